Context: an optimization exercise on an open-source flow, tuned for small area. The choices shown serve that exercise and are no tape-out recipe.
RTL that was checked went through simulation tests only; none was proved equivalent to the original.
Runs are listed by start time; runs that overlapped did not see each other's results, and the first one shown may already differ from the original design.
The series may have gaps, and a smaller design here may also do less where the tests do not look.
Function not checked in runs 1, 3, 5 to 7, 14, 15, 17 and 20: the RTL went through the layout flow alone.
The flow treats the clock pin as an ideal source, which a real chip does not have.

==> flow/run.sh <==
#!/bin/bash
# synth_recipe.tcl (not shown) runs the flow's synth.tcl, then flattens the netlist and writes it again
# the make line also repeats each setting of config.mk as NAME=value (left out here)
make -C /OpenROAD-flow-scripts/flow DESIGN_CONFIG=/design/flow/config.mk WORK_HOME=/design/flow/orfs CLKGATE_MAP_FILE= SYNTH_SCRIPT=/design/flow/synth_recipe.tcl finish
==> flow/config.mk <==
export PLATFORM = sky130hd
export DESIGN_NAME = swerv_mul
export DESIGN_NICKNAME = swerv_mul
export VERILOG_FILES = /design/flow/design.v
export SDC_FILE = /design/flow/constraint.sdc
export NUM_CORES = 4
export LEC_CHECK = 0
export CAP_MARGIN = 20
export CORE_MARGIN = 2
export CORE_UTILIZATION = 40
export SLEW_MARGIN = 20
==> flow/constraint.sdc <==
create_clock -name core_clock -period 8.0 [get_ports {clk}]
set_input_delay 1.6000 -clock core_clock [delete_from_list [all_inputs] [get_ports {clk}]]
set_output_delay 1.6000 -clock core_clock [all_outputs]
set_load 0.01 [all_outputs]
==> flow/design.v <==
module rvdff #( parameter WIDTH=1 )
   ( 
     input logic [WIDTH-1:0] din,
     input logic    	   clk,
     input logic	           rst_l,
     output logic [WIDTH-1:0] dout
     );
   always_ff @(posedge clk or negedge rst_l) begin
      if (rst_l == 0)
	dout[WIDTH-1:0] <= 0;
      else
	dout[WIDTH-1:0] <= din[WIDTH-1:0];
   end
endmodule 
module rvdffs #( parameter WIDTH=1 )
   ( 
     input logic [WIDTH-1:0] din,
     input logic             en,
     input logic    	   clk,
     input logic	           rst_l,
     output logic [WIDTH-1:0] dout
     );
   rvdff #(WIDTH) dffs (.din((en) ? din[WIDTH-1:0] : dout[WIDTH-1:0]), .*);
endmodule 
module rvdffe #( parameter WIDTH=1 )
   ( 
     input  logic [WIDTH-1:0] din,
     input  logic 	    en,
     input  logic 	    clk, 
     input  logic 	    rst_l,
     input  logic             scan_mode,
     output logic [WIDTH-1:0] dout
     );
   rvdffs #(WIDTH) dff (.din(din), .en(en), .clk(clk), .rst_l(rst_l), .dout(dout));
endmodule  
module rvtwoscomp #( parameter WIDTH=32 )
   ( 
     input logic [WIDTH-1:0] din,
     output logic [WIDTH-1:0] dout
     );
   logic [WIDTH-1:1] 	      dout_temp;    
   genvar 		      i;
   for ( i = 1; i < WIDTH; i++ )  begin : flip_after_first_one
      assign dout_temp[i] = (|din[i-1:0]) ? ~din[i] : din[i];
   end : flip_after_first_one
   assign dout[WIDTH-1:0]  = { dout_temp[WIDTH-1:1], din[0] };
endmodule   
module exu_mul_ctl
  (
   input logic         clk,               
   input logic         active_clk,        
   input logic         clk_override,      
   input logic         rst_l,             
   input logic         scan_mode,         
   input logic [31:0]  a,                 
   input logic [31:0]  b,                 
   input logic [31:0]  lsu_result_dc3,    
   input logic         freeze,            
   input logic         mp_valid,                    
   input logic         mp_rs1_sign,                 
   input logic         mp_rs2_sign,                 
   input logic         mp_low,                      
   input logic         mp_load_mul_rs1_bypass_e1,   
   input logic         mp_load_mul_rs2_bypass_e1,   
   output logic [31:0] out                
   );
   logic                valid_e1, valid_e2;
   logic                mul_c1_e1_clken,   mul_c1_e2_clken,   mul_c1_e3_clken;
   logic                exu_mul_c1_e1_clk, exu_mul_c1_e2_clk, exu_mul_c1_e3_clk;
   logic        [31:0]  a_ff_e1, a_e1;
   logic        [31:0]  b_ff_e1, b_e1;
   logic                load_mul_rs1_bypass_e1, load_mul_rs2_bypass_e1;
   logic                rs1_sign_e1, rs1_neg_e1;
   logic                rs2_sign_e1, rs2_neg_e1;
   logic signed [32:0]  a_ff_e2, b_ff_e2;
   logic        [63:0]  prod_e3;
   logic                low_e1, low_e2, low_e3;
   assign mul_c1_e1_clken        = (mp_valid | clk_override) & ~freeze;
   assign mul_c1_e2_clken        = (valid_e1 | clk_override) & ~freeze;
   assign mul_c1_e3_clken        = (valid_e2 | clk_override) & ~freeze;
   rvdffs #(1)  valid_e1_ff      (.*, .din(mp_valid),                  .dout(valid_e1),               .clk(active_clk),        .en(~freeze));
   rvdffs #(1)  rs1_sign_e1_ff   (.*, .din(mp_rs1_sign),               .dout(rs1_sign_e1),            .clk(active_clk),        .en(mul_c1_e1_clken));
   rvdffs #(1)  rs2_sign_e1_ff   (.*, .din(mp_rs2_sign),               .dout(rs2_sign_e1),            .clk(active_clk),        .en(mul_c1_e1_clken));
   rvdffs #(1)  low_e1_ff        (.*, .din(mp_low),                    .dout(low_e1),                 .clk(active_clk),        .en(mul_c1_e1_clken));
   rvdffs #(1)  ld_rs1_byp_e1_ff (.*, .din(mp_load_mul_rs1_bypass_e1), .dout(load_mul_rs1_bypass_e1), .clk(active_clk),        .en(mul_c1_e1_clken));
   rvdffs #(1)  ld_rs2_byp_e1_ff (.*, .din(mp_load_mul_rs2_bypass_e1), .dout(load_mul_rs2_bypass_e1), .clk(active_clk),        .en(mul_c1_e1_clken));
   rvdffs #(32) a_e1_ff          (.*, .din(a[31:0]),                   .dout(a_ff_e1[31:0]),          .clk(active_clk),        .en(mul_c1_e1_clken));
   rvdffs #(32) b_e1_ff          (.*, .din(b[31:0]),                   .dout(b_ff_e1[31:0]),          .clk(active_clk),        .en(mul_c1_e1_clken));
   assign a_e1[31:0]             = (load_mul_rs1_bypass_e1)  ?  lsu_result_dc3[31:0]  :  a_ff_e1[31:0];
   assign b_e1[31:0]             = (load_mul_rs2_bypass_e1)  ?  lsu_result_dc3[31:0]  :  b_ff_e1[31:0];
   assign rs1_neg_e1             =  rs1_sign_e1 & a_e1[31];
   assign rs2_neg_e1             =  rs2_sign_e1 & b_e1[31];
   rvdffs #(1)  valid_e2_ff      (.*, .din(valid_e1),                  .dout(valid_e2),               .clk(active_clk),        .en(~freeze));
   rvdffs #(1)  low_e2_ff        (.*, .din(low_e1),                    .dout(low_e2),                 .clk(active_clk),        .en(mul_c1_e2_clken));
   rvdffs #(33) a_e2_ff          (.*, .din({rs1_neg_e1, a_e1[31:0]}),  .dout(a_ff_e2[32:0]),          .clk(active_clk),        .en(mul_c1_e2_clken));
   rvdffs #(33) b_e2_ff          (.*, .din({rs2_neg_e1, b_e1[31:0]}),  .dout(b_ff_e2[32:0]),          .clk(active_clk),        .en(mul_c1_e2_clken));
   logic signed [65:0]  prod_e2;
   assign prod_e2[65:0]          =  a_ff_e2  *  b_ff_e2;
   rvdffs #(1)  low_e3_ff        (.*, .din(low_e2),                    .dout(low_e3),                 .clk(active_clk),        .en(mul_c1_e3_clken));
   rvdffs #(64) prod_e3_ff       (.*, .din(prod_e2[63:0]),             .dout(prod_e3[63:0]),          .clk(active_clk),        .en(mul_c1_e3_clken));
   assign out[31:0]            = low_e3  ?  prod_e3[31:0]  :  prod_e3[63:32];
endmodule  
module swerv_mul
  (
   input  logic        clk,
   input  logic        rst_l,        
   input  logic        valid,        
   input  logic        rs1_sign,     
   input  logic        rs2_sign,     
   input  logic        low,          
   input  logic [31:0] a,
   input  logic [31:0] b,
   input  logic        freeze,       
   output logic [31:0] out
   );
   exu_mul_ctl mul_e1 (
      .clk                       (clk),
      .active_clk                (clk),
      .clk_override              (1'b0),
      .rst_l                     (rst_l),
      .scan_mode                 (1'b0),
      .a                         (a),
      .b                         (b),
      .lsu_result_dc3            (32'd0),
      .freeze                    (freeze),
      .mp_valid                  (valid),
      .mp_rs1_sign               (rs1_sign),
      .mp_rs2_sign               (rs2_sign),
      .mp_low                    (low),
      .mp_load_mul_rs1_bypass_e1 (1'b0),
      .mp_load_mul_rs2_bypass_e1 (1'b0),
      .out                       (out));
endmodule
==> results of run 1 <==
[sequential cells by signal, summed over array words and instances, names as in the netlist, 32 cells and up]
| signal | cells |
|---|---|
| mul_e1.b_e1_ff.dffs.dout | 32 |
| mul_e1.a_e1_ff.dffs.dout | 32 |
| mul_e1.a_e2_ff.dffs.dout | 33 |
| mul_e1.prod_e3_ff.dffs.dout | 64 |
| mul_e1.b_e2_ff.dffs.dout | 33 |
[cell usage in the layout (no fill, tap or decap), drive strengths merged, types with 3 or more instances in the layout]
cell type	netlist	routed
a211oi	10	10
a21o	26	26
a21oi	67	67
a221oi	3	3
a31oi	8	8
and2	555	555
and3	5	5
buf	10	205
clkbuf	234	31
clkdlybuf4s50	0	101
clkinv	0	6
dfrtp	201	201
fa	1125	1125
ha	212	212
inv	1079	1084
mux2	165	165
nand2	625	625
nand2b	10	10
nand3	14	14
nand4	7	7
nor2	48	48
nor2b	6	6
nor3	5	5
nor4	3	3
o211ai	3	3
o21a	6	6
o21ai	92	92
o21bai	14	14
o221ai	3	3
o31a	4	4
o31ai	3	3
or3	4	4
xnor2	56	56
xor2	21	21
[cells by family after synthesis]
family,count (synthesis)
adders and majority gates,1337
DFF,201
AOI/OAI and AO/OA,250
muxes,165
xor gates and xnor gates,77
buffers and inverters,1323
and+or+nand+nor,1288
[timing repair]
action / 4_1_cts / 5_1_grt
resized for setup: 2 / 59
endpoints found under the setup margin: 2 / 23
pin swaps: 0 / 13
buffers inserted: 0 / 12
[synth_stat cells, types with 3 or more instances]
| master | n | area, sq um |
|---|---|---|
| a211oi_1 | 9 | 67.56 |
| a21o_1 | 24 | 180.2 |
| a21oi_1 | 66 | 330.3 |
| a31oi_1 | 8 | 50.05 |
| and2_1 | 555 | 3472 |
| and3_1 | 4 | 25.02 |
| buf_1 | 9 | 33.78 |
| clkbuf_1 | 232 | 870.8 |
| dfrtp_1 | 201 | 5030 |
| fa_1 | 1125 | 22520 |
| ha_1 | 212 | 2653 |
| inv_1 | 1079 | 4050 |
| mux2_2 | 165 | 1858 |
| nand2_1 | 624 | 2342 |
| nand2b_1 | 10 | 62.56 |
| nand3_1 | 13 | 65.06 |
| nand4_1 | 7 | 43.79 |
| nor2_1 | 47 | 176.4 |
| nor2b_1 | 6 | 37.54 |
| nor3_1 | 5 | 25.02 |
| o21a_1 | 6 | 45.04 |
| o21ai_0 | 89 | 445.4 |
| o21bai_1 | 14 | 105.1 |
| o31ai_1 | 3 | 22.52 |
| or3_1 | 4 | 25.02 |
| xnor2_1 | 56 | 490.5 |
| xor2_1 | 21 | 183.9 |
[worst max-delay path by stage]
| stage | to | slack (ns) | cells past startpoint | from |
|---|---|---|---|---|
| 2_1_floorplan | mul_e1.prod_e3_ff.dffs.dout[60] | 0.52 | 28 | mul_e1.b_e2_ff.dffs.dout[3] |
| 3_5_place_dp | mul_e1.prod_e3_ff.dffs.dout[56] | 0.03 | 27 | mul_e1.b_e2_ff.dffs.dout[2] |
| 5_1_grt | mul_e1.prod_e3_ff.dffs.dout[53] | -0.03 | 29 | mul_e1.a_e2_ff.dffs.dout[23] |
| 4_1_cts | mul_e1.prod_e3_ff.dffs.dout[61] | 0.02 | 27 | mul_e1.a_e2_ff.dffs.dout[31] |
| 3_3_place_gp | mul_e1.prod_e3_ff.dffs.dout[52] | 0.11 | 27 | mul_e1.b_e2_ff.dffs.dout[2] |
| 6_report | mul_e1.prod_e3_ff.dffs.dout[60] | 0.26 | 29 | mul_e1.a_e2_ff.dffs.dout[20] |
[worst max-delay path, delay by kind of cell, from the launching register on]
family                     cells  cell delay [ns]
AOI/OAI and AO/OA              5             1.05
DFF                            1             0.42
adders and majority gates      9             4.28
and+or+nand+nor                7             1.15
buffers and inverters          8             0.70
[cell type report]
| cell class | count | area [sq um] | share of cell area |
|---|---|---|---|
| Clock buffer | 31 | 656.9 | 0.01294 |
| Clock inverter | 13 | 148.9 | 0.002933 |
| Inverter | 1079 | 4050 | 0.07979 |
| Multi-Input combinational cell | 3117 | 35840 | 0.7061 |
| Sequential cell | 201 | 5047 | 0.09944 |
| Tap cell | 1500 | 1877 | 0.03697 |
| Timing Repair Buffer | 306 | 3138 | 0.06182 |
[per-layer routing]
layer,up-vias,GRT usage,part of all wire
met2,771,0.3799,0.50
met1,16480,0.2872,0.40
met5,-,0,0
li1,13600,-,-
met4,0,0.08214,0.045
met3,204,0.02733,0.050
[stage by stage]
step	util	setup slack [ns]	area [sq um]	setup TNS, ns	std cells
after detailed placement	0.4399	0.03320	49620	0	6190
after global placement	0.4399	0.1100	49620	0	6190
final	0.4500	0.2638	50760	0	6247
after floorplan	-	0.5165	45640	0	4641
after CTS	0.4471	0.01809	50430	0	6234
after global routing	0.4500	-0.02797	50760	-0.07096	6247
==> flow_summary.toml, run 1 <==
[worst_setup_path]
worstPathRequired_ns = 8.52
timing.rr.end = "mul_e1.prod_e3_ff.dffs.dout[60]"
rrSetupSlack_ns = 0.26
start_kind = "flop"
critPathKind = "reg -> reg"
slowest_stage = "fa_1"
crit_path_frequent_cell = "fa_1"
endpoint_kind = "flop"
crit_fanout = 25
slowest_delay_ns = 0.53
cp.arrival_ns = 8.25
reg2regPathDepth = 29
r2r-start = "mul_e1.a_e2_ff.dffs.dout[20]"

[timing]
rsz0062_at_grt = "yes"
slew_viol_final = 0
clock_skew_ns = 0.03202
hold_viol = 0
whs_ns = 0.4744
relSlewSlack = 0.2784
fmax_mhz = 129.3
period_minus_slack_ns = 7.736
tightest_slew_ns = 1.080
finalSetupViolations = 0
fin_crit_sh = 0.9670

[global_route]
grt_pass1_vias = 34640
grt_max_degree = 152
track_usage = 0.2214
grt_overflow = 0
grt_pass1_wl_um = 198400
antenna_found_initial = 2

[yosys]
ys_seq_area_frac = 0.1102
synth-main-ff-cell = "dfrtp_1"
synth-xor-area-share = 0.01478
synth-edff-count = 0
yosysUniqueCellTypes = 60
synthMuxAreaShare = 0.04071
syn_area_sq_mm = 0.04564
synth_compound_area_frac = 0.03374
synthAdderAreaFrac = 0.5515
yosys_warnings = 4
synth_top_family_by_area = "adder cells"
netlist_instances = 4641
synth-seq-cells = 201
synth_area_per_cell_sq_um = 9.835
synthSimpleGateAreaFrac = 0.1398
synthArstFlopShare = 1.000

[cts]
worst_skew_pair.late_latency_ns = 0.59
clk_pin_slew_ns = 0.07
ctsHtreeMaxLevel = 1
cts_tree = "done"
clock_path_buffers = 3
cts.sinks = 201
cts_buffers = 24
postCtsHoldBufs = 0
root_buffer = "clkbuf_16"

[cells_and_area]
final_nets = 6137
drive_above_1_share = 0.1001
diodes = 0
area_growth_pct = 11.21
n_fill_cell = 10640

[floorplan]
ios = 103
dieArea_sq_mm = 0.1168
core_area_sq_mm = 0.1128
initial_core_util = 0.4046
num_rows = 123
chipHeight_um = 341.8
die_x_um = 341.8

[job]
max_cap_violations = 0

[drt]
dr.first_iter.drc_count = 1804
vias = 31060
viasPerCell = 4.972
detail_route.wl_per_cell_um = 19.69
drcViolationCount = 0
wl_um = 123000
first_pass_iters = 7
postRouteAntennaNets = 0

[placed_design]
place_congestion = 0.8953
place_hpwl_um = 101800
io_buffers = 102

[worst_hold_path]
holdPathStages = 2
min_from = "mul_e1.prod_e3_ff.dffs.dout[58]"
hold_class = "reg -> reg"
min_to = "mul_e1.prod_e3_ff.dffs.dout[58]"

[status]
status = "timing/DRC/antenna clean"
Power of run 1 is not shown: default switching activity piles up to over one toggle a cycle in this logic, so the estimate is an artifact.
## Run 2: large edit since run 1, in outline
flow/design.v: 133 -> 3491 lines; modules unchanged: 0
  rvdffe_nr: new, 12 lines
  rvdffs: edited, 10 -> 15 lines
  mul_fa: new, 4 lines
  mul_ha: new, 4 lines
  mul33: new, 3404 lines, shown in part
  exu_mul_ctl: edited, 55 -> 27 lines
  swerv_mul: edited, 31 -> 25 lines
  removed: rvdff, rvdffe, rvtwoscomp
==> module rvdffe_nr as of run 2 <==
module rvdffe_nr #( parameter WIDTH=1 )
   (
     input  logic [WIDTH-1:0] din,
     input  logic             en,
     input  logic             clk,
     output logic [WIDTH-1:0] dout
     );
   always_ff @(posedge clk) begin
      if (en)
        dout[WIDTH-1:0] <= din[WIDTH-1:0];
   end
endmodule
==> module rvdffs as of run 2 <==
module rvdffs #( parameter WIDTH=1 )
   (
     input  logic [WIDTH-1:0] din,
     input  logic             en,
     input  logic             clk,
     input  logic             rst_l,
     output logic [WIDTH-1:0] dout
     );
   always_ff @(posedge clk or negedge rst_l) begin
      if (rst_l == 0)
        dout[WIDTH-1:0] <= 0;
      else if (en)
        dout[WIDTH-1:0] <= din[WIDTH-1:0];
   end
endmodule
==> module mul_fa as of run 2 <==
module mul_fa (input logic x, input logic y, input logic z, output logic s, output logic c);
   assign s = x ^ y ^ z;
   assign c = (x & y) | (x & z) | (y & z);
endmodule
==> module mul_ha as of run 2 <==
module mul_ha (input logic x, input logic y, output logic s, output logic c);
   assign s = x ^ y;
   assign c = x & y;
endmodule
==> module mul33 as of run 2, first 115 of 3404 lines <==
module mul33
  (
   input  logic [32:0] A,
   input  logic [32:0] B,
   output logic [63:0] P
   );
   wire one0;
   wire two0;
   wire neg0;
   wire pp0_0;
   wire pp0_1;
   wire pp0_2;
   wire pp0_3;
   wire pp0_4;
   wire pp0_5;
   wire pp0_6;
   wire pp0_7;
   wire pp0_8;
   wire pp0_9;
   wire pp0_10;
   wire pp0_11;
   wire pp0_12;
   wire pp0_13;
   wire pp0_14;
   wire pp0_15;
   wire pp0_16;
   wire pp0_17;
   wire pp0_18;
   wire pp0_19;
   wire pp0_20;
   wire pp0_21;
   wire pp0_22;
   wire pp0_23;
   wire pp0_24;
   wire pp0_25;
   wire pp0_26;
   wire pp0_27;
   wire pp0_28;
   wire pp0_29;
   wire pp0_30;
   wire pp0_31;
   wire pp0_32;
   wire pp0_33;
   wire one1;
   wire two1;
   wire neg1;
   wire pp1_0;
   wire pp1_1;
   wire pp1_2;
   wire pp1_3;
   wire pp1_4;
   wire pp1_5;
   wire pp1_6;
   wire pp1_7;
   wire pp1_8;
   wire pp1_9;
   wire pp1_10;
   wire pp1_11;
   wire pp1_12;
   wire pp1_13;
   wire pp1_14;
   wire pp1_15;
   wire pp1_16;
   wire pp1_17;
   wire pp1_18;
   wire pp1_19;
   wire pp1_20;
   wire pp1_21;
   wire pp1_22;
   wire pp1_23;
   wire pp1_24;
   wire pp1_25;
   wire pp1_26;
   wire pp1_27;
   wire pp1_28;
   wire pp1_29;
   wire pp1_30;
   wire pp1_31;
   wire pp1_32;
   wire pp1_33;
   wire one2;
   wire two2;
   wire neg2;
   wire pp2_0;
   wire pp2_1;
   wire pp2_2;
   wire pp2_3;
   wire pp2_4;
   wire pp2_5;
   wire pp2_6;
   wire pp2_7;
   wire pp2_8;
   wire pp2_9;
   wire pp2_10;
   wire pp2_11;
   wire pp2_12;
   wire pp2_13;
   wire pp2_14;
   wire pp2_15;
   wire pp2_16;
   wire pp2_17;
   wire pp2_18;
   wire pp2_19;
   wire pp2_20;
   wire pp2_21;
   wire pp2_22;
   wire pp2_23;
   wire pp2_24;
   wire pp2_25;
   wire pp2_26;
   wire pp2_27;
   wire pp2_28;
   wire pp2_29;
   wire pp2_30;
   wire pp2_31;
==> module exu_mul_ctl as of run 2 <==
module exu_mul_ctl
  (
   input  logic        clk,
   input  logic        rst_l,
   input  logic [31:0] a,
   input  logic [31:0] b,
   input  logic        freeze,
   input  logic        mp_valid,
   input  logic        mp_rs1_sign,
   input  logic        mp_rs2_sign,
   input  logic        mp_low,
   output logic [31:0] out
   );
   logic               valid_e1, valid_e2;
   logic        [32:0] a_e1, b_e1;
   logic               low_e1;
   logic        [63:0] prod_e1;
   logic        [31:0] res_e2;
   rvdffs    #(1)  valid_e1_ff (.din(mp_valid), .en(~freeze), .clk(clk), .rst_l(rst_l), .dout(valid_e1));
   rvdffs    #(1)  valid_e2_ff (.din(valid_e1), .en(~freeze), .clk(clk), .rst_l(rst_l), .dout(valid_e2));
   rvdffe_nr #(67) op_e1_ff    (.din({mp_low, mp_rs1_sign & a[31], a[31:0], mp_rs2_sign & b[31], b[31:0]}),
                                .en(mp_valid & ~freeze), .clk(clk), .dout({low_e1, a_e1, b_e1}));
   mul33 mul (.A(a_e1), .B(b_e1), .P(prod_e1));
   rvdffe_nr #(32) res_e2_ff   (.din(low_e1 ? prod_e1[31:0] : prod_e1[63:32]),
                                .en(valid_e1 & ~freeze), .clk(clk), .dout(res_e2));
   rvdffe_nr #(32) res_e3_ff   (.din(res_e2), .en(valid_e2 & ~freeze), .clk(clk), .dout(out));
endmodule
==> module swerv_mul as of run 2 <==
module swerv_mul
  (
   input  logic        clk,
   input  logic        rst_l,        
   input  logic        valid,        
   input  logic        rs1_sign,     
   input  logic        rs2_sign,     
   input  logic        low,          
   input  logic [31:0] a,
   input  logic [31:0] b,
   input  logic        freeze,       
   output logic [31:0] out
   );
   exu_mul_ctl mul_e1 (
      .clk                       (clk),
      .rst_l                     (rst_l),
      .a                         (a),
      .b                         (b),
      .freeze                    (freeze),
      .mp_valid                  (valid),
      .mp_rs1_sign               (rs1_sign),
      .mp_rs2_sign               (rs2_sign),
      .mp_low                    (low),
      .out                       (out));
endmodule
--- a/flow/config.mk
+++ b/flow/config.mk
@@ -10,2 +10,4 @@
 export CORE_UTILIZATION = 40
 export SLEW_MARGIN = 20
+export SYNTH_HIERARCHICAL = 1
+export SYNTH_MINIMUM_KEEP_SIZE = 0
==> run 2 against run 1 <==
Net effect: sequential share of layout area increased by 2.5 points; routed wire length decreased by 11%; maximum frequency decreased by 1.1%; via count decreased by 28%; synthesized area decreased by 38%; die area decreased by 37%; design area decreased by 37%; worst setup slack got worse by 0.089 ns; critical path depth decreased by 8; final cell count decreased by 42%; critical endpoint is now mul_e1.res_e2_ff.dout[18].
==> flow_summary.toml, run 2 <==
[status]
status = "timing/DRC/antenna clean"

[cells_and_area]
final_nets = 3344
drive_above_1_share = 0.1187
multiInputGateArea_sq_mm = 0.02318
final_common_cell = "xnor2_1"
reg_top3 = "mul_e1.op_e1_ff.dout (67), mul_e1.res_e2_ff.dout (32), mul_e1.res_e3_ff.dout (32)"
n_fill_cell = 6525
largest_register_ffs = 67
max_flop_register = "mul_e1.op_e1_ff.dout"
layout.area.seq_sq_mm = 0.003984
area_growth_pct = 12.32
final_cell_mix = "592 x xnor2_1, 489 x fa_1, 480 x a22oi_1, 186 x buf_4, 131 x edfxtp_1"

[worst_hold_path]
hold_class = "reg -> reg"
holdPathStages = 0

[timing]
clock_skew_ns = 0.01377
period_minus_slack_ns = 7.825
tightest_slew_ns = 1.122
fin_crit_sh = 0.9782
finalSetupTns_ns = 0
relSlewSlack = 0.2468
slew_viol_final = 0
hold_viol = 0
fmax_mhz = 127.8
finalSetupViolations = 0
rsz0062_at_grt = "no"

[yosys]
synthArstFlopShare = 0.01504
synth_most_common_cell = "xnor2_1"
yosysTopAreaCellShare = 0.3442
synth-edff-count = 131
yosys_warnings = 9
synthTopCellsByArea = "fa_1 34%, xnor2_1 18%, edfxtp_1 14%"
netlist_instances = 2632
yosysUniqueCellTypes = 57
synth_area_per_cell_sq_um = 10.81
synth-seq-cells = 133
ys_seq_area_frac = 0.1401
yosys-top-cells-count = "593 x xnor2_1, 489 x fa_1, 480 x a22oi_1"
yosysTopAreaCell = "fa_1"
syn_area_sq_mm = 0.02844
synth-main-ff-cell = "edfxtp_1"

[cts]
ctsHtreeMaxLevel = 4
cts_buffers = 17
root_buffer = "clkbuf_16"
clock_path_buffers = 2
cts_tree = "done"
clk_pin_slew_ns = 0.07
worst_skew_pair.late_latency_ns = 0.48
cts.sinks = 133

[worst_setup_path]
path_cells = "o21ai_2 -> buf_4 -> a22oi_1 -> xnor2_1 -> fa_1 -> fa_1 -> fa_1 -> fa_1 -> fa_1 -> ha_1 -> nand4_1 -> nor4_1 -> a21o_1 -> o211ai_2 -> nand2_2 -> o211ai_1 -> nand2_1 -> a31oi_1 -> buf_4 -> xnor2_1 -> mux2_4"
crit_buf_inv = 2
endpoint_kind = "flop"
crit_fanout = 14
critPathKind = "reg -> reg"
cp.arrival_ns = 8.17
crit_family = "adder cells"
slowest_stage = "o21ai_2"
start_kind = "flop"
slowest_delay_ns = 0.69
worstPathRequired_ns = 8.35
crit_path_frequent_cell = "fa_1"
reg2regPathDepth = 21
cp.depth = 21

[drt]
dr.first_iter.drc_count = 2818
vias = 22400
detail_route.wl_per_cell_um = 30.09
viasPerCell = 6.187
wl_um = 108900
drcViolationCount = 0
postRouteAntennaNets = 0
first_pass_iters = 7

[floorplan]
initial_core_util = 0.4047
num_rows = 97
core_area_sq_mm = 0.07027
dieArea_sq_mm = 0.07325
chipHeight_um = 270.6
ios = 103
die_x_um = 270.6

[job]
max_cap_violations = 0

[global_route]
grt_pass1_vias = 23510
antenna_found_initial = 2
track_usage = 0.2995
grt_max_degree = 68
grt_overflow = 0
grt_pass1_wl_um = 160300

[placed_design]
io_buffers = 102
place_hpwl_um = 85370
place_congestion = 1.031
==> run 2: per-stage QoR <==
stage / hold slack (ns) / instances / cell area, sq um / setup WS (ns) / util
2_1_floorplan: 0.4003 / 2648 / 28500 / 1.105 / -
3_5_place_dp: 0.4056 / 3587 / 31300 / 0.2887 / 0.4454
6_report: 0.4133 / 3620 / 31940 / 0.1746 / 0.4546
5_1_grt: 0.4260 / 3619 / 31940 / 0.005102 / 0.4546
4_1_cts: 0.4143 / 3619 / 31930 / 0.2566 / 0.4544
3_3_place_gp: 0.4011 / 3587 / 31300 / 0.3964 / 0.4454
==> run 2: area by class of cell <==
| class | count | share of cell area |
|---|---|---|
| Antenna cell | 1 | 0.00007834 |
| Clock buffer | 17 | 0.01332 |
| Clock inverter | 15 | 0.006384 |
| Inverter | 57 | 0.006854 |
| Multi-Input combinational cell | 2152 | 0.7255 |
| Sequential cell | 133 | 0.1247 |
| Tap cell | 940 | 0.03682 |
| Timing Repair Buffer | 305 | 0.08633 |
==> run 2: cell families after synthesis <==
family          Yosys count  synth area share
compound gates          664            0.1656
xor+xnor                620            0.1909
fa+ha+maj               607            0.3961
buf+inv                 363           0.04989
simple gates            208           0.03911
flops                   133            0.1401
mux                      35           0.01804
other cells               2         0.0002641
==> run 2: path summary, 6_finish.rpt <==
check,from,end,slack [ns]
max in group asynchronous,rst_l,mul_e1.valid_e2_ff.dout,6.58
worst max-delay path,mul_e1.op_e1_ff.dout[5],mul_e1.res_e2_ff.dout[18],0.17
worst min register to register,mul_e1.res_e2_ff.dout[7],mul_e1.res_e3_ff.dout[7],0.41
worst max register to register,mul_e1.op_e1_ff.dout[5],mul_e1.res_e2_ff.dout[18],0.17
worst min-delay path,mul_e1.res_e2_ff.dout[7],mul_e1.res_e3_ff.dout[7],0.41
min in group asynchronous,rst_l,mul_e1.valid_e1_ff.dout,1.29
==> run 2: metal layers <==
layer / wire length [um] / vias to the layer above / GRT usage
met1: 40020 / 11440 / 0.3747
met4: 7528 / 0 / 0.1739
met2: 49340 / 1479 / 0.4655
li1: - / 9133 / -
met3: 12030 / 347 / 0.08157
met5: 0 / - / 0
==> run 2: timing repair <==
item / CTS / global route
setup endpoints to repair: 0 / 5
resized for setup: 0 / 5
hold buffers: 0 / 0
buffers inserted: 0 / 0
==> run 2: Yosys stat by module (local to each module, per instance), excerpt <==
module	copies in the design	flip-flops and latches	area, sq um	cells inside
exu_mul_ctl	1	0	579.3	42
mul_fa	488	0	20.02	1
mul_ha	45	0	12.51	1
mul33	1	0	13510	1922
Power of run 2 is left out for the same reason.
==> run 3: too many edits to list; what changed since run 2 <==
flow/design.v: 3491 -> 4086 lines; modules unchanged: 6
  mul33: edited, 3404 -> 3999 lines, shown in part
==> module mul33, changes in run 3, first 30 of 1804 lines <==
@@ -1906,630 +1906,1225 @@
    assign two0 = (B[1] & ~B[0] & ~1'b0) | (~B[1] & B[0] & 1'b0);
    assign neg0 = B[1] & ~(B[0] & 1'b0);
-   assign pp0_0 = ((one0 & A[0])) ^ neg0;
-   assign pp0_1 = ((one0 & A[1]) | (two0 & A[0])) ^ neg0;
-   assign pp0_2 = ((one0 & A[2]) | (two0 & A[1])) ^ neg0;
-   assign pp0_3 = ((one0 & A[3]) | (two0 & A[2])) ^ neg0;
-   assign pp0_4 = ((one0 & A[4]) | (two0 & A[3])) ^ neg0;
-   assign pp0_5 = ((one0 & A[5]) | (two0 & A[4])) ^ neg0;
-   assign pp0_6 = ((one0 & A[6]) | (two0 & A[5])) ^ neg0;
-   assign pp0_7 = ((one0 & A[7]) | (two0 & A[6])) ^ neg0;
-   assign pp0_8 = ((one0 & A[8]) | (two0 & A[7])) ^ neg0;
-   assign pp0_9 = ((one0 & A[9]) | (two0 & A[8])) ^ neg0;
-   assign pp0_10 = ((one0 & A[10]) | (two0 & A[9])) ^ neg0;
-   assign pp0_11 = ((one0 & A[11]) | (two0 & A[10])) ^ neg0;
-   assign pp0_12 = ((one0 & A[12]) | (two0 & A[11])) ^ neg0;
-   assign pp0_13 = ((one0 & A[13]) | (two0 & A[12])) ^ neg0;
-   assign pp0_14 = ((one0 & A[14]) | (two0 & A[13])) ^ neg0;
-   assign pp0_15 = ((one0 & A[15]) | (two0 & A[14])) ^ neg0;
-   assign pp0_16 = ((one0 & A[16]) | (two0 & A[15])) ^ neg0;
-   assign pp0_17 = ((one0 & A[17]) | (two0 & A[16])) ^ neg0;
-   assign pp0_18 = ((one0 & A[18]) | (two0 & A[17])) ^ neg0;
-   assign pp0_19 = ((one0 & A[19]) | (two0 & A[18])) ^ neg0;
-   assign pp0_20 = ((one0 & A[20]) | (two0 & A[19])) ^ neg0;
-   assign pp0_21 = ((one0 & A[21]) | (two0 & A[20])) ^ neg0;
-   assign pp0_22 = ((one0 & A[22]) | (two0 & A[21])) ^ neg0;
-   assign pp0_23 = ((one0 & A[23]) | (two0 & A[22])) ^ neg0;
-   assign pp0_24 = ((one0 & A[24]) | (two0 & A[23])) ^ neg0;
-   assign pp0_25 = ((one0 & A[25]) | (two0 & A[24])) ^ neg0;
-   assign pp0_26 = ((one0 & A[26]) | (two0 & A[25])) ^ neg0;
==> run 3 against run 2 <==
Net effect: maximum frequency up 0.14%; hold slack better by 0.0046 ns; worst setup slack gained 0.011 ns; non-clock buffer count is 63 lower; critical endpoint is now mul_e1.res_e2_ff.dout[24]; highest routed layer unchanged; clock-buffer cell count grew 1; still clean.
==> flow_summary.toml, run 3 <==
[cts]
cts_buffers = 17
worst_skew_pair.late_latency_ns = 0.49
root_buffer = "clkbuf_16"
postCtsHoldBufs = 0
cts_tree = "done"
clk_pin_slew_ns = 0.07
cts.sinks = 133
ctsHtreeMaxLevel = 4
clock_path_buffers = 2

[drt]
postRouteAntennaNets = 0
vias = 21450
detail_route.wl_per_cell_um = 29.33
wl_um = 100600
viasPerCell = 6.253
first_pass_iters = 6
dr.first_iter.drc_count = 2394
drcViolationCount = 0

[global_route]
grt_pass1_wl_um = 149600
grt_pass1_vias = 23070
grt_overflow = 0
grt_max_degree = 68
antenna_found_initial = 1
track_usage = 0.2905

[timing]
rsz0062_at_grt = "no"
slew_viol_final = 0
fmax_mhz = 128.0
finalSetupViolations = 0
fin_crit_sh = 0.9768
finalSetupTns_ns = 0
period_minus_slack_ns = 7.815
tightest_slew_ns = 1.099
hold_viol = 0
clock_skew_ns = 0.01944
relSlewSlack = 0.2673

[job]
max_cap_violations = 0

[status]
status = "timing/DRC/antenna clean"

[yosys]
yosysTopAreaCell = "fa_1"
synthMuxAreaShare = 0.03050
yosys-top-cells-count = "548 x xnor2_1, 489 x fa_1, 466 x o22ai_1"
synth_compound_area_frac = 0.1532
yosysUniqueCellTypes = 62
synth-main-ff-cell = "edfxtp_1"
yosys_warnings = 9
ys_seq_area_frac = 0.1456
netlist_instances = 2504
synthSimpleGateAreaFrac = 0.03402
synth_most_common_cell = "xnor2_1"
synthTopCellsByArea = "fa_1 36%, xnor2_1 18%, edfxtp_1 14%"
synth-seq-cells = 133
synth_area_per_cell_sq_um = 10.93
synth_top_family_by_area = "adder cells"
synthAdderAreaFrac = 0.4117
yosysTopAreaCellShare = 0.3578
synth-edff-count = 131
synth-xor-area-share = 0.1844
synthArstFlopShare = 0.01504
syn_area_sq_mm = 0.02736

[floorplan]
core_area_sq_mm = 0.06740
initial_core_util = 0.4060
dieArea_sq_mm = 0.07052
die_x_um = 265.6
ios = 103
chipHeight_um = 265.6
num_rows = 95

[worst_setup_path]
rrSetupSlack_ns = 0.19
cp.arrival_ns = 8.05
critPathKind = "reg -> reg"
r2r-start = "mul_e1.op_e1_ff.dout[1]"
crit_fanout = 16
start_kind = "flop"
endpoint_kind = "flop"
timing.rr.end = "mul_e1.res_e2_ff.dout[24]"
worstPathRequired_ns = 8.24
reg2regPathDepth = 22

[worst_hold_path]
min_from = "mul_e1.res_e2_ff.dout[17]"
hold_class = "reg -> reg"
min_to = "mul_e1.res_e3_ff.dout[17]"
holdPathStages = 0

[cells_and_area]
area_growth_pct = 12.20
final_area_sq_mm = 0.03070
drive_above_1_share = 0.1017
final_cells = 3431
final_nets = 3222
post-route-util = 0.4556
largest_register_ffs = 67
max_flop_register = "mul_e1.op_e1_ff.dout"
reg_top3 = "mul_e1.op_e1_ff.dout (67), mul_e1.res_e2_ff.dout (32), mul_e1.res_e3_ff.dout (32)"
final_common_cell = "xnor2_1"
final_cell_mix = "548 x xnor2_1, 489 x fa_1, 465 x o22ai_1, 131 x edfxtp_1, 118 x buf_4"

[placed_design]
dp_cells = 3398
place_congestion = 0.9742
place_hpwl_um = 80340
placed_area_sq_mm = 0.03009
io_buffers = 102
## run 3: changes by cell type after synthesis, sizes merged, moves of 14 or more
cell	previous run	this run
xnor2	593	548
a22oi	480	0
o22ai	0	466
nor2	41	69
nor2b	16	36
o2bb2ai	0	14
a22o	1	31
mux2i	1	32
a21oi	92	51
clkbuf	250	159
buf	56	78
nand2b	61	3
inv	57	42
## run 3: repair_timing
action,CTS,global route
endpoints found under the hold margin,0,0
setup buffers,0,0
resized for setup,0,6
setup endpoints to repair,0,11
## run 3: worst max path at each step
| stage | startpoint | endpoint | slack [ns] | cells after the start |
|---|---|---|---|---|
| floorplan | mul_e1.op_e1_ff.dout[21] | mul_e1.res_e2_ff.dout[30] | 0.84 | 24 |
| global placement | mul_e1.op_e1_ff.dout[23] | mul_e1.res_e2_ff.dout[24] | 0.18 | 24 |
| detailed placement | mul_e1.op_e1_ff.dout[23] | mul_e1.res_e2_ff.dout[24] | 0.06 | 24 |
| CTS | mul_e1.op_e1_ff.dout[23] | mul_e1.res_e2_ff.dout[24] | 0.05 | 24 |
| global route | mul_e1.op_e1_ff.dout[23] | mul_e1.res_e2_ff.dout[20] | 0.05 | 23 |
| finish | mul_e1.op_e1_ff.dout[1] | mul_e1.res_e2_ff.dout[24] | 0.19 | 22 |
## run 3: Yosys stat by module, one instance, submodules excluded, excerpt
module / cells inside / times used
mul33: 1794 / 1
exu_mul_ctl: 42 / 1
mul_fa: 1 / 488
mul_ha: 1 / 45
## run 3: logic make-up after synthesis
kind of cell / count (synthesis)
AOI/OAI and AO/OA: 653
adders and majority gates: 607
xor gates and xnor gates: 576
buffers and inverters: 279
and+or+nand+nor: 187
DFF: 133
muxes: 67
other: 2
## run 3: critical path, stage by stage, from the launching register on
cell and delay, ns:
edfxtp_1 0.41, ha_1 0.25, nor2b_4 0.12, buf_4 0.31, xnor2_1 0.13, o21ai_0 0.54, fa_1 0.58, fa_1 0.61
fa_1 0.48, fa_1 0.44, fa_1 0.47, fa_1 0.50, ha_1 0.37, nand4_1 0.18, or3_1 0.42, a2111o_1 0.43
a21boi_0 0.39, buf_4 0.20, o21ai_0 0.07, nand2b_1 0.11, a21oi_1 0.08, xnor2_1 0.17, mux2_4 0.28
## run 3: through the flow
stage          worst slack [ns]  hold slack [ns]
2_1_floorplan            0.8417           0.4003
3_3_place_gp             0.1812           0.4025
3_5_place_dp            0.05966           0.4045
4_1_cts                 0.04919           0.4198
5_1_grt                 0.04943           0.4271
6_report                 0.1855           0.4179
## run 3: per-layer routing
metal  vias to the layer above  track usage  share of wire
li1                       8982            -              -
met1                     10930       0.3727           0.39
met2                      1237       0.4624           0.45
met3                       303      0.07101           0.10
met4                         0       0.1367          0.052
met5                         -            0              0
## run 3: cell type report
type	instances	area [sq um]
diodes	1	2.502
clock buffers	18	429.2
clock inverters	14	150.1
fillers	6188	36690
inverters	42	157.7
multi-input cells	2108	22550
flip-flops and latches	133	3984
well taps	873	1092
repair buffers	242	2338
Power of run 3 is left out for the same reason.
==> inputs of run 4 (changes only) <==
==> flow/design.v: back to that of run 2 <==
==> flow/flow/run.sh (new file) <==
#!/bin/bash
# Standard ORFS layout, except that the port buffers are the smallest buffer
# cell instead of the default delay buffer.
set -euo pipefail
bash standard.sh "BUFFER_PORTS_ARGS=-buffer_cell sky130_fd_sc_hd__buf_1" finish > standard_flow.log 2>&1
==> flow/standard.sh (new file) <==
#!/bin/bash
# synth_recipe.tcl (not shown) runs the flow's synth.tcl, then flattens the netlist and writes it again
# the make line also repeats each setting of config.mk as NAME=value (left out here)
make -C /OpenROAD-flow-scripts/flow DESIGN_CONFIG=/design/flow/config.mk WORK_HOME=/design/flow/orfs CLKGATE_MAP_FILE= SYNTH_SCRIPT=/design/flow/synth_recipe.tcl "${@:-finish}"
removed: flow/run.sh
==> run 4 against run 3 <==
Net effect: die area increased by 3.9%; still clean; highest routed layer is now met5; worst setup slack got worse by 0.013 ns; clock skew increased by 0.012 ns; register-to-register slack about the same; sequential share of layout area decreased by 0.26 points; critical path depth decreased by 2; synthesized cell count increased by 5.1%; critical path type unchanged; synthesized area increased by 3.9%; maximum frequency decreased by 0.16%; non-clock buffer count increased by 58; final cell count increased by 5.5%; global-route usage increased by 1.1 points.
==> flow_summary.toml, run 4 <==
[status]
status = "timing/DRC/antenna clean"

[drt]
postRouteAntennaNets = 0
dr.first_iter.drc_count = 2837
viasPerCell = 6.282
vias = 22730
wl_um = 110400
detail_route.wl_per_cell_um = 30.51
first_pass_iters = 6
drcViolationCount = 0

[yosys]
synthTopCellsByArea = "fa_1 34%, xnor2_1 18%, edfxtp_1 14%"
yosysUniqueCellTypes = 57
netlist_instances = 2632
synth-seq-cells = 133
yosysTopAreaCell = "fa_1"
yosys-top-cells-count = "593 x xnor2_1, 489 x fa_1, 480 x a22oi_1"
syn_area_sq_mm = 0.02844
synth_area_per_cell_sq_um = 10.81
synthArstFlopShare = 0.01504
synth-edff-count = 131
yosysTopAreaCellShare = 0.3442
ys_seq_area_frac = 0.1401
synth-main-ff-cell = "edfxtp_1"
yosys_warnings = 9
synth_most_common_cell = "xnor2_1"

[placed_design]
place_congestion = 1.053
io_buffers = 102
place_hpwl_um = 82530

[floorplan]
num_rows = 97
chipHeight_um = 270.6
dieArea_sq_mm = 0.07325
core_area_sq_mm = 0.07027
initial_core_util = 0.4047
ios = 103
die_x_um = 270.6

[worst_setup_path]
cp.arrival_ns = 8.19
worstPathRequired_ns = 8.37
slowest_delay_ns = 0.88
crit_family = "adder cells"
path_cells = "o21ai_2 -> a22oi_1 -> xnor2_1 -> fa_1 -> fa_1 -> fa_1 -> fa_1 -> fa_1 -> fa_1 -> ha_1 -> a21o_1 -> a21o_1 -> a21oi_1 -> o21ai_1 -> o21ai_2 -> a21boi_2 -> o21a_1 -> or4b_1 -> nand3_1 -> mux2_4"
crit_buf_inv = 0
endpoint_kind = "flop"
start_kind = "flop"
slowest_stage = "o21ai_2"
crit_path_frequent_cell = "fa_1"
crit_fanout = 15
critPathKind = "reg -> reg"

[cts]
cts.sinks = 133
root_buffer = "clkbuf_16"
ctsResizeCount = 0
cts_tree = "done"
ctsHtreeMaxLevel = 4
clock_path_buffers = 2
postCtsSetupBuffers = 0
postCtsHoldBufs = 0
clk_pin_slew_ns = 0.07
worst_skew_pair.late_latency_ns = 0.51
cts_buffers = 17

[timing]
relSlewSlack = 0.2575
fin_crit_sh = 0.9784
hold_viol = 0
fmax_mhz = 127.8
period_minus_slack_ns = 7.827
slew_viol_final = 0
rsz0062_at_grt = "no"
tightest_slew_ns = 1.114
finalSetupTns_ns = 0
finalSetupViolations = 0
clock_skew_ns = 0.03143

[cells_and_area]
largest_register_ffs = 67
final_common_cell = "xnor2_1"
final_nets = 3339
reg_top3 = "mul_e1.op_e1_ff.dout (67), mul_e1.res_e2_ff.dout (32), mul_e1.res_e3_ff.dout (32)"
max_flop_register = "mul_e1.op_e1_ff.dout"
area_growth_pct = 10.20
drive_above_1_share = 0.1171
n_fill_cell = 6624
final_cell_mix = "593 x xnor2_1, 489 x fa_1, 480 x a22oi_1, 177 x buf_4, 131 x edfxtp_1"

[job]
max_cap_violations = 0

[global_route]
grt_pass1_vias = 23500
grt_pass1_wl_um = 160600
grt_max_degree = 68
track_usage = 0.3011
antenna_found_initial = 5
grt_overflow = 0

[worst_hold_path]
hold_class = "reg -> reg"
## run 4: metrics by stage
| stage | cell area [sq um] | hold slack [ns] | setup WS [ns] | util | cells |
|---|---|---|---|---|---|
| after floorplan | 28500 | 0.4003 | 1.105 | - | 2648 |
| after global placement | 30640 | 0.4016 | 0.4114 | 0.4361 | 3581 |
| after detailed placement | 30640 | 0.4054 | 0.2789 | 0.4361 | 3581 |
| after CTS | 31270 | 0.4084 | 0.2514 | 0.4450 | 3613 |
| after global routing | 31330 | 0.4201 | 0.02903 | 0.4458 | 3614 |
| final | 31340 | 0.4130 | 0.1726 | 0.4460 | 3618 |
## run 4: cell type report
cell class / instances / area (sq um) / share of cell area
antenna: 4 / 10.01 / 0.0003194
clock buffer: 17 / 425.4 / 0.01357
clock inverter: 15 / 206.4 / 0.006587
inverter: 57 / 214.0 / 0.006827
multi-input combinational: 2152 / 23190 / 0.7401
sequential: 133 / 3984 / 0.1271
tap: 940 / 1176 / 0.03753
timing repair buffer: 300 / 2131 / 0.06799
## run 4: Yosys stat by module (local to each module, per instance), excerpt
module | copies in the design | area (sq um) | cells
exu_mul_ctl | 1 | 579.3 | 42
mul33 | 1 | 13510 | 1922
mul_fa | 488 | 20.02 | 1
mul_ha | 45 | 12.51 | 1
## run 4: worst paths after layout
path	start	endpoint	slack [ns]	cells past startpoint
worst max-delay path	mul_e1.op_e1_ff.dout[5]	mul_e1.res_e2_ff.dout[13]	0.17	20
max in group asynchronous	rst_l	mul_e1.valid_e1_ff.dout	6.97	1
worst min-delay path	mul_e1.res_e2_ff.dout[23]	mul_e1.res_e3_ff.dout[23]	0.41	0
worst max register to register	mul_e1.op_e1_ff.dout[5]	mul_e1.res_e2_ff.dout[13]	0.17	20
min in group asynchronous	rst_l	mul_e1.valid_e2_ff.dout	0.88	1
worst min register to register	mul_e1.res_e2_ff.dout[23]	mul_e1.res_e3_ff.dout[23]	0.41	0
## run 4: routing by layer
layer,global-route usage,vias to the layer above,wire length [um]
met1,0.3816,11640,40710
met3,0.08645,375,12870
li1,-,9131,-
met2,0.4650,1576,49760
met4,0.1618,6,6813
met5,0,-,240
## run 4: kinds of logic after synthesis
kind of cell	share of synthesized area
AOI/OAI and AO/OA	0.1656
xor gates and xnor gates	0.1909
adders and majority gates	0.3961
buffers and inverters	0.04989
DFF	0.1401
muxes	0.01804
other	0.0002641
and+or+nand+nor	0.03911
Power of run 4 is left out for the same reason.
## Run 5: large edit since run 4, in outline
flow/design.v: 3491 -> 4772 lines; modules unchanged: 6
  mul_bx: new, 3 lines
  mul_bs: new, 3 lines
  mul33: edited, 3404 -> 4679 lines, shown in part
==> module mul_bx as of run 5 <==
module mul_bx (input logic a, input logic neg, output logic zn);
   assign zn = ~(a ^ neg);
endmodule
==> module mul_bs as of run 5 <==
module mul_bs (input logic onen, input logic z0n, input logic twon, input logic z1n, output logic pp);
   assign pp = ~((onen | z0n) & (twon | z1n));
endmodule
==> module mul33, changes in run 5, first 111 of 6823 lines <==
@@ -8,4 +8,6 @@
    wire two0;
    wire neg0;
+   wire onen0;
+   wire twon0;
    wire pp0_0;
    wire pp0_1;
@@ -42,7 +44,10 @@
    wire pp0_32;
    wire pp0_33;
+   wire ps1;
    wire one1;
    wire two1;
    wire neg1;
+   wire onen1;
+   wire twon1;
    wire pp1_0;
    wire pp1_1;
@@ -79,7 +84,10 @@
    wire pp1_32;
    wire pp1_33;
+   wire ps2;
    wire one2;
    wire two2;
    wire neg2;
+   wire onen2;
+   wire twon2;
    wire pp2_0;
    wire pp2_1;
@@ -116,7 +124,10 @@
    wire pp2_32;
    wire pp2_33;
+   wire ps3;
    wire one3;
    wire two3;
    wire neg3;
+   wire onen3;
+   wire twon3;
    wire pp3_0;
    wire pp3_1;
@@ -153,7 +164,10 @@
    wire pp3_32;
    wire pp3_33;
+   wire ps4;
    wire one4;
    wire two4;
    wire neg4;
+   wire onen4;
+   wire twon4;
    wire pp4_0;
    wire pp4_1;
@@ -190,7 +204,10 @@
    wire pp4_32;
    wire pp4_33;
+   wire ps5;
    wire one5;
    wire two5;
    wire neg5;
+   wire onen5;
+   wire twon5;
    wire pp5_0;
    wire pp5_1;
@@ -227,7 +244,10 @@
    wire pp5_32;
    wire pp5_33;
+   wire ps6;
    wire one6;
    wire two6;
    wire neg6;
+   wire onen6;
+   wire twon6;
    wire pp6_0;
    wire pp6_1;
@@ -264,7 +284,10 @@
    wire pp6_32;
    wire pp6_33;
+   wire ps7;
    wire one7;
    wire two7;
    wire neg7;
+   wire onen7;
+   wire twon7;
    wire pp7_0;
    wire pp7_1;
@@ -301,7 +324,10 @@
    wire pp7_32;
    wire pp7_33;
+   wire ps8;
    wire one8;
    wire two8;
    wire neg8;
+   wire onen8;
+   wire twon8;
    wire pp8_0;
    wire pp8_1;
@@ -338,7 +364,10 @@
    wire pp8_32;
    wire pp8_33;
+   wire ps9;
    wire one9;
    wire two9;
    wire neg9;
+   wire onen9;
+   wire twon9;
    wire pp9_0;
    wire pp9_1;
@@ -375,7 +404,10 @@
    wire pp9_32;
    wire pp9_33;
+   wire ps10;
    wire one10;
removed: flow/flow/run.sh
removed: flow/standard.sh
==> flow/run.sh (new file) <==
#!/bin/bash
# synth_recipe.tcl (not shown) runs the flow's synth.tcl, then flattens the netlist and writes it again
# the make line also repeats each setting of config.mk as NAME=value (left out here)
make -C /OpenROAD-flow-scripts/flow DESIGN_CONFIG=/design/flow/config.mk WORK_HOME=/design/flow/orfs CLKGATE_MAP_FILE= SYNTH_SCRIPT=/design/flow/synth_recipe.tcl finish
==> run 5 against run 4 <==
Net effect: hold slack gained 0.0056 ns; clock-buffer cell count unchanged; design area shrank 1.4%; die area down 5.1%; synthesized cell count down 11%; synthesized area fell by 5.2%; global-route usage fell by 1.7 points; critical path depth up 2; sequential share of layout area rose by 0.18 points; critical endpoint unchanged.
==> flow_summary.toml, run 5 <==
[drt]
dr.first_iter.drc_count = 2330
postRouteAntennaNets = 0
viasPerCell = 6.282
vias = 22130
drcViolationCount = 0
detail_route.wl_per_cell_um = 27.66
first_pass_iters = 5
wl_um = 97450

[cells_and_area]
largest_register_ffs = 67
reg_top3 = "mul_e1.op_e1_ff.dout (67), mul_e1.res_e2_ff.dout (32), mul_e1.res_e3_ff.dout (32)"
final_nets = 3315
drive_above_1_share = 0.08943
max_flop_register = "mul_e1.op_e1_ff.dout"
final_cells = 3523
multiInputGateArea_sq_mm = 0.02290
diodes = 0
post-route-util = 0.4616
final_cell_mix = "603 x xnor2_1, 576 x o22ai_1, 489 x fa_1, 131 x edfxtp_1, 120 x buf_4"
final_common_cell = "xnor2_1"
area_growth_pct = 14.60
layout.area.seq_sq_mm = 0.003984
n_fill_cell = 6164

[global_route]
track_usage = 0.2839
grt_pass1_wl_um = 147200
grt_pass1_vias = 22860
grt_max_degree = 67
antenna_found_initial = 2
grt_overflow = 0

[placed_design]
io_buffers = 102
place_ws_ns = 0.1161
place_hpwl_um = 79140
dp_cells = 3482
place_congestion = 0.9979

[yosys]
netlist_instances = 2344
yosysUniqueCellTypes = 66
synth_most_common_cell = "xnor2_1"
ys_seq_area_frac = 0.1478
yosys-top-cells-count = "603 x xnor2_1, 576 x o22ai_1, 489 x fa_1"
yosysTopAreaCell = "fa_1"
syn_area_sq_mm = 0.02696
synthArstFlopShare = 0.01504
yosys_warnings = 9
synth_area_per_cell_sq_um = 11.50
synthTopCellsByArea = "fa_1 36%, xnor2_1 20%, edfxtp_1 15%"
yosysTopAreaCellShare = 0.3631
synth-edff-count = 131
synth-main-ff-cell = "edfxtp_1"
synth-seq-cells = 133

[worst_setup_path]
crit_fanout = 30
cp.arrival_ns = 7.87
crit_path_frequent_cell = "fa_1"
slowest_stage = "fa_1"
timing.rr.end = "mul_e1.res_e2_ff.dout[13]"
r2r-start = "mul_e1.op_e1_ff.dout[17]"
cp-endpoint = "mul_e1.res_e2_ff.dout[13]"
endpoint_kind = "flop"
worstPathRequired_ns = 8.25
reg2regPathDepth = 22
slowest_delay_ns = 0.55
critPathKind = "reg -> reg"
start_kind = "flop"
path_cells = "ha_1 -> nand2b_1 -> clkinv_1 -> buf_4 -> xnor2_1 -> o22ai_1 -> fa_1 -> fa_1 -> fa_1 -> fa_1 -> fa_1 -> fa_1 -> ha_1 -> o21ai_0 -> o21bai_2 -> a211oi_2 -> o311ai_4 -> o21ai_1 -> a31oi_2 -> nor4_1 -> a311o_1 -> mux2_4"
rrSetupSlack_ns = 0.38
startpoint = "mul_e1.op_e1_ff.dout[17]"

[cts]
worst_skew_pair.late_latency_ns = 0.50
root_buffer = "clkbuf_16"
ctsHtreeMaxLevel = 4
cts_tree = "done"
cts_buffers = 17
clk_pin_slew_ns = 0.09
postCtsHoldBufs = 0
clock_path_buffers = 2
cts.sinks = 133

[timing]
tightest_slew_ns = 1.101
fin_crit_sh = 0.9520
rsz0062_at_grt = "no"
relSlewSlack = 0.2658
slew_viol_final = 0
hold_viol = 0
period_minus_slack_ns = 7.616
fin_ws_ns = 0.3843
finalSetupTns_ns = 0
fmax_mhz = 131.3
finalSetupViolations = 0
clock_skew_ns = 0.03054

[floorplan]
ios = 103
die_x_um = 263.6
dieArea_sq_mm = 0.06949
chipHeight_um = 263.6
initial_core_util = 0.4028
core_area_sq_mm = 0.06692
num_rows = 95

[job]
max_cap_violations = 0

[worst_hold_path]
hold_class = "reg -> reg"

[status]
status = "timing/DRC/antenna clean"
==> run 5: cell families (layout without fill, tap and decap cells) <==
group	Yosys count	after routing	synth area share
AOI/OAI and AO/OA	711	711	0.1687
xor gates and xnor gates	620	620	0.2014
adders and majority gates	607	607	0.4179
buffers and inverters	71	329	0.01197
DFF	133	133	0.1478
muxes	35	35	0.01903
other	2	50	0.0002786
and+or+nand+nor	165	165	0.03291
==> run 5: critical path: cells and delay by family, from the launching register on <==
family	cells	cell delay (ns)
XOR/XNOR	1	0.27
buffers and inverters	2	0.66
flip-flops	1	0.48
multiplexers	1	0.27
AO/OA/AOI/OAI	8	2.00
AND/OR/NAND/NOR	2	0.25
adder cells (fa/ha/maj)	8	3.44
==> run 5: worst min path at each step <==
stage | depth (start not counted) | startpoint | end | slack [ns]
after floorplan | 0 | mul_e1.res_e2_ff.dout[0] | mul_e1.res_e3_ff.dout[0] | 0.40
after global placement | 0 | mul_e1.res_e2_ff.dout[26] | mul_e1.res_e3_ff.dout[26] | 0.40
after detailed placement | 0 | mul_e1.res_e2_ff.dout[5] | mul_e1.res_e3_ff.dout[5] | 0.40
after CTS | 0 | mul_e1.res_e2_ff.dout[21] | mul_e1.res_e3_ff.dout[21] | 0.42
after global routing | 0 | mul_e1.res_e2_ff.dout[14] | mul_e1.res_e3_ff.dout[14] | 0.42
final | 0 | mul_e1.res_e2_ff.dout[21] | mul_e1.res_e3_ff.dout[21] | 0.42
==> run 5: stage by stage <==
stage | hold WS [ns] | area (sq um)
floorplan | 0.4003 | 27140
global placement | 0.4017 | 30240
detailed placement | 0.4045 | 30240
CTS | 0.4207 | 30800
global route | 0.4238 | 30890
finish | 0.4186 | 30890
==> run 5: Yosys stat by module, one instance, submodules excluded, excerpt <==
module       cell area (sq um)  cells inside  copies in the design
exu_mul_ctl              579.3            42                     1
mul33                     3383           482                     1
mul_bs                   6.256             1                   576
mul_bx                   8.758             1                   576
mul_fa                   20.02             1                   488
mul_ha                   12.51             1                    45
==> run 5: timing repair <==
| item | 4_1_cts | 5_1_grt |
|---|---|---|
| setup buffers | 0 | 9 |
| endpoints found under the setup margin | 0 | 16 |
| resized for setup | 0 | 7 |
==> run 5: cell type report <==
type	count	area share
Clock inverter	15	0.004577
Sequential cell	133	0.1290
Clock buffer	17	0.01377
Timing Repair Buffer	231	0.06748
Tap cell	873	0.03536
Multi-Input combinational cell	2188	0.7414
Inverter	66	0.008505
==> run 5: metal layers <==
layer  track usage  share of wire  vias to the layer above
li1              -              -                     9304
met1        0.3856           0.40                    11090
met2        0.4294           0.43                     1516
met3       0.08362           0.13                      224
met4        0.1050          0.039                        2
met5             0        0.00011                        -
Power of run 5 is left out for the same reason.
## Run 6: large edit since run 5, in outline
flow/design.v: 4772 -> 4710 lines; modules unchanged: 7
  mul33: edited, 4679 -> 4611 lines, shown in part
  mul_hsel: new, 3 lines
  exu_mul_ctl: edited, 27 -> 30 lines
==> module mul33 as of run 6, first 115 of 4611 lines <==
module mul33
  (
   input  logic [32:0] A,
   input  logic [32:0] B,
   output logic [63:0] P
   );
   wire one0;
   wire two0;
   wire neg0;
   wire onen0;
   wire twon0;
   wire pp0_0;
   wire pp0_1;
   wire pp0_2;
   wire pp0_3;
   wire pp0_4;
   wire pp0_5;
   wire pp0_6;
   wire pp0_7;
   wire pp0_8;
   wire pp0_9;
   wire pp0_10;
   wire pp0_11;
   wire pp0_12;
   wire pp0_13;
   wire pp0_14;
   wire pp0_15;
   wire pp0_16;
   wire pp0_17;
   wire pp0_18;
   wire pp0_19;
   wire pp0_20;
   wire pp0_21;
   wire pp0_22;
   wire pp0_23;
   wire pp0_24;
   wire pp0_25;
   wire pp0_26;
   wire pp0_27;
   wire pp0_28;
   wire pp0_29;
   wire pp0_30;
   wire pp0_31;
   wire pp0_32;
   wire pp0_33;
   wire one1;
   wire two1;
   wire neg1;
   wire onen1;
   wire twon1;
   wire pp1_0;
   wire pp1_1;
   wire pp1_2;
   wire pp1_3;
   wire pp1_4;
   wire pp1_5;
   wire pp1_6;
   wire pp1_7;
   wire pp1_8;
   wire pp1_9;
   wire pp1_10;
   wire pp1_11;
   wire pp1_12;
   wire pp1_13;
   wire pp1_14;
   wire pp1_15;
   wire pp1_16;
   wire pp1_17;
   wire pp1_18;
   wire pp1_19;
   wire pp1_20;
   wire pp1_21;
   wire pp1_22;
   wire pp1_23;
   wire pp1_24;
   wire pp1_25;
   wire pp1_26;
   wire pp1_27;
   wire pp1_28;
   wire pp1_29;
   wire pp1_30;
   wire pp1_31;
   wire pp1_32;
   wire pp1_33;
   wire one2;
   wire two2;
   wire neg2;
   wire onen2;
   wire twon2;
   wire pp2_0;
   wire pp2_1;
   wire pp2_2;
   wire pp2_3;
   wire pp2_4;
   wire pp2_5;
   wire pp2_6;
   wire pp2_7;
   wire pp2_8;
   wire pp2_9;
   wire pp2_10;
   wire pp2_11;
   wire pp2_12;
   wire pp2_13;
   wire pp2_14;
   wire pp2_15;
   wire pp2_16;
   wire pp2_17;
   wire pp2_18;
   wire pp2_19;
   wire pp2_20;
   wire pp2_21;
   wire pp2_22;
   wire pp2_23;
   wire pp2_24;
   wire pp2_25;
==> module mul_hsel as of run 6 <==
module mul_hsel (input logic low, input logic lo, input logic hi, output logic y);
   assign y = low ? lo : hi;
endmodule
==> module exu_mul_ctl, changes in run 6 <==
@@ -16,4 +16,5 @@
    logic               low_e1;
    logic        [63:0] prod_e1;
+   logic        [31:0] half_e1;
    logic        [31:0] res_e2;
    rvdffs    #(1)  valid_e1_ff (.din(mp_valid), .en(~freeze), .clk(clk), .rst_l(rst_l), .dout(valid_e1));
@@ -22,6 +23,8 @@
                                 .en(mp_valid & ~freeze), .clk(clk), .dout({low_e1, a_e1, b_e1}));
    mul33 mul (.A(a_e1), .B(b_e1), .P(prod_e1));
-   rvdffe_nr #(32) res_e2_ff   (.din(low_e1 ? prod_e1[31:0] : prod_e1[63:32]),
-                                .en(valid_e1 & ~freeze), .clk(clk), .dout(res_e2));
+   for (genvar i = 0; i < 32; i++) begin : hsel
+      mul_hsel sel (.low(low_e1), .lo(prod_e1[i]), .hi(prod_e1[i+32]), .y(half_e1[i]));
+   end
+   rvdffe_nr #(32) res_e2_ff   (.din(half_e1), .en(valid_e1 & ~freeze), .clk(clk), .dout(res_e2));
    rvdffe_nr #(32) res_e3_ff   (.din(res_e2), .en(valid_e2 & ~freeze), .clk(clk), .dout(out));
 endmodule
removed: flow/run.sh
==> flow/flow/run.sh (new file) <==
#!/bin/bash
# Standard ORFS layout, except that the port buffers are the smallest buffer
# cell instead of the default delay buffer.
set -euo pipefail
bash standard.sh "BUFFER_PORTS_ARGS=-buffer_cell sky130_fd_sc_hd__buf_1" finish > standard_flow.log 2>&1
==> flow/standard.sh (new file) <==
#!/bin/bash
# synth_recipe.tcl (not shown) runs the flow's synth.tcl, then flattens the netlist and writes it again
# the make line also repeats each setting of config.mk as NAME=value (left out here)
make -C /OpenROAD-flow-scripts/flow DESIGN_CONFIG=/design/flow/config.mk WORK_HOME=/design/flow/orfs CLKGATE_MAP_FILE= SYNTH_SCRIPT=/design/flow/synth_recipe.tcl "${@:-finish}"
==> run 6 against run 5 <==
Net effect: flip-flop and latch count did not move; synthesized cell count fell by 3.8%; clock-buffer cell count did not move; critical path depth rose by 2.
==> flow_summary.toml, run 6 <==
[timing]
slew_viol_final = 0
tightest_slew_ns = 1.005
finalSetupTns_ns = 0
fin_crit_sh = 0.9663
period_minus_slack_ns = 7.731
fmax_mhz = 129.4
clock_skew_ns = 0.02615
rsz0062_at_grt = "no"
hold_viol = 0
finalSetupViolations = 0
relSlewSlack = 0.3303

[yosys]
synthArstFlopShare = 0.01504
syn_area_sq_mm = 0.02630
yosys-top-cells-count = "597 x xnor2_1, 528 x o22ai_1, 489 x fa_1"
yosysTopAreaCellShare = 0.3722
ys_seq_area_frac = 0.1515
synth-main-ff-cell = "edfxtp_1"
netlist_instances = 2256
synthTopCellsByArea = "fa_1 37%, xnor2_1 20%, edfxtp_1 15%"
yosysTopAreaCell = "fa_1"
synth-xor-area-share = 0.2031
yosysUniqueCellTypes = 51
synthMuxAreaShare = 0.01941
yosys_warnings = 9
synth_area_per_cell_sq_um = 11.66
synthAdderAreaFrac = 0.4283
synth_top_family_by_area = "adder cells"
synth-seq-cells = 133
synth-edff-count = 131
synth_compound_area_frac = 0.1575
synthSimpleGateAreaFrac = 0.03316
synth_most_common_cell = "xnor2_1"

[drt]
vias = 21300
detail_route.wl_per_cell_um = 28.06
highest_layer = "met4"
first_pass_iters = 7
wl_um = 95930
dr.first_iter.drc_count = 2277
drcViolationCount = 0
postRouteAntennaNets = 0
wl_met2_um = 43550
m1WireLength_um = 37290
viasPerCell = 6.229
wl_met3_um = 9467

[worst_setup_path]
reg2regPathDepth = 24
slowest_stage = "edfxtp_1"
r2r-start = "mul_e1.op_e1_ff.dout[1]"
path_cells = "ha_1 -> nand2b_4 -> clkinvlp_4 -> xnor2_2 -> o22ai_1 -> fa_1 -> fa_1 -> fa_1 -> fa_1 -> fa_1 -> fa_1 -> ha_1 -> nand2_1 -> o21ai_0 -> buf_4 -> a21oi_1 -> o221ai_1 -> or2b_4 -> nand3b_4 -> a21oi_4 -> o21ai_0 -> o211ai_1 -> xnor2_1 -> mux2_4"
worstPathRequired_ns = 8.24
endpoint_kind = "flop"
slowest_delay_ns = 0.58
startpoint = "mul_e1.op_e1_ff.dout[1]"
timing.rr.end = "mul_e1.res_e2_ff.dout[20]"
start_kind = "flop"
critPathKind = "reg -> reg"
rrSetupSlack_ns = 0.27
cp.arrival_ns = 7.97
crit_path_frequent_cell = "fa_1"
crit_fanout = 8

[floorplan]
chipHeight_um = 260.4
ios = 103
initial_core_util = 0.4022
num_rows = 94
dieArea_sq_mm = 0.06782
core_area_sq_mm = 0.06539
die_x_um = 260.4

[cts]
ctsHtreeMaxLevel = 4
postCtsHoldBufs = 0
root_buffer = "clkbuf_16"
cts_buffers = 17
cts.sinks = 133
worst_skew_pair.late_latency_ns = 0.50
postCtsSetupBuffers = 0
cts_tree = "done"
clk_pin_slew_ns = 0.08
clock_path_buffers = 2

[global_route]
grt_max_degree = 68
track_usage = 0.2887
grt_pass1_wl_um = 143200
grt_overflow = 0
antenna_found_initial = 0
grt_pass1_vias = 22830

[placed_design]
place_hpwl_um = 78280
place_congestion = 1.012
io_buffers = 102

[cells_and_area]
max_flop_register = "mul_e1.op_e1_ff.dout"
final_common_cell = "xnor2_1"
final_cell_mix = "586 x xnor2_1, 525 x o22ai_1, 467 x fa_1, 146 x buf_4, 131 x edfxtp_1"
final_nets = 3220
diodes = 0
largest_register_ffs = 67
area_growth_pct = 14.35
drive_above_1_share = 0.1190
n_fill_cell = 6110
reg_top3 = "mul_e1.op_e1_ff.dout (67), mul_e1.res_e2_ff.dout (32), mul_e1.res_e3_ff.dout (32)"

[worst_hold_path]
hold_class = "reg -> reg"
min_to = "mul_e1.res_e3_ff.dout[2]"
holdPathStages = 0
min_from = "mul_e1.res_e2_ff.dout[2]"

[job]
max_cap_violations = 0

[status]
status = "timing/DRC/antenna clean"
==> run 6: metrics by stage <==
stage	hold WS [ns]	instance area, sq um	setup slack, ns	instances	util
detailed placement	0.4057	29410	0.1629	3387	0.4498
global placement	0.4058	29410	0.2668	3387	0.4498
floorplan	0.4003	26680	-0.1111	2272	-
global route	0.4224	30080	0.008518	3419	0.4599
finish	0.4087	30080	0.2692	3419	0.4599
CTS	0.4005	30050	0.1289	3419	0.4596
==> run 6: how the worst max path moves through the flow <==
stage,to,slack (ns)
2_1_floorplan,mul_e1.res_e2_ff.dout[16],-0.11
3_3_place_gp,mul_e1.res_e2_ff.dout[24],0.27
3_5_place_dp,mul_e1.res_e2_ff.dout[20],0.16
4_1_cts,mul_e1.res_e2_ff.dout[20],0.13
5_1_grt,mul_e1.res_e2_ff.dout[30],0.009
6_report,mul_e1.res_e2_ff.dout[20],0.27
==> run 6: kinds of logic after synthesis <==
family,count (synthesis)
compound gates,655
buf+inv,47
xor+xnor,610
flops,133
mux,34
other cells,2
simple gates,168
fa+ha+maj,607
==> run 6: final cells by class <==
cell class              count  area (sq um)  area share
repair buffers            254          1599     0.05317
inverters                  44         183.9    0.006115
well taps                 864          1081     0.03594
clock buffers              17         425.4     0.01414
clock inverters            15         215.2    0.007155
multi-input cells        2092         22590      0.7510
flip-flops and latches    133          3984      0.1325
==> run 6: modules after synthesis, one instance, submodules excluded, a selection <==
module       flops+latches  cells
mul33                    0    462
mul_fa                   0      1
mul_bs                   0      1
exu_mul_ctl              0      6
mul_ha                   0      1
mul_hsel                 0      1
==> run 6: repair_timing <==
action                     4_1_cts  5_1_grt
hold endpoints to repair         0        0
setup endpoints to repair        0       20
gates resized for setup          0        4
==> run 6: metal layers <==
layer  GRT usage  vias to the layer above
met5           0                        -
met4      0.1529                        0
met3     0.06964                      288
met2      0.4565                     1198
met1      0.3670                    10880
li1            -                     8936
==> run 6: worst max-delay path, delay by kind of cell (launching register included) <==
family                   cells  cell delay, ns
adder cells (fa/ha/maj)      8            3.56
XOR/XNOR                     2            0.67
flip-flops                   1            0.58
AND/OR/NAND/NOR              4            0.70
multiplexers                 1            0.27
AO/OA/AOI/OAI                7            1.17
buffers and inverters        2            0.53
Power of run 6 is left out for the same reason.
==> inputs of run 7 (changes only) <==
--- a/flow/config.mk
+++ b/flow/config.mk
@@ -8,5 +8,5 @@
 export CAP_MARGIN = 20
 export CORE_MARGIN = 2
-export CORE_UTILIZATION = 40
+export CORE_UTILIZATION = 60
 export SLEW_MARGIN = 20
 export SYNTH_HIERARCHICAL = 1
==> run 7 against run 6 <==
Net effect: critical path depth did not move; design area fell by 1.3%; global-route usage rose by 13 points; register-to-register slack improved by 0.05 ns; critical path type unchanged; still clean on timing, DRC and antenna; synthesized cell count did not move; hold slack improved by 0.012 ns; clock-buffer cell count did not move; final cell count fell by 8.3%; first-iteration DRC count rose by 13%; worst setup slack improved by 0.054 ns; flip-flop and latch count did not move; sequential share of layout area rose by 0.18 points.
==> flow_summary.toml, run 7 <==
[status]
status = "timing/DRC/antenna clean"

[cells_and_area]
n_fill_cell = 3303
final_common_cell = "xnor2_1"
final_cells = 3134
drive_above_1_share = 0.1181
diodes = 0
largest_register_ffs = 67
final_cell_mix = "586 x xnor2_1, 525 x o22ai_1, 467 x fa_1, 138 x buf_4, 131 x edfxtp_1"
reg_top3 = "mul_e1.op_e1_ff.dout (67), mul_e1.res_e2_ff.dout (32), mul_e1.res_e3_ff.dout (32)"
max_flop_register = "mul_e1.op_e1_ff.dout"
area_growth_pct = 12.82
final_nets = 3214
post-route-util = 0.6873

[floorplan]
num_rows = 76
chipHeight_um = 213.4
ios = 103
die_x_um = 213.4
dieArea_sq_mm = 0.04553
initial_core_util = 0.6092
core_area_sq_mm = 0.04317

[timing]
fmax_mhz = 130.3
slew_viol_final = 0
finalSetupTns_ns = 0
fin_crit_sh = 0.9596
period_minus_slack_ns = 7.677
hold_viol = 0
tightest_slew_ns = 1.116
finalSetupViolations = 0
clock_skew_ns = 0.03132
relSlewSlack = 0.2560
rsz0062_at_grt = "no"

[worst_setup_path]
cp-endpoint = "mul_e1.res_e2_ff.dout[16]"
reg2regPathDepth = 24
startpoint = "mul_e1.op_e1_ff.dout[5]"
cp.arrival_ns = 7.90
r2r-start = "mul_e1.op_e1_ff.dout[5]"
crit_fanout = 34
timing.rr.end = "mul_e1.res_e2_ff.dout[16]"
endpoint_kind = "flop"
start_kind = "flop"
worstPathRequired_ns = 8.23
rrSetupSlack_ns = 0.32
critPathKind = "reg -> reg"

[placed_design]
io_buffers = 102
place_congestion = 1.059
dp_cells = 3097
place_hpwl_um = 76360

[yosys]
synth_area_per_cell_sq_um = 11.66
synth-edff-count = 131
yosys_warnings = 9
ys_seq_area_frac = 0.1515
synth-seq-cells = 133
synthTopCellsByArea = "fa_1 37%, xnor2_1 20%, edfxtp_1 15%"
yosysTopAreaCellShare = 0.3722
yosys-top-cells-count = "597 x xnor2_1, 528 x o22ai_1, 489 x fa_1"
synth_most_common_cell = "xnor2_1"
yosysUniqueCellTypes = 51
syn_area_sq_mm = 0.02630
synthArstFlopShare = 0.01504
netlist_instances = 2256
synth-main-ff-cell = "edfxtp_1"
yosysTopAreaCell = "fa_1"

[drt]
first_pass_iters = 6
wl_um = 92930
viasPerCell = 6.819
drcViolationCount = 0
detail_route.wl_per_cell_um = 29.65
vias = 21370
postRouteAntennaNets = 0
dr.first_iter.drc_count = 2577

[cts]
cts.sinks = 133
cts_buffers = 17
clk_pin_slew_ns = 0.07
cts_tree = "done"
worst_skew_pair.late_latency_ns = 0.50
root_buffer = "clkbuf_16"
ctsHtreeMaxLevel = 4
postCtsHoldBufs = 0
clock_path_buffers = 2

[global_route]
grt_pass1_vias = 21950
grt_overflow = 0
grt_max_degree = 59
track_usage = 0.4221
antenna_found_initial = 0
grt_pass1_wl_um = 137600

[job]
max_cap_violations = 0

[worst_hold_path]
hold_class = "reg -> reg"
==> run 7: cell counts after synthesis <==
Identical to the previous run, type by type.
==> run 7: cell type report <==
type	count	area, sq um	share of cell area
clock buffers	17	425.4	0.01434
repair buffers	248	1570	0.05292
clock inverters	15	181.4	0.006114
multi-input cells	2092	22590	0.7612
flip-flops and latches	133	3984	0.1343
well taps	585	732.0	0.02467
inverters	44	191.4	0.006452
==> run 7: worst min path at each step <==
stage / startpoint / to / slack [ns] / cells past startpoint
floorplan: mul_e1.res_e2_ff.dout[0] / mul_e1.res_e3_ff.dout[0] / 0.40 / 0
global placement: mul_e1.res_e2_ff.dout[3] / mul_e1.res_e3_ff.dout[3] / 0.40 / 0
detailed placement: mul_e1.res_e2_ff.dout[10] / mul_e1.res_e3_ff.dout[10] / 0.41 / 0
CTS: mul_e1.res_e2_ff.dout[10] / mul_e1.res_e3_ff.dout[10] / 0.42 / 0
global route: mul_e1.res_e2_ff.dout[9] / mul_e1.res_e3_ff.dout[9] / 0.43 / 0
finish: mul_e1.res_e2_ff.dout[15] / mul_e1.res_e3_ff.dout[15] / 0.42 / 0
==> run 7: timing repair <==
action	4_1_cts	5_1_grt
resized for setup	0	7
buffers inserted	0	5
setup endpoints to repair	0	21
==> run 7: critical path, stage by stage (launching register included) <==
cell,delay (ns)
edfxtp_1,0.51
ha_1,0.25
nand2b_1,0.29
clkinv_1,0.11
buf_6,0.38
xnor2_1,0.19
o22ai_1,0.41
fa_1,0.52
fa_2,0.39
fa_1,0.52
fa_2,0.39
fa_1,0.59
fa_1,0.48
ha_4,0.31
nand2_1,0.08
nor2_1,0.15
a21oi_1,0.09
o221ai_1,0.34
or2b_4,0.36
nand3b_4,0.11
a21oi_4,0.09
o21bai_1,0.25
a21oi_1,0.13
xnor2_1,0.16
mux2_4,0.28
==> run 7: stage by stage <==
| stage | hold slack [ns] | setup WS, ns | instance area, sq um |
|---|---|---|---|
| 6_report | 0.4203 | 0.3234 | 29670 |
| 5_1_grt | 0.4308 | 0.01914 | 29670 |
| 4_1_cts | 0.4224 | 0.01962 | 29600 |
| 3_5_place_dp | 0.4066 | 0.1277 | 28990 |
| 3_3_place_gp | 0.4024 | 0.2427 | 28990 |
| 2_1_floorplan | 0.4003 | -0.1111 | 26680 |
==> run 7: per-layer routing <==
| layer | track usage | part of all wire |
|---|---|---|
| met1 | 0.5721 | 0.39 |
| met2 | 0.6046 | 0.42 |
| met3 | 0.1577 | 0.14 |
| met4 | 0.1952 | 0.049 |
| met5 | 0 | 0 |
==> run 7: per-module statistics from Yosys (local to each module, per instance), excerpt <==
module | cells inside | area, sq um | times used | flip-flops and latches
exu_mul_ctl | 6 | 35.03 | 1 | 0
mul_bx | 1 | 8.758 | 560 | 0
mul_fa | 1 | 20.02 | 488 | 0
mul_ha | 1 | 12.51 | 45 | 0
mul33 | 462 | 3232 | 1 | 0
mul_hsel | 1 | 15.01 | 32 | 0
mul_bs | 1 | 6.256 | 528 | 0
==> run 7: kinds of logic after synthesis <==
kind of cell / share of synthesized area
xor+xnor: 0.2031
buf+inv: 0.006708
flops: 0.1515
simple gates: 0.03316
compound gates: 0.1575
other cells: 0.0002855
mux: 0.01941
fa+ha+maj: 0.4283
Power of run 7 is left out for the same reason.
==> inputs of run 8 (changes only) <==
--- a/flow/design.v
+++ b/flow/design.v
@@ -4315,7 +4315,7 @@
    assign rc[0] = 1'b0;
    mul_fa rfa0 (.x(fx[0]), .y(fy[0]), .z(rc[0]), .s(P[0]), .c(rc[1]));
-   mul_fa rfa1 (.x(fx[1]), .y(fy[1]), .z(rc[1]), .s(P[1]), .c(rc[2]));
-   mul_fa rfa2 (.x(fx[2]), .y(fy[2]), .z(rc[2]), .s(P[2]), .c(rc[3]));
-   mul_fa rfa3 (.x(fx[3]), .y(fy[3]), .z(rc[3]), .s(P[3]), .c(rc[4]));
+   mul_ha rha1 (.x(fx[1]), .y(rc[1]), .s(P[1]), .c(rc[2]));
+   mul_ha rha2 (.x(fx[2]), .y(rc[2]), .s(P[2]), .c(rc[3]));
+   mul_ha rha3 (.x(fx[3]), .y(rc[3]), .s(P[3]), .c(rc[4]));
    mul_fa rfa4 (.x(fx[4]), .y(fy[4]), .z(rc[4]), .s(P[4]), .c(rc[5]));
    mul_fa rfa5 (.x(fx[5]), .y(fy[5]), .z(rc[5]), .s(P[5]), .c(rc[6]));
==> run 8 against run 7 <==
Net effect: worst setup slack worse by 0.071 ns; non-clock buffer count increased by 12; synthesized cell count is the same; hold slack got worse by 0.0084 ns; flip-flop and latch count unchanged.
==> flow_summary.toml, run 8 <==
[cells_and_area]
final_common_cell = "xnor2_1"
n_fill_cell = 3335
area_growth_pct = 13.01
final_nets = 3224
max_flop_register = "mul_e1.op_e1_ff.dout"
final_area_sq_mm = 0.02970
final_cell_mix = "586 x xnor2_1, 525 x o22ai_1, 464 x fa_1, 154 x buf_4, 131 x edfxtp_1"
drive_above_1_share = 0.1227
reg_top3 = "mul_e1.op_e1_ff.dout (67), mul_e1.res_e2_ff.dout (32), mul_e1.res_e3_ff.dout (32)"
largest_register_ffs = 67

[timing]
whs_ns = 0.4119
fmax_mhz = 129.1
fin_crit_sh = 0.9684
finalSetupViolations = 0
tightest_slew_ns = 1.066
period_minus_slack_ns = 7.747
hold_viol = 0
relSlewSlack = 0.2893
clock_skew_ns = 0.02343
slew_viol_final = 0

[cts]
root_buffer = "clkbuf_16"
clk_pin_slew_ns = 0.07
worst_skew_pair.late_latency_ns = 0.48
clock_path_buffers = 2
cts_tree = "done"
postCtsHoldBufs = 0
cts.sinks = 133
cts_buffers = 17
ctsHtreeMaxLevel = 4

[floorplan]
core_area_sq_mm = 0.04317
num_rows = 76
dieArea_sq_mm = 0.04549
initial_core_util = 0.6087
ios = 103
die_x_um = 213.3
chipHeight_um = 213.3

[worst_hold_path]
holdPathStages = 0
min_from = "mul_e1.res_e2_ff.dout[6]"
min_to = "mul_e1.res_e3_ff.dout[6]"
hold_class = "reg -> reg"

[drt]
dr.first_iter.drc_count = 2838
drcViolationCount = 0
wl_um = 93840
first_pass_iters = 6
postRouteAntennaNets = 0
vias = 21680
detail_route.wl_per_cell_um = 29.84
viasPerCell = 6.892

[worst_setup_path]
r2r-start = "mul_e1.op_e1_ff.dout[21]"
reg2regPathDepth = 23
endpoint_kind = "flop"
worstPathRequired_ns = 8.22
path_cells = "ha_1 -> nand2b_1 -> clkinvlp_4 -> xnor2_1 -> o22ai_1 -> fa_1 -> fa_1 -> fa_1 -> fa_1 -> fa_1 -> fa_1 -> ha_4 -> a21oi_1 -> o21ai_1 -> a21oi_1 -> o221ai_1 -> or2b_4 -> nand3b_4 -> a21oi_4 -> nor2_1 -> a211oi_1 -> xnor2_1 -> mux2_4"
start_kind = "flop"
crit_fanout = 10
timing.rr.end = "mul_e1.res_e2_ff.dout[17]"
critPathKind = "reg -> reg"
slowest_stage = "fa_1"
slowest_delay_ns = 0.64
rrSetupSlack_ns = 0.25
cp.arrival_ns = 7.96
crit_path_frequent_cell = "fa_1"

[yosys]
syn_area_sq_mm = 0.02628
ys_seq_area_frac = 0.1516
yosys_warnings = 9
synthArstFlopShare = 0.01504
synth_most_common_cell = "xnor2_1"
yosysUniqueCellTypes = 51
synthTopCellsByArea = "fa_1 37%, xnor2_1 20%, edfxtp_1 15%"
netlist_instances = 2256
synth_area_per_cell_sq_um = 11.65
yosys-top-cells-count = "597 x xnor2_1, 528 x o22ai_1, 486 x fa_1"
synth-seq-cells = 133
synth-edff-count = 131
synth-main-ff-cell = "edfxtp_1"
yosysTopAreaCell = "fa_1"
yosysTopAreaCellShare = 0.3702

[global_route]
antenna_found_initial = 2
grt_overflow = 0
grt_pass1_wl_um = 138700
track_usage = 0.4266
grt_max_degree = 56
grt_pass1_vias = 22140

[job]
max_cap_violations = 0

[placed_design]
place_congestion = 1.059
place_hpwl_um = 77140
placed_area_sq_mm = 0.02901
io_buffers = 102

[status]
status = "timing/DRC/antenna clean"
-- run 8: changes by cell type in the layout (fill, tap and decap cells not counted), sizes merged, moves of 2 or more --
cell | previous run | this run
inv | 40 | 42
clkinv | 10 | 7
ha | 118 | 121
buf | 248 | 260
fa | 489 | 486
conb | 18 | 15
-- run 8: cell type report --
cell class | instances | area, sq um | share of cell area
Timing Repair inverter | 1 | 7.507 | 0.0002528
Inverter | 44 | 191.4 | 0.006446
Antenna cell | 1 | 2.502 | 0.00008426
Clock inverter | 15 | 200.2 | 0.006741
Sequential cell | 133 | 3984 | 0.1341
Clock buffer | 17 | 425.4 | 0.01432
Timing Repair Buffer | 260 | 1602 | 0.05393
Tap cell | 585 | 732.0 | 0.02465
Multi-Input combinational cell | 2089 | 22550 | 0.7594
-- run 8: metal layers --
metal | up-vias | part of all wire | track usage
met5 | - | 0.00012 | 0
met4 | 2 | 0.043 | 0.1662
met3 | 269 | 0.15 | 0.1603
met2 | 1654 | 0.42 | 0.6172
met1 | 10790 | 0.39 | 0.5836
li1 | 8959 | - | -
-- run 8: kinds of logic after synthesis --
family / count (synthesis) / synth area share
simple gates: 168 / 0.03319
fa+ha+maj: 607 / 0.4278
xor+xnor: 610 / 0.2033
other cells: 2 / 0.0002858
flops: 133 / 0.1516
buf+inv: 47 / 0.006713
mux: 34 / 0.01943
compound gates: 655 / 0.1576
-- run 8: per-module statistics from Yosys (local to each module, per instance), a selection --
| module | flip-flops and latches | copies in the design | cell area [sq um] | cells |
|---|---|---|---|---|
| mul_fa | 0 | 485 | 20.02 | 1 |
| mul_hsel | 0 | 32 | 15.01 | 1 |
| mul_bs | 0 | 528 | 6.256 | 1 |
| exu_mul_ctl | 0 | 1 | 35.03 | 6 |
| mul_bx | 0 | 560 | 8.758 | 1 |
| mul_ha | 0 | 48 | 12.51 | 1 |
| mul33 | 0 | 1 | 3232 | 462 |
-- run 8: timing repair --
| action | 4_1_cts | 5_1_grt |
|---|---|---|
| buffers inserted | 0 | 3 |
| gates resized for setup | 0 | 10 |
| setup endpoints to repair | 0 | 25 |
| endpoints found under the hold margin | 0 | 0 |
-- run 8: how the worst max path moves through the flow --
| stage | startpoint | end | cells past startpoint |
|---|---|---|---|
| 2_1_floorplan | mul_e1.op_e1_ff.dout[1] | mul_e1.res_e2_ff.dout[16] | 21 |
| 6_report | mul_e1.op_e1_ff.dout[21] | mul_e1.res_e2_ff.dout[17] | 23 |
| 3_5_place_dp | mul_e1.op_e1_ff.dout[21] | mul_e1.res_e2_ff.dout[20] | 23 |
| 3_3_place_gp | mul_e1.op_e1_ff.dout[3] | mul_e1.res_e2_ff.dout[31] | 24 |
| 5_1_grt | mul_e1.op_e1_ff.dout[11] | mul_e1.res_e2_ff.dout[17] | 24 |
| 4_1_cts | mul_e1.op_e1_ff.dout[21] | mul_e1.res_e2_ff.dout[20] | 23 |
-- run 8: critical path: cells and delay by family (launching register included) --
family / cells / cell delay (ns)
xor+xnor: 2 / 0.54
compound gates: 7 / 1.38
fa+ha+maj: 8 / 3.57
mux: 1 / 0.28
simple gates: 4 / 0.83
buf+inv: 1 / 0.45
flops: 1 / 0.46
-- run 8: metrics by stage --
step / TNS, ns / setup WS, ns / util / cells
final: 0 / 0.2527 / 0.6879 / 3145
after global routing: -0.008171 / -0.008171 / 0.6879 / 3144
after CTS: 0 / 0.01308 / 0.6865 / 3140
after detailed placement: 0 / 0.07257 / 0.6720 / 3108
after global placement: 0 / 0.1508 / 0.6720 / 3108
after floorplan: -0.8116 / -0.1111 / - / 2269
Power of run 8 is left out for the same reason.
==> inputs of run 9 (changes only) <==
--- a/flow/config.mk
+++ b/flow/config.mk
@@ -6,8 +6,9 @@
 export NUM_CORES = 4
 export LEC_CHECK = 0
-export CAP_MARGIN = 20
+export CAP_MARGIN = 0
 export CORE_MARGIN = 2
 export CORE_UTILIZATION = 60
-export SLEW_MARGIN = 20
+export CTS_BUF_LIST = sky130_fd_sc_hd__clkbuf_8
+export SLEW_MARGIN = 0
 export SYNTH_HIERARCHICAL = 1
 export SYNTH_MINIMUM_KEEP_SIZE = 0
==> run 9 against run 8 <==
Net effect: synthesized cell count did not move; final cell count hardly changed; still clean; die area did not move; non-clock buffer count grew 3; global-route usage fell by 0.14 points; design area decreased by 0.58%; critical path type unchanged; highest routed layer is now met4.
==> flow_summary.toml, run 9 <==
[status]
status = "timing/DRC/antenna clean"

[cells_and_area]
reg_top3 = "mul_e1.op_e1_ff.dout (67), mul_e1.res_e2_ff.dout (32), mul_e1.res_e3_ff.dout (32)"
diodes = 0
final_common_cell = "xnor2_1"
drive_above_1_share = 0.1237
final_cells = 3147
largest_register_ffs = 67
post-route-util = 0.6840
area_growth_pct = 12.36
final_cell_mix = "586 x xnor2_1, 525 x o22ai_1, 464 x fa_1, 157 x buf_4, 131 x edfxtp_1"
max_flop_register = "mul_e1.op_e1_ff.dout"
final_nets = 3227

[yosys]
ys_seq_area_frac = 0.1516
yosys-top-cells-count = "597 x xnor2_1, 528 x o22ai_1, 486 x fa_1"
yosys_warnings = 9
synthArstFlopShare = 0.01504
synth_area_per_cell_sq_um = 11.65
yosysUniqueCellTypes = 51
synth_most_common_cell = "xnor2_1"
yosysTopAreaCellShare = 0.3702
netlist_instances = 2256
yosysTopAreaCell = "fa_1"
synth-edff-count = 131
synthTopCellsByArea = "fa_1 37%, xnor2_1 20%, edfxtp_1 15%"
syn_area_sq_mm = 0.02628
synth-main-ff-cell = "edfxtp_1"
synth-seq-cells = 133

[cts]
clock_path_buffers = 2
clk_pin_slew_ns = 0.11
cts_buffers = 17
cts_tree = "done"
cts.sinks = 133
worst_skew_pair.late_latency_ns = 0.55
root_buffer = "clkbuf_8"
ctsHtreeMaxLevel = 4

[drt]
drcViolationCount = 0
m1WireLength_um = 36500
postRouteAntennaNets = 0
vias = 21580
wl_met2_um = 38990
first_pass_iters = 6
dr.first_iter.drc_count = 2886
detail_route.wl_per_cell_um = 29.61
wl_um = 93180
wl_met3_um = 13680
viasPerCell = 6.858
highest_layer = "met4"

[global_route]
grt_overflow = 0
grt_pass1_wl_um = 138100
antenna_found_initial = 0
grt_max_degree = 56
track_usage = 0.4253
grt_pass1_vias = 22040

[placed_design]
io_buffers = 102
dp_cells = 3108
place_congestion = 1.059
place_hpwl_um = 77140

[worst_setup_path]
reg2regPathDepth = 24
cp-endpoint = "mul_e1.res_e2_ff.dout[17]"
cp.arrival_ns = 8.08
critPathKind = "reg -> reg"
startpoint = "mul_e1.op_e1_ff.dout[5]"
rrSetupSlack_ns = 0.21
endpoint_kind = "flop"
crit_fanout = 6
timing.rr.end = "mul_e1.res_e2_ff.dout[17]"
start_kind = "flop"
worstPathRequired_ns = 8.29
r2r-start = "mul_e1.op_e1_ff.dout[5]"

[timing]
tightest_slew_ns = 1.068
rsz0062_at_grt = "no"
fin_crit_sh = 0.9736
relSlewSlack = 0.2881
hold_viol = 0
period_minus_slack_ns = 7.789
finalSetupViolations = 0
fmax_mhz = 128.4
slew_viol_final = 0
clock_skew_ns = 0.03635

[floorplan]
initial_core_util = 0.6087
num_rows = 76
ios = 103
core_area_sq_mm = 0.04317
die_x_um = 213.3
chipHeight_um = 213.3
dieArea_sq_mm = 0.04549

[job]
max_cap_violations = 0

[worst_hold_path]
hold_class = "reg -> reg"
[run 9: cell types whose count changed in the layout (fill, tap and decap cells not counted), sizes merged]
cell / previous run / this run
buf: 260 / 263
diode: 1 / 0
[run 9: cell families (layout without fill, tap and decap cells)]
family                     count (synthesis)  after routing  synth area share
xor gates and xnor gates                 610            610            0.2033
other                                      2             15         0.0002858
buffers and inverters                     47            340          0.006713
DFF                                      133            133            0.1516
adders and majority gates                607            607            0.4278
and+or+nand+nor                          168            168           0.03319
muxes                                     34             34           0.01943
AOI/OAI and AO/OA                        655            655            0.1576
[run 9: worst min-delay path by stage]
stage	startpoint	cells after the start	end	slack, ns
5_1_grt	mul_e1.res_e2_ff.dout[9]	0	mul_e1.res_e3_ff.dout[9]	0.43
6_report	mul_e1.res_e2_ff.dout[9]	0	mul_e1.res_e3_ff.dout[9]	0.42
2_1_floorplan	mul_e1.res_e2_ff.dout[0]	0	mul_e1.res_e3_ff.dout[0]	0.40
3_5_place_dp	mul_e1.res_e2_ff.dout[22]	0	mul_e1.res_e3_ff.dout[22]	0.41
4_1_cts	mul_e1.res_e2_ff.dout[9]	0	mul_e1.res_e3_ff.dout[9]	0.42
3_3_place_gp	mul_e1.res_e2_ff.dout[23]	0	mul_e1.res_e3_ff.dout[23]	0.40
[run 9: per-layer routing]
layer,track usage,vias to the layer above
met5,0,-
met4,0.1710,0
met3,0.1588,256
met2,0.6098,1579
met1,0.5850,10790
li1,-,8959
[run 9: through the flow]
stage          hold slack, ns  worst slack [ns]  area (sq um)  setup TNS, ns
6_report               0.4180            0.2111         29530              0
5_1_grt                0.4323          0.001413         29530              0
4_1_cts                0.4184           0.03448         29440              0
3_5_place_dp           0.4052           0.07257         29010              0
3_3_place_gp           0.4048            0.1508         29010              0
2_1_floorplan          0.4003           -0.1111         26640        -0.8116
[run 9: what timing repair did]
| action | in CTS | in global routing |
|---|---|---|
| buffers inserted | 0 | 6 |
| gates resized for setup | 0 | 10 |
| hold buffers | 0 | 0 |
| endpoints found under the setup margin | 0 | 25 |
[run 9: per-module statistics from Yosys (local to each module, per instance), a selection]
| module | cell area, sq um | cells inside | flops+latches |
|---|---|---|---|
| mul33 | 3232 | 462 | 0 |
| mul_bx | 8.758 | 1 | 0 |
| mul_bs | 6.256 | 1 | 0 |
| mul_fa | 20.02 | 1 | 0 |
| mul_ha | 12.51 | 1 | 0 |
| mul_hsel | 15.01 | 1 | 0 |
| exu_mul_ctl | 35.03 | 6 | 0 |
[run 9: worst max-delay path, stage by stage, from the launching register on]
cell and delay [ns]:
edfxtp_1 0.52, ha_1 0.19, nand2b_1 0.29, clkinvlp_4 0.28, buf_4 0.23, xnor2_1 0.25, o22ai_1 0.20, fa_1 0.51
fa_1 0.47, fa_1 0.44, fa_1 0.47, fa_1 0.56, fa_1 0.43, ha_1 0.39, a21oi_1 0.19, o21ai_1 0.18
a21oi_1 0.29, o221ai_1 0.21, or2b_4 0.29, nand3b_4 0.11, a21oi_4 0.25, nor2_1 0.08, a211oi_1 0.26, xnor2_1 0.16
mux2_4 0.28
[run 9: layout make-up]
| class | instances | area, sq um |
|---|---|---|
| multi-input combinational | 2089 | 22550 |
| fill | 3369 | 13640 |
| sequential | 133 | 3984 |
| timing repair buffer | 263 | 1624 |
| tap | 585 | 732.0 |
| clock buffer | 17 | 234.0 |
| clock inverter | 15 | 200.2 |
| inverter | 44 | 191.4 |
| timing repair inverter | 1 | 7.507 |
Power of run 9 is left out for the same reason.
==> inputs of run 10 (changes only) <==
--- a/flow/config.mk
+++ b/flow/config.mk
@@ -6,9 +6,9 @@
 export NUM_CORES = 4
 export LEC_CHECK = 0
-export CAP_MARGIN = 0
+export CAP_MARGIN = 20
 export CORE_MARGIN = 2
 export CORE_UTILIZATION = 60
 export CTS_BUF_LIST = sky130_fd_sc_hd__clkbuf_8
-export SLEW_MARGIN = 0
+export SLEW_MARGIN = 20
 export SYNTH_HIERARCHICAL = 1
 export SYNTH_MINIMUM_KEEP_SIZE = 0
==> run 10 against run 9 <==
Net effect: non-clock buffer count unchanged; routed wire length unchanged; critical path type unchanged; global-route usage is the same.
==> flow_summary.toml, run 10 <==
[yosys]
synth-main-ff-cell = "edfxtp_1"
synthArstFlopShare = 0.01504
yosys-top-cells-count = "597 x xnor2_1, 528 x o22ai_1, 486 x fa_1"
netlist_instances = 2256
synthTopCellsByArea = "fa_1 37%, xnor2_1 20%, edfxtp_1 15%"
yosys_warnings = 9
yosysUniqueCellTypes = 51
yosysTopAreaCellShare = 0.3702
yosysTopAreaCell = "fa_1"
synth_most_common_cell = "xnor2_1"
synth-edff-count = 131
synth-seq-cells = 133
syn_area_sq_mm = 0.02628
synth_area_per_cell_sq_um = 11.65
ys_seq_area_frac = 0.1516

[cts]
worst_skew_pair.late_latency_ns = 0.55
root_buffer = "clkbuf_8"
postCtsHoldBufs = 0
cts.sinks = 133
cts_tree = "done"
ctsHtreeMaxLevel = 4
clk_pin_slew_ns = 0.11
cts_buffers = 17
clock_path_buffers = 2

[status]
status = "timing/DRC/antenna clean"

[timing]
fin_crit_sh = 0.9736
fmax_mhz = 128.4
clock_skew_ns = 0.03635
finalSetupViolations = 0
period_minus_slack_ns = 7.789
fin_ws_ns = 0.2111
finalSetupTns_ns = 0
rsz0062_at_grt = "no"
tightest_slew_ns = 1.068
slew_viol_final = 0
hold_viol = 0
relSlewSlack = 0.2881

[cells_and_area]
drive_above_1_share = 0.1237
final_cells = 3147
final_common_cell = "xnor2_1"
area_growth_pct = 12.36
final_nets = 3227
post-route-util = 0.6840
max_flop_register = "mul_e1.op_e1_ff.dout"
diodes = 0
reg_top3 = "mul_e1.op_e1_ff.dout (67), mul_e1.res_e2_ff.dout (32), mul_e1.res_e3_ff.dout (32)"
largest_register_ffs = 67
final_cell_mix = "586 x xnor2_1, 525 x o22ai_1, 464 x fa_1, 157 x buf_4, 131 x edfxtp_1"

[global_route]
track_usage = 0.4253
grt_overflow = 0
grt_pass1_vias = 22040
grt_max_degree = 56
antenna_found_initial = 0
grt_pass1_wl_um = 138100

[drt]
postRouteAntennaNets = 0
drcViolationCount = 0
wl_um = 93180
dr.first_iter.drc_count = 2886
viasPerCell = 6.858
vias = 21580
detail_route.wl_per_cell_um = 29.61
first_pass_iters = 6

[job]
max_cap_violations = 0

[worst_setup_path]
critPathKind = "reg -> reg"
crit_fanout = 6
cp.arrival_ns = 8.08
reg2regPathDepth = 24
endpoint_kind = "flop"
timing.rr.end = "mul_e1.res_e2_ff.dout[17]"
worstPathRequired_ns = 8.29
rrSetupSlack_ns = 0.21
r2r-start = "mul_e1.op_e1_ff.dout[5]"
start_kind = "flop"

[worst_hold_path]
min_from = "mul_e1.res_e2_ff.dout[9]"
min_to = "mul_e1.res_e3_ff.dout[9]"
holdPathStages = 0
hold_class = "reg -> reg"

[placed_design]
place_ws_ns = 0.07257
place_congestion = 1.059
dp_cells = 3108
place_hpwl_um = 77140
io_buffers = 102

[floorplan]
num_rows = 76
chipHeight_um = 213.3
dieArea_sq_mm = 0.04549
core_area_sq_mm = 0.04317
ios = 103
initial_core_util = 0.6087
die_x_um = 213.3
-- run 10: cell counts in the layout (fill, tap and decap cells not counted) --
Identical to the previous run, type by type.
-- run 10: routing by layer --
| layer | vias to the layer above | global-route usage | share of wire | wire length, um |
|---|---|---|---|---|
| met5 | - | 0 | 0 | 0 |
| met4 | 0 | 0.1710 | 0.043 | 4014 |
| met3 | 256 | 0.1588 | 0.15 | 13680 |
| met2 | 1579 | 0.6098 | 0.42 | 38990 |
| met1 | 10790 | 0.5850 | 0.39 | 36500 |
| li1 | 8959 | - | - | - |
-- run 10: final cells by class --
type	instances	area (sq um)
Clock buffer	17	234.0
Clock inverter	15	200.2
Fill cell	3369	13640
Inverter	44	191.4
Multi-Input combinational cell	2089	22550
Sequential cell	133	3984
Tap cell	585	732.0
Timing Repair Buffer	263	1624
Timing Repair inverter	1	7.507
-- run 10: critical path: stages, from the launching register on --
cell and delay (ns):
edfxtp_1 0.52, ha_1 0.19, nand2b_1 0.29, clkinvlp_4 0.28
buf_4 0.23, xnor2_1 0.25, o22ai_1 0.20, fa_1 0.51
fa_1 0.47, fa_1 0.44, fa_1 0.47, fa_1 0.56
fa_1 0.43, ha_1 0.39, a21oi_1 0.19, o21ai_1 0.18
a21oi_1 0.29, o221ai_1 0.21, or2b_4 0.29, nand3b_4 0.11
a21oi_4 0.25, nor2_1 0.08, a211oi_1 0.26, xnor2_1 0.16
mux2_4 0.28
-- run 10: per-module statistics from Yosys, one instance, submodules excluded, excerpt --
module	times used	cell area (sq um)
exu_mul_ctl	1	35.03
mul33	1	3232
mul_bs	528	6.256
mul_bx	560	8.758
mul_fa	485	20.02
mul_ha	48	12.51
mul_hsel	32	15.01
-- run 10: worst max path at each step --
stage,from,endpoint
5_1_grt,mul_e1.op_e1_ff.dout[21],mul_e1.res_e2_ff.dout[30]
3_3_place_gp,mul_e1.op_e1_ff.dout[3],mul_e1.res_e2_ff.dout[31]
4_1_cts,mul_e1.op_e1_ff.dout[21],mul_e1.res_e2_ff.dout[20]
3_5_place_dp,mul_e1.op_e1_ff.dout[21],mul_e1.res_e2_ff.dout[20]
2_1_floorplan,mul_e1.op_e1_ff.dout[1],mul_e1.res_e2_ff.dout[16]
6_report,mul_e1.op_e1_ff.dout[5],mul_e1.res_e2_ff.dout[17]
-- run 10: kinds of logic (layout without fill, tap and decap cells) --
logic type,count (synthesis),after routing,share of synthesized area
other,2,15,0.0002858
and+or+nand+nor,168,168,0.03319
xor gates and xnor gates,610,610,0.2033
AOI/OAI and AO/OA,655,655,0.1576
muxes,34,34,0.01943
DFF,133,133,0.1516
buffers and inverters,47,340,0.006713
adders and majority gates,607,607,0.4278
-- run 10: repair_timing --
action                     4_1_cts  5_1_grt
resized for setup                0       10
buffers inserted                 0        6
setup endpoints to repair        0       25
-- run 10: per-stage QoR --
stage | hold slack (ns) | instance area, sq um
2_1_floorplan | 0.4003 | 26640
3_3_place_gp | 0.4048 | 29010
3_5_place_dp | 0.4052 | 29010
4_1_cts | 0.4184 | 29440
5_1_grt | 0.4323 | 29530
6_report | 0.4180 | 29530
Power of run 10 is left out for the same reason.
==> inputs of run 11 (changes only) <==
--- a/flow/config.mk
+++ b/flow/config.mk
@@ -8,6 +8,8 @@
 export CAP_MARGIN = 20
 export CORE_MARGIN = 2
-export CORE_UTILIZATION = 60
+export CORE_UTILIZATION = 70
 export CTS_BUF_LIST = sky130_fd_sc_hd__clkbuf_8
+export CTS_CLUSTER_DIAMETER = 100
+export CTS_CLUSTER_SIZE = 30
 export SLEW_MARGIN = 20
 export SYNTH_HIERARCHICAL = 1
==> run 11 against run 10 <==
Net effect: via count rose by 4.5%; flip-flop and latch count did not move; global-route usage rose by 7.4 points; hold slack improved by 0.0057 ns; die area down 14%; final cell count down 4.6%; worst setup slack got worse by 0.046 ns; utilization increased by 11 points; register-to-register slack got worse by 0.05 ns; clock-buffer cell count rose by 1; design area down 1.2%; critical path type unchanged; critical endpoint is now mul_e1.res_e2_ff.dout[30]; largest cell class unchanged.
==> flow_summary.toml, run 11 <==
[status]
status = "timing/DRC/antenna clean"

[cts]
root_buffer = "clkbuf_8"
clk_pin_slew_ns = 0.10
postCtsHoldBufs = 0
cts_tree = "done"
ctsResizeCount = 1
cts.sinks = 133
ctsHtreeMaxLevel = 4
worst_skew_pair.late_latency_ns = 0.52
postCtsSetupBuffers = 0
cts_buffers = 17
clock_path_buffers = 2

[yosys]
yosysTopAreaCell = "fa_1"
synthSimpleGateAreaFrac = 0.03319
synth-seq-cells = 133
netlist_instances = 2256
synthTopCellsByArea = "fa_1 37%, xnor2_1 20%, edfxtp_1 15%"
yosys_warnings = 9
syn_area_sq_mm = 0.02628
synth_top_family_by_area = "adder cells"
synth-edff-count = 131
synth-main-ff-cell = "edfxtp_1"
yosys-top-cells-count = "597 x xnor2_1, 528 x o22ai_1, 486 x fa_1"
synthAdderAreaFrac = 0.4278
synth_area_per_cell_sq_um = 11.65
synthArstFlopShare = 0.01504
synthMuxAreaShare = 0.01943
ys_seq_area_frac = 0.1516
synth_most_common_cell = "xnor2_1"
yosysTopAreaCellShare = 0.3702
synth_compound_area_frac = 0.1576
yosysUniqueCellTypes = 51
synth-xor-area-share = 0.2033

[worst_hold_path]
hold_class = "reg -> reg"

[global_route]
grt_overflow = 0
track_usage = 0.4991
antenna_found_initial = 0
grt_use_met3 = 0.2332
grt_pass1_wl_um = 140800
busiest_layer = "met2"
use_met1 = 0.6317
met2_usage = 0.7102
grt_pass1_vias = 23190
grt_max_degree = 61

[timing]
fin_crit_sh = 0.9794
clock_skew_ns = 0.03400
rsz0062_at_grt = "no"
period_minus_slack_ns = 7.835
slew_viol_final = 0
finalSetupTns_ns = 0
fmax_mhz = 127.6
finalSetupViolations = 0
relSlewSlack = 0.1549
tightest_slew_ns = 1.268
whs_ns = 0.4237
hold_viol = 0

[drt]
postRouteAntennaNets = 0
first_pass_iters = 9
detail_route.wl_per_cell_um = 31.61
vias = 22560
viasPerCell = 7.516
dr.first_iter.drc_count = 3459
drcViolationCount = 0
wl_um = 94890

[cells_and_area]
final_nets = 3199
post-route-util = 0.7927
area_growth_pct = 10.97
drive_above_1_share = 0.1125
diodes = 0
max_flop_register = "mul_e1.op_e1_ff.dout"
final_cells = 3002
reg_top3 = "mul_e1.op_e1_ff.dout (67), mul_e1.res_e2_ff.dout (32), mul_e1.res_e3_ff.dout (32)"
final_common_cell = "xnor2_1"
final_cell_mix = "585 x xnor2_1, 525 x o22ai_1, 464 x fa_1, 131 x edfxtp_1, 127 x buf_4"
largest_register_ffs = 67

[worst_setup_path]
endpoint_kind = "flop"
critPathKind = "reg -> reg"
crit_fanout = 19
start_kind = "flop"
cp.arrival_ns = 8.10
worstPathRequired_ns = 8.26

[placed_design]
place_congestion = 1.094
io_buffers = 102
dp_cells = 2970
place_hpwl_um = 75050

[floorplan]
die_x_um = 197.8
dieArea_sq_mm = 0.03911
num_rows = 70
chipHeight_um = 197.8
core_area_sq_mm = 0.03679
initial_core_util = 0.7144
ios = 103

[job]
max_cap_violations = 0
[run 11: cell counts after synthesis]
No cell type changed its count.
[run 11: path summary, 6_finish.rpt]
check | from | endpoint | slack (ns) | cells past startpoint
setup / recovery | mul_e1.op_e1_ff.dout[7] | mul_e1.res_e2_ff.dout[30] | 0.16 | 24
hold / removal | mul_e1.res_e2_ff.dout[9] | mul_e1.res_e3_ff.dout[9] | 0.42 | 0
setup reg to reg | mul_e1.op_e1_ff.dout[7] | mul_e1.res_e2_ff.dout[30] | 0.16 | 24
hold reg to reg | mul_e1.res_e2_ff.dout[9] | mul_e1.res_e3_ff.dout[9] | 0.42 | 0
max in group asynchronous | rst_l | mul_e1.valid_e2_ff.dout | 7.00 | 1
min in group asynchronous | rst_l | mul_e1.valid_e1_ff.dout | 0.87 | 1
[run 11: kinds of logic after synthesis]
logic type	after synthesis
other	2
multiplexers	34
buffers and inverters	47
adder cells (fa/ha/maj)	607
AND/OR/NAND/NOR	168
XOR/XNOR	610
flip-flops	133
AO/OA/AOI/OAI	655
[run 11: area by class of cell]
type | instances | area (sq um)
well taps | 468 | 585.6
clock buffers | 18 | 247.7
fillers | 2317 | 7625
repair buffers | 236 | 1476
flip-flops and latches | 133 | 3984
multi-input cells | 2089 | 22550
inverters | 44 | 173.9
clock inverters | 14 | 138.9
[run 11: worst max-delay path: stages (launching register included)]
cell and delay (ns):
edfxtp_1 0.50, ha_1 0.24, nand2b_1 0.30, inv_1 0.14, buf_4 0.35, xnor2_1 0.18, o22ai_1 0.40, fa_1 0.53
fa_1 0.52, fa_1 0.44, fa_1 0.45, fa_1 0.54, fa_1 0.42, ha_1 0.34, nand4_1 0.17, nor3_1 0.11
a221oi_2 0.29, o21ai_2 0.11, a221o_1 0.36, a21o_1 0.23, o2111ai_2 0.25, nand3b_2 0.14, a21oi_2 0.17, xnor2_1 0.09
mux2_4 0.27
[run 11: stage by stage]
step / instance area [sq um] / setup WS (ns)
floorplan: 26640 / -0.1111
global placement: 28760 / 0.1704
detailed placement: 28760 / -0.1815
CTS: 29150 / 0.1570
global route: 29160 / 0.005422
finish: 29160 / 0.1650
[run 11: per-layer routing]
metal / wire length [um] / up-vias
li1: - / 8881
met1: 32880 / 10910
met2: 38890 / 2208
met3: 16460 / 562
met4: 6636 / 2
met5: 20 / -
[run 11: per-module statistics from Yosys, one instance, submodules excluded, a selection]
module / times used / cell area [sq um]
exu_mul_ctl: 1 / 35.03
mul33: 1 / 3232
mul_bs: 528 / 6.256
mul_bx: 560 / 8.758
mul_fa: 485 / 20.02
mul_ha: 48 / 12.51
mul_hsel: 32 / 15.01
Power of run 11 is left out for the same reason.
==> inputs of run 12 (changes only) <==
==> flow/flow/run.sh (replaced) <==
#!/bin/bash
# Standard ORFS layout with three changes: the port buffers are the smallest
# buffer cell, CTS uses clkbuf_8 and no dummy loads, and after CTS the
# resizer's power recovery downsizes cells that have setup slack to spare.
set -euo pipefail
here=$(pwd)
bash standard.sh \
  "BUFFER_PORTS_ARGS=-buffer_cell sky130_fd_sc_hd__buf_1" \
  "CTS_ARGS=-sink_clustering_enable -repair_clock_nets -buf_list sky130_fd_sc_hd__clkbuf_8 -dont_use_dummy_load" \
  "POST_CTS_TCL=$here/flow/post_cts.tcl" \
  finish > standard_flow.log 2>&1
==> flow/flow/post_cts.tcl (new file) <==
# Downsize cells on paths with setup slack to spare, then re-legalize.
estimate_parasitics -placement
repair_timing -recover_power 100 -setup_margin 0.1 -verbose
detailed_placement
check_placement -verbose
--- a/flow/config.mk
+++ b/flow/config.mk
@@ -8,8 +8,5 @@
 export CAP_MARGIN = 20
 export CORE_MARGIN = 2
-export CORE_UTILIZATION = 70
-export CTS_BUF_LIST = sky130_fd_sc_hd__clkbuf_8
-export CTS_CLUSTER_DIAMETER = 100
-export CTS_CLUSTER_SIZE = 30
+export CORE_UTILIZATION = 60
 export SLEW_MARGIN = 20
 export SYNTH_HIERARCHICAL = 1
==> run 12 against run 11 <==
Net effect: hold slack got worse by 0.011 ns; sequential share of layout area decreased by 0.073 points; first-iteration DRC count decreased by 15%; register-to-register slack improved by 0.04 ns; critical endpoint is now mul_e1.res_e2_ff.dout[17]; highest routed layer unchanged.
==> flow_summary.toml, run 12 <==
[yosys]
synth-edff-count = 131
synthAdderAreaFrac = 0.4278
synth_top_family_by_area = "adder cells"
synthSimpleGateAreaFrac = 0.03319
yosysTopAreaCellShare = 0.3702
synthTopCellsByArea = "fa_1 37%, xnor2_1 20%, edfxtp_1 15%"
synth_most_common_cell = "xnor2_1"
synth_compound_area_frac = 0.1576
yosysUniqueCellTypes = 51
yosysTopAreaCell = "fa_1"
synth-main-ff-cell = "edfxtp_1"
synth-seq-cells = 133
ys_seq_area_frac = 0.1516
synth_area_per_cell_sq_um = 11.65
yosys-top-cells-count = "597 x xnor2_1, 528 x o22ai_1, 486 x fa_1"
synthArstFlopShare = 0.01504
syn_area_sq_mm = 0.02628
netlist_instances = 2256
synthMuxAreaShare = 0.01943
yosys_warnings = 9
synth-xor-area-share = 0.2033

[worst_setup_path]
slowest_delay_ns = 0.56
crit_path_frequent_cell = "fa_1"
slowest_stage = "edfxtp_1"
startpoint = "mul_e1.op_e1_ff.dout[3]"
cp.arrival_ns = 8.06
start_kind = "flop"
worstPathRequired_ns = 8.26
r2r-start = "mul_e1.op_e1_ff.dout[3]"
crit_fanout = 34
critPathKind = "reg -> reg"
endpoint_kind = "flop"
path_cells = "ha_1 -> nand2b_1 -> clkinv_1 -> buf_6 -> xnor2_1 -> o22ai_1 -> fa_1 -> fa_1 -> fa_1 -> fa_1 -> fa_1 -> fa_1 -> ha_1 -> a21oi_1 -> o21ai_1 -> a21oi_1 -> o221ai_1 -> or2b_4 -> nand3b_4 -> a21oi_4 -> nor2_1 -> a211oi_1 -> xnor2_1 -> mux2_1"

[cells_and_area]
largest_register_ffs = 67
drive_above_1_share = 0.1116
final_area_sq_mm = 0.02932
final_cells = 3140
final_nets = 3233
reg_top3 = "mul_e1.op_e1_ff.dout (67), mul_e1.res_e2_ff.dout (32), mul_e1.res_e3_ff.dout (32)"
area_growth_pct = 11.56
max_flop_register = "mul_e1.op_e1_ff.dout"
final_common_cell = "xnor2_1"
final_cell_mix = "586 x xnor2_1, 525 x o22ai_1, 464 x fa_1, 156 x buf_4, 131 x edfxtp_1"

[job]
max_cap_violations = 0

[cts]
worst_skew_pair.late_latency_ns = 0.53
cts_tree = "done"
clk_pin_slew_ns = 0.10
cts.sinks = 133

[timing]
finalSetupViolations = 0
fmax_mhz = 128.2
clock_skew_ns = 0.05364
whs_ns = 0.4123
relSlewSlack = 0.2867
fin_crit_sh = 0.9749
tightest_slew_ns = 1.070
hold_viol = 0
period_minus_slack_ns = 7.799
slew_viol_final = 0

[floorplan]
die_x_um = 213.3
ios = 103
core_area_sq_mm = 0.04317
dieArea_sq_mm = 0.04549
initial_core_util = 0.6087
num_rows = 76
chipHeight_um = 213.3

[placed_design]
io_buffers = 102
place_congestion = 1.059
dp_cells = 3108
place_hpwl_um = 77140
placed_area_sq_mm = 0.02901

[drt]
first_pass_iters = 6
viasPerCell = 6.897
drcViolationCount = 0
dr.first_iter.drc_count = 2940
postRouteAntennaNets = 0
vias = 21660
detail_route.wl_per_cell_um = 29.72
wl_um = 93330

[global_route]
grt_pass1_vias = 21960
grt_pass1_wl_um = 137800
grt_max_degree = 56
track_usage = 0.4243
grt_overflow = 0
antenna_found_initial = 2

[worst_hold_path]
hold_class = "reg -> reg"
min_from = "mul_e1.res_e2_ff.dout[23]"

[status]
status = "timing/DRC/antenna clean"
-- run 12: cell counts after synthesis --
Identical to the previous run, type by type.
-- run 12: path summary, 6_finish.rpt --
kind                            cells after the start                         to  slack, ns
min in group asynchronous                           1    mul_e1.valid_e2_ff.dout       0.83
worst max-delay path                               24  mul_e1.res_e2_ff.dout[17]       0.20
worst max register to register                     24  mul_e1.res_e2_ff.dout[17]       0.20
worst min register to register                      0  mul_e1.res_e3_ff.dout[23]       0.41
max in group asynchronous                           1    mul_e1.valid_e1_ff.dout       7.05
worst min-delay path                                0  mul_e1.res_e3_ff.dout[23]       0.41
-- run 12: cells by family (layout without fill, tap and decap cells) --
kind of cell / Yosys count / in the layout
AO/OA/AOI/OAI: 655 / 655
XOR/XNOR: 610 / 610
adder cells (fa/ha/maj): 607 / 607
buffers and inverters: 47 / 331
flip-flops: 133 / 133
multiplexers: 34 / 34
other: 2 / 17
AND/OR/NAND/NOR: 168 / 168
-- run 12: through the flow --
step | setup TNS (ns) | setup slack, ns | utilization
6_report | 0 | 0.2012 | 0.6791
5_1_grt | -0.02420 | -0.01436 | 0.6790
3_5_place_dp | 0 | 0.07257 | 0.6720
3_3_place_gp | 0 | 0.1508 | 0.6720
2_1_floorplan | -0.8116 | -0.1111 | -
-- run 12: routing by layer --
metal | vias to the layer above | track usage | wire (um)
li1 | 8967 | - | -
met1 | 10870 | 0.5879 | 36590
met2 | 1566 | 0.6144 | 39440
met3 | 254 | 0.1515 | 13670
met5 | - | 0 | 12
met4 | 2 | 0.1592 | 3621
-- run 12: Yosys stat by module (local to each module, per instance), a selection --
| module | cell area, sq um | cells | copies in the design | flip-flops and latches |
|---|---|---|---|---|
| exu_mul_ctl | 35.03 | 6 | 1 | 0 |
| mul33 | 3232 | 462 | 1 | 0 |
| mul_bs | 6.256 | 1 | 528 | 0 |
| mul_bx | 8.758 | 1 | 560 | 0 |
| mul_fa | 20.02 | 1 | 485 | 0 |
| mul_ha | 12.51 | 1 | 48 | 0 |
| mul_hsel | 15.01 | 1 | 32 | 0 |
-- run 12: critical path, delay by kind of cell, from the launching register on --
kind                     cells  cell delay [ns]
flip-flops                   1             0.56
buffers and inverters        2             0.49
AO/OA/AOI/OAI                7             1.54
adder cells (fa/ha/maj)      8             3.51
AND/OR/NAND/NOR              4             0.72
XOR/XNOR                     2             0.38
multiplexers                 1             0.30
-- run 12: layout make-up --
type,count,area [sq um]
diodes,2,5.005
fillers,3444,13850
repair buffers,269,1704
repair inverters,1,7.507
flip-flops and latches,133,3984
inverters,44,195.2
well taps,585,732.0
clock buffers,17,234.0
multi-input cells,2089,22460
Power of run 12 is left out for the same reason.
==> inputs of run 13 (changes only) <==
--- a/flow/config.mk
+++ b/flow/config.mk
@@ -8,5 +8,6 @@
 export CAP_MARGIN = 20
 export CORE_MARGIN = 2
-export CORE_UTILIZATION = 60
+export CORE_UTILIZATION = 70
+export PLACE_DENSITY = 0.85
 export SLEW_MARGIN = 20
 export SYNTH_HIERARCHICAL = 1
==> run 13 against run 12 <==
Net effect: clock-buffer cell count unchanged; hold slack got worse by 0.022 ns; maximum frequency is 0.31% higher; final cell count decreased by 4.6%; worst setup slack improved by 0.024 ns; synthesized area stayed put; via count rose by 4.0%; routed wire length hardly changed; critical endpoint is now mul_e1.res_e2_ff.dout[31]; synthesized cell count stayed put; global-route usage is 7.0 points higher; design area is 1.1% lower.
==> flow_summary.toml, run 13 <==
[cts]
cts_tree = "done"
cts.sinks = 133
clk_pin_slew_ns = 0.09
worst_skew_pair.late_latency_ns = 0.52

[drt]
wl_um = 93320
dr.first_iter.drc_count = 3463
first_pass_iters = 14
viasPerCell = 7.523
postRouteAntennaNets = 0
detail_route.wl_per_cell_um = 31.17
vias = 22530
drcViolationCount = 0

[yosys]
synth_area_per_cell_sq_um = 11.65
synth-seq-cells = 133
yosysTopAreaCell = "fa_1"
synthArstFlopShare = 0.01504
synth-main-ff-cell = "edfxtp_1"
yosysUniqueCellTypes = 51
ys_seq_area_frac = 0.1516
yosys_warnings = 9
yosys-top-cells-count = "597 x xnor2_1, 528 x o22ai_1, 486 x fa_1"
synth-edff-count = 131
synth_most_common_cell = "xnor2_1"
netlist_instances = 2256
yosysTopAreaCellShare = 0.3702
syn_area_sq_mm = 0.02628
synthTopCellsByArea = "fa_1 37%, xnor2_1 20%, edfxtp_1 15%"

[cells_and_area]
final_nets = 3206
area_growth_pct = 10.28
final_cells = 2994
drive_above_1_share = 0.09897
multiInputGateArea_sq_mm = 0.02243
max_flop_register = "mul_e1.op_e1_ff.dout"
final_common_cell = "xnor2_1"
final_cell_mix = "586 x xnor2_1, 525 x o22ai_1, 464 x fa_1, 131 x edfxtp_1, 127 x buf_4"
layout.area.seq_sq_mm = 0.003984
n_fill_cell = 2408
reg_top3 = "mul_e1.op_e1_ff.dout (67), mul_e1.res_e2_ff.dout (32), mul_e1.res_e3_ff.dout (32)"
diodes = 0
largest_register_ffs = 67

[global_route]
use_met1 = 0.6163
grt_max_degree = 64
grt_pass1_wl_um = 140200
track_usage = 0.4942
busiest_layer = "met2"
grt_use_met3 = 0.2155
grt_pass1_vias = 23390
antenna_found_initial = 1
grt_overflow = 0
met2_usage = 0.7174

[job]
max_cap_violations = 0

[timing]
clock_skew_ns = 0.04607
slew_viol_final = 0
hold_viol = 0
fmax_mhz = 128.6
rsz0062_at_grt = "no"
whs_ns = 0.3906
finalSetupViolations = 0
period_minus_slack_ns = 7.775
tightest_slew_ns = 1.187
relSlewSlack = 0.2071
fin_crit_sh = 0.9718

[status]
status = "timing/DRC/antenna clean"

[worst_setup_path]
slowest_delay_ns = 0.66
critPathKind = "reg -> reg"
cp.arrival_ns = 8.05
cp.depth = 23
crit_family = "adder cells"
crit_fanout = 39
crit_path_frequent_cell = "fa_1"
start_kind = "flop"
reg2regPathDepth = 23
rrSetupSlack_ns = 0.23
slowest_stage = "buf_4"
path_cells = "buf_4 -> nor2_1 -> a21oi_2 -> buf_4 -> o22ai_1 -> fa_1 -> fa_1 -> fa_1 -> fa_1 -> fa_1 -> fa_1 -> ha_1 -> nand2_1 -> o21ai_0 -> a21oi_1 -> o221ai_1 -> or2b_1 -> a21oi_4 -> o2111ai_2 -> nand3_1 -> o211ai_1 -> xnor2_1 -> mux2_1"
endpoint_kind = "flop"
crit_buf_inv = 2
worstPathRequired_ns = 8.28

[worst_hold_path]
holdPathStages = 0
hold_class = "reg -> reg"

[floorplan]
num_rows = 70
initial_core_util = 0.7144
core_area_sq_mm = 0.03679
chipHeight_um = 197.8
die_x_um = 197.8
dieArea_sq_mm = 0.03911
ios = 103

[placed_design]
dp_cells = 2969
place_congestion = 1.074
io_buffers = 102
place_hpwl_um = 73570
run 13: cell counts after synthesis:
No cell type changed its count.
run 13: through the flow:
step / util / cell area (sq um) / setup TNS, ns / setup WS (ns)
2_1_floorplan: - / 26640 / -0.8116 / -0.1111
3_3_place_gp: 0.7813 / 28740 / 0 / 0.3862
3_5_place_dp: 0.7813 / 28740 / 0 / 0.1828
5_1_grt: 0.7879 / 28980 / 0 / 0.009813
6_report: 0.7879 / 28980 / 0 / 0.2253
run 13: cells by family after synthesis:
group                      after synthesis  synth area share
DFF                                    133            0.1516
muxes                                   34           0.01943
other                                    2         0.0002858
adders and majority gates              607            0.4278
buffers and inverters                   47          0.006713
xor gates and xnor gates               610            0.2033
and+or+nand+nor                        168           0.03319
AOI/OAI and AO/OA                      655            0.1576
run 13: final timing paths:
path | startpoint | to
max | mul_e1.op_e1_ff.dout[1] | mul_e1.res_e2_ff.dout[31]
min | mul_e1.res_e2_ff.dout[23] | mul_e1.res_e3_ff.dout[23]
max reg2reg | mul_e1.op_e1_ff.dout[1] | mul_e1.res_e2_ff.dout[31]
min reg2reg | mul_e1.res_e2_ff.dout[23] | mul_e1.res_e3_ff.dout[23]
max in group asynchronous | rst_l | mul_e1.valid_e1_ff.dout
min in group asynchronous | rst_l | mul_e1.valid_e2_ff.dout
run 13: per-module statistics from Yosys (local to each module, per instance), excerpt:
module / times used / cells
exu_mul_ctl: 1 / 6
mul_bs: 528 / 1
mul_hsel: 32 / 1
mul_ha: 48 / 1
mul33: 1 / 462
mul_bx: 560 / 1
mul_fa: 485 / 1
run 13: layout make-up:
type	count	area share
inverter	44	0.006087
sequential	133	0.1375
clock buffer	17	0.008073
multi-input combinational	2089	0.7739
tap	468	0.02020
timing repair buffer	243	0.05427
run 13: routing by layer:
| layer | wire (um) | vias to the layer above |
|---|---|---|
| li1 | - | 8870 |
| met1 | 31210 | 10900 |
| met2 | 39010 | 2192 |
| met3 | 16010 | 560 |
| met4 | 6939 | 2 |
| met5 | 149 | - |
Power of run 13 is left out for the same reason.
==> run 14: too many edits to list; what changed since run 13 <==
flow/design.v: 4710 -> 4674 lines; modules unchanged: 9
  mul33: edited, 4611 -> 4575 lines, shown in part
==> module mul33, changes in run 14, first 55 of 2394 lines <==
@@ -1921,20 +1921,4 @@
    wire G1252;
    wire Pp1253;
-   wire G1254;
-   wire Pp1255;
-   wire G1256;
-   wire Pp1257;
-   wire G1258;
-   wire Pp1259;
-   wire G1260;
-   wire Pp1261;
-   wire G1262;
-   wire Pp1263;
-   wire G1264;
-   wire Pp1265;
-   wire G1266;
-   wire Pp1267;
-   wire G1268;
-   wire Pp1269;
    assign one0 = B[0] ^ 1'b0;
    assign two0 = (B[1] & ~B[0] & ~1'b0) | (~B[1] & B[0] & 1'b0);
@@ -1943,70 +1927,70 @@
    assign twon0 = ~two0;
    wire zn0_1;
-   mul_bx bx0_1 (.a(A[0]), .neg(neg0), .zn(zn0_1));
+   mul_bx bx0_1 (.a(A[0]), .neg(B[1]), .zn(zn0_1));
    wire zn0_2;
-   mul_bx bx0_2 (.a(A[1]), .neg(neg0), .zn(zn0_2));
+   mul_bx bx0_2 (.a(A[1]), .neg(B[1]), .zn(zn0_2));
    wire zn0_3;
-   mul_bx bx0_3 (.a(A[2]), .neg(neg0), .zn(zn0_3));
+   mul_bx bx0_3 (.a(A[2]), .neg(B[1]), .zn(zn0_3));
    wire zn0_4;
-   mul_bx bx0_4 (.a(A[3]), .neg(neg0), .zn(zn0_4));
+   mul_bx bx0_4 (.a(A[3]), .neg(B[1]), .zn(zn0_4));
    wire zn0_5;
-   mul_bx bx0_5 (.a(A[4]), .neg(neg0), .zn(zn0_5));
+   mul_bx bx0_5 (.a(A[4]), .neg(B[1]), .zn(zn0_5));
    wire zn0_6;
-   mul_bx bx0_6 (.a(A[5]), .neg(neg0), .zn(zn0_6));
+   mul_bx bx0_6 (.a(A[5]), .neg(B[1]), .zn(zn0_6));
    wire zn0_7;
-   mul_bx bx0_7 (.a(A[6]), .neg(neg0), .zn(zn0_7));
+   mul_bx bx0_7 (.a(A[6]), .neg(B[1]), .zn(zn0_7));
    wire zn0_8;
-   mul_bx bx0_8 (.a(A[7]), .neg(neg0), .zn(zn0_8));
+   mul_bx bx0_8 (.a(A[7]), .neg(B[1]), .zn(zn0_8));
    wire zn0_9;
-   mul_bx bx0_9 (.a(A[8]), .neg(neg0), .zn(zn0_9));
+   mul_bx bx0_9 (.a(A[8]), .neg(B[1]), .zn(zn0_9));
    wire zn0_10;
-   mul_bx bx0_10 (.a(A[9]), .neg(neg0), .zn(zn0_10));
+   mul_bx bx0_10 (.a(A[9]), .neg(B[1]), .zn(zn0_10));
    wire zn0_11;
-   mul_bx bx0_11 (.a(A[10]), .neg(neg0), .zn(zn0_11));
==> run 14 against run 13 <==
Net effect: critical endpoint is now mul_e1.res_e2_ff.dout[19]; synthesized cell count rose by 0.40%; via count increased by 6.0%; die area barely moved.
==> flow_summary.toml, run 14 <==
[status]
status = "timing/DRC/antenna clean"

[yosys]
synthTopCellsByArea = "fa_1 37%, xnor2_1 20%, edfxtp_1 15%"
yosysTopAreaCell = "fa_1"
synth_compound_area_frac = 0.1605
synth_most_common_cell = "xnor2_1"
syn_area_sq_mm = 0.02630
synthAdderAreaFrac = 0.4287
netlist_instances = 2265
yosysUniqueCellTypes = 49
synthSimpleGateAreaFrac = 0.03083
synthMuxAreaShare = 0.01941
ys_seq_area_frac = 0.1515
synth-seq-cells = 133
synth-edff-count = 131
synth_top_family_by_area = "adder cells"
yosysTopAreaCellShare = 0.3730
synth-xor-area-share = 0.2022
synth-main-ff-cell = "edfxtp_1"
yosys_warnings = 9
synthArstFlopShare = 0.01504
yosys-top-cells-count = "588 x xnor2_1, 528 x o22ai_1, 490 x fa_1"
synth_area_per_cell_sq_um = 11.61

[placed_design]
place_hpwl_um = 80910
io_buffers = 102
place_congestion = 1.148
dp_cells = 2989

[timing]
clock_skew_ns = 0.04897
period_minus_slack_ns = 7.700
tightest_slew_ns = 1.075
hold_viol = 0
finalSetupViolations = 0
fin_crit_sh = 0.9625
relSlewSlack = 0.2823
rsz0062_at_grt = "no"
fmax_mhz = 129.9
slew_viol_final = 0

[global_route]
grt_pass1_wl_um = 161000
grt_max_degree = 67
antenna_found_initial = 5
grt_overflow = 0
grt_pass1_vias = 25280
grt_use_met3 = 0.3308
track_usage = 0.5810
busiest_layer = "met2"
use_met1 = 0.6611
met2_usage = 0.7873

[worst_hold_path]
hold_class = "reg -> reg"

[cts]
clk_pin_slew_ns = 0.12
cts.sinks = 133
cts_tree = "done"
worst_skew_pair.late_latency_ns = 0.56

[worst_setup_path]
crit_path_frequent_cell = "fa_1"
critPathKind = "reg -> reg"
slowest_delay_ns = 0.58
cp.arrival_ns = 7.94
start_kind = "flop"
worstPathRequired_ns = 8.24
crit_fanout = 15
path_cells = "buf_4 -> nor2b_1 -> a21oi_2 -> buf_4 -> o22ai_1 -> fa_1 -> fa_1 -> fa_1 -> fa_1 -> fa_1 -> fa_1 -> ha_1 -> nand2_1 -> o21ai_1 -> o21ai_1 -> o21bai_1 -> nor2_1 -> a21oi_1 -> o21a_1 -> nor2_1 -> mux2_1"
endpoint_kind = "flop"
slowest_stage = "a21oi_2"

[drt]
dr.first_iter.drc_count = 4119
detail_route.wl_per_cell_um = 35.87
first_pass_iters = 14
vias = 23880
postRouteAntennaNets = 0
wl_um = 108000
viasPerCell = 7.932
drcViolationCount = 0

[cells_and_area]
largest_register_ffs = 67
final_common_cell = "xnor2_1"
max_flop_register = "mul_e1.op_e1_ff.dout"
final_cell_mix = "587 x xnor2_1, 528 x o22ai_1, 481 x fa_1, 136 x buf_4, 131 x edfxtp_1"
final_cells = 3011
n_fill_cell = 2332
reg_top3 = "mul_e1.op_e1_ff.dout (67), mul_e1.res_e2_ff.dout (32), mul_e1.res_e3_ff.dout (32)"
area_growth_pct = 9.698
final_nets = 3221
drive_above_1_share = 0.09327

[floorplan]
chipHeight_um = 197.8
initial_core_util = 0.7148
num_rows = 70
die_x_um = 197.8
core_area_sq_mm = 0.03679
ios = 103
dieArea_sq_mm = 0.03913

[job]
max_cap_violations = 0
==> run 14: cell types whose count changed in the layout (fill, tap and decap cells not counted), moves of 5 or more <==
cell	delta
nand2_1	+11
xor2_1	+6
nor3_1	+11
nor3b_1	-12
buf_4	+9
nand2b_1	-15
xnor2_2	-10
fa_2	-13
nor2_1	+16
nand4_1	-5
fa_1	+17
==> run 14: kinds of logic after synthesis <==
| group | Yosys count |
|---|---|
| xor gates and xnor gates | 607 |
| buffers and inverters | 46 |
| adders and majority gates | 607 |
| muxes | 34 |
| other | 2 |
| DFF | 133 |
| and+or+nand+nor | 174 |
| AOI/OAI and AO/OA | 662 |
==> run 14: stage by stage <==
stage	setup WS [ns]	hold slack, ns	TNS, ns	utilization	cell area [sq um]
6_report	0.3001	0.3887	0	0.7842	28850
5_1_grt	0.06828	0.4161	0	0.7840	28840
3_5_place_dp	0.6894	0.4045	0	0.7784	28640
3_3_place_gp	0.7687	0.4010	0	0.7784	28640
2_1_floorplan	-0.1510	0.4003	-0.6151	-	26520
==> run 14: path summary, 6_finish.rpt <==
path                                            from                   endpoint  slack [ns]  depth (start not counted)
max                         mul_e1.op_e1_ff.dout[15]  mul_e1.res_e2_ff.dout[19]        0.30                         21
min                        mul_e1.res_e2_ff.dout[17]  mul_e1.res_e3_ff.dout[17]        0.39                          0
max reg2reg                 mul_e1.op_e1_ff.dout[15]  mul_e1.res_e2_ff.dout[19]        0.30                         21
min reg2reg                mul_e1.res_e2_ff.dout[17]  mul_e1.res_e3_ff.dout[17]        0.39                          0
max in group asynchronous                      rst_l    mul_e1.valid_e1_ff.dout        7.05                          1
min in group asynchronous                      rst_l    mul_e1.valid_e2_ff.dout        0.81                          1
==> run 14: metal layers <==
metal  share of wire  wire length [um]
met2            0.40             42970
met5          0.0019               209
met1            0.31             33320
met4            0.11             12240
met3            0.18             19280
==> run 14: final cells by class <==
class / instances / area, sq um / area share
diodes: 2 / 5.005 / 0.0001735
clock buffers: 17 / 234.0 / 0.008111
repair buffers: 249 / 1589 / 0.05509
well taps: 468 / 585.6 / 0.02030
flip-flops and latches: 133 / 3984 / 0.1381
multi-input cells: 2099 / 22290 / 0.7726
inverters: 43 / 161.4 / 0.005596
==> run 14: worst max-delay path, delay by kind of cell, from the launching register on <==
family / cells / cell delay [ns]
adders and majority gates: 7 / 3.46
and+or+nand+nor: 4 / 0.34
AOI/OAI and AO/OA: 7 / 1.96
DFF: 1 / 0.48
muxes: 1 / 0.39
buffers and inverters: 2 / 0.75
==> run 14: per-module statistics from Yosys, one instance, submodules excluded, a selection <==
module / cells inside / flip-flops and latches
exu_mul_ctl: 6 / 0
mul33: 467 / 0
mul_bs: 1 / 0
mul_bx: 1 / 0
mul_fa: 1 / 0
mul_ha: 1 / 0
mul_hsel: 1 / 0
Power of run 14 is left out for the same reason.
==> run 15: too many edits to list; what changed since run 14 <==
flow/design.v: 4674 -> 4678 lines; modules unchanged: 9
  mul_fa1: new, 4 lines
  mul33: edited, 4575 -> 4575 lines, shown in part
==> module mul_fa1 as of run 15 <==
module mul_fa1 (input logic x, input logic y, output logic s, output logic c);
   assign s = ~(x ^ y);
   assign c = x | y;
endmodule
==> module mul33, changes in run 15, first 44 of 1785 lines <==
@@ -1927,70 +1927,70 @@
    assign twon0 = ~two0;
    wire zn0_1;
-   mul_bx bx0_1 (.a(A[0]), .neg(B[1]), .zn(zn0_1));
+   mul_bx bx0_1 (.a(A[0]), .neg(neg0), .zn(zn0_1));
    wire zn0_2;
-   mul_bx bx0_2 (.a(A[1]), .neg(B[1]), .zn(zn0_2));
+   mul_bx bx0_2 (.a(A[1]), .neg(neg0), .zn(zn0_2));
    wire zn0_3;
-   mul_bx bx0_3 (.a(A[2]), .neg(B[1]), .zn(zn0_3));
+   mul_bx bx0_3 (.a(A[2]), .neg(neg0), .zn(zn0_3));
    wire zn0_4;
-   mul_bx bx0_4 (.a(A[3]), .neg(B[1]), .zn(zn0_4));
+   mul_bx bx0_4 (.a(A[3]), .neg(neg0), .zn(zn0_4));
    wire zn0_5;
-   mul_bx bx0_5 (.a(A[4]), .neg(B[1]), .zn(zn0_5));
+   mul_bx bx0_5 (.a(A[4]), .neg(neg0), .zn(zn0_5));
    wire zn0_6;
-   mul_bx bx0_6 (.a(A[5]), .neg(B[1]), .zn(zn0_6));
+   mul_bx bx0_6 (.a(A[5]), .neg(neg0), .zn(zn0_6));
    wire zn0_7;
-   mul_bx bx0_7 (.a(A[6]), .neg(B[1]), .zn(zn0_7));
+   mul_bx bx0_7 (.a(A[6]), .neg(neg0), .zn(zn0_7));
    wire zn0_8;
-   mul_bx bx0_8 (.a(A[7]), .neg(B[1]), .zn(zn0_8));
+   mul_bx bx0_8 (.a(A[7]), .neg(neg0), .zn(zn0_8));
    wire zn0_9;
-   mul_bx bx0_9 (.a(A[8]), .neg(B[1]), .zn(zn0_9));
+   mul_bx bx0_9 (.a(A[8]), .neg(neg0), .zn(zn0_9));
    wire zn0_10;
-   mul_bx bx0_10 (.a(A[9]), .neg(B[1]), .zn(zn0_10));
+   mul_bx bx0_10 (.a(A[9]), .neg(neg0), .zn(zn0_10));
    wire zn0_11;
-   mul_bx bx0_11 (.a(A[10]), .neg(B[1]), .zn(zn0_11));
+   mul_bx bx0_11 (.a(A[10]), .neg(neg0), .zn(zn0_11));
    wire zn0_12;
-   mul_bx bx0_12 (.a(A[11]), .neg(B[1]), .zn(zn0_12));
+   mul_bx bx0_12 (.a(A[11]), .neg(neg0), .zn(zn0_12));
    wire zn0_13;
-   mul_bx bx0_13 (.a(A[12]), .neg(B[1]), .zn(zn0_13));
+   mul_bx bx0_13 (.a(A[12]), .neg(neg0), .zn(zn0_13));
    wire zn0_14;
-   mul_bx bx0_14 (.a(A[13]), .neg(B[1]), .zn(zn0_14));
+   mul_bx bx0_14 (.a(A[13]), .neg(neg0), .zn(zn0_14));
--- a/flow/config.mk
+++ b/flow/config.mk
@@ -10,4 +10,5 @@
 export CORE_UTILIZATION = 70
 export PLACE_DENSITY = 0.85
+export SETUP_SLACK_MARGIN = 0.05
 export SLEW_MARGIN = 20
 export SYNTH_HIERARCHICAL = 1
==> run 15 against run 14 <==
Net effect: still clean; utilization is 1.3 points lower; global-route usage is 6.6 points lower; routed wire length is 8.9% lower; synthesized area hardly changed; critical path type unchanged; critical endpoint is now mul_e1.res_e2_ff.dout[12]; largest cell class unchanged.
==> flow_summary.toml, run 15 <==
[cells_and_area]
final_nets = 3204
area_growth_pct = 9.404
reg_top3 = "mul_e1.op_e1_ff.dout (67), mul_e1.res_e2_ff.dout (32), mul_e1.res_e3_ff.dout (32)"
final_common_cell = "xnor2_1"
max_flop_register = "mul_e1.op_e1_ff.dout"
drive_above_1_share = 0.09231
layout.area.seq_sq_mm = 0.003984
multiInputGateArea_sq_mm = 0.02230
final_cells = 3000
largest_register_ffs = 67
final_cell_mix = "584 x xnor2_1, 527 x o22ai_1, 483 x fa_1, 131 x edfxtp_1, 121 x buf_4"
n_fill_cell = 2363

[drt]
postRouteAntennaNets = 0
first_pass_iters = 6
vias = 22650
wl_um = 98390
viasPerCell = 7.551
drcViolationCount = 0
dr.first_iter.drc_count = 3188
detail_route.wl_per_cell_um = 32.80

[yosys]
yosys_warnings = 9
synth-edff-count = 131
synth_area_per_cell_sq_um = 11.63
ys_seq_area_frac = 0.1515
yosysTopAreaCellShare = 0.3729
synth_most_common_cell = "xnor2_1"
yosysUniqueCellTypes = 47
synthArstFlopShare = 0.01504
syn_area_sq_mm = 0.02630
yosysTopAreaCell = "fa_1"
yosys-top-cells-count = "590 x xnor2_1, 529 x o22ai_1, 490 x fa_1"
synthTopCellsByArea = "fa_1 37%, xnor2_1 20%, edfxtp_1 15%"
synth-main-ff-cell = "edfxtp_1"
netlist_instances = 2261
synth-seq-cells = 133

[worst_setup_path]
cp.arrival_ns = 8.07
endpoint_kind = "flop"
critPathKind = "reg -> reg"
crit_path_frequent_cell = "fa_1"
start_kind = "flop"
slowest_delay_ns = 0.56
path_cells = "ha_1 -> nand2b_1 -> inv_1 -> buf_12 -> xnor2_1 -> o22ai_1 -> fa_1 -> fa_1 -> fa_1 -> fa_1 -> fa_1 -> fa_1 -> ha_1 -> nand2_1 -> nor2_1 -> nand2_1 -> nor2_1 -> o211ai_2 -> nand2b_1 -> a31oi_1 -> xnor2_1 -> mux2_1"
crit_family = "adder cells"
worstPathRequired_ns = 8.30
slowest_stage = "fa_1"
crit_buf_inv = 2
crit_fanout = 34

[timing]
period_minus_slack_ns = 7.762
fin_ws_ns = 0.2376
finalSetupViolations = 0
clock_skew_ns = 0.04478
rsz0062_at_grt = "no"
tightest_slew_ns = 1.212
relSlewSlack = 0.1911
hold_viol = 0
fmax_mhz = 128.8
fin_crit_sh = 0.9703
finalSetupTns_ns = 0
slew_viol_final = 0

[cts]
worst_skew_pair.late_latency_ns = 0.56
cts.sinks = 133
cts_tree = "done"
clk_pin_slew_ns = 0.11

[global_route]
track_usage = 0.5153
antenna_found_initial = 6
grt_overflow = 0
grt_pass1_wl_um = 144300
grt_max_degree = 68
grt_pass1_vias = 23230

[floorplan]
num_rows = 71
core_area_sq_mm = 0.03731
ios = 103
die_x_um = 197.9
dieArea_sq_mm = 0.03914
chipHeight_um = 197.9
initial_core_util = 0.7050

[placed_design]
place_congestion = 1.131
place_hpwl_um = 77270
io_buffers = 102
dp_cells = 2973
place_ws_ns = 0.3168

[job]
max_cap_violations = 0

[worst_hold_path]
hold_class = "reg -> reg"

[status]
status = "timing/DRC/antenna clean"
-- run 15: metrics by stage --
step | hold slack (ns) | util | area (sq um)
after floorplan | 0.4003 | - | 26440
after global placement | 0.4013 | 0.7627 | 28460
after detailed placement | 0.4045 | 0.7627 | 28460
after global routing | 0.4153 | 0.7712 | 28770
final | 0.4185 | 0.7713 | 28780
-- run 15: worst paths after layout --
kind / end / startpoint / depth (start not counted) / slack [ns]
max in group asynchronous: mul_e1.valid_e2_ff.dout / rst_l / 1 / 7.02
worst min-delay path: mul_e1.res_e3_ff.dout[22] / mul_e1.res_e2_ff.dout[22] / 0 / 0.42
min in group asynchronous: mul_e1.valid_e1_ff.dout / rst_l / 1 / 0.82
worst max register to register: mul_e1.res_e2_ff.dout[12] / mul_e1.op_e1_ff.dout[16] / 22 / 0.24
worst min register to register: mul_e1.res_e3_ff.dout[22] / mul_e1.res_e2_ff.dout[22] / 0 / 0.42
worst max-delay path: mul_e1.res_e2_ff.dout[12] / mul_e1.op_e1_ff.dout[16] / 22 / 0.24
-- run 15: layout make-up --
class / count / share of cell area
Multi-Input combinational cell: 2093 / 0.7750
Antenna cell: 2 / 0.0001739
Inverter: 45 / 0.006261
Clock buffer: 17 / 0.008130
Sequential cell: 133 / 0.1384
Tap cell: 474 / 0.02061
Timing Repair Buffer: 236 / 0.05135
-- run 15: per-module statistics from Yosys, one instance, submodules excluded, a selection --
module	times used	cells	flops+latches
exu_mul_ctl	1	6	0
mul33	1	463	0
mul_bs	528	1	0
mul_bx	560	1	0
mul_fa	489	1	0
mul_ha	48	1	0
mul_hsel	32	1	0
-- run 15: cells by family after synthesis --
group / synth area share
compound gates: 0.1593
fa+ha+maj: 0.4286
xor+xnor: 0.2014
simple gates: 0.03268
flops: 0.1515
buf+inv: 0.006850
mux: 0.01941
other cells: 0.0002855
-- run 15: per-layer routing --
metal	GRT usage	share of wire	routed length, um	vias to the layer above
met4	0.2949	0.071	6972	8
li1	-	-	-	8889
met1	0.6375	0.34	33470	11060
met5	0	0.00050	49	-
met2	0.7504	0.42	41510	2161
met3	0.2337	0.17	16390	537
Power of run 15 is left out for the same reason.
==> inputs of run 16 (changes only) <==
--- a/flow/design.v
+++ b/flow/design.v
@@ -36,8 +36,4 @@
    assign pp = ~((onen | z0n) & (twon | z1n));
 endmodule
-module mul_fa1 (input logic x, input logic y, output logic s, output logic c);
-   assign s = ~(x ^ y);
-   assign c = x | y;
-endmodule
 module mul_ha (input logic x, input logic y, output logic s, output logic c);
    assign s = x ^ y;
==> run 16 against run 15 <==
Net effect: final cell count unchanged; die area unchanged; hold slack is the same; synthesized cell count is the same; via count unchanged; highest routed layer unchanged; register-to-register slack barely moved; flip-flop and latch count is the same; still clean; first-iteration DRC count stayed put; global-route usage unchanged; worst setup slack stayed put; clock-buffer cell count is the same.
==> flow_summary.toml, run 16 <==
[status]
status = "timing/DRC/antenna clean"

[placed_design]
io_buffers = 102
place_hpwl_um = 77270
place_congestion = 1.131

[worst_hold_path]
holdPathStages = 0
min_from = "mul_e1.res_e2_ff.dout[22]"
hold_class = "reg -> reg"
min_to = "mul_e1.res_e3_ff.dout[22]"

[yosys]
ys_seq_area_frac = 0.1515
synth_most_common_cell = "xnor2_1"
synth-edff-count = 131
synthArstFlopShare = 0.01504
yosysTopAreaCellShare = 0.3729
synthTopCellsByArea = "fa_1 37%, xnor2_1 20%, edfxtp_1 15%"
yosysTopAreaCell = "fa_1"
yosys_warnings = 9
yosys-top-cells-count = "590 x xnor2_1, 529 x o22ai_1, 490 x fa_1"
synth-seq-cells = 133
synth_area_per_cell_sq_um = 11.63
syn_area_sq_mm = 0.02630
netlist_instances = 2261
yosysUniqueCellTypes = 47
synth-main-ff-cell = "edfxtp_1"

[worst_setup_path]
timing.rr.end = "mul_e1.res_e2_ff.dout[12]"
reg2regPathDepth = 22
cp.arrival_ns = 8.07
worstPathRequired_ns = 8.30
slowest_delay_ns = 0.56
critPathKind = "reg -> reg"
crit_path_frequent_cell = "fa_1"
endpoint_kind = "flop"
slowest_stage = "fa_1"
start_kind = "flop"
r2r-start = "mul_e1.op_e1_ff.dout[16]"
path_cells = "ha_1 -> nand2b_1 -> inv_1 -> buf_12 -> xnor2_1 -> o22ai_1 -> fa_1 -> fa_1 -> fa_1 -> fa_1 -> fa_1 -> fa_1 -> ha_1 -> nand2_1 -> nor2_1 -> nand2_1 -> nor2_1 -> o211ai_2 -> nand2b_1 -> a31oi_1 -> xnor2_1 -> mux2_1"
rrSetupSlack_ns = 0.24
crit_family = "adder cells"
crit_fanout = 34
crit_buf_inv = 2

[global_route]
grt_pass1_wl_um = 144300
grt_pass1_vias = 23230
track_usage = 0.5153
grt_max_degree = 68
grt_overflow = 0
antenna_found_initial = 6

[cells_and_area]
layout.area.seq_sq_mm = 0.003984
area_growth_pct = 9.404
multiInputGateArea_sq_mm = 0.02230
largest_register_ffs = 67
max_flop_register = "mul_e1.op_e1_ff.dout"
reg_top3 = "mul_e1.op_e1_ff.dout (67), mul_e1.res_e2_ff.dout (32), mul_e1.res_e3_ff.dout (32)"
final_common_cell = "xnor2_1"
drive_above_1_share = 0.09231
final_nets = 3204
final_cell_mix = "584 x xnor2_1, 527 x o22ai_1, 483 x fa_1, 131 x edfxtp_1, 121 x buf_4"
n_fill_cell = 2363
post-route-util = 0.7713

[drt]
postRouteAntennaNets = 0
dr.first_iter.drc_count = 3188
first_pass_iters = 6
drcViolationCount = 0
viasPerCell = 7.551
detail_route.wl_per_cell_um = 32.80
wl_um = 98390
vias = 22650

[timing]
fmax_mhz = 128.8
rsz0062_at_grt = "no"
tightest_slew_ns = 1.212
finalSetupViolations = 0
whs_ns = 0.4185
clock_skew_ns = 0.04478
slew_viol_final = 0
hold_viol = 0
period_minus_slack_ns = 7.762
fin_crit_sh = 0.9703
relSlewSlack = 0.1911

[floorplan]
ios = 103
core_area_sq_mm = 0.03731
chipHeight_um = 197.9
num_rows = 71
initial_core_util = 0.7050
die_x_um = 197.9
dieArea_sq_mm = 0.03914

[job]
max_cap_violations = 0

[cts]
clk_pin_slew_ns = 0.11
worst_skew_pair.late_latency_ns = 0.56
cts_tree = "done"
cts.sinks = 133
run 16: worst max path at each step:
stage	from	end	cells after the start
5_1_grt	mul_e1.op_e1_ff.dout[21]	mul_e1.res_e2_ff.dout[31]	23
2_1_floorplan	mul_e1.op_e1_ff.dout[1]	mul_e1.res_e2_ff.dout[1]	24
3_5_place_dp	mul_e1.op_e1_ff.dout[21]	mul_e1.res_e2_ff.dout[13]	22
6_report	mul_e1.op_e1_ff.dout[16]	mul_e1.res_e2_ff.dout[12]	22
3_3_place_gp	mul_e1.op_e1_ff.dout[21]	mul_e1.res_e2_ff.dout[13]	22
run 16: worst register-to-register path: cells and delay by family, from the launching register on:
kind	cells	cell delay, ns
compound gates	3	0.50
mux	1	0.45
simple gates	6	1.30
buf+inv	2	0.46
fa+ha+maj	8	3.64
xor+xnor	2	0.62
flops	1	0.53
run 16: through the flow:
step                      worst slack, ns  setup TNS, ns  cell area [sq um]  instances
after floorplan                   -0.1015        -0.4306              26440       2274
after global placement             0.5802              0              28460       2973
after detailed placement           0.3168              0              28460       2973
final                              0.2376              0              28780       3000
after global routing              0.05110              0              28770       2998
run 16: cell families (layout without fill, tap and decap cells):
| kind of cell | after synthesis | after routing | synth area share |
|---|---|---|---|
| adders and majority gates | 607 | 607 | 0.4286 |
| AOI/OAI and AO/OA | 662 | 662 | 0.1593 |
| xor gates and xnor gates | 605 | 605 | 0.2014 |
| buffers and inverters | 48 | 298 | 0.006850 |
| DFF | 133 | 133 | 0.1515 |
| and+or+nand+nor | 170 | 170 | 0.03268 |
| muxes | 34 | 34 | 0.01941 |
| other | 2 | 17 | 0.0002855 |
run 16: cell type report:
type                       instances  share of cell area
antenna                            2           0.0001739
clock buffer                      17            0.008130
inverter                          45            0.006261
multi-input combinational       2093              0.7750
sequential                       133              0.1384
tap                              474             0.02061
timing repair buffer             236             0.05135
run 16: layer usage:
metal  track usage  share of wire  vias up
li1              -              -     8889
met1        0.6375           0.34    11060
met2        0.7504           0.42     2161
met3        0.2337           0.17      537
met4        0.2949          0.071        8
met5             0        0.00050        -
run 16: per-module statistics from Yosys (local to each module, per instance), a selection:
module	area [sq um]	copies in the design	cells
exu_mul_ctl	35.03	1	6
mul_hsel	15.01	32	1
mul_bx	8.758	560	1
mul33	3177	1	463
mul_bs	6.256	528	1
mul_fa	20.02	489	1
mul_ha	12.51	48	1
Power of run 16 is left out for the same reason.
==> run 17: too many edits to list; what changed since run 16 <==
flow/design.v: 4674 -> 4673 lines; modules unchanged: 9
  mul_cn2: new, 4 lines
  mul_cp2: new, 4 lines
  mul_cn1: new, 3 lines
  mul_cp1: new, 3 lines
  mul33: edited, 4575 -> 4560 lines, shown in part
==> module mul_cn2 as of run 17 <==
module mul_cn2 (input logic g1, input logic p1, input logic g0, input logic p0, output logic g, output logic p);
   assign g = ~(g1 | (p1 & g0));
   assign p = ~(p1 & p0);
endmodule
==> module mul_cp2 as of run 17 <==
module mul_cp2 (input logic g1, input logic p1, input logic g0, input logic p0, output logic g, output logic p);
   assign g = ~(g1 & (p1 | g0));
   assign p = ~(p1 | p0);
endmodule
==> module mul_cn1 as of run 17 <==
module mul_cn1 (input logic g1, input logic p1, input logic g0, output logic g);
   assign g = ~(g1 | (p1 & g0));
endmodule
==> module mul_cp1 as of run 17 <==
module mul_cp1 (input logic g1, input logic p1, input logic g0, output logic g);
   assign g = ~(g1 & (p1 | g0));
endmodule
==> module mul33, changes in run 17, first 108 of 2670 lines <==
@@ -1725,114 +1725,114 @@
    wire c1056;
    wire s1057;
-   wire G1058;
-   wire Pp1059;
-   wire G1060;
-   wire Pp1061;
-   wire G1062;
-   wire Pp1063;
-   wire G1064;
-   wire Pp1065;
-   wire G1066;
-   wire Pp1067;
-   wire G1068;
-   wire Pp1069;
-   wire G1070;
-   wire Pp1071;
-   wire G1072;
-   wire Pp1073;
-   wire G1074;
-   wire Pp1075;
-   wire G1076;
-   wire Pp1077;
-   wire G1078;
-   wire Pp1079;
-   wire G1080;
-   wire Pp1081;
-   wire G1082;
-   wire Pp1083;
-   wire G1084;
-   wire Pp1085;
-   wire G1086;
-   wire Pp1087;
-   wire G1088;
-   wire Pp1089;
-   wire G1090;
-   wire Pp1091;
-   wire G1092;
-   wire Pp1093;
-   wire G1094;
-   wire Pp1095;
-   wire G1096;
-   wire Pp1097;
-   wire G1098;
-   wire Pp1099;
-   wire G1100;
-   wire Pp1101;
-   wire G1102;
-   wire Pp1103;
-   wire G1104;
-   wire Pp1105;
-   wire G1106;
-   wire Pp1107;
-   wire G1108;
-   wire Pp1109;
-   wire G1110;
-   wire Pp1111;
-   wire G1112;
-   wire Pp1113;
-   wire G1114;
-   wire Pp1115;
-   wire G1116;
-   wire Pp1117;
-   wire G1118;
-   wire Pp1119;
-   wire G1120;
-   wire Pp1121;
-   wire G1122;
-   wire Pp1123;
-   wire G1124;
-   wire Pp1125;
-   wire G1126;
-   wire Pp1127;
-   wire G1128;
-   wire Pp1129;
-   wire G1130;
-   wire Pp1131;
-   wire G1132;
-   wire Pp1133;
-   wire G1134;
-   wire Pp1135;
-   wire G1136;
-   wire Pp1137;
-   wire G1138;
-   wire Pp1139;
-   wire G1140;
-   wire Pp1141;
-   wire G1142;
-   wire Pp1143;
-   wire G1144;
-   wire Pp1145;
-   wire G1146;
-   wire Pp1147;
-   wire G1148;
-   wire Pp1149;
-   wire G1150;
-   wire Pp1151;
-   wire G1152;
-   wire Pp1153;
-   wire G1154;
-   wire Pp1155;
-   wire G1156;
-   wire Pp1157;
-   wire G1158;
-   wire Pp1159;
-   wire G1160;
-   wire Pp1161;
-   wire G1162;
==> run 17 against run 16 <==
Net effect: still clean; largest cell class unchanged; critical endpoint is now mul_e1.res_e2_ff.dout[9]; flip-flop and latch count is the same; die area shrank 0.24%; maximum frequency shrank 2.1%; clock-buffer cell count is the same; utilization grew 1.3 points.
==> flow_summary.toml, run 17 <==
[status]
status = "timing/DRC/antenna clean"

[yosys]
yosys-top-cells-count = "598 x xnor2_1, 528 x o22ai_1, 489 x fa_1"
synth-main-ff-cell = "edfxtp_1"
yosysTopAreaCell = "fa_1"
synth-seq-cells = 133
netlist_instances = 2228
synthSimpleGateAreaFrac = 0.02284
synthAdderAreaFrac = 0.4298
synth_area_per_cell_sq_um = 11.78
synth-xor-area-share = 0.2053
synthArstFlopShare = 0.01504
synth_compound_area_frac = 0.1629
synthMuxAreaShare = 0.01946
synth-edff-count = 131
yosysUniqueCellTypes = 29
synthTopCellsByArea = "fa_1 37%, xnor2_1 20%, edfxtp_1 15%"
ys_seq_area_frac = 0.1518
synth_top_family_by_area = "adder cells"
yosys_warnings = 9
yosysTopAreaCellShare = 0.3731
syn_area_sq_mm = 0.02624
synth_most_common_cell = "xnor2_1"

[global_route]
use_met1 = 0.6220
grt_pass1_vias = 23420
grt_overflow = 0
grt_pass1_wl_um = 142200
antenna_found_initial = 4
busiest_layer = "met2"
grt_max_degree = 50
grt_use_met3 = 0.1892
track_usage = 0.5083
met2_usage = 0.7646

[floorplan]
initial_core_util = 0.7133
num_rows = 70
dieArea_sq_mm = 0.03905
ios = 103
core_area_sq_mm = 0.03679
chipHeight_um = 197.6
die_x_um = 197.6

[placed_design]
place_ws_ns = 0.2556
place_hpwl_um = 75080
placed_area_sq_mm = 0.02848
place_congestion = 1.070
io_buffers = 102

[cells_and_area]
drive_above_1_share = 0.1220
post-route-util = 0.7845
final_cell_mix = "597 x xnor2_1, 527 x o22ai_1, 483 x fa_1, 131 x edfxtp_1, 130 x buf_4"
layout.area.seq_sq_mm = 0.003984
final_nets = 3181
multiInputGateArea_sq_mm = 0.02225
max_flop_register = "mul_e1.op_e1_ff.dout"
final_common_cell = "xnor2_1"
largest_register_ffs = 67
final_area_sq_mm = 0.02886
area_growth_pct = 9.985
reg_top3 = "mul_e1.op_e1_ff.dout (67), mul_e1.res_e2_ff.dout (32), mul_e1.res_e3_ff.dout (32)"
n_fill_cell = 2375

[timing]
fin_crit_sh = 0.9913
finalSetupViolations = 0
rsz0062_at_grt = "no"
relSlewSlack = 0.2996
hold_viol = 0
fin_ws_ns = 0.06937
period_minus_slack_ns = 7.931
fmax_mhz = 126.1
tightest_slew_ns = 1.051
slew_viol_final = 0
finalSetupTns_ns = 0
clock_skew_ns = 0.05426

[drt]
dr.first_iter.drc_count = 3019
vias = 22300
detail_route.wl_per_cell_um = 32.49
first_pass_iters = 9
viasPerCell = 7.509
wl_um = 96460
postRouteAntennaNets = 0
drcViolationCount = 0

[worst_setup_path]
worstPathRequired_ns = 8.41
rrSetupSlack_ns = 0.07
endpoint_kind = "flop"
cp.arrival_ns = 8.34
crit_fanout = 12
critPathKind = "reg -> reg"
start_kind = "flop"

[job]
max_cap_violations = 0

[cts]
worst_skew_pair.late_latency_ns = 0.56
cts_tree = "done"
cts.sinks = 133
clk_pin_slew_ns = 0.10

[worst_hold_path]
hold_class = "reg -> reg"
run 17: cell types whose count changed after synthesis, sizes merged, moves of 10 or more:
cell	previous run	this run
a21oi	50	79
nand2b	17	0
a21o	26	13
nor3	12	1
o21a	11	0
o21ai	20	30
run 17: area by class of cell:
cell class              count  share of cell area
clock buffers              17            0.008108
multi-input cells        2055              0.7710
well taps                 468             0.02029
inverters                  50            0.007024
diodes                      1          0.00008671
repair buffers            245             0.05541
flip-flops and latches    133              0.1380
run 17: per-stage QoR:
stage	hold slack (ns)	instances
after floorplan	0.4003	2241
after detailed placement	0.4045	2942
after global routing	0.4133	2968
final	0.3940	2969
after global placement	0.4013	2942
run 17: path summary, 6_finish.rpt:
path	start	endpoint	cells past startpoint
max	mul_e1.op_e1_ff.dout[11]	mul_e1.res_e2_ff.dout[9]	21
min	mul_e1.res_e2_ff.dout[24]	mul_e1.res_e3_ff.dout[24]	0
max in group asynchronous	rst_l	mul_e1.valid_e1_ff.dout	1
min reg2reg	mul_e1.res_e2_ff.dout[24]	mul_e1.res_e3_ff.dout[24]	0
min in group asynchronous	rst_l	mul_e1.valid_e2_ff.dout	1
max reg2reg	mul_e1.op_e1_ff.dout[11]	mul_e1.res_e2_ff.dout[9]	21
run 17: logic make-up after synthesis:
logic type | count (synthesis)
fa+ha+maj | 608
mux | 34
flops | 133
simple gates | 130
compound gates | 653
other cells | 2
buf+inv | 53
xor+xnor | 615
run 17: modules after synthesis (local to each module, per instance), excerpt:
module	cells	area, sq um	flops+latches
mul_bx	1	8.758	0
exu_mul_ctl	6	35.03	0
mul33	236	1490	0
mul_fa	1	20.02	0
mul_ha	1	12.51	0
mul_bs	1	6.256	0
mul_hsel	1	15.01	0
run 17: critical path, cell delays in order (launching register included):
cell and delay [ns]:
edfxtp_1 0.61, ha_1 0.38, inv_1 0.42, buf_4 0.27, o22ai_1 0.11, fa_1 0.47
fa_1 0.48, fa_1 0.44, fa_1 0.55, fa_1 0.58, fa_1 0.42, ha_1 0.37
nand2_1 0.10, nor2_1 0.44, nand2_1 0.17, o21ai_2 0.41, buf_4 0.23, a21oi_2 0.11
o21ai_1 0.36, a21oi_2 0.12, xnor2_2 0.49, mux2_4 0.26
run 17: per-layer routing:
metal / vias to the layer above / part of all wire
li1: 8743 / -
met1: 10910 / 0.33
met2: 2035 / 0.43
met3: 603 / 0.15
met4: 6 / 0.084
met5: - / 0.00048
Power of run 17 is left out for the same reason.
==> inputs of run 18 (changes only) <==
--- a/flow/design.v
+++ b/flow/design.v
@@ -1888,18 +1888,18 @@
    wire pp1164;
    wire gg1165;
-   wire G1166;
-   wire G1167;
-   wire G1168;
-   wire Pp1169;
-   wire G1170;
-   wire Pp1171;
-   wire G1172;
-   wire Pp1173;
-   wire G1174;
-   wire Pp1175;
-   wire G1176;
-   wire Pp1177;
+   wire pp1166;
+   wire gg1167;
+   wire pp1168;
+   wire gg1169;
+   wire pp1170;
+   wire gg1171;
+   wire pp1172;
+   wire gg1173;
+   wire pp1174;
+   wire gg1175;
+   wire pp1176;
+   wire gg1177;
    wire G1178;
-   wire Pp1179;
+   wire G1179;
    wire G1180;
    wire Pp1181;
@@ -1943,22 +1943,22 @@
    wire Pp1219;
    wire G1220;
-   wire G1221;
-   wire Pp1222;
-   wire G1223;
-   wire Pp1224;
-   wire G1225;
-   wire Pp1226;
-   wire G1227;
-   wire Pp1228;
-   wire G1229;
-   wire Pp1230;
-   wire G1231;
-   wire Pp1232;
-   wire G1233;
-   wire Pp1234;
-   wire G1235;
-   wire Pp1236;
-   wire G1237;
-   wire Pp1238;
+   wire Pp1221;
+   wire G1222;
+   wire Pp1223;
+   wire G1224;
+   wire Pp1225;
+   wire G1226;
+   wire Pp1227;
+   wire G1228;
+   wire Pp1229;
+   wire G1230;
+   wire Pp1231;
+   wire G1232;
+   wire Pp1233;
+   wire G1234;
+   wire Pp1235;
+   wire G1236;
+   wire Pp1237;
+   wire G1238;
    wire G1239;
    wire Pp1240;
@@ -1968,15 +1968,15 @@
    wire Pp1244;
    wire G1245;
-   wire G1246;
-   wire Pp1247;
-   wire G1248;
-   wire Pp1249;
-   wire G1250;
-   wire Pp1251;
-   wire G1252;
-   wire Pp1253;
-   wire G1254;
-   wire Pp1255;
-   wire G1256;
+   wire Pp1246;
+   wire G1247;
+   wire Pp1248;
+   wire G1249;
+   wire Pp1250;
+   wire G1251;
+   wire Pp1252;
+   wire G1253;
+   wire Pp1254;
+   wire G1255;
+   wire Pp1256;
    wire G1257;
    wire Pp1258;
@@ -1984,45 +1984,45 @@
    wire Pp1260;
    wire G1261;
-   wire iv1262;
+   wire Pp1262;
    wire G1263;
-   wire iv1264;
+   wire Pp1264;
    wire G1265;
-   wire G1266;
-   wire iv1267;
+   wire Pp1266;
+   wire G1267;
    wire G1268;
-   wire G1269;
+   wire Pp1269;
    wire G1270;
-   wire G1271;
+   wire Pp1271;
    wire G1272;
-   wire iv1273;
+   wire Pp1273;
    wire G1274;
-   wire iv1275;
+   wire Pp1275;
    wire G1276;
-   wire G1277;
+   wire Pp1277;
    wire G1278;
-   wire G1279;
+   wire Pp1279;
    wire G1280;
-   wire iv1281;
-   wire G1282;
+   wire G1281;
+   wire Pp1282;
    wire G1283;
-   wire G1284;
+   wire Pp1284;
    wire G1285;
    wire iv1286;
    wire G1287;
-   wire G1288;
+   wire iv1288;
    wire G1289;
    wire G1290;
-   wire iv1291;
-   wire G1292;
+   wire G1291;
+   wire iv1292;
    wire G1293;
    wire G1294;
    wire G1295;
    wire G1296;
-   wire iv1297;
-   wire G1298;
+   wire G1297;
+   wire iv1298;
    wire G1299;
    wire G1300;
-   wire G1301;
-   wire iv1302;
+   wire iv1301;
+   wire G1302;
    wire G1303;
    wire G1304;
@@ -2041,9 +2041,40 @@
    wire iv1317;
    wire G1318;
-   wire G1319;
+   wire iv1319;
    wire G1320;
    wire G1321;
-   wire iv1322;
+   wire G1322;
    wire G1323;
+   wire G1324;
+   wire iv1325;
+   wire G1326;
+   wire G1327;
+   wire G1328;
+   wire G1329;
+   wire iv1330;
+   wire G1331;
+   wire G1332;
+   wire G1333;
+   wire G1334;
+   wire iv1335;
+   wire G1336;
+   wire G1337;
+   wire G1338;
+   wire G1339;
+   wire iv1340;
+   wire G1341;
+   wire G1342;
+   wire G1343;
+   wire G1344;
+   wire iv1345;
+   wire G1346;
+   wire G1347;
+   wire G1348;
+   wire G1349;
+   wire iv1350;
+   wire G1351;
+   wire G1352;
+   wire G1353;
+   wire G1354;
    assign one0 = B[0] ^ 1'b0;
    assign two0 = (B[1] & ~B[0] & ~1'b0) | (~B[1] & B[0] & 1'b0);
@@ -4386,231 +4417,250 @@
    mul_ha rha2 (.x(fx[2]), .y(rc[2]), .s(P[2]), .c(rc[3]));
    mul_ha rha3 (.x(fx[3]), .y(rc[3]), .s(P[3]), .c(rc[4]));
-   mul_fa rfa4 (.x(fx[4]), .y(fy[4]), .z(rc[4]), .s(P[4]), .c(rc[5]));
-   mul_fa rfa5 (.x(fx[5]), .y(fy[5]), .z(rc[5]), .s(P[5]), .c(rc[6]));
-   mul_fa rfa6 (.x(fx[6]), .y(fy[6]), .z(rc[6]), .s(P[6]), .c(rc[7]));
-   mul_fa rfa7 (.x(fx[7]), .y(fy[7]), .z(rc[7]), .s(P[7]), .c(rc[8]));
-   mul_fa rfa8 (.x(fx[8]), .y(fy[8]), .z(rc[8]), .s(P[8]), .c(rc[9]));
-   mul_fa rfa9 (.x(fx[9]), .y(fy[9]), .z(rc[9]), .s(P[9]), .c(rc[10]));
-   mul_ha pgha10 (.x(fx[10]), .y(fy[10]), .s(pp1058), .c(gg1059));
-   mul_ha pgha11 (.x(fx[11]), .y(fy[11]), .s(pp1060), .c(gg1061));
-   mul_ha pgha12 (.x(fx[12]), .y(fy[12]), .s(pp1062), .c(gg1063));
-   mul_ha pgha13 (.x(fx[13]), .y(fy[13]), .s(pp1064), .c(gg1065));
-   mul_ha pgha14 (.x(fx[14]), .y(fy[14]), .s(pp1066), .c(gg1067));
-   mul_ha pgha15 (.x(fx[15]), .y(fy[15]), .s(pp1068), .c(gg1069));
-   mul_ha pgha16 (.x(fx[16]), .y(fy[16]), .s(pp1070), .c(gg1071));
-   mul_ha pgha17 (.x(fx[17]), .y(fy[17]), .s(pp1072), .c(gg1073));
-   mul_ha pgha18 (.x(fx[18]), .y(fy[18]), .s(pp1074), .c(gg1075));
-   mul_ha pgha19 (.x(fx[19]), .y(fy[19]), .s(pp1076), .c(gg1077));
-   mul_ha pgha20 (.x(fx[20]), .y(fy[20]), .s(pp1078), .c(gg1079));
-   mul_ha pgha21 (.x(fx[21]), .y(fy[21]), .s(pp1080), .c(gg1081));
-   mul_ha pgha22 (.x(fx[22]), .y(fy[22]), .s(pp1082), .c(gg1083));
-   mul_ha pgha23 (.x(fx[23]), .y(fy[23]), .s(pp1084), .c(gg1085));
-   mul_ha pgha24 (.x(fx[24]), .y(fy[24]), .s(pp1086), .c(gg1087));
-   mul_ha pgha25 (.x(fx[25]), .y(fy[25]), .s(pp1088), .c(gg1089));
-   mul_ha pgha26 (.x(fx[26]), .y(fy[26]), .s(pp1090), .c(gg1091));
-   mul_ha pgha27 (.x(fx[27]), .y(fy[27]), .s(pp1092), .c(gg1093));
-   mul_ha pgha28 (.x(fx[28]), .y(fy[28]), .s(pp1094), .c(gg1095));
-   mul_ha pgha29 (.x(fx[29]), .y(fy[29]), .s(pp1096), .c(gg1097));
-   mul_ha pgha30 (.x(fx[30]), .y(fy[30]), .s(pp1098), .c(gg1099));
-   mul_ha pgha31 (.x(fx[31]), .y(fy[31]), .s(pp1100), .c(gg1101));
-   mul_ha pgha32 (.x(fx[32]), .y(fy[32]), .s(pp1102), .c(gg1103));
-   mul_ha pgha33 (.x(fx[33]), .y(fy[33]), .s(pp1104), .c(gg1105));
-   mul_ha pgha34 (.x(fx[34]), .y(fy[34]), .s(pp1106), .c(gg1107));
-   mul_ha pgha35 (.x(fx[35]), .y(fy[35]), .s(pp1108), .c(gg1109));
-   mul_ha pgha36 (.x(fx[36]), .y(fy[36]), .s(pp1110), .c(gg1111));
-   mul_ha pgha37 (.x(fx[37]), .y(fy[37]), .s(pp1112), .c(gg1113));
-   mul_ha pgha38 (.x(fx[38]), .y(fy[38]), .s(pp1114), .c(gg1115));
-   mul_ha pgha39 (.x(fx[39]), .y(fy[39]), .s(pp1116), .c(gg1117));
-   mul_ha pgha40 (.x(fx[40]), .y(fy[40]), .s(pp1118), .c(gg1119));
-   mul_ha pgha41 (.x(fx[41]), .y(fy[41]), .s(pp1120), .c(gg1121));
-   mul_ha pgha42 (.x(fx[42]), .y(fy[42]), .s(pp1122), .c(gg1123));
-   mul_ha pgha43 (.x(fx[43]), .y(fy[43]), .s(pp1124), .c(gg1125));
-   mul_ha pgha44 (.x(fx[44]), .y(fy[44]), .s(pp1126), .c(gg1127));
-   mul_ha pgha45 (.x(fx[45]), .y(fy[45]), .s(pp1128), .c(gg1129));
-   mul_ha pgha46 (.x(fx[46]), .y(fy[46]), .s(pp1130), .c(gg1131));
-   mul_ha pgha47 (.x(fx[47]), .y(fy[47]), .s(pp1132), .c(gg1133));
-   mul_ha pgha48 (.x(fx[48]), .y(fy[48]), .s(pp1134), .c(gg1135));
-   mul_ha pgha49 (.x(fx[49]), .y(fy[49]), .s(pp1136), .c(gg1137));
-   mul_ha pgha50 (.x(fx[50]), .y(fy[50]), .s(pp1138), .c(gg1139));
-   mul_ha pgha51 (.x(fx[51]), .y(fy[51]), .s(pp1140), .c(gg1141));
-   mul_ha pgha52 (.x(fx[52]), .y(fy[52]), .s(pp1142), .c(gg1143));
-   mul_ha pgha53 (.x(fx[53]), .y(fy[53]), .s(pp1144), .c(gg1145));
-   mul_ha pgha54 (.x(fx[54]), .y(fy[54]), .s(pp1146), .c(gg1147));
-   mul_ha pgha55 (.x(fx[55]), .y(fy[55]), .s(pp1148), .c(gg1149));
-   mul_ha pgha56 (.x(fx[56]), .y(fy[56]), .s(pp1150), .c(gg1151));
-   mul_ha pgha57 (.x(fx[57]), .y(fy[57]), .s(pp1152), .c(gg1153));
-   mul_ha pgha58 (.x(fx[58]), .y(fy[58]), .s(pp1154), .c(gg1155));
-   mul_ha pgha59 (.x(fx[59]), .y(fy[59]), .s(pp1156), .c(gg1157));
-   mul_ha pgha60 (.x(fx[60]), .y(fy[60]), .s(pp1158), .c(gg1159));
-   mul_ha pgha61 (.x(fx[61]), .y(fy[61]), .s(pp1160), .c(gg1161));
-   mul_ha pgha62 (.x(fx[62]), .y(fy[62]), .s(pp1162), .c(gg1163));
-   mul_ha pgha63 (.x(fx[63]), .y(fy[63]), .s(pp1164), .c(gg1165));
-   assign G1166 = gg1059 | (pp1058 & rc[10]);
-   mul_cn1 pc1 (.g1(gg1061), .p1(pp1060), .g0(G1166), .g(G1167));
-   mul_cn2 pc2 (.g1(gg1065), .p1(pp1064), .g0(gg1063), .p0(pp1062), .g(G1168), .p(Pp1169));
-   mul_cn2 pc3 (.g1(gg1069), .p1(pp1068), .g0(gg1067), .p0(pp1066), .g(G1170), .p(Pp1171));
-   mul_cn2 pc4 (.g1(gg1073), .p1(pp1072), .g0(gg1071), .p0(pp1070), .g(G1172), .p(Pp1173));
-   mul_cn2 pc5 (.g1(gg1077), .p1(pp1076), .g0(gg1075), .p0(pp1074), .g(G1174), .p(Pp1175));
-   mul_cn2 pc6 (.g1(gg1081), .p1(pp1080), .g0(gg1079), .p0(pp1078), .g(G1176), .p(Pp1177));
-   mul_cn2 pc7 (.g1(gg1085), .p1(pp1084), .g0(gg1083), .p0(pp1082), .g(G1178), .p(Pp1179));
-   mul_cn2 pc8 (.g1(gg1089), .p1(pp1088), .g0(gg1087), .p0(pp1086), .g(G1180), .p(Pp1181));
-   mul_cn2 pc9 (.g1(gg1093), .p1(pp1092), .g0(gg1091), .p0(pp1090), .g(G1182), .p(Pp1183));
-   mul_cn2 pc10 (.g1(gg1097), .p1(pp1096), .g0(gg1095), .p0(pp1094), .g(G1184), .p(Pp1185));
-   mul_cn2 pc11 (.g1(gg1101), .p1(pp1100), .g0(gg1099), .p0(pp1098), .g(G1186), .p(Pp1187));
-   mul_cn2 pc12 (.g1(gg1105), .p1(pp1104), .g0(gg1103), .p0(pp1102), .g(G1188), .p(Pp1189));
-   mul_cn2 pc13 (.g1(gg1109), .p1(pp1108), .g0(gg1107), .p0(pp1106), .g(G1190), .p(Pp1191));
-   mul_cn2 pc14 (.g1(gg1113), .p1(pp1112), .g0(gg1111), .p0(pp1110), .g(G1192), .p(Pp1193));
-   mul_cn2 pc15 (.g1(gg1117), .p1(pp1116), .g0(gg1115), .p0(pp1114), .g(G1194), .p(Pp1195));
-   mul_cn2 pc16 (.g1(gg1121), .p1(pp1120), .g0(gg1119), .p0(pp1118), .g(G1196), .p(Pp1197));
-   mul_cn2 pc17 (.g1(gg1125), .p1(pp1124), .g0(gg1123), .p0(pp1122), .g(G1198), .p(Pp1199));
-   mul_cn2 pc18 (.g1(gg1129), .p1(pp1128), .g0(gg1127), .p0(pp1126), .g(G1200), .p(Pp1201));
-   mul_cn2 pc19 (.g1(gg1133), .p1(pp1132), .g0(gg1131), .p0(pp1130), .g(G1202), .p(Pp1203));
-   mul_cn2 pc20 (.g1(gg1137), .p1(pp1136), .g0(gg1135), .p0(pp1134), .g(G1204), .p(Pp1205));
-   mul_cn2 pc21 (.g1(gg1141), .p1(pp1140), .g0(gg1139), .p0(pp1138), .g(G1206), .p(Pp1207));
-   mul_cn2 pc22 (.g1(gg1145), .p1(pp1144), .g0(gg1143), .p0(pp1142), .g(G1208), .p(Pp1209));
-   mul_cn2 pc23 (.g1(gg1149), .p1(pp1148), .g0(gg1147), .p0(pp1146), .g(G1210), .p(Pp1211));
-   mul_cn2 pc24 (.g1(gg1153), .p1(pp1152), .g0(gg1151), .p0(pp1150), .g(G1212), .p(Pp1213));
-   mul_cn2 pc25 (.g1(gg1157), .p1(pp1156), .g0(gg1155), .p0(pp1154), .g(G1214), .p(Pp1215));
-   mul_cn2 pc26 (.g1(gg1161), .p1(pp1160), .g0(gg1159), .p0(pp1158), .g(G1216), .p(Pp1217));
-   mul_cn2 pc27 (.g1(gg1165), .p1(pp1164), .g0(gg1163), .p0(pp1162), .g(G1218), .p(Pp1219));
-   mul_cp1 pc28 (.g1(G1168), .p1(Pp1169), .g0(G1167), .g(G1220));
-   mul_cp2 pc29 (.g1(G1172), .p1(Pp1173), .g0(G1170), .p0(Pp1171), .g(G1221), .p(Pp1222));
-   mul_cp2 pc30 (.g1(G1176), .p1(Pp1177), .g0(G1174), .p0(Pp1175), .g(G1223), .p(Pp1224));
-   mul_cp2 pc31 (.g1(G1180), .p1(Pp1181), .g0(G1178), .p0(Pp1179), .g(G1225), .p(Pp1226));
-   mul_cp2 pc32 (.g1(G1184), .p1(Pp1185), .g0(G1182), .p0(Pp1183), .g(G1227), .p(Pp1228));
-   mul_cp2 pc33 (.g1(G1188), .p1(Pp1189), .g0(G1186), .p0(Pp1187), .g(G1229), .p(Pp1230));
-   mul_cp2 pc34 (.g1(G1192), .p1(Pp1193), .g0(G1190), .p0(Pp1191), .g(G1231), .p(Pp1232));
-   mul_cp2 pc35 (.g1(G1196), .p1(Pp1197), .g0(G1194), .p0(Pp1195), .g(G1233), .p(Pp1234));
-   mul_cp2 pc36 (.g1(G1200), .p1(Pp1201), .g0(G1198), .p0(Pp1199), .g(G1235), .p(Pp1236));
-   mul_cp2 pc37 (.g1(G1204), .p1(Pp1205), .g0(G1202), .p0(Pp1203), .g(G1237), .p(Pp1238));
-   mul_cp2 pc38 (.g1(G1208), .p1(Pp1209), .g0(G1206), .p0(Pp1207), .g(G1239), .p(Pp1240));
-   mul_cp2 pc39 (.g1(G1212), .p1(Pp1213), .g0(G1210), .p0(Pp1211), .g(G1241), .p(Pp1242));
-   mul_cp2 pc40 (.g1(G1216), .p1(Pp1217), .g0(G1214), .p0(Pp1215), .g(G1243), .p(Pp1244));
-   mul_cn1 pc41 (.g1(G1221), .p1(Pp1222), .g0(G1220), .g(G1245));
-   mul_cn2 pc42 (.g1(G1225), .p1(Pp1226), .g0(G1223), .p0(Pp1224), .g(G1246), .p(Pp1247));
-   mul_cn2 pc43 (.g1(G1229), .p1(Pp1230), .g0(G1227), .p0(Pp1228), .g(G1248), .p(Pp1249));
-   mul_cn2 pc44 (.g1(G1233), .p1(Pp1234), .g0(G1231), .p0(Pp1232), .g(G1250), .p(Pp1251));
-   mul_cn2 pc45 (.g1(G1237), .p1(Pp1238), .g0(G1235), .p0(Pp1236), .g(G1252), .p(Pp1253));
-   mul_cn2 pc46 (.g1(G1241), .p1(Pp1242), .g0(G1239), .p0(Pp1240), .g(G1254), .p(Pp1255));
-   mul_cp1 pc47 (.g1(G1246), .p1(Pp1247), .g0(G1245), .g(G1256));
-   mul_cp2 pc48 (.g1(G1250), .p1(Pp1251), .g0(G1248), .p0(Pp1249), .g(G1257), .p(Pp1258));
-   mul_cp2 pc49 (.g1(G1254), .p1(Pp1255), .g0(G1252), .p0(Pp1253), .g(G1259), .p(Pp1260));
-   mul_cn1 pc50 (.g1(G1257), .p1(Pp1258), .g0(G1256), .g(G1261));
-   assign iv1262 = ~G1261;
-   mul_cn1 pc51 (.g1(G1259), .p1(Pp1260), .g0(iv1262), .g(G1263));
-   assign iv1264 = ~G1256;
-   mul_cp1 pc52 (.g1(G1248), .p1(Pp1249), .g0(iv1264), .g(G1265));
-   mul_cp1 pc53 (.g1(G1252), .p1(Pp1253), .g0(G1261), .g(G1266));
-   assign iv1267 = ~G1245;
-   mul_cn1 pc54 (.g1(G1223), .p1(Pp1224), .g0(iv1267), .g(G1268));
-   mul_cn1 pc55 (.g1(G1227), .p1(Pp1228), .g0(G1256), .g(G1269));
-   mul_cn1 pc56 (.g1(G1231), .p1(Pp1232), .g0(G1265), .g(G1270));
-   mul_cn1 pc57 (.g1(G1235), .p1(Pp1236), .g0(iv1262), .g(G1271));
-   mul_cn1 pc58 (.g1(G1239), .p1(Pp1240), .g0(G1266), .g(G1272));
-   assign iv1273 = ~G1263;
-   mul_cn1 pc59 (.g1(G1243), .p1(Pp1244), .g0(iv1273), .g(G1274));
-   assign iv1275 = ~G1220;
-   mul_cp1 pc60 (.g1(G1170), .p1(Pp1171), .g0(iv1275), .g(G1276));
-   mul_cp1 pc61 (.g1(G1174), .p1(Pp1175), .g0(G1245), .g(G1277));
-   mul_cp1 pc62 (.g1(G1178), .p1(Pp1179), .g0(G1268), .g(G1278));
-   mul_cp1 pc63 (.g1(G1182), .p1(Pp1183), .g0(iv1264), .g(G1279));
-   mul_cp1 pc64 (.g1(G1186), .p1(Pp1187), .g0(G1269), .g(G1280));
-   assign iv1281 = ~G1265;
-   mul_cp1 pc65 (.g1(G1190), .p1(Pp1191), .g0(iv1281), .g(G1282));
-   mul_cp1 pc66 (.g1(G1194), .p1(Pp1195), .g0(G1270), .g(G1283));
-   mul_cp1 pc67 (.g1(G1198), .p1(Pp1199), .g0(G1261), .g(G1284));
-   mul_cp1 pc68 (.g1(G1202), .p1(Pp1203), .g0(G1271), .g(G1285));
-   assign iv1286 = ~G1266;
-   mul_cp1 pc69 (.g1(G1206), .p1(Pp1207), .g0(iv1286), .g(G1287));
-   mul_cp1 pc70 (.g1(G1210), .p1(Pp1211), .g0(G1272), .g(G1288));
-   mul_cp1 pc71 (.g1(G1214), .p1(Pp1215), .g0(G1263), .g(G1289));
-   mul_cp1 pc72 (.g1(G1218), .p1(Pp1219), .g0(G1274), .g(G1290));
-   assign iv1291 = ~G1167;
-   mul_cn1 pc73 (.g1(gg1063), .p1(pp1062), .g0(iv1291), .g(G1292));
-   mul_cn1 pc74 (.g1(gg1067), .p1(pp1066), .g0(G1220), .g(G1293));
-   mul_cn1 pc75 (.g1(gg1071), .p1(pp1070), .g0(G1276), .g(G1294));
-   mul_cn1 pc76 (.g1(gg1075), .p1(pp1074), .g0(iv1267), .g(G1295));
-   mul_cn1 pc77 (.g1(gg1079), .p1(pp1078), .g0(G1277), .g(G1296));
-   assign iv1297 = ~G1268;
-   mul_cn1 pc78 (.g1(gg1083), .p1(pp1082), .g0(iv1297), .g(G1298));
-   mul_cn1 pc79 (.g1(gg1087), .p1(pp1086), .g0(G1278), .g(G1299));
-   mul_cn1 pc80 (.g1(gg1091), .p1(pp1090), .g0(G1256), .g(G1300));
-   mul_cn1 pc81 (.g1(gg1095), .p1(pp1094), .g0(G1279), .g(G1301));
-   assign iv1302 = ~G1269;
-   mul_cn1 pc82 (.g1(gg1099), .p1(pp1098), .g0(iv1302), .g(G1303));
-   mul_cn1 pc83 (.g1(gg1103), .p1(pp1102), .g0(G1280), .g(G1304));
-   mul_cn1 pc84 (.g1(gg1107), .p1(pp1106), .g0(G1265), .g(G1305));
-   mul_cn1 pc85 (.g1(gg1111), .p1(pp1110), .g0(G1282), .g(G1306));
-   assign iv1307 = ~G1270;
-   mul_cn1 pc86 (.g1(gg1115), .p1(pp1114), .g0(iv1307), .g(G1308));
-   mul_cn1 pc87 (.g1(gg1119), .p1(pp1118), .g0(G1283), .g(G1309));
-   mul_cn1 pc88 (.g1(gg1123), .p1(pp1122), .g0(iv1262), .g(G1310));
-   mul_cn1 pc89 (.g1(gg1127), .p1(pp1126), .g0(G1284), .g(G1311));
-   assign iv1312 = ~G1271;
-   mul_cn1 pc90 (.g1(gg1131), .p1(pp1130), .g0(iv1312), .g(G1313));
-   mul_cn1 pc91 (.g1(gg1135), .p1(pp1134), .g0(G1285), .g(G1314));
-   mul_cn1 pc92 (.g1(gg1139), .p1(pp1138), .g0(G1266), .g(G1315));
-   mul_cn1 pc93 (.g1(gg1143), .p1(pp1142), .g0(G1287), .g(G1316));
-   assign iv1317 = ~G1272;
-   mul_cn1 pc94 (.g1(gg1147), .p1(pp1146), .g0(iv1317), .g(G1318));
-   mul_cn1 pc95 (.g1(gg1151), .p1(pp1150), .g0(G1288), .g(G1319));
-   mul_cn1 pc96 (.g1(gg1155), .p1(pp1154), .g0(iv1273), .g(G1320));
-   mul_cn1 pc97 (.g1(gg1159), .p1(pp1158), .g0(G1289), .g(G1321));
-   assign iv1322 = ~G1274;
-   mul_cn1 pc98 (.g1(gg1163), .p1(pp1162), .g0(iv1322), .g(G1323));
-   assign P[10] = pp1058 ^ rc[10];
-   assign P[11] = pp1060 ^ G1166;
-   assign P[12] = ~(pp1062 ^ G1167);
-   assign P[13] = ~(pp1064 ^ G1292);
-   assign P[14] = pp1066 ^ G1220;
-   assign P[15] = ~(pp1068 ^ G1293);
-   assign P[16] = pp1070 ^ G1276;
-   assign P[17] = ~(pp1072 ^ G1294);
-   assign P[18] = ~(pp1074 ^ G1245);
-   assign P[19] = ~(pp1076 ^ G1295);
-   assign P[20] = pp1078 ^ G1277;
-   assign P[21] = ~(pp1080 ^ G1296);
-   assign P[22] = ~(pp1082 ^ G1268);
-   assign P[23] = ~(pp1084 ^ G1298);
-   assign P[24] = pp1086 ^ G1278;
-   assign P[25] = ~(pp1088 ^ G1299);
-   assign P[26] = pp1090 ^ G1256;
-   assign P[27] = ~(pp1092 ^ G1300);
-   assign P[28] = pp1094 ^ G1279;
-   assign P[29] = ~(pp1096 ^ G1301);
-   assign P[30] = ~(pp1098 ^ G1269);
-   assign P[31] = ~(pp1100 ^ G1303);
-   assign P[32] = pp1102 ^ G1280;
-   assign P[33] = ~(pp1104 ^ G1304);
-   assign P[34] = pp1106 ^ G1265;
-   assign P[35] = ~(pp1108 ^ G1305);
-   assign P[36] = pp1110 ^ G1282;
-   assign P[37] = ~(pp1112 ^ G1306);
-   assign P[38] = ~(pp1114 ^ G1270);
-   assign P[39] = ~(pp1116 ^ G1308);
-   assign P[40] = pp1118 ^ G1283;
-   assign P[41] = ~(pp1120 ^ G1309);
-   assign P[42] = ~(pp1122 ^ G1261);
-   assign P[43] = ~(pp1124 ^ G1310);
-   assign P[44] = pp1126 ^ G1284;
-   assign P[45] = ~(pp1128 ^ G1311);
-   assign P[46] = ~(pp1130 ^ G1271);
-   assign P[47] = ~(pp1132 ^ G1313);
-   assign P[48] = pp1134 ^ G1285;
-   assign P[49] = ~(pp1136 ^ G1314);
-   assign P[50] = pp1138 ^ G1266;
-   assign P[51] = ~(pp1140 ^ G1315);
-   assign P[52] = pp1142 ^ G1287;
-   assign P[53] = ~(pp1144 ^ G1316);
-   assign P[54] = ~(pp1146 ^ G1272);
-   assign P[55] = ~(pp1148 ^ G1318);
-   assign P[56] = pp1150 ^ G1288;
-   assign P[57] = ~(pp1152 ^ G1319);
-   assign P[58] = ~(pp1154 ^ G1263);
-   assign P[59] = ~(pp1156 ^ G1320);
-   assign P[60] = pp1158 ^ G1289;
-   assign P[61] = ~(pp1160 ^ G1321);
-   assign P[62] = ~(pp1162 ^ G1274);
-   assign P[63] = ~(pp1164 ^ G1323);
+   mul_ha pgha4 (.x(fx[4]), .y(fy[4]), .s(pp1058), .c(gg1059));
+   mul_ha pgha5 (.x(fx[5]), .y(fy[5]), .s(pp1060), .c(gg1061));
+   mul_ha pgha6 (.x(fx[6]), .y(fy[6]), .s(pp1062), .c(gg1063));
+   mul_ha pgha7 (.x(fx[7]), .y(fy[7]), .s(pp1064), .c(gg1065));
+   mul_ha pgha8 (.x(fx[8]), .y(fy[8]), .s(pp1066), .c(gg1067));
+   mul_ha pgha9 (.x(fx[9]), .y(fy[9]), .s(pp1068), .c(gg1069));
+   mul_ha pgha10 (.x(fx[10]), .y(fy[10]), .s(pp1070), .c(gg1071));
+   mul_ha pgha11 (.x(fx[11]), .y(fy[11]), .s(pp1072), .c(gg1073));
+   mul_ha pgha12 (.x(fx[12]), .y(fy[12]), .s(pp1074), .c(gg1075));
+   mul_ha pgha13 (.x(fx[13]), .y(fy[13]), .s(pp1076), .c(gg1077));
+   mul_ha pgha14 (.x(fx[14]), .y(fy[14]), .s(pp1078), .c(gg1079));
+   mul_ha pgha15 (.x(fx[15]), .y(fy[15]), .s(pp1080), .c(gg1081));
+   mul_ha pgha16 (.x(fx[16]), .y(fy[16]), .s(pp1082), .c(gg1083));
+   mul_ha pgha17 (.x(fx[17]), .y(fy[17]), .s(pp1084), .c(gg1085));
+   mul_ha pgha18 (.x(fx[18]), .y(fy[18]), .s(pp1086), .c(gg1087));
+   mul_ha pgha19 (.x(fx[19]), .y(fy[19]), .s(pp1088), .c(gg1089));
+   mul_ha pgha20 (.x(fx[20]), .y(fy[20]), .s(pp1090), .c(gg1091));
+   mul_ha pgha21 (.x(fx[21]), .y(fy[21]), .s(pp1092), .c(gg1093));
+   mul_ha pgha22 (.x(fx[22]), .y(fy[22]), .s(pp1094), .c(gg1095));
+   mul_ha pgha23 (.x(fx[23]), .y(fy[23]), .s(pp1096), .c(gg1097));
+   mul_ha pgha24 (.x(fx[24]), .y(fy[24]), .s(pp1098), .c(gg1099));
+   mul_ha pgha25 (.x(fx[25]), .y(fy[25]), .s(pp1100), .c(gg1101));
+   mul_ha pgha26 (.x(fx[26]), .y(fy[26]), .s(pp1102), .c(gg1103));
+   mul_ha pgha27 (.x(fx[27]), .y(fy[27]), .s(pp1104), .c(gg1105));
+   mul_ha pgha28 (.x(fx[28]), .y(fy[28]), .s(pp1106), .c(gg1107));
+   mul_ha pgha29 (.x(fx[29]), .y(fy[29]), .s(pp1108), .c(gg1109));
+   mul_ha pgha30 (.x(fx[30]), .y(fy[30]), .s(pp1110), .c(gg1111));
+   mul_ha pgha31 (.x(fx[31]), .y(fy[31]), .s(pp1112), .c(gg1113));
+   mul_ha pgha32 (.x(fx[32]), .y(fy[32]), .s(pp1114), .c(gg1115));
+   mul_ha pgha33 (.x(fx[33]), .y(fy[33]), .s(pp1116), .c(gg1117));
+   mul_ha pgha34 (.x(fx[34]), .y(fy[34]), .s(pp1118), .c(gg1119));
+   mul_ha pgha35 (.x(fx[35]), .y(fy[35]), .s(pp1120), .c(gg1121));
+   mul_ha pgha36 (.x(fx[36]), .y(fy[36]), .s(pp1122), .c(gg1123));
+   mul_ha pgha37 (.x(fx[37]), .y(fy[37]), .s(pp1124), .c(gg1125));
+   mul_ha pgha38 (.x(fx[38]), .y(fy[38]), .s(pp1126), .c(gg1127));
+   mul_ha pgha39 (.x(fx[39]), .y(fy[39]), .s(pp1128), .c(gg1129));
+   mul_ha pgha40 (.x(fx[40]), .y(fy[40]), .s(pp1130), .c(gg1131));
+   mul_ha pgha41 (.x(fx[41]), .y(fy[41]), .s(pp1132), .c(gg1133));
+   mul_ha pgha42 (.x(fx[42]), .y(fy[42]), .s(pp1134), .c(gg1135));
+   mul_ha pgha43 (.x(fx[43]), .y(fy[43]), .s(pp1136), .c(gg1137));
+   mul_ha pgha44 (.x(fx[44]), .y(fy[44]), .s(pp1138), .c(gg1139));
+   mul_ha pgha45 (.x(fx[45]), .y(fy[45]), .s(pp1140), .c(gg1141));
+   mul_ha pgha46 (.x(fx[46]), .y(fy[46]), .s(pp1142), .c(gg1143));
+   mul_ha pgha47 (.x(fx[47]), .y(fy[47]), .s(pp1144), .c(gg1145));
+   mul_ha pgha48 (.x(fx[48]), .y(fy[48]), .s(pp1146), .c(gg1147));
+   mul_ha pgha49 (.x(fx[49]), .y(fy[49]), .s(pp1148), .c(gg1149));
+   mul_ha pgha50 (.x(fx[50]), .y(fy[50]), .s(pp1150), .c(gg1151));
+   mul_ha pgha51 (.x(fx[51]), .y(fy[51]), .s(pp1152), .c(gg1153));
+   mul_ha pgha52 (.x(fx[52]), .y(fy[52]), .s(pp1154), .c(gg1155));
+   mul_ha pgha53 (.x(fx[53]), .y(fy[53]), .s(pp1156), .c(gg1157));
+   mul_ha pgha54 (.x(fx[54]), .y(fy[54]), .s(pp1158), .c(gg1159));
+   mul_ha pgha55 (.x(fx[55]), .y(fy[55]), .s(pp1160), .c(gg1161));
+   mul_ha pgha56 (.x(fx[56]), .y(fy[56]), .s(pp1162), .c(gg1163));
+   mul_ha pgha57 (.x(fx[57]), .y(fy[57]), .s(pp1164), .c(gg1165));
+   mul_ha pgha58 (.x(fx[58]), .y(fy[58]), .s(pp1166), .c(gg1167));
+   mul_ha pgha59 (.x(fx[59]), .y(fy[59]), .s(pp1168), .c(gg1169));
+   mul_ha pgha60 (.x(fx[60]), .y(fy[60]), .s(pp1170), .c(gg1171));
+   mul_ha pgha61 (.x(fx[61]), .y(fy[61]), .s(pp1172), .c(gg1173));
+   mul_ha pgha62 (.x(fx[62]), .y(fy[62]), .s(pp1174), .c(gg1175));
+   mul_ha pgha63 (.x(fx[63]), .y(fy[63]), .s(pp1176), .c(gg1177));
+   assign G1178 = gg1059 | (pp1058 & rc[4]);
+   mul_cn1 pc1 (.g1(gg1061), .p1(pp1060), .g0(G1178), .g(G1179));
+   mul_cn2 pc2 (.g1(gg1065), .p1(pp1064), .g0(gg1063), .p0(pp1062), .g(G1180), .p(Pp1181));
+   mul_cn2 pc3 (.g1(gg1069), .p1(pp1068), .g0(gg1067), .p0(pp1066), .g(G1182), .p(Pp1183));
+   mul_cn2 pc4 (.g1(gg1073), .p1(pp1072), .g0(gg1071), .p0(pp1070), .g(G1184), .p(Pp1185));
+   mul_cn2 pc5 (.g1(gg1077), .p1(pp1076), .g0(gg1075), .p0(pp1074), .g(G1186), .p(Pp1187));
+   mul_cn2 pc6 (.g1(gg1081), .p1(pp1080), .g0(gg1079), .p0(pp1078), .g(G1188), .p(Pp1189));
+   mul_cn2 pc7 (.g1(gg1085), .p1(pp1084), .g0(gg1083), .p0(pp1082), .g(G1190), .p(Pp1191));
+   mul_cn2 pc8 (.g1(gg1089), .p1(pp1088), .g0(gg1087), .p0(pp1086), .g(G1192), .p(Pp1193));
+   mul_cn2 pc9 (.g1(gg1093), .p1(pp1092), .g0(gg1091), .p0(pp1090), .g(G1194), .p(Pp1195));
+   mul_cn2 pc10 (.g1(gg1097), .p1(pp1096), .g0(gg1095), .p0(pp1094), .g(G1196), .p(Pp1197));
+   mul_cn2 pc11 (.g1(gg1101), .p1(pp1100), .g0(gg1099), .p0(pp1098), .g(G1198), .p(Pp1199));
+   mul_cn2 pc12 (.g1(gg1105), .p1(pp1104), .g0(gg1103), .p0(pp1102), .g(G1200), .p(Pp1201));
+   mul_cn2 pc13 (.g1(gg1109), .p1(pp1108), .g0(gg1107), .p0(pp1106), .g(G1202), .p(Pp1203));
+   mul_cn2 pc14 (.g1(gg1113), .p1(pp1112), .g0(gg1111), .p0(pp1110), .g(G1204), .p(Pp1205));
+   mul_cn2 pc15 (.g1(gg1117), .p1(pp1116), .g0(gg1115), .p0(pp1114), .g(G1206), .p(Pp1207));
+   mul_cn2 pc16 (.g1(gg1121), .p1(pp1120), .g0(gg1119), .p0(pp1118), .g(G1208), .p(Pp1209));
+   mul_cn2 pc17 (.g1(gg1125), .p1(pp1124), .g0(gg1123), .p0(pp1122), .g(G1210), .p(Pp1211));
+   mul_cn2 pc18 (.g1(gg1129), .p1(pp1128), .g0(gg1127), .p0(pp1126), .g(G1212), .p(Pp1213));
+   mul_cn2 pc19 (.g1(gg1133), .p1(pp1132), .g0(gg1131), .p0(pp1130), .g(G1214), .p(Pp1215));
+   mul_cn2 pc20 (.g1(gg1137), .p1(pp1136), .g0(gg1135), .p0(pp1134), .g(G1216), .p(Pp1217));
+   mul_cn2 pc21 (.g1(gg1141), .p1(pp1140), .g0(gg1139), .p0(pp1138), .g(G1218), .p(Pp1219));
+   mul_cn2 pc22 (.g1(gg1145), .p1(pp1144), .g0(gg1143), .p0(pp1142), .g(G1220), .p(Pp1221));
+   mul_cn2 pc23 (.g1(gg1149), .p1(pp1148), .g0(gg1147), .p0(pp1146), .g(G1222), .p(Pp1223));
+   mul_cn2 pc24 (.g1(gg1153), .p1(pp1152), .g0(gg1151), .p0(pp1150), .g(G1224), .p(Pp1225));
+   mul_cn2 pc25 (.g1(gg1157), .p1(pp1156), .g0(gg1155), .p0(pp1154), .g(G1226), .p(Pp1227));
+   mul_cn2 pc26 (.g1(gg1161), .p1(pp1160), .g0(gg1159), .p0(pp1158), .g(G1228), .p(Pp1229));
+   mul_cn2 pc27 (.g1(gg1165), .p1(pp1164), .g0(gg1163), .p0(pp1162), .g(G1230), .p(Pp1231));
+   mul_cn2 pc28 (.g1(gg1169), .p1(pp1168), .g0(gg1167), .p0(pp1166), .g(G1232), .p(Pp1233));
+   mul_cn2 pc29 (.g1(gg1173), .p1(pp1172), .g0(gg1171), .p0(pp1170), .g(G1234), .p(Pp1235));
+   mul_cn2 pc30 (.g1(gg1177), .p1(pp1176), .g0(gg1175), .p0(pp1174), .g(G1236), .p(Pp1237));
+   mul_cp1 pc31 (.g1(G1180), .p1(Pp1181), .g0(G1179), .g(G1238));
+   mul_cp2 pc32 (.g1(G1184), .p1(Pp1185), .g0(G1182), .p0(Pp1183), .g(G1239), .p(Pp1240));
+   mul_cp2 pc33 (.g1(G1188), .p1(Pp1189), .g0(G1186), .p0(Pp1187), .g(G1241), .p(Pp1242));
+   mul_cp2 pc34 (.g1(G1192), .p1(Pp1193), .g0(G1190), .p0(Pp1191), .g(G1243), .p(Pp1244));
+   mul_cp2 pc35 (.g1(G1196), .p1(Pp1197), .g0(G1194), .p0(Pp1195), .g(G1245), .p(Pp1246));
+   mul_cp2 pc36 (.g1(G1200), .p1(Pp1201), .g0(G1198), .p0(Pp1199), .g(G1247), .p(Pp1248));
+   mul_cp2 pc37 (.g1(G1204), .p1(Pp1205), .g0(G1202), .p0(Pp1203), .g(G1249), .p(Pp1250));
+   mul_cp2 pc38 (.g1(G1208), .p1(Pp1209), .g0(G1206), .p0(Pp1207), .g(G1251), .p(Pp1252));
+   mul_cp2 pc39 (.g1(G1212), .p1(Pp1213), .g0(G1210), .p0(Pp1211), .g(G1253), .p(Pp1254));
+   mul_cp2 pc40 (.g1(G1216), .p1(Pp1217), .g0(G1214), .p0(Pp1215), .g(G1255), .p(Pp1256));
+   mul_cp2 pc41 (.g1(G1220), .p1(Pp1221), .g0(G1218), .p0(Pp1219), .g(G1257), .p(Pp1258));
+   mul_cp2 pc42 (.g1(G1224), .p1(Pp1225), .g0(G1222), .p0(Pp1223), .g(G1259), .p(Pp1260));
+   mul_cp2 pc43 (.g1(G1228), .p1(Pp1229), .g0(G1226), .p0(Pp1227), .g(G1261), .p(Pp1262));
+   mul_cp2 pc44 (.g1(G1232), .p1(Pp1233), .g0(G1230), .p0(Pp1231), .g(G1263), .p(Pp1264));
+   mul_cp2 pc45 (.g1(G1236), .p1(Pp1237), .g0(G1234), .p0(Pp1235), .g(G1265), .p(Pp1266));
+   mul_cn1 pc46 (.g1(G1239), .p1(Pp1240), .g0(G1238), .g(G1267));
+   mul_cn2 pc47 (.g1(G1243), .p1(Pp1244), .g0(G1241), .p0(Pp1242), .g(G1268), .p(Pp1269));
+   mul_cn2 pc48 (.g1(G1247), .p1(Pp1248), .g0(G1245), .p0(Pp1246), .g(G1270), .p(Pp1271));
+   mul_cn2 pc49 (.g1(G1251), .p1(Pp1252), .g0(G1249), .p0(Pp1250), .g(G1272), .p(Pp1273));
+   mul_cn2 pc50 (.g1(G1255), .p1(Pp1256), .g0(G1253), .p0(Pp1254), .g(G1274), .p(Pp1275));
+   mul_cn2 pc51 (.g1(G1259), .p1(Pp1260), .g0(G1257), .p0(Pp1258), .g(G1276), .p(Pp1277));
+   mul_cn2 pc52 (.g1(G1263), .p1(Pp1264), .g0(G1261), .p0(Pp1262), .g(G1278), .p(Pp1279));
+   mul_cp1 pc53 (.g1(G1268), .p1(Pp1269), .g0(G1267), .g(G1280));
+   mul_cp2 pc54 (.g1(G1272), .p1(Pp1273), .g0(G1270), .p0(Pp1271), .g(G1281), .p(Pp1282));
+   mul_cp2 pc55 (.g1(G1276), .p1(Pp1277), .g0(G1274), .p0(Pp1275), .g(G1283), .p(Pp1284));
+   mul_cn1 pc56 (.g1(G1281), .p1(Pp1282), .g0(G1280), .g(G1285));
+   assign iv1286 = ~G1285;
+   mul_cn1 pc57 (.g1(G1283), .p1(Pp1284), .g0(iv1286), .g(G1287));
+   assign iv1288 = ~G1280;
+   mul_cp1 pc58 (.g1(G1270), .p1(Pp1271), .g0(iv1288), .g(G1289));
+   mul_cp1 pc59 (.g1(G1274), .p1(Pp1275), .g0(G1285), .g(G1290));
+   mul_cp1 pc60 (.g1(G1278), .p1(Pp1279), .g0(G1287), .g(G1291));
+   assign iv1292 = ~G1267;
+   mul_cn1 pc61 (.g1(G1241), .p1(Pp1242), .g0(iv1292), .g(G1293));
+   mul_cn1 pc62 (.g1(G1245), .p1(Pp1246), .g0(G1280), .g(G1294));
+   mul_cn1 pc63 (.g1(G1249), .p1(Pp1250), .g0(G1289), .g(G1295));
+   mul_cn1 pc64 (.g1(G1253), .p1(Pp1254), .g0(iv1286), .g(G1296));
+   mul_cn1 pc65 (.g1(G1257), .p1(Pp1258), .g0(G1290), .g(G1297));
+   assign iv1298 = ~G1287;
+   mul_cn1 pc66 (.g1(G1261), .p1(Pp1262), .g0(iv1298), .g(G1299));
+   mul_cn1 pc67 (.g1(G1265), .p1(Pp1266), .g0(G1291), .g(G1300));
+   assign iv1301 = ~G1238;
+   mul_cp1 pc68 (.g1(G1182), .p1(Pp1183), .g0(iv1301), .g(G1302));
+   mul_cp1 pc69 (.g1(G1186), .p1(Pp1187), .g0(G1267), .g(G1303));
+   mul_cp1 pc70 (.g1(G1190), .p1(Pp1191), .g0(G1293), .g(G1304));
+   mul_cp1 pc71 (.g1(G1194), .p1(Pp1195), .g0(iv1288), .g(G1305));
+   mul_cp1 pc72 (.g1(G1198), .p1(Pp1199), .g0(G1294), .g(G1306));
+   assign iv1307 = ~G1289;
+   mul_cp1 pc73 (.g1(G1202), .p1(Pp1203), .g0(iv1307), .g(G1308));
+   mul_cp1 pc74 (.g1(G1206), .p1(Pp1207), .g0(G1295), .g(G1309));
+   mul_cp1 pc75 (.g1(G1210), .p1(Pp1211), .g0(G1285), .g(G1310));
+   mul_cp1 pc76 (.g1(G1214), .p1(Pp1215), .g0(G1296), .g(G1311));
+   assign iv1312 = ~G1290;
+   mul_cp1 pc77 (.g1(G1218), .p1(Pp1219), .g0(iv1312), .g(G1313));
+   mul_cp1 pc78 (.g1(G1222), .p1(Pp1223), .g0(G1297), .g(G1314));
+   mul_cp1 pc79 (.g1(G1226), .p1(Pp1227), .g0(G1287), .g(G1315));
+   mul_cp1 pc80 (.g1(G1230), .p1(Pp1231), .g0(G1299), .g(G1316));
+   assign iv1317 = ~G1291;
+   mul_cp1 pc81 (.g1(G1234), .p1(Pp1235), .g0(iv1317), .g(G1318));
+   assign iv1319 = ~G1179;
+   mul_cn1 pc82 (.g1(gg1063), .p1(pp1062), .g0(iv1319), .g(G1320));
+   mul_cn1 pc83 (.g1(gg1067), .p1(pp1066), .g0(G1238), .g(G1321));
+   mul_cn1 pc84 (.g1(gg1071), .p1(pp1070), .g0(G1302), .g(G1322));
+   mul_cn1 pc85 (.g1(gg1075), .p1(pp1074), .g0(iv1292), .g(G1323));
+   mul_cn1 pc86 (.g1(gg1079), .p1(pp1078), .g0(G1303), .g(G1324));
+   assign iv1325 = ~G1293;
+   mul_cn1 pc87 (.g1(gg1083), .p1(pp1082), .g0(iv1325), .g(G1326));
+   mul_cn1 pc88 (.g1(gg1087), .p1(pp1086), .g0(G1304), .g(G1327));
+   mul_cn1 pc89 (.g1(gg1091), .p1(pp1090), .g0(G1280), .g(G1328));
+   mul_cn1 pc90 (.g1(gg1095), .p1(pp1094), .g0(G1305), .g(G1329));
+   assign iv1330 = ~G1294;
+   mul_cn1 pc91 (.g1(gg1099), .p1(pp1098), .g0(iv1330), .g(G1331));
+   mul_cn1 pc92 (.g1(gg1103), .p1(pp1102), .g0(G1306), .g(G1332));
+   mul_cn1 pc93 (.g1(gg1107), .p1(pp1106), .g0(G1289), .g(G1333));
+   mul_cn1 pc94 (.g1(gg1111), .p1(pp1110), .g0(G1308), .g(G1334));
+   assign iv1335 = ~G1295;
+   mul_cn1 pc95 (.g1(gg1115), .p1(pp1114), .g0(iv1335), .g(G1336));
+   mul_cn1 pc96 (.g1(gg1119), .p1(pp1118), .g0(G1309), .g(G1337));
+   mul_cn1 pc97 (.g1(gg1123), .p1(pp1122), .g0(iv1286), .g(G1338));
+   mul_cn1 pc98 (.g1(gg1127), .p1(pp1126), .g0(G1310), .g(G1339));
+   assign iv1340 = ~G1296;
+   mul_cn1 pc99 (.g1(gg1131), .p1(pp1130), .g0(iv1340), .g(G1341));
+   mul_cn1 pc100 (.g1(gg1135), .p1(pp1134), .g0(G1311), .g(G1342));
+   mul_cn1 pc101 (.g1(gg1139), .p1(pp1138), .g0(G1290), .g(G1343));
+   mul_cn1 pc102 (.g1(gg1143), .p1(pp1142), .g0(G1313), .g(G1344));
+   assign iv1345 = ~G1297;
+   mul_cn1 pc103 (.g1(gg1147), .p1(pp1146), .g0(iv1345), .g(G1346));
+   mul_cn1 pc104 (.g1(gg1151), .p1(pp1150), .g0(G1314), .g(G1347));
+   mul_cn1 pc105 (.g1(gg1155), .p1(pp1154), .g0(iv1298), .g(G1348));
+   mul_cn1 pc106 (.g1(gg1159), .p1(pp1158), .g0(G1315), .g(G1349));
+   assign iv1350 = ~G1299;
+   mul_cn1 pc107 (.g1(gg1163), .p1(pp1162), .g0(iv1350), .g(G1351));
+   mul_cn1 pc108 (.g1(gg1167), .p1(pp1166), .g0(G1316), .g(G1352));
+   mul_cn1 pc109 (.g1(gg1171), .p1(pp1170), .g0(G1291), .g(G1353));
+   mul_cn1 pc110 (.g1(gg1175), .p1(pp1174), .g0(G1318), .g(G1354));
+   assign P[4] = pp1058 ^ rc[4];
+   assign P[5] = pp1060 ^ G1178;
+   assign P[6] = ~(pp1062 ^ G1179);
+   assign P[7] = ~(pp1064 ^ G1320);
+   assign P[8] = pp1066 ^ G1238;
+   assign P[9] = ~(pp1068 ^ G1321);
+   assign P[10] = pp1070 ^ G1302;
+   assign P[11] = ~(pp1072 ^ G1322);
+   assign P[12] = ~(pp1074 ^ G1267);
+   assign P[13] = ~(pp1076 ^ G1323);
+   assign P[14] = pp1078 ^ G1303;
+   assign P[15] = ~(pp1080 ^ G1324);
+   assign P[16] = ~(pp1082 ^ G1293);
+   assign P[17] = ~(pp1084 ^ G1326);
+   assign P[18] = pp1086 ^ G1304;
+   assign P[19] = ~(pp1088 ^ G1327);
+   assign P[20] = pp1090 ^ G1280;
+   assign P[21] = ~(pp1092 ^ G1328);
+   assign P[22] = pp1094 ^ G1305;
+   assign P[23] = ~(pp1096 ^ G1329);
+   assign P[24] = ~(pp1098 ^ G1294);
+   assign P[25] = ~(pp1100 ^ G1331);
+   assign P[26] = pp1102 ^ G1306;
+   assign P[27] = ~(pp1104 ^ G1332);
+   assign P[28] = pp1106 ^ G1289;
+   assign P[29] = ~(pp1108 ^ G1333);
+   assign P[30] = pp1110 ^ G1308;
+   assign P[31] = ~(pp1112 ^ G1334);
+   assign P[32] = ~(pp1114 ^ G1295);
+   assign P[33] = ~(pp1116 ^ G1336);
+   assign P[34] = pp1118 ^ G1309;
+   assign P[35] = ~(pp1120 ^ G1337);
+   assign P[36] = ~(pp1122 ^ G1285);
+   assign P[37] = ~(pp1124 ^ G1338);
+   assign P[38] = pp1126 ^ G1310;
+   assign P[39] = ~(pp1128 ^ G1339);
+   assign P[40] = ~(pp1130 ^ G1296);
+   assign P[41] = ~(pp1132 ^ G1341);
+   assign P[42] = pp1134 ^ G1311;
+   assign P[43] = ~(pp1136 ^ G1342);
+   assign P[44] = pp1138 ^ G1290;
+   assign P[45] = ~(pp1140 ^ G1343);
+   assign P[46] = pp1142 ^ G1313;
+   assign P[47] = ~(pp1144 ^ G1344);
+   assign P[48] = ~(pp1146 ^ G1297);
+   assign P[49] = ~(pp1148 ^ G1346);
+   assign P[50] = pp1150 ^ G1314;
+   assign P[51] = ~(pp1152 ^ G1347);
+   assign P[52] = ~(pp1154 ^ G1287);
+   assign P[53] = ~(pp1156 ^ G1348);
+   assign P[54] = pp1158 ^ G1315;
+   assign P[55] = ~(pp1160 ^ G1349);
+   assign P[56] = ~(pp1162 ^ G1299);
+   assign P[57] = ~(pp1164 ^ G1351);
+   assign P[58] = pp1166 ^ G1316;
+   assign P[59] = ~(pp1168 ^ G1352);
+   assign P[60] = pp1170 ^ G1291;
+   assign P[61] = ~(pp1172 ^ G1353);
+   assign P[62] = pp1174 ^ G1318;
+   assign P[63] = ~(pp1176 ^ G1354);
 endmodule
 module mul_hsel (input logic low, input logic lo, input logic hi, output logic y);
==> run 18 against run 17 <==
Net effect: still clean on timing, DRC and antenna; sequential share of layout area grew 0.069 points; synthesized area grew 0.44%; die area grew 0.43%; worst setup slack gained 0.22 ns; register-to-register slack gained 0.22 ns; non-clock buffer count shrank 15; routed wire length grew 2.1%; final cell count grew 1.8%; global-route usage grew 0.92 points; maximum frequency grew 2.9%.
==> flow_summary.toml, run 18 <==
[cells_and_area]
drive_above_1_share = 0.1108
area_growth_pct = 8.964
reg_top3 = "mul_e1.op_e1_ff.dout (67), mul_e1.res_e2_ff.dout (32), mul_e1.res_e3_ff.dout (32)"
max_flop_register = "mul_e1.op_e1_ff.dout"
final_cell_mix = "601 x xnor2_1, 527 x o22ai_1, 482 x fa_1, 131 x edfxtp_1, 125 x ha_1"
final_nets = 3189
largest_register_ffs = 67
final_common_cell = "xnor2_1"

[worst_setup_path]
crit_path_frequent_cell = "fa_1"
crit_family = "adder cells"
start_kind = "flop"
slowest_delay_ns = 0.54
cp.arrival_ns = 7.99
crit_fanout = 16
crit_buf_inv = 4
path_cells = "buf_4 -> ha_1 -> inv_1 -> buf_4 -> buf_4 -> o22ai_1 -> fa_1 -> fa_1 -> fa_1 -> fa_1 -> fa_1 -> fa_1 -> ha_1 -> nand2_1 -> nor2_1 -> nand2_1 -> o21ai_1 -> a21oi_2 -> o21ai_1 -> a21oi_2 -> xnor2_1 -> mux2_4"
critPathKind = "reg -> reg"
worstPathRequired_ns = 8.29
endpoint_kind = "flop"
slowest_stage = "fa_1"

[yosys]
yosysUniqueCellTypes = 29
synthTopCellsByArea = "fa_1 37%, xnor2_1 20%, edfxtp_1 15%"
yosysTopAreaCellShare = 0.3669
ys_seq_area_frac = 0.1512
synth-seq-cells = 133
synth_most_common_cell = "xnor2_1"
syn_area_sq_mm = 0.02635
synth-edff-count = 131
netlist_instances = 2251
synth_area_per_cell_sq_um = 11.71
synth-main-ff-cell = "edfxtp_1"
yosys_warnings = 9
yosysTopAreaCell = "fa_1"
yosys-top-cells-count = "601 x xnor2_1, 528 x o22ai_1, 483 x fa_1"
synthArstFlopShare = 0.01504

[timing]
fin_crit_sh = 0.9635
tightest_slew_ns = 1.130
finalSetupTns_ns = 0
fmax_mhz = 129.7
clock_skew_ns = 0.03094
rsz0062_at_grt = "no"
hold_viol = 0
relSlewSlack = 0.2464
slew_viol_final = 0
period_minus_slack_ns = 7.708
finalSetupViolations = 0

[drt]
viasPerCell = 7.438
wl_um = 98460
drcViolationCount = 0
dr.first_iter.drc_count = 3462
postRouteAntennaNets = 0
detail_route.wl_per_cell_um = 32.58
vias = 22480
first_pass_iters = 7

[global_route]
grt_pass1_vias = 22970
grt_max_degree = 63
grt_overflow = 0
grt_pass1_wl_um = 143800
antenna_found_initial = 4
track_usage = 0.5175

[cts]
cts.sinks = 133
cts_tree = "done"
clk_pin_slew_ns = 0.09
worst_skew_pair.late_latency_ns = 0.54

[worst_hold_path]
hold_class = "reg -> reg"

[job]
max_cap_violations = 0

[status]
status = "timing/DRC/antenna clean"

[placed_design]
place_congestion = 1.046
place_hpwl_um = 75920
io_buffers = 102

[floorplan]
core_area_sq_mm = 0.03740
dieArea_sq_mm = 0.03922
chipHeight_um = 198.0
die_x_um = 198.0
ios = 103
num_rows = 71
initial_core_util = 0.7047
run 18: changes by cell type in the layout (fill, tap and decap cells not counted), sizes merged, moves of 3 or more:
cell      change
nand2         +4
o21ai         +4
clkinvlp      -3
xnor2         +3
inv           +4
clkbuf        +3
a21oi         +7
fa            -6
buf          -18
ha            +6
xor2          +3
run 18: through the flow:
| stage | instance area [sq um] | std cells | hold WS, ns | util | worst slack (ns) |
|---|---|---|---|---|---|
| 5_1_grt | 28710 | 3020 | 0.4117 | 0.7677 | 0.1507 |
| 3_3_place_gp | 28450 | 2997 | 0.4031 | 0.7608 | 0.6002 |
| 2_1_floorplan | 26460 | 2264 | 0.4003 | - | 0.09814 |
| 6_report | 28720 | 3022 | 0.4123 | 0.7678 | 0.2919 |
| 3_5_place_dp | 28450 | 2997 | 0.4071 | 0.7608 | 0.4880 |
run 18: area by class of cell:
type / count / area (sq um)
multi-input combinational: 2077 / 22240
fill: 2418 / 8683
timing repair buffer: 230 / 1416
clock buffer: 17 / 234.0
inverter: 51 / 195.2
sequential: 133 / 3984
tap: 511 / 639.4
antenna: 3 / 7.507
run 18: cells by family (layout without fill, tap and decap cells):
family | count (synthesis) | after routing | share of synthesized area
multiplexers | 34 | 34 | 0.01937
other | 2 | 18 | 0.0002850
buffers and inverters | 54 | 298 | 0.007691
XOR/XNOR | 621 | 621 | 0.2064
adder cells (fa/ha/maj) | 608 | 608 | 0.4262
AND/OR/NAND/NOR | 135 | 135 | 0.02345
flip-flops | 133 | 133 | 0.1512
AO/OA/AOI/OAI | 664 | 664 | 0.1654
run 18: modules after synthesis (local to each module, per instance), a selection:
module | flops+latches | cells | area, sq um
mul_bs | 0 | 1 | 6.256
mul_ha | 0 | 1 | 12.51
mul_cp1 | 0 | 1 | 5.005
mul_bx | 0 | 1 | 8.758
mul_cn1 | 0 | 1 | 8.758
mul_hsel | 0 | 1 | 15.01
run 18: final timing paths:
| kind | startpoint | to | slack, ns | cells after the start |
|---|---|---|---|---|
| worst max-delay path | mul_e1.op_e1_ff.dout[17] | mul_e1.res_e2_ff.dout[19] | 0.29 | 22 |
| worst min-delay path | mul_e1.res_e2_ff.dout[19] | mul_e1.res_e3_ff.dout[19] | 0.41 | 0 |
| worst max register to register | mul_e1.op_e1_ff.dout[17] | mul_e1.res_e2_ff.dout[19] | 0.29 | 22 |
| worst min register to register | mul_e1.res_e2_ff.dout[19] | mul_e1.res_e3_ff.dout[19] | 0.41 | 0 |
| max in group asynchronous | rst_l | mul_e1.valid_e2_ff.dout | 7.04 | 1 |
| min in group asynchronous | rst_l | mul_e1.valid_e1_ff.dout | 0.83 | 1 |
run 18: layer usage:
metal / up-vias / track usage / share of wire
li1: 8809 / - / -
met1: 10960 / 0.6394 / 0.34
met2: 2144 / 0.7164 / 0.41
met3: 560 / 0.2844 / 0.18
met4: 2 / 0.2888 / 0.070
met5: - / 0.02937 / 0.00066
Power of run 18 is left out for the same reason.
==> inputs of run 19 (changes only) <==
--- a/flow/config.mk
+++ b/flow/config.mk
@@ -10,5 +10,4 @@
 export CORE_UTILIZATION = 70
 export PLACE_DENSITY = 0.85
-export SETUP_SLACK_MARGIN = 0.05
 export SLEW_MARGIN = 20
 export SYNTH_HIERARCHICAL = 1
==> run 19 against run 18 <==
Net effect: routed wire length about the same; die area unchanged; register-to-register slack worse by 0.06 ns; utilization down 0.077 points; hold slack about the same; critical path depth unchanged; via count down 0.17%; maximum frequency down 0.76%; global-route usage unchanged.
==> flow_summary.toml, run 19 <==
[worst_setup_path]
slowest_stage = "edfxtp_1"
path_cells = "xnor2_1 -> o22ai_1 -> fa_1 -> fa_1 -> fa_1 -> fa_1 -> fa_1 -> fa_1 -> ha_1 -> a21oi_2 -> o21ai_0 -> a21oi_2 -> o21ai_2 -> a21oi_2 -> inv_1 -> a21oi_1 -> inv_1 -> a21oi_1 -> o21ai_1 -> a21oi_2 -> xnor2_1 -> mux2_1"
cp.arrival_ns = 8.05
crit_path_frequent_cell = "fa_1"
timing.rr.end = "mul_e1.res_e2_ff.dout[27]"
rrSetupSlack_ns = 0.23
reg2regPathDepth = 22
worstPathRequired_ns = 8.29
r2r-start = "mul_e1.op_e1_ff.dout[39]"
start_kind = "flop"
critPathKind = "reg -> reg"
slowest_delay_ns = 0.72
crit_fanout = 5
endpoint_kind = "flop"

[placed_design]
place_hpwl_um = 75920
place_congestion = 1.046
io_buffers = 102

[drt]
first_pass_iters = 10
postRouteAntennaNets = 0
dr.first_iter.drc_count = 3575
vias = 22440
drcViolationCount = 0
viasPerCell = 7.430
wl_um = 98400
detail_route.wl_per_cell_um = 32.58

[timing]
finalSetupViolations = 0
fin_crit_sh = 0.9709
slew_viol_final = 0
tightest_slew_ns = 1.121
relSlewSlack = 0.2524
fmax_mhz = 128.7
clock_skew_ns = 0.03142
finalSetupTns_ns = 0
hold_viol = 0
period_minus_slack_ns = 7.767
rsz0062_at_grt = "no"

[yosys]
synth-main-ff-cell = "edfxtp_1"
yosysTopAreaCell = "fa_1"
syn_area_sq_mm = 0.02635
synth_area_per_cell_sq_um = 11.71
yosysTopAreaCellShare = 0.3669
synth-seq-cells = 133
ys_seq_area_frac = 0.1512
synthArstFlopShare = 0.01504
netlist_instances = 2251
yosys_warnings = 9
synthTopCellsByArea = "fa_1 37%, xnor2_1 20%, edfxtp_1 15%"
synth-edff-count = 131
synth_most_common_cell = "xnor2_1"
yosys-top-cells-count = "601 x xnor2_1, 528 x o22ai_1, 483 x fa_1"
yosysUniqueCellTypes = 29

[floorplan]
chipHeight_um = 198.0
dieArea_sq_mm = 0.03922
initial_core_util = 0.7047
ios = 103
num_rows = 71
die_x_um = 198.0
core_area_sq_mm = 0.03740

[cts]
clk_pin_slew_ns = 0.09
worst_skew_pair.late_latency_ns = 0.55
cts_tree = "done"
cts.sinks = 133

[global_route]
grt_pass1_wl_um = 143800
grt_overflow = 0
grt_pass1_vias = 22970
track_usage = 0.5175
grt_max_degree = 63
antenna_found_initial = 4

[cells_and_area]
largest_register_ffs = 67
final_common_cell = "xnor2_1"
reg_top3 = "mul_e1.op_e1_ff.dout (67), mul_e1.res_e2_ff.dout (32), mul_e1.res_e3_ff.dout (32)"
drive_above_1_share = 0.1090
area_growth_pct = 8.854
final_cell_mix = "601 x xnor2_1, 527 x o22ai_1, 482 x fa_1, 131 x edfxtp_1, 125 x ha_1"
max_flop_register = "mul_e1.op_e1_ff.dout"
final_nets = 3185
n_fill_cell = 2421

[worst_hold_path]
holdPathStages = 0
min_from = "mul_e1.res_e2_ff.dout[19]"
min_to = "mul_e1.res_e3_ff.dout[19]"
hold_class = "reg -> reg"

[job]
max_cap_violations = 0

[status]
status = "timing/DRC/antenna clean"
==> run 19: critical path: cells and delay by family (launching register included) <==
kind                       cells  cell delay, ns
adders and majority gates      7            3.44
AOI/OAI and AO/OA             10            2.06
xor gates and xnor gates       2            0.76
DFF                            1            0.72
muxes                          1            0.28
buffers and inverters          2            0.27
==> run 19: metrics by stage <==
stage	instance area, sq um	setup slack [ns]	hold WS (ns)	utilization	cells
after floorplan	26460	0.09814	0.4003	-	2264
after global placement	28450	0.6002	0.4031	0.7608	2997
after detailed placement	28450	0.4880	0.4071	0.7608	2997
after global routing	28680	0.01946	0.4117	0.7668	3016
final	28690	0.2326	0.4126	0.7671	3020
==> run 19: per-module statistics from Yosys, one instance, submodules excluded, excerpt <==
module	flip-flops and latches	area (sq um)
exu_mul_ctl	0	35.03
mul33	0	1546
mul_bs	0	6.256
mul_bx	0	8.758
mul_cn2	0	12.51
mul_cp1	0	5.005
mul_cp2	0	12.51
mul_fa	0	20.02
mul_ha	0	12.51
mul_hsel	0	15.01
==> run 19: cells by family after synthesis <==
group | share of synthesized area
and+or+nand+nor | 0.02345
muxes | 0.01937
other | 0.0002850
buffers and inverters | 0.007691
adders and majority gates | 0.4262
AOI/OAI and AO/OA | 0.1654
DFF | 0.1512
xor gates and xnor gates | 0.2064
==> run 19: area by class of cell <==
cell class,instances,area [sq um],area share
Tap cell,511,639.4,0.02229
Multi-Input combinational cell,2077,22240,0.7751
Inverter,51,195.2,0.006804
Sequential cell,133,3984,0.1389
Timing Repair Buffer,226,1386,0.04833
Clock buffer,17,234.0,0.008156
Antenna cell,5,12.51,0.0004361
==> run 19: layer usage <==
metal,part of all wire,vias up,global-route usage
met4,0.070,6,0.2888
met2,0.40,2175,0.7164
met5,0.0016,-,0.02937
met3,0.18,568,0.2844
met1,0.34,10900,0.6394
li1,-,8792,-
==> run 19: how the worst max path moves through the flow <==
stage / startpoint / end / cells after the start
5_1_grt: mul_e1.op_e1_ff.dout[33] / mul_e1.res_e2_ff.dout[27] / 23
6_report: mul_e1.op_e1_ff.dout[39] / mul_e1.res_e2_ff.dout[27] / 22
2_1_floorplan: mul_e1.op_e1_ff.dout[3] / mul_e1.res_e2_ff.dout[31] / 24
3_5_place_dp: mul_e1.op_e1_ff.dout[3] / mul_e1.res_e2_ff.dout[27] / 23
3_3_place_gp: mul_e1.op_e1_ff.dout[3] / mul_e1.res_e2_ff.dout[27] / 23
Power of run 19 is left out for the same reason.
==> inputs of run 20 (changes only) <==
--- a/flow/design.v
+++ b/flow/design.v
@@ -1961,64 +1961,64 @@
    wire Pp1237;
    wire G1238;
-   wire G1239;
-   wire Pp1240;
+   wire Pp1239;
+   wire iv1240;
    wire G1241;
-   wire Pp1242;
-   wire G1243;
-   wire Pp1244;
-   wire G1245;
-   wire Pp1246;
-   wire G1247;
-   wire Pp1248;
-   wire G1249;
-   wire Pp1250;
-   wire G1251;
-   wire Pp1252;
-   wire G1253;
-   wire Pp1254;
-   wire G1255;
-   wire Pp1256;
-   wire G1257;
-   wire Pp1258;
-   wire G1259;
-   wire Pp1260;
-   wire G1261;
-   wire Pp1262;
-   wire G1263;
-   wire Pp1264;
-   wire G1265;
-   wire Pp1266;
-   wire G1267;
+   wire G1242;
+   wire Pp1243;
+   wire G1244;
+   wire Pp1245;
+   wire G1246;
+   wire Pp1247;
+   wire G1248;
+   wire Pp1249;
+   wire G1250;
+   wire Pp1251;
+   wire G1252;
+   wire Pp1253;
+   wire G1254;
+   wire Pp1255;
+   wire G1256;
+   wire Pp1257;
+   wire G1258;
+   wire Pp1259;
+   wire G1260;
+   wire Pp1261;
+   wire G1262;
+   wire Pp1263;
+   wire G1264;
+   wire Pp1265;
+   wire G1266;
+   wire Pp1267;
    wire G1268;
    wire Pp1269;
    wire G1270;
-   wire Pp1271;
-   wire G1272;
-   wire Pp1273;
-   wire G1274;
-   wire Pp1275;
-   wire G1276;
-   wire Pp1277;
-   wire G1278;
-   wire Pp1279;
-   wire G1280;
+   wire G1271;
+   wire Pp1272;
+   wire G1273;
+   wire Pp1274;
+   wire G1275;
+   wire Pp1276;
+   wire G1277;
+   wire Pp1278;
+   wire G1279;
+   wire Pp1280;
    wire G1281;
    wire Pp1282;
    wire G1283;
-   wire Pp1284;
-   wire G1285;
-   wire iv1286;
-   wire G1287;
-   wire iv1288;
-   wire G1289;
+   wire G1284;
+   wire Pp1285;
+   wire G1286;
+   wire Pp1287;
+   wire G1288;
+   wire iv1289;
    wire G1290;
-   wire G1291;
-   wire iv1292;
+   wire iv1291;
+   wire G1292;
    wire G1293;
    wire G1294;
-   wire G1295;
+   wire iv1295;
    wire G1296;
    wire G1297;
-   wire iv1298;
+   wire G1298;
    wire G1299;
    wire G1300;
@@ -2026,55 +2026,60 @@
    wire G1302;
    wire G1303;
-   wire G1304;
+   wire iv1304;
    wire G1305;
    wire G1306;
-   wire iv1307;
+   wire G1307;
    wire G1308;
    wire G1309;
-   wire G1310;
+   wire iv1310;
    wire G1311;
-   wire iv1312;
+   wire G1312;
    wire G1313;
    wire G1314;
-   wire G1315;
+   wire iv1315;
    wire G1316;
-   wire iv1317;
+   wire G1317;
    wire G1318;
-   wire iv1319;
-   wire G1320;
+   wire G1319;
+   wire iv1320;
    wire G1321;
    wire G1322;
    wire G1323;
    wire G1324;
-   wire iv1325;
+   wire G1325;
    wire G1326;
    wire G1327;
-   wire G1328;
+   wire iv1328;
    wire G1329;
-   wire iv1330;
+   wire G1330;
    wire G1331;
    wire G1332;
-   wire G1333;
+   wire iv1333;
    wire G1334;
-   wire iv1335;
+   wire G1335;
    wire G1336;
    wire G1337;
-   wire G1338;
+   wire iv1338;
    wire G1339;
-   wire iv1340;
+   wire G1340;
    wire G1341;
    wire G1342;
-   wire G1343;
+   wire iv1343;
    wire G1344;
-   wire iv1345;
+   wire G1345;
    wire G1346;
    wire G1347;
-   wire G1348;
+   wire iv1348;
    wire G1349;
-   wire iv1350;
+   wire G1350;
    wire G1351;
    wire G1352;
-   wire G1353;
+   wire iv1353;
    wire G1354;
+   wire G1355;
+   wire G1356;
+   wire G1357;
+   wire iv1358;
+   wire G1359;
    assign one0 = B[0] ^ 1'b0;
    assign two0 = (B[1] & ~B[0] & ~1'b0) | (~B[1] & B[0] & 1'b0);
@@ -4415,6 +4420,4 @@
    mul_fa rfa0 (.x(fx[0]), .y(fy[0]), .z(rc[0]), .s(P[0]), .c(rc[1]));
    mul_ha rha1 (.x(fx[1]), .y(rc[1]), .s(P[1]), .c(rc[2]));
-   mul_ha rha2 (.x(fx[2]), .y(rc[2]), .s(P[2]), .c(rc[3]));
-   mul_ha rha3 (.x(fx[3]), .y(rc[3]), .s(P[3]), .c(rc[4]));
    mul_ha pgha4 (.x(fx[4]), .y(fy[4]), .s(pp1058), .c(gg1059));
    mul_ha pgha5 (.x(fx[5]), .y(fy[5]), .s(pp1060), .c(gg1061));
@@ -4477,190 +4480,196 @@
    mul_ha pgha62 (.x(fx[62]), .y(fy[62]), .s(pp1174), .c(gg1175));
    mul_ha pgha63 (.x(fx[63]), .y(fy[63]), .s(pp1176), .c(gg1177));
-   assign G1178 = gg1059 | (pp1058 & rc[4]);
-   mul_cn1 pc1 (.g1(gg1061), .p1(pp1060), .g0(G1178), .g(G1179));
-   mul_cn2 pc2 (.g1(gg1065), .p1(pp1064), .g0(gg1063), .p0(pp1062), .g(G1180), .p(Pp1181));
-   mul_cn2 pc3 (.g1(gg1069), .p1(pp1068), .g0(gg1067), .p0(pp1066), .g(G1182), .p(Pp1183));
-   mul_cn2 pc4 (.g1(gg1073), .p1(pp1072), .g0(gg1071), .p0(pp1070), .g(G1184), .p(Pp1185));
-   mul_cn2 pc5 (.g1(gg1077), .p1(pp1076), .g0(gg1075), .p0(pp1074), .g(G1186), .p(Pp1187));
-   mul_cn2 pc6 (.g1(gg1081), .p1(pp1080), .g0(gg1079), .p0(pp1078), .g(G1188), .p(Pp1189));
-   mul_cn2 pc7 (.g1(gg1085), .p1(pp1084), .g0(gg1083), .p0(pp1082), .g(G1190), .p(Pp1191));
-   mul_cn2 pc8 (.g1(gg1089), .p1(pp1088), .g0(gg1087), .p0(pp1086), .g(G1192), .p(Pp1193));
-   mul_cn2 pc9 (.g1(gg1093), .p1(pp1092), .g0(gg1091), .p0(pp1090), .g(G1194), .p(Pp1195));
-   mul_cn2 pc10 (.g1(gg1097), .p1(pp1096), .g0(gg1095), .p0(pp1094), .g(G1196), .p(Pp1197));
-   mul_cn2 pc11 (.g1(gg1101), .p1(pp1100), .g0(gg1099), .p0(pp1098), .g(G1198), .p(Pp1199));
-   mul_cn2 pc12 (.g1(gg1105), .p1(pp1104), .g0(gg1103), .p0(pp1102), .g(G1200), .p(Pp1201));
-   mul_cn2 pc13 (.g1(gg1109), .p1(pp1108), .g0(gg1107), .p0(pp1106), .g(G1202), .p(Pp1203));
-   mul_cn2 pc14 (.g1(gg1113), .p1(pp1112), .g0(gg1111), .p0(pp1110), .g(G1204), .p(Pp1205));
-   mul_cn2 pc15 (.g1(gg1117), .p1(pp1116), .g0(gg1115), .p0(pp1114), .g(G1206), .p(Pp1207));
-   mul_cn2 pc16 (.g1(gg1121), .p1(pp1120), .g0(gg1119), .p0(pp1118), .g(G1208), .p(Pp1209));
-   mul_cn2 pc17 (.g1(gg1125), .p1(pp1124), .g0(gg1123), .p0(pp1122), .g(G1210), .p(Pp1211));
-   mul_cn2 pc18 (.g1(gg1129), .p1(pp1128), .g0(gg1127), .p0(pp1126), .g(G1212), .p(Pp1213));
-   mul_cn2 pc19 (.g1(gg1133), .p1(pp1132), .g0(gg1131), .p0(pp1130), .g(G1214), .p(Pp1215));
-   mul_cn2 pc20 (.g1(gg1137), .p1(pp1136), .g0(gg1135), .p0(pp1134), .g(G1216), .p(Pp1217));
-   mul_cn2 pc21 (.g1(gg1141), .p1(pp1140), .g0(gg1139), .p0(pp1138), .g(G1218), .p(Pp1219));
-   mul_cn2 pc22 (.g1(gg1145), .p1(pp1144), .g0(gg1143), .p0(pp1142), .g(G1220), .p(Pp1221));
-   mul_cn2 pc23 (.g1(gg1149), .p1(pp1148), .g0(gg1147), .p0(pp1146), .g(G1222), .p(Pp1223));
-   mul_cn2 pc24 (.g1(gg1153), .p1(pp1152), .g0(gg1151), .p0(pp1150), .g(G1224), .p(Pp1225));
-   mul_cn2 pc25 (.g1(gg1157), .p1(pp1156), .g0(gg1155), .p0(pp1154), .g(G1226), .p(Pp1227));
-   mul_cn2 pc26 (.g1(gg1161), .p1(pp1160), .g0(gg1159), .p0(pp1158), .g(G1228), .p(Pp1229));
-   mul_cn2 pc27 (.g1(gg1165), .p1(pp1164), .g0(gg1163), .p0(pp1162), .g(G1230), .p(Pp1231));
-   mul_cn2 pc28 (.g1(gg1169), .p1(pp1168), .g0(gg1167), .p0(pp1166), .g(G1232), .p(Pp1233));
-   mul_cn2 pc29 (.g1(gg1173), .p1(pp1172), .g0(gg1171), .p0(pp1170), .g(G1234), .p(Pp1235));
-   mul_cn2 pc30 (.g1(gg1177), .p1(pp1176), .g0(gg1175), .p0(pp1174), .g(G1236), .p(Pp1237));
-   mul_cp1 pc31 (.g1(G1180), .p1(Pp1181), .g0(G1179), .g(G1238));
-   mul_cp2 pc32 (.g1(G1184), .p1(Pp1185), .g0(G1182), .p0(Pp1183), .g(G1239), .p(Pp1240));
-   mul_cp2 pc33 (.g1(G1188), .p1(Pp1189), .g0(G1186), .p0(Pp1187), .g(G1241), .p(Pp1242));
-   mul_cp2 pc34 (.g1(G1192), .p1(Pp1193), .g0(G1190), .p0(Pp1191), .g(G1243), .p(Pp1244));
-   mul_cp2 pc35 (.g1(G1196), .p1(Pp1197), .g0(G1194), .p0(Pp1195), .g(G1245), .p(Pp1246));
-   mul_cp2 pc36 (.g1(G1200), .p1(Pp1201), .g0(G1198), .p0(Pp1199), .g(G1247), .p(Pp1248));
-   mul_cp2 pc37 (.g1(G1204), .p1(Pp1205), .g0(G1202), .p0(Pp1203), .g(G1249), .p(Pp1250));
-   mul_cp2 pc38 (.g1(G1208), .p1(Pp1209), .g0(G1206), .p0(Pp1207), .g(G1251), .p(Pp1252));
-   mul_cp2 pc39 (.g1(G1212), .p1(Pp1213), .g0(G1210), .p0(Pp1211), .g(G1253), .p(Pp1254));
-   mul_cp2 pc40 (.g1(G1216), .p1(Pp1217), .g0(G1214), .p0(Pp1215), .g(G1255), .p(Pp1256));
-   mul_cp2 pc41 (.g1(G1220), .p1(Pp1221), .g0(G1218), .p0(Pp1219), .g(G1257), .p(Pp1258));
-   mul_cp2 pc42 (.g1(G1224), .p1(Pp1225), .g0(G1222), .p0(Pp1223), .g(G1259), .p(Pp1260));
-   mul_cp2 pc43 (.g1(G1228), .p1(Pp1229), .g0(G1226), .p0(Pp1227), .g(G1261), .p(Pp1262));
-   mul_cp2 pc44 (.g1(G1232), .p1(Pp1233), .g0(G1230), .p0(Pp1231), .g(G1263), .p(Pp1264));
-   mul_cp2 pc45 (.g1(G1236), .p1(Pp1237), .g0(G1234), .p0(Pp1235), .g(G1265), .p(Pp1266));
-   mul_cn1 pc46 (.g1(G1239), .p1(Pp1240), .g0(G1238), .g(G1267));
-   mul_cn2 pc47 (.g1(G1243), .p1(Pp1244), .g0(G1241), .p0(Pp1242), .g(G1268), .p(Pp1269));
-   mul_cn2 pc48 (.g1(G1247), .p1(Pp1248), .g0(G1245), .p0(Pp1246), .g(G1270), .p(Pp1271));
-   mul_cn2 pc49 (.g1(G1251), .p1(Pp1252), .g0(G1249), .p0(Pp1250), .g(G1272), .p(Pp1273));
-   mul_cn2 pc50 (.g1(G1255), .p1(Pp1256), .g0(G1253), .p0(Pp1254), .g(G1274), .p(Pp1275));
-   mul_cn2 pc51 (.g1(G1259), .p1(Pp1260), .g0(G1257), .p0(Pp1258), .g(G1276), .p(Pp1277));
-   mul_cn2 pc52 (.g1(G1263), .p1(Pp1264), .g0(G1261), .p0(Pp1262), .g(G1278), .p(Pp1279));
-   mul_cp1 pc53 (.g1(G1268), .p1(Pp1269), .g0(G1267), .g(G1280));
-   mul_cp2 pc54 (.g1(G1272), .p1(Pp1273), .g0(G1270), .p0(Pp1271), .g(G1281), .p(Pp1282));
-   mul_cp2 pc55 (.g1(G1276), .p1(Pp1277), .g0(G1274), .p0(Pp1275), .g(G1283), .p(Pp1284));
-   mul_cn1 pc56 (.g1(G1281), .p1(Pp1282), .g0(G1280), .g(G1285));
-   assign iv1286 = ~G1285;
-   mul_cn1 pc57 (.g1(G1283), .p1(Pp1284), .g0(iv1286), .g(G1287));
-   assign iv1288 = ~G1280;
-   mul_cp1 pc58 (.g1(G1270), .p1(Pp1271), .g0(iv1288), .g(G1289));
-   mul_cp1 pc59 (.g1(G1274), .p1(Pp1275), .g0(G1285), .g(G1290));
-   mul_cp1 pc60 (.g1(G1278), .p1(Pp1279), .g0(G1287), .g(G1291));
-   assign iv1292 = ~G1267;
-   mul_cn1 pc61 (.g1(G1241), .p1(Pp1242), .g0(iv1292), .g(G1293));
-   mul_cn1 pc62 (.g1(G1245), .p1(Pp1246), .g0(G1280), .g(G1294));
-   mul_cn1 pc63 (.g1(G1249), .p1(Pp1250), .g0(G1289), .g(G1295));
-   mul_cn1 pc64 (.g1(G1253), .p1(Pp1254), .g0(iv1286), .g(G1296));
-   mul_cn1 pc65 (.g1(G1257), .p1(Pp1258), .g0(G1290), .g(G1297));
-   assign iv1298 = ~G1287;
-   mul_cn1 pc66 (.g1(G1261), .p1(Pp1262), .g0(iv1298), .g(G1299));
-   mul_cn1 pc67 (.g1(G1265), .p1(Pp1266), .g0(G1291), .g(G1300));
-   assign iv1301 = ~G1238;
-   mul_cp1 pc68 (.g1(G1182), .p1(Pp1183), .g0(iv1301), .g(G1302));
-   mul_cp1 pc69 (.g1(G1186), .p1(Pp1187), .g0(G1267), .g(G1303));
-   mul_cp1 pc70 (.g1(G1190), .p1(Pp1191), .g0(G1293), .g(G1304));
-   mul_cp1 pc71 (.g1(G1194), .p1(Pp1195), .g0(iv1288), .g(G1305));
-   mul_cp1 pc72 (.g1(G1198), .p1(Pp1199), .g0(G1294), .g(G1306));
-   assign iv1307 = ~G1289;
-   mul_cp1 pc73 (.g1(G1202), .p1(Pp1203), .g0(iv1307), .g(G1308));
-   mul_cp1 pc74 (.g1(G1206), .p1(Pp1207), .g0(G1295), .g(G1309));
-   mul_cp1 pc75 (.g1(G1210), .p1(Pp1211), .g0(G1285), .g(G1310));
-   mul_cp1 pc76 (.g1(G1214), .p1(Pp1215), .g0(G1296), .g(G1311));
-   assign iv1312 = ~G1290;
-   mul_cp1 pc77 (.g1(G1218), .p1(Pp1219), .g0(iv1312), .g(G1313));
-   mul_cp1 pc78 (.g1(G1222), .p1(Pp1223), .g0(G1297), .g(G1314));
-   mul_cp1 pc79 (.g1(G1226), .p1(Pp1227), .g0(G1287), .g(G1315));
-   mul_cp1 pc80 (.g1(G1230), .p1(Pp1231), .g0(G1299), .g(G1316));
-   assign iv1317 = ~G1291;
-   mul_cp1 pc81 (.g1(G1234), .p1(Pp1235), .g0(iv1317), .g(G1318));
-   assign iv1319 = ~G1179;
-   mul_cn1 pc82 (.g1(gg1063), .p1(pp1062), .g0(iv1319), .g(G1320));
-   mul_cn1 pc83 (.g1(gg1067), .p1(pp1066), .g0(G1238), .g(G1321));
-   mul_cn1 pc84 (.g1(gg1071), .p1(pp1070), .g0(G1302), .g(G1322));
-   mul_cn1 pc85 (.g1(gg1075), .p1(pp1074), .g0(iv1292), .g(G1323));
-   mul_cn1 pc86 (.g1(gg1079), .p1(pp1078), .g0(G1303), .g(G1324));
-   assign iv1325 = ~G1293;
-   mul_cn1 pc87 (.g1(gg1083), .p1(pp1082), .g0(iv1325), .g(G1326));
-   mul_cn1 pc88 (.g1(gg1087), .p1(pp1086), .g0(G1304), .g(G1327));
-   mul_cn1 pc89 (.g1(gg1091), .p1(pp1090), .g0(G1280), .g(G1328));
-   mul_cn1 pc90 (.g1(gg1095), .p1(pp1094), .g0(G1305), .g(G1329));
-   assign iv1330 = ~G1294;
-   mul_cn1 pc91 (.g1(gg1099), .p1(pp1098), .g0(iv1330), .g(G1331));
-   mul_cn1 pc92 (.g1(gg1103), .p1(pp1102), .g0(G1306), .g(G1332));
-   mul_cn1 pc93 (.g1(gg1107), .p1(pp1106), .g0(G1289), .g(G1333));
-   mul_cn1 pc94 (.g1(gg1111), .p1(pp1110), .g0(G1308), .g(G1334));
-   assign iv1335 = ~G1295;
-   mul_cn1 pc95 (.g1(gg1115), .p1(pp1114), .g0(iv1335), .g(G1336));
-   mul_cn1 pc96 (.g1(gg1119), .p1(pp1118), .g0(G1309), .g(G1337));
-   mul_cn1 pc97 (.g1(gg1123), .p1(pp1122), .g0(iv1286), .g(G1338));
-   mul_cn1 pc98 (.g1(gg1127), .p1(pp1126), .g0(G1310), .g(G1339));
-   assign iv1340 = ~G1296;
-   mul_cn1 pc99 (.g1(gg1131), .p1(pp1130), .g0(iv1340), .g(G1341));
-   mul_cn1 pc100 (.g1(gg1135), .p1(pp1134), .g0(G1311), .g(G1342));
-   mul_cn1 pc101 (.g1(gg1139), .p1(pp1138), .g0(G1290), .g(G1343));
-   mul_cn1 pc102 (.g1(gg1143), .p1(pp1142), .g0(G1313), .g(G1344));
-   assign iv1345 = ~G1297;
-   mul_cn1 pc103 (.g1(gg1147), .p1(pp1146), .g0(iv1345), .g(G1346));
-   mul_cn1 pc104 (.g1(gg1151), .p1(pp1150), .g0(G1314), .g(G1347));
-   mul_cn1 pc105 (.g1(gg1155), .p1(pp1154), .g0(iv1298), .g(G1348));
-   mul_cn1 pc106 (.g1(gg1159), .p1(pp1158), .g0(G1315), .g(G1349));
-   assign iv1350 = ~G1299;
-   mul_cn1 pc107 (.g1(gg1163), .p1(pp1162), .g0(iv1350), .g(G1351));
-   mul_cn1 pc108 (.g1(gg1167), .p1(pp1166), .g0(G1316), .g(G1352));
-   mul_cn1 pc109 (.g1(gg1171), .p1(pp1170), .g0(G1291), .g(G1353));
-   mul_cn1 pc110 (.g1(gg1175), .p1(pp1174), .g0(G1318), .g(G1354));
-   assign P[4] = pp1058 ^ rc[4];
-   assign P[5] = pp1060 ^ G1178;
-   assign P[6] = ~(pp1062 ^ G1179);
-   assign P[7] = ~(pp1064 ^ G1320);
-   assign P[8] = pp1066 ^ G1238;
-   assign P[9] = ~(pp1068 ^ G1321);
-   assign P[10] = pp1070 ^ G1302;
-   assign P[11] = ~(pp1072 ^ G1322);
-   assign P[12] = ~(pp1074 ^ G1267);
-   assign P[13] = ~(pp1076 ^ G1323);
-   assign P[14] = pp1078 ^ G1303;
-   assign P[15] = ~(pp1080 ^ G1324);
-   assign P[16] = ~(pp1082 ^ G1293);
-   assign P[17] = ~(pp1084 ^ G1326);
-   assign P[18] = pp1086 ^ G1304;
-   assign P[19] = ~(pp1088 ^ G1327);
-   assign P[20] = pp1090 ^ G1280;
-   assign P[21] = ~(pp1092 ^ G1328);
-   assign P[22] = pp1094 ^ G1305;
-   assign P[23] = ~(pp1096 ^ G1329);
-   assign P[24] = ~(pp1098 ^ G1294);
-   assign P[25] = ~(pp1100 ^ G1331);
-   assign P[26] = pp1102 ^ G1306;
-   assign P[27] = ~(pp1104 ^ G1332);
-   assign P[28] = pp1106 ^ G1289;
-   assign P[29] = ~(pp1108 ^ G1333);
-   assign P[30] = pp1110 ^ G1308;
-   assign P[31] = ~(pp1112 ^ G1334);
-   assign P[32] = ~(pp1114 ^ G1295);
-   assign P[33] = ~(pp1116 ^ G1336);
-   assign P[34] = pp1118 ^ G1309;
-   assign P[35] = ~(pp1120 ^ G1337);
-   assign P[36] = ~(pp1122 ^ G1285);
-   assign P[37] = ~(pp1124 ^ G1338);
-   assign P[38] = pp1126 ^ G1310;
-   assign P[39] = ~(pp1128 ^ G1339);
-   assign P[40] = ~(pp1130 ^ G1296);
-   assign P[41] = ~(pp1132 ^ G1341);
-   assign P[42] = pp1134 ^ G1311;
-   assign P[43] = ~(pp1136 ^ G1342);
-   assign P[44] = pp1138 ^ G1290;
-   assign P[45] = ~(pp1140 ^ G1343);
-   assign P[46] = pp1142 ^ G1313;
-   assign P[47] = ~(pp1144 ^ G1344);
-   assign P[48] = ~(pp1146 ^ G1297);
-   assign P[49] = ~(pp1148 ^ G1346);
-   assign P[50] = pp1150 ^ G1314;
-   assign P[51] = ~(pp1152 ^ G1347);
-   assign P[52] = ~(pp1154 ^ G1287);
-   assign P[53] = ~(pp1156 ^ G1348);
-   assign P[54] = pp1158 ^ G1315;
-   assign P[55] = ~(pp1160 ^ G1349);
-   assign P[56] = ~(pp1162 ^ G1299);
-   assign P[57] = ~(pp1164 ^ G1351);
-   assign P[58] = pp1166 ^ G1316;
-   assign P[59] = ~(pp1168 ^ G1352);
-   assign P[60] = pp1170 ^ G1291;
-   assign P[61] = ~(pp1172 ^ G1353);
-   assign P[62] = pp1174 ^ G1318;
-   assign P[63] = ~(pp1176 ^ G1354);
+   assign G1178 = fx[2] & rc[2];
+   assign G1179 = 1'b0 | (fx[3] & G1178);
+   mul_cn2 pc1 (.g1(gg1061), .p1(pp1060), .g0(gg1059), .p0(pp1058), .g(G1180), .p(Pp1181));
+   mul_cn2 pc2 (.g1(gg1065), .p1(pp1064), .g0(gg1063), .p0(pp1062), .g(G1182), .p(Pp1183));
+   mul_cn2 pc3 (.g1(gg1069), .p1(pp1068), .g0(gg1067), .p0(pp1066), .g(G1184), .p(Pp1185));
+   mul_cn2 pc4 (.g1(gg1073), .p1(pp1072), .g0(gg1071), .p0(pp1070), .g(G1186), .p(Pp1187));
+   mul_cn2 pc5 (.g1(gg1077), .p1(pp1076), .g0(gg1075), .p0(pp1074), .g(G1188), .p(Pp1189));
+   mul_cn2 pc6 (.g1(gg1081), .p1(pp1080), .g0(gg1079), .p0(pp1078), .g(G1190), .p(Pp1191));
+   mul_cn2 pc7 (.g1(gg1085), .p1(pp1084), .g0(gg1083), .p0(pp1082), .g(G1192), .p(Pp1193));
+   mul_cn2 pc8 (.g1(gg1089), .p1(pp1088), .g0(gg1087), .p0(pp1086), .g(G1194), .p(Pp1195));
+   mul_cn2 pc9 (.g1(gg1093), .p1(pp1092), .g0(gg1091), .p0(pp1090), .g(G1196), .p(Pp1197));
+   mul_cn2 pc10 (.g1(gg1097), .p1(pp1096), .g0(gg1095), .p0(pp1094), .g(G1198), .p(Pp1199));
+   mul_cn2 pc11 (.g1(gg1101), .p1(pp1100), .g0(gg1099), .p0(pp1098), .g(G1200), .p(Pp1201));
+   mul_cn2 pc12 (.g1(gg1105), .p1(pp1104), .g0(gg1103), .p0(pp1102), .g(G1202), .p(Pp1203));
+   mul_cn2 pc13 (.g1(gg1109), .p1(pp1108), .g0(gg1107), .p0(pp1106), .g(G1204), .p(Pp1205));
+   mul_cn2 pc14 (.g1(gg1113), .p1(pp1112), .g0(gg1111), .p0(pp1110), .g(G1206), .p(Pp1207));
+   mul_cn2 pc15 (.g1(gg1117), .p1(pp1116), .g0(gg1115), .p0(pp1114), .g(G1208), .p(Pp1209));
+   mul_cn2 pc16 (.g1(gg1121), .p1(pp1120), .g0(gg1119), .p0(pp1118), .g(G1210), .p(Pp1211));
+   mul_cn2 pc17 (.g1(gg1125), .p1(pp1124), .g0(gg1123), .p0(pp1122), .g(G1212), .p(Pp1213));
+   mul_cn2 pc18 (.g1(gg1129), .p1(pp1128), .g0(gg1127), .p0(pp1126), .g(G1214), .p(Pp1215));
+   mul_cn2 pc19 (.g1(gg1133), .p1(pp1132), .g0(gg1131), .p0(pp1130), .g(G1216), .p(Pp1217));
+   mul_cn2 pc20 (.g1(gg1137), .p1(pp1136), .g0(gg1135), .p0(pp1134), .g(G1218), .p(Pp1219));
+   mul_cn2 pc21 (.g1(gg1141), .p1(pp1140), .g0(gg1139), .p0(pp1138), .g(G1220), .p(Pp1221));
+   mul_cn2 pc22 (.g1(gg1145), .p1(pp1144), .g0(gg1143), .p0(pp1142), .g(G1222), .p(Pp1223));
+   mul_cn2 pc23 (.g1(gg1149), .p1(pp1148), .g0(gg1147), .p0(pp1146), .g(G1224), .p(Pp1225));
+   mul_cn2 pc24 (.g1(gg1153), .p1(pp1152), .g0(gg1151), .p0(pp1150), .g(G1226), .p(Pp1227));
+   mul_cn2 pc25 (.g1(gg1157), .p1(pp1156), .g0(gg1155), .p0(pp1154), .g(G1228), .p(Pp1229));
+   mul_cn2 pc26 (.g1(gg1161), .p1(pp1160), .g0(gg1159), .p0(pp1158), .g(G1230), .p(Pp1231));
+   mul_cn2 pc27 (.g1(gg1165), .p1(pp1164), .g0(gg1163), .p0(pp1162), .g(G1232), .p(Pp1233));
+   mul_cn2 pc28 (.g1(gg1169), .p1(pp1168), .g0(gg1167), .p0(pp1166), .g(G1234), .p(Pp1235));
+   mul_cn2 pc29 (.g1(gg1173), .p1(pp1172), .g0(gg1171), .p0(pp1170), .g(G1236), .p(Pp1237));
+   mul_cn2 pc30 (.g1(gg1177), .p1(pp1176), .g0(gg1175), .p0(pp1174), .g(G1238), .p(Pp1239));
+   assign iv1240 = ~G1179;
+   mul_cp1 pc31 (.g1(G1180), .p1(Pp1181), .g0(iv1240), .g(G1241));
+   mul_cp2 pc32 (.g1(G1184), .p1(Pp1185), .g0(G1182), .p0(Pp1183), .g(G1242), .p(Pp1243));
+   mul_cp2 pc33 (.g1(G1188), .p1(Pp1189), .g0(G1186), .p0(Pp1187), .g(G1244), .p(Pp1245));
+   mul_cp2 pc34 (.g1(G1192), .p1(Pp1193), .g0(G1190), .p0(Pp1191), .g(G1246), .p(Pp1247));
+   mul_cp2 pc35 (.g1(G1196), .p1(Pp1197), .g0(G1194), .p0(Pp1195), .g(G1248), .p(Pp1249));
+   mul_cp2 pc36 (.g1(G1200), .p1(Pp1201), .g0(G1198), .p0(Pp1199), .g(G1250), .p(Pp1251));
+   mul_cp2 pc37 (.g1(G1204), .p1(Pp1205), .g0(G1202), .p0(Pp1203), .g(G1252), .p(Pp1253));
+   mul_cp2 pc38 (.g1(G1208), .p1(Pp1209), .g0(G1206), .p0(Pp1207), .g(G1254), .p(Pp1255));
+   mul_cp2 pc39 (.g1(G1212), .p1(Pp1213), .g0(G1210), .p0(Pp1211), .g(G1256), .p(Pp1257));
+   mul_cp2 pc40 (.g1(G1216), .p1(Pp1217), .g0(G1214), .p0(Pp1215), .g(G1258), .p(Pp1259));
+   mul_cp2 pc41 (.g1(G1220), .p1(Pp1221), .g0(G1218), .p0(Pp1219), .g(G1260), .p(Pp1261));
+   mul_cp2 pc42 (.g1(G1224), .p1(Pp1225), .g0(G1222), .p0(Pp1223), .g(G1262), .p(Pp1263));
+   mul_cp2 pc43 (.g1(G1228), .p1(Pp1229), .g0(G1226), .p0(Pp1227), .g(G1264), .p(Pp1265));
+   mul_cp2 pc44 (.g1(G1232), .p1(Pp1233), .g0(G1230), .p0(Pp1231), .g(G1266), .p(Pp1267));
+   mul_cp2 pc45 (.g1(G1236), .p1(Pp1237), .g0(G1234), .p0(Pp1235), .g(G1268), .p(Pp1269));
+   mul_cn1 pc46 (.g1(G1242), .p1(Pp1243), .g0(G1241), .g(G1270));
+   mul_cn2 pc47 (.g1(G1246), .p1(Pp1247), .g0(G1244), .p0(Pp1245), .g(G1271), .p(Pp1272));
+   mul_cn2 pc48 (.g1(G1250), .p1(Pp1251), .g0(G1248), .p0(Pp1249), .g(G1273), .p(Pp1274));
+   mul_cn2 pc49 (.g1(G1254), .p1(Pp1255), .g0(G1252), .p0(Pp1253), .g(G1275), .p(Pp1276));
+   mul_cn2 pc50 (.g1(G1258), .p1(Pp1259), .g0(G1256), .p0(Pp1257), .g(G1277), .p(Pp1278));
+   mul_cn2 pc51 (.g1(G1262), .p1(Pp1263), .g0(G1260), .p0(Pp1261), .g(G1279), .p(Pp1280));
+   mul_cn2 pc52 (.g1(G1266), .p1(Pp1267), .g0(G1264), .p0(Pp1265), .g(G1281), .p(Pp1282));
+   mul_cp1 pc53 (.g1(G1271), .p1(Pp1272), .g0(G1270), .g(G1283));
+   mul_cp2 pc54 (.g1(G1275), .p1(Pp1276), .g0(G1273), .p0(Pp1274), .g(G1284), .p(Pp1285));
+   mul_cp2 pc55 (.g1(G1279), .p1(Pp1280), .g0(G1277), .p0(Pp1278), .g(G1286), .p(Pp1287));
+   mul_cn1 pc56 (.g1(G1284), .p1(Pp1285), .g0(G1283), .g(G1288));
+   assign iv1289 = ~G1288;
+   mul_cn1 pc57 (.g1(G1286), .p1(Pp1287), .g0(iv1289), .g(G1290));
+   assign iv1291 = ~G1283;
+   mul_cp1 pc58 (.g1(G1273), .p1(Pp1274), .g0(iv1291), .g(G1292));
+   mul_cp1 pc59 (.g1(G1277), .p1(Pp1278), .g0(G1288), .g(G1293));
+   mul_cp1 pc60 (.g1(G1281), .p1(Pp1282), .g0(G1290), .g(G1294));
+   assign iv1295 = ~G1270;
+   mul_cn1 pc61 (.g1(G1244), .p1(Pp1245), .g0(iv1295), .g(G1296));
+   mul_cn1 pc62 (.g1(G1248), .p1(Pp1249), .g0(G1283), .g(G1297));
+   mul_cn1 pc63 (.g1(G1252), .p1(Pp1253), .g0(G1292), .g(G1298));
+   mul_cn1 pc64 (.g1(G1256), .p1(Pp1257), .g0(iv1289), .g(G1299));
+   mul_cn1 pc65 (.g1(G1260), .p1(Pp1261), .g0(G1293), .g(G1300));
+   assign iv1301 = ~G1290;
+   mul_cn1 pc66 (.g1(G1264), .p1(Pp1265), .g0(iv1301), .g(G1302));
+   mul_cn1 pc67 (.g1(G1268), .p1(Pp1269), .g0(G1294), .g(G1303));
+   assign iv1304 = ~G1241;
+   mul_cp1 pc68 (.g1(G1182), .p1(Pp1183), .g0(iv1304), .g(G1305));
+   mul_cp1 pc69 (.g1(G1186), .p1(Pp1187), .g0(G1270), .g(G1306));
+   mul_cp1 pc70 (.g1(G1190), .p1(Pp1191), .g0(G1296), .g(G1307));
+   mul_cp1 pc71 (.g1(G1194), .p1(Pp1195), .g0(iv1291), .g(G1308));
+   mul_cp1 pc72 (.g1(G1198), .p1(Pp1199), .g0(G1297), .g(G1309));
+   assign iv1310 = ~G1292;
+   mul_cp1 pc73 (.g1(G1202), .p1(Pp1203), .g0(iv1310), .g(G1311));
+   mul_cp1 pc74 (.g1(G1206), .p1(Pp1207), .g0(G1298), .g(G1312));
+   mul_cp1 pc75 (.g1(G1210), .p1(Pp1211), .g0(G1288), .g(G1313));
+   mul_cp1 pc76 (.g1(G1214), .p1(Pp1215), .g0(G1299), .g(G1314));
+   assign iv1315 = ~G1293;
+   mul_cp1 pc77 (.g1(G1218), .p1(Pp1219), .g0(iv1315), .g(G1316));
+   mul_cp1 pc78 (.g1(G1222), .p1(Pp1223), .g0(G1300), .g(G1317));
+   mul_cp1 pc79 (.g1(G1226), .p1(Pp1227), .g0(G1290), .g(G1318));
+   mul_cp1 pc80 (.g1(G1230), .p1(Pp1231), .g0(G1302), .g(G1319));
+   assign iv1320 = ~G1294;
+   mul_cp1 pc81 (.g1(G1234), .p1(Pp1235), .g0(iv1320), .g(G1321));
+   mul_cp1 pc82 (.g1(G1238), .p1(Pp1239), .g0(G1303), .g(G1322));
+   mul_cn1 pc83 (.g1(gg1059), .p1(pp1058), .g0(G1179), .g(G1323));
+   mul_cn1 pc84 (.g1(gg1063), .p1(pp1062), .g0(G1241), .g(G1324));
+   mul_cn1 pc85 (.g1(gg1067), .p1(pp1066), .g0(G1305), .g(G1325));
+   mul_cn1 pc86 (.g1(gg1071), .p1(pp1070), .g0(iv1295), .g(G1326));
+   mul_cn1 pc87 (.g1(gg1075), .p1(pp1074), .g0(G1306), .g(G1327));
+   assign iv1328 = ~G1296;
+   mul_cn1 pc88 (.g1(gg1079), .p1(pp1078), .g0(iv1328), .g(G1329));
+   mul_cn1 pc89 (.g1(gg1083), .p1(pp1082), .g0(G1307), .g(G1330));
+   mul_cn1 pc90 (.g1(gg1087), .p1(pp1086), .g0(G1283), .g(G1331));
+   mul_cn1 pc91 (.g1(gg1091), .p1(pp1090), .g0(G1308), .g(G1332));
+   assign iv1333 = ~G1297;
+   mul_cn1 pc92 (.g1(gg1095), .p1(pp1094), .g0(iv1333), .g(G1334));
+   mul_cn1 pc93 (.g1(gg1099), .p1(pp1098), .g0(G1309), .g(G1335));
+   mul_cn1 pc94 (.g1(gg1103), .p1(pp1102), .g0(G1292), .g(G1336));
+   mul_cn1 pc95 (.g1(gg1107), .p1(pp1106), .g0(G1311), .g(G1337));
+   assign iv1338 = ~G1298;
+   mul_cn1 pc96 (.g1(gg1111), .p1(pp1110), .g0(iv1338), .g(G1339));
+   mul_cn1 pc97 (.g1(gg1115), .p1(pp1114), .g0(G1312), .g(G1340));
+   mul_cn1 pc98 (.g1(gg1119), .p1(pp1118), .g0(iv1289), .g(G1341));
+   mul_cn1 pc99 (.g1(gg1123), .p1(pp1122), .g0(G1313), .g(G1342));
+   assign iv1343 = ~G1299;
+   mul_cn1 pc100 (.g1(gg1127), .p1(pp1126), .g0(iv1343), .g(G1344));
+   mul_cn1 pc101 (.g1(gg1131), .p1(pp1130), .g0(G1314), .g(G1345));
+   mul_cn1 pc102 (.g1(gg1135), .p1(pp1134), .g0(G1293), .g(G1346));
+   mul_cn1 pc103 (.g1(gg1139), .p1(pp1138), .g0(G1316), .g(G1347));
+   assign iv1348 = ~G1300;
+   mul_cn1 pc104 (.g1(gg1143), .p1(pp1142), .g0(iv1348), .g(G1349));
+   mul_cn1 pc105 (.g1(gg1147), .p1(pp1146), .g0(G1317), .g(G1350));
+   mul_cn1 pc106 (.g1(gg1151), .p1(pp1150), .g0(iv1301), .g(G1351));
+   mul_cn1 pc107 (.g1(gg1155), .p1(pp1154), .g0(G1318), .g(G1352));
+   assign iv1353 = ~G1302;
+   mul_cn1 pc108 (.g1(gg1159), .p1(pp1158), .g0(iv1353), .g(G1354));
+   mul_cn1 pc109 (.g1(gg1163), .p1(pp1162), .g0(G1319), .g(G1355));
+   mul_cn1 pc110 (.g1(gg1167), .p1(pp1166), .g0(G1294), .g(G1356));
+   mul_cn1 pc111 (.g1(gg1171), .p1(pp1170), .g0(G1321), .g(G1357));
+   assign iv1358 = ~G1303;
+   mul_cn1 pc112 (.g1(gg1175), .p1(pp1174), .g0(iv1358), .g(G1359));
+   assign P[2] = fx[2] ^ rc[2];
+   assign P[3] = fx[3] ^ G1178;
+   assign P[4] = pp1058 ^ G1179;
+   assign P[5] = ~(pp1060 ^ G1323);
+   assign P[6] = pp1062 ^ G1241;
+   assign P[7] = ~(pp1064 ^ G1324);
+   assign P[8] = pp1066 ^ G1305;
+   assign P[9] = ~(pp1068 ^ G1325);
+   assign P[10] = ~(pp1070 ^ G1270);
+   assign P[11] = ~(pp1072 ^ G1326);
+   assign P[12] = pp1074 ^ G1306;
+   assign P[13] = ~(pp1076 ^ G1327);
+   assign P[14] = ~(pp1078 ^ G1296);
+   assign P[15] = ~(pp1080 ^ G1329);
+   assign P[16] = pp1082 ^ G1307;
+   assign P[17] = ~(pp1084 ^ G1330);
+   assign P[18] = pp1086 ^ G1283;
+   assign P[19] = ~(pp1088 ^ G1331);
+   assign P[20] = pp1090 ^ G1308;
+   assign P[21] = ~(pp1092 ^ G1332);
+   assign P[22] = ~(pp1094 ^ G1297);
+   assign P[23] = ~(pp1096 ^ G1334);
+   assign P[24] = pp1098 ^ G1309;
+   assign P[25] = ~(pp1100 ^ G1335);
+   assign P[26] = pp1102 ^ G1292;
+   assign P[27] = ~(pp1104 ^ G1336);
+   assign P[28] = pp1106 ^ G1311;
+   assign P[29] = ~(pp1108 ^ G1337);
+   assign P[30] = ~(pp1110 ^ G1298);
+   assign P[31] = ~(pp1112 ^ G1339);
+   assign P[32] = pp1114 ^ G1312;
+   assign P[33] = ~(pp1116 ^ G1340);
+   assign P[34] = ~(pp1118 ^ G1288);
+   assign P[35] = ~(pp1120 ^ G1341);
+   assign P[36] = pp1122 ^ G1313;
+   assign P[37] = ~(pp1124 ^ G1342);
+   assign P[38] = ~(pp1126 ^ G1299);
+   assign P[39] = ~(pp1128 ^ G1344);
+   assign P[40] = pp1130 ^ G1314;
+   assign P[41] = ~(pp1132 ^ G1345);
+   assign P[42] = pp1134 ^ G1293;
+   assign P[43] = ~(pp1136 ^ G1346);
+   assign P[44] = pp1138 ^ G1316;
+   assign P[45] = ~(pp1140 ^ G1347);
+   assign P[46] = ~(pp1142 ^ G1300);
+   assign P[47] = ~(pp1144 ^ G1349);
+   assign P[48] = pp1146 ^ G1317;
+   assign P[49] = ~(pp1148 ^ G1350);
+   assign P[50] = ~(pp1150 ^ G1290);
+   assign P[51] = ~(pp1152 ^ G1351);
+   assign P[52] = pp1154 ^ G1318;
+   assign P[53] = ~(pp1156 ^ G1352);
+   assign P[54] = ~(pp1158 ^ G1302);
+   assign P[55] = ~(pp1160 ^ G1354);
+   assign P[56] = pp1162 ^ G1319;
+   assign P[57] = ~(pp1164 ^ G1355);
+   assign P[58] = pp1166 ^ G1294;
+   assign P[59] = ~(pp1168 ^ G1356);
+   assign P[60] = pp1170 ^ G1321;
+   assign P[61] = ~(pp1172 ^ G1357);
+   assign P[62] = ~(pp1174 ^ G1303);
+   assign P[63] = ~(pp1176 ^ G1359);
 endmodule
 module mul_hsel (input logic low, input logic lo, input logic hi, output logic y);
--- a/flow/config.mk
+++ b/flow/config.mk
@@ -10,4 +10,5 @@
 export CORE_UTILIZATION = 70
 export PLACE_DENSITY = 0.85
+export SETUP_SLACK_MARGIN = 0.05
 export SLEW_MARGIN = 20
 export SYNTH_HIERARCHICAL = 1
==> run 20 against run 19 <==
Net effect: still clean; die area up 0.11%; register-to-register slack better by 0.04 ns; via count up 1.8%; synthesized cell count up 0.22%; final cell count increased by 0.86%; global-route usage rose by 0.41 points; critical path depth is 1 higher; non-clock buffer count up 22; clock-buffer cell count did not move; critical endpoint is now mul_e1.res_e2_ff.dout[29]; largest cell class unchanged; highest routed layer unchanged.
==> flow_summary.toml, run 20 <==
[status]
status = "timing/DRC/antenna clean"

[cells_and_area]
reg_top3 = "mul_e1.op_e1_ff.dout (67), mul_e1.res_e2_ff.dout (32), mul_e1.res_e3_ff.dout (32)"
final_common_cell = "xnor2_1"
area_growth_pct = 9.253
largest_register_ffs = 67
max_flop_register = "mul_e1.op_e1_ff.dout"
n_fill_cell = 2421
final_nets = 3211
drive_above_1_share = 0.1162
final_area_sq_mm = 0.02882
final_cell_mix = "601 x xnor2_1, 528 x o22ai_1, 483 x fa_1, 140 x buf_4, 131 x edfxtp_1"

[timing]
finalSetupViolations = 0
fmax_mhz = 129.4
period_minus_slack_ns = 7.728
relSlewSlack = 0.2137
rsz0062_at_grt = "no"
finalSetupTns_ns = 0
clock_skew_ns = 0.03620
hold_viol = 0
slew_viol_final = 0
fin_crit_sh = 0.9660
tightest_slew_ns = 1.179

[cts]
cts_tree = "done"
cts.sinks = 133
clk_pin_slew_ns = 0.10
worst_skew_pair.late_latency_ns = 0.56

[global_route]
grt_overflow = 0
track_usage = 0.5216
grt_pass1_vias = 23570
grt_pass1_wl_um = 145200
antenna_found_initial = 7
grt_max_degree = 62

[placed_design]
io_buffers = 102
placed_area_sq_mm = 0.02859
place_hpwl_um = 78480
place_congestion = 1.097

[yosys]
synth_most_common_cell = "xnor2_1"
yosysTopAreaCell = "fa_1"
yosysUniqueCellTypes = 28
yosys-top-cells-count = "602 x xnor2_1, 528 x o22ai_1, 483 x fa_1"
syn_area_sq_mm = 0.02638
yosysTopAreaCellShare = 0.3665
synthTopCellsByArea = "fa_1 37%, xnor2_1 20%, edfxtp_1 15%"
ys_seq_area_frac = 0.1510
netlist_instances = 2256
synth-edff-count = 131
yosys_warnings = 9
synth-seq-cells = 133
synthArstFlopShare = 0.01504
synth-main-ff-cell = "edfxtp_1"
synth_area_per_cell_sq_um = 11.69

[worst_setup_path]
cp.arrival_ns = 8.02
slowest_stage = "buf_4"
worstPathRequired_ns = 8.29
rrSetupSlack_ns = 0.27
reg2regPathDepth = 23
crit_fanout = 34
path_cells = "buf_4 -> xnor2_1 -> o22ai_1 -> fa_1 -> fa_1 -> fa_1 -> fa_1 -> fa_1 -> fa_1 -> ha_1 -> nand2_1 -> nor2_1 -> nand2_1 -> o21ai_0 -> a21oi_2 -> inv_1 -> a21oi_2 -> o21ai_0 -> inv_1 -> o21ai_0 -> a21oi_2 -> xnor2_1 -> mux2_1"
slowest_delay_ns = 0.57
crit_path_frequent_cell = "fa_1"
start_kind = "flop"
endpoint_kind = "flop"
critPathKind = "reg -> reg"

[worst_hold_path]
hold_class = "reg -> reg"
holdPathStages = 0

[floorplan]
core_area_sq_mm = 0.03740
ios = 103
die_x_um = 198.1
chipHeight_um = 198.1
initial_core_util = 0.7054
num_rows = 71
dieArea_sq_mm = 0.03926

[drt]
dr.first_iter.drc_count = 3395
wl_um = 99730
first_pass_iters = 10
drcViolationCount = 0
postRouteAntennaNets = 0
detail_route.wl_per_cell_um = 32.74
viasPerCell = 7.496
vias = 22830

[job]
max_cap_violations = 0
## run 20: kinds of logic (layout without fill, tap and decap cells)
kind of cell	count (synthesis)	after routing	synth area share
fa+ha+maj	607	607	0.4253
xor+xnor	622	622	0.2065
other cells	2	19	0.0002847
buf+inv	55	317	0.007826
mux	34	34	0.01935
flops	133	133	0.1510
compound gates	667	667	0.1662
simple gates	136	136	0.02348
## run 20: critical path: cells and delay by family (launching register included)
kind | cells | cell delay [ns]
flops | 1 | 0.54
simple gates | 3 | 0.46
buf+inv | 3 | 0.81
compound gates | 7 | 1.66
fa+ha+maj | 7 | 3.34
mux | 1 | 0.29
xor+xnor | 2 | 0.34
## run 20: modules after synthesis, one instance, submodules excluded, excerpt
module	cells	copies in the design	area (sq um)
mul_bs	1	528	6.256
mul_cn1	1	40	8.758
mul33	245	1	1565
mul_ha	1	106	12.51
mul_fa	1	483	20.02
exu_mul_ctl	6	1	35.03
mul_cp1	1	19	5.005
## run 20: layout make-up
| class | instances | area (sq um) | share of cell area |
|---|---|---|---|
| multi-input combinational | 2081 | 22260 | 0.7722 |
| antenna | 4 | 10.01 | 0.0003473 |
| timing repair buffer | 248 | 1503 | 0.05214 |
| sequential | 133 | 3984 | 0.1382 |
| clock buffer | 17 | 234.0 | 0.008118 |
| tap | 511 | 639.4 | 0.02218 |
| inverter | 52 | 195.2 | 0.006772 |
## run 20: metrics by stage
stage	util	hold WS (ns)	worst slack, ns	instances
3_5_place_dp	0.7644	0.4045	0.6319	3023
3_3_place_gp	0.7644	0.4038	0.7392	3023
5_1_grt	0.7704	0.4217	0.07593	3042
2_1_floorplan	-	0.4003	0.08423	2269
6_report	0.7707	0.3973	0.2717	3046
## run 20: per-layer routing
layer	vias up	routed length (um)	GRT usage
li1	8838	-	-
met1	11030	33190	0.6377
met2	2300	41060	0.7279
met3	652	17200	0.2500
met4	10	8126	0.3542
met5	-	149	0.02427
## run 20: worst paths after layout
check / end / start
max: mul_e1.res_e2_ff.dout[29] / mul_e1.op_e1_ff.dout[7]
min: mul_e1.res_e3_ff.dout[18] / mul_e1.res_e2_ff.dout[18]
max reg2reg: mul_e1.res_e2_ff.dout[29] / mul_e1.op_e1_ff.dout[7]
min reg2reg: mul_e1.res_e3_ff.dout[18] / mul_e1.res_e2_ff.dout[18]
max in group asynchronous: mul_e1.valid_e2_ff.dout / rst_l
min in group asynchronous: mul_e1.valid_e1_ff.dout / rst_l
Power of run 20 is left out for the same reason.

[afterwards: timing with drivers on the ports]
No port has a modelled driver above. Below, the same layouts with a new extraction and two added sets of constraints.
Step 1, drivers: a clkbuf_16 drives clk and a buf_2 each remaining input, both assumed.
Step 2, shift: input delay + t, output delay - t, t = (earliest + latest rising clock arrival at the registers) / 2. This alone moves slack from input paths to output paths.
a / b / c = no drivers / after step 1 / after step 2; a / b = the first two.
run | t (ns) | setup slack, ns | cell pins on the clock port's net
run 1 | 0.632 | 0.264 / 0.264 / 0.264 | 1
run 2 | 0.538 | 0.175 / 0.175 / 0.175 | 1
run 3 | 0.543 | 0.185 / 0.185 / 0.185 | 1
run 4 | 0.564 | 0.173 / 0.173 / 0.173 | 1
run 5 | 0.542 | 0.384 / 0.384 / 0.384 | 1
run 6 | 0.548 | 0.269 / 0.269 / 0.269 | 1
run 7 | 0.544 | 0.323 / 0.323 / 0.323 | 1
run 8 | 0.526 | 0.253 / 0.253 / 0.253 | 1
run 9 | 0.592 | 0.211 / 0.211 / 0.211 | 1
run 10 | 0.592 | 0.211 / 0.211 / 0.211 | 1
run 11 | 0.556 | 0.165 / 0.165 / 0.165 | 1
run 12 | 0.563 | 0.201 / 0.201 / 0.201 | 1
run 13 | 0.549 | 0.225 / 0.225 / 0.225 | 1
run 14 | 0.591 | 0.300 / 0.300 / 0.300 | 1
run 15 | 0.587 | 0.238 / 0.238 / 0.238 | 1
run 16 | 0.587 | 0.238 / 0.238 / 0.238 | 1
run 17 | 0.585 | 0.069 / 0.069 / 0.069 | 1
run 18 | 0.581 | 0.292 / 0.292 / 0.292 | 1
run 19 | 0.583 | 0.233 / 0.233 / 0.233 | 1
run 20 | 0.601 | 0.272 / 0.272 / 0.272 | 1
After both steps every run listed still meets setup and hold.
